From an optimization exercise on the open Yosys and OpenROAD flow, aimed at small area; shortcuts taken in it are not production practice.
In this exercise RTL edits were held to simulation tests only and were not proved equivalent to the original.
The runs stand in the order in which they began. Some may have run side by side, so a run need not build on the results above it, and the first need not be the original design.
The series may have gaps, and a smaller design here may also do less where the tests do not look.
No activity file was given, so power comes from the tool's default toggle rates.

--- run.sh ---
#!/bin/bash
# synth_recipe.tcl (not shown) runs the flow's synth.tcl, then flattens the netlist and writes it again
# the make line also repeats each setting of config.mk as NAME=value (left out here)
make -C /OpenROAD-flow-scripts/flow DESIGN_CONFIG=/design/flow/config.mk WORK_HOME=/design/flow/orfs CLKGATE_MAP_FILE= SYNTH_SCRIPT=/design/flow/synth_recipe.tcl finish
--- config.mk ---
export PLATFORM = sky130hd
export DESIGN_NAME = motor_subsystem
export DESIGN_NICKNAME = motor_subsystem
export VERILOG_FILES = /design/flow/design.v
export SDC_FILE = /design/flow/constraint.sdc
export NUM_CORES = 4
export LEC_CHECK = 0
export CAP_MARGIN = 20
export CORE_MARGIN = 2
export CORE_UTILIZATION = 40
export SLEW_MARGIN = 20
--- constraint.sdc ---
create_clock -name core_clock -period 10.0 [get_ports {clock}]
set_input_delay 2.0000 -clock core_clock [delete_from_list [all_inputs] [get_ports {clock}]]
set_output_delay 2.0000 -clock core_clock [all_outputs]
set_load 0.01 [all_outputs]
--- design.v ---
module spark_pwm 
(
    input       reset_n,     
    input       clock,       
    input       clk_en,      
    input       pwm_enable,  
    input [7:0] pwm_ratio,   
    input       pwm_direction,  
    input       pwm_update,  
    output reg  pwm_done,    
    output reg  pwm_signal   
);
wire [11:0]  high_time;
reg  [11:0]  pwm_counter;
reg  [11:0]  pwm_target;
reg          pwm_en_sync;
assign high_time = pwm_direction ?  12'd635 + {4'b0, pwm_ratio[7:0]}:
                                    12'd635 - {4'b0, pwm_ratio[7:0]};
always @( posedge clock or negedge reset_n ) begin
    if( ~reset_n ) begin
        pwm_counter <= 12'h0;
        pwm_target  <= 12'h0;
        pwm_done    <= 1'b0;
        pwm_signal  <= 1'b0;
        pwm_en_sync <= 1'b0;
    end
    else if(clk_en) begin
        if(pwm_en_sync) begin
            pwm_counter <= pwm_counter + 12'h1;
            if(pwm_counter[11:0] == 12'h0) begin
                if(!pwm_enable)
                    pwm_en_sync <= 1'b0;
                if(pwm_update) begin
                    pwm_target <= high_time;
                    pwm_done   <= 1'b1;
                end                
            end
            else if(pwm_counter[11:0] < pwm_target[11:0]) begin
                pwm_signal <= 1'b1;
                pwm_done   <= 1'b0;
            end
            else begin
                pwm_signal <= 1'b0;
                pwm_done   <= 1'b0;
            end
        end
        else 
            pwm_en_sync <= pwm_enable;
    end
end
endmodule
module pwm 
(
    input       reset_n,     
    input       clock,       
    input       clk_en,      
    input       pwm_enable,  
    input [7:0] pwm_ratio,   
    input       pwm_update,  
    output reg  pwm_done,    
    output reg  pwm_signal   
);
reg [7:0]   pwm_counter;
reg [7:0]   pwm_target;
reg         pwm_en_sync;
always @( posedge clock or negedge reset_n ) begin
    if( ~reset_n ) begin
        pwm_counter <= 8'h0;
        pwm_target  <= 8'h0;
        pwm_done    <= 1'b0;
        pwm_signal  <= 1'b0;
        pwm_en_sync <= 1'b0;
    end
    else if(clk_en) begin
        if(pwm_en_sync) begin
            pwm_counter <= pwm_counter + 8'h1;
            if(pwm_counter[7:0] == 8'h0) begin
                if(!pwm_enable)
                    pwm_en_sync <= 1'b0;
                if(pwm_update) begin
                    pwm_target <= pwm_ratio;
                    pwm_done   <= 1'b1;
                end                
            end
            else if(pwm_counter[7:0] < pwm_target[7:0]) begin
                pwm_signal <= 1'b1;
                pwm_done   <= 1'b0;
            end
            else begin
                pwm_signal <= 1'b0;
                pwm_done   <= 1'b0;
            end
        end
        else 
            pwm_en_sync <= pwm_enable;
    end
end
endmodule
module servo_ctrl 
(
    input       reset_n,             
    input       clock,               
    input       clk_en,              
    input       pwm_enable,          
    input [7:0] start_pwm_ratio,     
    input [7:0] target_pwm_ratio,    
    output      pwm_signal           
);
localparam IDLE             = 3'd0;
localparam GO_TO_START      = 3'd1;
localparam CALCULATE_DELTA  = 3'd2;
localparam ACCELERATE       = 3'd3;
localparam CRUISE           = 3'd4;
localparam DECELERATE       = 3'd5;
localparam HOLD             = 3'd6;
wire    [7:0]   pwm_ratio;            
wire    [7:0]   linear_profile       [7:0];
reg     [7:0]   adjusted_pwm_ratio;
wire            pwm_done;
reg     [2:0]   curr_step;
reg     [7:0]   curr_pwm_ratio;
reg     [7:0]   profile_delay;
reg     [2:0]   state;
reg             accel_flag;
reg             direction;
reg             pwm_done_ff, pwm_done_went_high;
assign linear_profile[0][7:0]  = 8'd65;
assign linear_profile[1][7:0]  = 8'd48;
assign linear_profile[2][7:0]  = 8'd33;
assign linear_profile[3][7:0]  = 8'd21;
assign linear_profile[4][7:0]  = 8'd12;
assign linear_profile[5][7:0]  = 8'd6;
assign linear_profile[6][7:0]  = 8'd3;
assign linear_profile[7][7:0]  = 8'd2;
always @( posedge clock or negedge reset_n ) begin
    if( ~reset_n ) begin
        curr_step           <= 3'h0;
        curr_pwm_ratio      <= 8'h0;
        profile_delay       <= 8'h0;
        accel_flag          <= 1'b0;
        direction           <= 1'b0;
        state               <= IDLE;
        pwm_done_ff         <= 1'b0;
        pwm_done_went_high  <= 1'b0;        
        adjusted_pwm_ratio  <= 8'h0;
    end
    else if(clk_en) begin
        pwm_done_ff         <= pwm_done;
        pwm_done_went_high  <= ~pwm_done_ff & pwm_done;
        case(state)
            IDLE: begin
                if(pwm_enable) begin
                    curr_pwm_ratio      <= start_pwm_ratio;
                    state               <= GO_TO_START;
                    if(target_pwm_ratio == 8'h0)
                        adjusted_pwm_ratio  <= start_pwm_ratio;
                    else
                        adjusted_pwm_ratio  <= target_pwm_ratio;
                end
            end
            GO_TO_START: begin
                if(profile_delay[7:0] == 8'h20) begin
                    state           <= CALCULATE_DELTA;
                    profile_delay   <= 8'h0;
                end
                else begin
                    if( pwm_done_went_high == 1'b1 ) 
                        profile_delay   <= profile_delay + 8'h1;
                end
            end
            CALCULATE_DELTA: begin
                if(adjusted_pwm_ratio > curr_pwm_ratio) begin
                    direction       <= 1'b1;
                    if(adjusted_pwm_ratio - curr_pwm_ratio > 8'd16) begin
                        state       <= ACCELERATE;
                        accel_flag  <= 1'b1;
                    end
                    else begin
                        state       <= CRUISE;
                        accel_flag  <= 1'b0;
                    end
                end
                else if(adjusted_pwm_ratio <= curr_pwm_ratio) begin
                    direction       <= 1'b0;
                    if(curr_pwm_ratio - adjusted_pwm_ratio > 8'd16) begin
                        state       <= ACCELERATE;
                        accel_flag  <= 1'b1;
                    end
                    else begin
                        state       <= CRUISE;
                        accel_flag  <= 1'b0;
                    end
                end
            end
            ACCELERATE: begin
                if(curr_step < 3'h7) begin
                    if( pwm_done_went_high == 1'b1 ) begin
                        if(profile_delay[7:0] == linear_profile[curr_step]) begin
                            curr_step       <= curr_step + 3'h1;
                            profile_delay   <= 8'h0;
                            if(direction) begin
                                curr_pwm_ratio <= curr_pwm_ratio + 8'h1;
                            end
                            else begin
                                curr_pwm_ratio <= curr_pwm_ratio - 8'h1;
                            end
                        end
                        else begin
                            profile_delay   <= profile_delay + 8'h1;
                        end
                    end
                end
                else begin
                    state           <= CRUISE;
                    profile_delay   <= 8'h0;
                end
            end
            CRUISE: begin
                if(accel_flag) begin
                    if( pwm_done_went_high == 1'b1 ) begin
                        if(profile_delay[7:0] == linear_profile[7]) begin
                            if(direction == 1'b0) begin
                                if(curr_pwm_ratio - adjusted_pwm_ratio < 8) begin
                                    state           <= DECELERATE;
                                    profile_delay   <= 8'h0;
                                    curr_step       <= 3'h6;
                                end 
                                else begin
                                    curr_pwm_ratio  <= curr_pwm_ratio - 8'h1;
                                    profile_delay   <= 8'h0;
                                end
                            end
                            else begin
                                if(adjusted_pwm_ratio - curr_pwm_ratio < 8) begin
                                    state           <= DECELERATE;
                                    profile_delay   <= 8'h0;
                                    curr_step       <= 3'h6;
                                end 
                                else begin
                                    curr_pwm_ratio  <= curr_pwm_ratio + 8'h1;
                                    profile_delay   <= 8'h0;
                                end
                            end
                        end
                        else begin
                            profile_delay   <= profile_delay + 8'h1;
                        end
                    end
                end
                else begin
                    if(curr_pwm_ratio == adjusted_pwm_ratio) begin
                        state           <= HOLD;
                    end
                    else begin
                        if( pwm_done_went_high == 1'b1 ) begin
                            if(profile_delay[7:0] == linear_profile[7]) begin
                                if(direction == 1'b0)
                                    curr_pwm_ratio  <= curr_pwm_ratio - 8'h1;
                                else 
                                    curr_pwm_ratio  <= curr_pwm_ratio + 8'h1;
                                profile_delay   <= 8'h0;
                            end
                            else begin
                                profile_delay       <= profile_delay + 8'h1;
                            end
                        end
                    end
                end
            end
            DECELERATE: begin
                if(curr_step > 3'h0) begin
                    if( pwm_done_went_high == 1'b1 ) begin
                        if(profile_delay[7:0] == linear_profile[curr_step]) begin
                            curr_step       <= curr_step - 3'h1;
                            profile_delay   <= 8'h0;
                            if(direction) begin
                                curr_pwm_ratio <= curr_pwm_ratio + 8'h1;
                            end
                            else begin
                                curr_pwm_ratio <= curr_pwm_ratio - 8'h1;
                            end
                        end
                        else begin
                            profile_delay   <= profile_delay + 8'h1;
                        end
                    end
                end
                else begin
                    state           <= HOLD;
                    profile_delay   <= 8'h0;
                end
            end
            HOLD: begin
                profile_delay   <= 8'h0;
                if(pwm_enable == 1'b0) begin
                    state <= IDLE;
                end
                else begin
                    if(target_pwm_ratio == 8'h0)
                        adjusted_pwm_ratio  <= start_pwm_ratio;
                    else
                        adjusted_pwm_ratio  <= target_pwm_ratio;  
                    if(curr_pwm_ratio != adjusted_pwm_ratio) begin
                        state <= CALCULATE_DELTA;
                    end
                end
            end
            default: begin
                state <= IDLE;
            end
        endcase
    end
end
pwm servo_pwm(
    .reset_n                (reset_n),
    .clock                  (clock),
    .clk_en                 (clk_en),
    .pwm_enable             (pwm_enable),
    .pwm_ratio              (curr_pwm_ratio[7:0]),
    .pwm_update             (1'b1),
    .pwm_done               (pwm_done),
    .pwm_signal             (pwm_signal)
);
endmodule
module spi ( 
    input                   reset_n,     
    input                   clock,       
    input                   spi_clk,     
    input                   cs_n,        
    input                   mosi,        
    input           [7:0]   rd_data,
    output                  miso,        
    output reg      [5:0]   address,
    output reg              write_en,
    output reg      [7:0]   wr_data,
    output reg              read_en
);
wire                rx_parity, tx_parity, data_valid;
wire                shift_en;
reg                 shift_en_ff, shift_en_ff2;
reg                 shift_en_wentlow;
reg                 read, write;
reg                 parity;
reg                 cs_n_ff, cs_n_ff2;
reg                 mosi_ff;
reg                 csn_wenthigh, csn_wenthigh_ff, csn_wentlow;
reg     [15:0]      shift_in_reg, shift_out_reg, mosi_reg;
assign shift_en = spi_clk & (~cs_n);
assign rx_parity = ^({mosi_reg[15], mosi_reg[13:0]});
always @(posedge clock or negedge reset_n) begin
    if(~reset_n) begin
        wr_data[7:0]    <= 8'b0;
        address[5:0]    <= 6'b0;
        parity          <= 1'b0;
        read            <= 1'b0;
        write           <= 1'b0;
    end
    else begin
        if(csn_wenthigh) begin
            wr_data[7:0]    <= mosi_reg[7:0];
            address[5:0]    <= mosi_reg[13:8];
            parity          <= mosi_reg[14];
            read            <= mosi_reg[15];
            write           <= ~mosi_reg[15];
        end
    end   
end
assign data_valid = (mosi_reg[15:0] != 16'hFF) & ~(parity ^ rx_parity);
always @(posedge clock or negedge reset_n) begin
    if(~reset_n) begin
        cs_n_ff             <= 1'b0;
        cs_n_ff2            <= 1'b0;
        shift_en_ff         <= 1'b0;
        shift_en_ff2        <= 1'b0;
        mosi_ff             <= 1'b0;
        shift_en_wentlow    <= 1'b0;
        csn_wenthigh        <= 1'b0;
        csn_wenthigh_ff     <= 1'b0;
        csn_wentlow         <= 1'b0;
    end
    else begin
        cs_n_ff             <= cs_n;
        cs_n_ff2            <= cs_n_ff;
        shift_en_ff         <= shift_en;
        mosi_ff             <= mosi;
        shift_en_ff2        <= shift_en_ff;
        shift_en_wentlow    <= (~shift_en_ff) & shift_en_ff2;
        csn_wenthigh        <= cs_n_ff & (~cs_n_ff2);
        csn_wenthigh_ff     <= csn_wenthigh;
        csn_wentlow         <= (~cs_n_ff) & cs_n_ff2; 
    end
end
assign tx_parity    =   ^({1'b1, address[5:0], rd_data[7:0]});
always @(posedge clock or negedge reset_n) begin
    if(~reset_n) begin
        write_en    <= 1'b0;
        read_en     <= 1'b0;
    end    
    else begin
        write_en    <= csn_wenthigh_ff & write & data_valid;
        read_en     <= csn_wenthigh_ff & read & data_valid; 
    end
end
always @(posedge clock or negedge reset_n) begin
    if(~reset_n)
        shift_in_reg[15:0] <= 16'h0;
    else if(shift_en_ff & ~shift_en_ff2) begin
        shift_in_reg [15:1] <= shift_in_reg[14:0];
        shift_in_reg[0] <= mosi_ff;
    end
end
always @(posedge clock or negedge reset_n) begin
    if(~reset_n)
        mosi_reg[15:0]  <= 16'h0;
    else if(cs_n_ff & (~cs_n_ff2))
        mosi_reg [15:0] <= shift_in_reg[15:0];
end
always @(posedge clock or negedge reset_n) begin
    if(~reset_n)
        shift_out_reg[15:0]     <= 16'b0;
    else begin
        if(csn_wentlow)
            shift_out_reg[15:0]     <= {7'b0, tx_parity, rd_data[7:0]};
        else if(shift_en_wentlow)
            shift_out_reg[15:0]     <= (shift_out_reg[15:0] << 1);   
    end
end
assign miso     = shift_out_reg[15] | cs_n;
endmodule
module reg_file ( 
    input           reset_n,   	      
    input           clock,     	      
    input   [5:0]   address,   	      
    input           write_en,  	      
    input   [7:0]   wr_data,   	      
    input           read_en,  	      
    output reg [7:0]   rd_data,   	  
    output              drv_pwm_enable0,     
    output              drv_pwm_dir0,        
    output      [5:0]   drv_pwm_ratio0,      
    output              drv_pwm_enable1,     
    output              drv_pwm_dir1,        
    output      [5:0]   drv_pwm_ratio1,      
    output              drv_pwm_enable2,     
    output              drv_pwm_dir2,        
    output      [5:0]   drv_pwm_ratio2,      
    output              drv_pwm_enable3,     
    output              drv_pwm_dir3,        
    output      [5:0]   drv_pwm_ratio3,      
    output              rot_pwm_enable0,     
    output              rot_pwm_dir0,        
    output      [5:0]   rot_pwm_ratio0,      
    output              rot_pwm_enable1,     
    output              rot_pwm_dir1,        
    output      [5:0]   rot_pwm_ratio1,      
    output              rot_pwm_enable2,     
    output              rot_pwm_dir2,        
    output      [5:0]   rot_pwm_ratio2,      
    output              rot_pwm_enable3,     
    output              rot_pwm_dir3,        
    output      [5:0]   rot_pwm_ratio3,      
    input       [11:0]  current_angle0,      
    input       [11:0]  current_angle1,      
    input       [11:0]  current_angle2,      
    input       [11:0]  current_angle3,      
    output      [7:0]   servo_position0,     
    output      [7:0]   servo_position1,     
    output      [7:0]   servo_position2,     
    output      [7:0]   servo_position3,     
    input       [31:0]  debug_signals,       
    output      [3:0]   led_pwm,             
    output              led_test_enable,     
    output              motor_hot_led,       
    output              pi_connected_led,    
    output              ps4_connected_led,   
    output              fault_led            
);
reg     [7:0]   reg_file    [27:4];
reg     [11:0]  angle_snap0, angle_snap1, angle_snap2, angle_snap3;
wire drv_bcast = (address == 6'h3) | (address == 6'h1);
always @(posedge clock or negedge reset_n) begin
    if(~reset_n) begin
        rd_data[7:0]        <= 8'b0;
        angle_snap0[11:0]   <= 12'b0;
        angle_snap1[11:0]   <= 12'b0;
        angle_snap2[11:0]   <= 12'b0;
        angle_snap3[11:0]   <= 12'b0;
        reg_file[4] <= 8'b0;
        reg_file[5] <= 8'b0;
        reg_file[6] <= 8'b0;
        reg_file[7] <= 8'b0;
        reg_file[8] <= 8'b0;
        reg_file[9] <= 8'b0;
        reg_file[10] <= 8'b0;
        reg_file[11] <= 8'b0;
        reg_file[12] <= 8'b0;
        reg_file[13] <= 8'b0;
        reg_file[14] <= 8'b0;
        reg_file[15] <= 8'b0;
        reg_file[16] <= 8'b0;
        reg_file[17] <= 8'b0;
        reg_file[18] <= 8'b0;
        reg_file[19] <= 8'b0;
        reg_file[20] <= 8'b0;
        reg_file[21] <= 8'b0;
        reg_file[22] <= 8'b0;
        reg_file[23] <= 8'b0;
        reg_file[24] <= 8'b0;
        reg_file[25] <= 8'b0;
        reg_file[26] <= 8'b0;
        reg_file[27] <= 8'b0;
    end
    else begin
        if(read_en)
            rd_data[7:0]    <= ((address >= 6'h4) & (address <= 6'h1B)) ? reg_file[address[4:0]] : 8'b0;
        if(write_en & ((address == 6'h4) | drv_bcast)) reg_file[6'h4] <= wr_data[7:0];
        if(write_en & ((address == 6'h5) | drv_bcast)) reg_file[6'h5] <= wr_data[7:0];
        if(write_en & ((address == 6'h6) | drv_bcast)) reg_file[6'h6] <= wr_data[7:0];
        if(write_en & ((address == 6'h7) | drv_bcast)) reg_file[6'h7] <= wr_data[7:0];
        if(write_en & (address == 6'h8)) reg_file[6'h8] <= wr_data[7:0];
        if(write_en & (address == 6'hB)) reg_file[6'hB] <= wr_data[7:0];
        if(write_en & (address == 6'hE)) reg_file[6'hE] <= wr_data[7:0];
        if(write_en & (address == 6'h11)) reg_file[6'h11] <= wr_data[7:0];
        reg_file[6'h9]  <= angle_snap0[7:0];
        reg_file[6'hA] <= {4'h0, angle_snap0[11:8]};
        reg_file[6'hC]  <= angle_snap1[7:0];
        reg_file[6'hD] <= {4'h0, angle_snap1[11:8]};
        reg_file[6'hF]  <= angle_snap2[7:0];
        reg_file[6'h10] <= {4'h0, angle_snap2[11:8]};
        reg_file[6'h12]  <= angle_snap3[7:0];
        reg_file[6'h13] <= {4'h0, angle_snap3[11:8]};
        if(write_en & (address == 6'hA) & wr_data[6]) angle_snap0[11:0] <= current_angle0[11:0];
        if(write_en & (address == 6'hD) & wr_data[6]) angle_snap1[11:0] <= current_angle1[11:0];
        if(write_en & (address == 6'h10) & wr_data[6]) angle_snap2[11:0] <= current_angle2[11:0];
        if(write_en & (address == 6'h13) & wr_data[6]) angle_snap3[11:0] <= current_angle3[11:0];
        if(write_en & (address == 6'h14)) reg_file[6'h14] <= wr_data[7:0];
        if(write_en & (address == 6'h15)) reg_file[6'h15] <= wr_data[7:0];
        if(write_en & (address == 6'h16)) reg_file[6'h16] <= wr_data[7:0];
        if(write_en & (address == 6'h17)) reg_file[6'h17] <= wr_data[7:0];
        reg_file[6'h18] <= debug_signals[7:0];
        reg_file[6'h19] <= debug_signals[15:8];
        reg_file[6'h1A] <= debug_signals[23:16];
        if(write_en & (address == 6'h1B)) reg_file[6'h1B] <= wr_data[7:0];
    end
end
assign drv_pwm_enable0      = reg_file[6'h4][7];
assign drv_pwm_dir0         = reg_file[6'h4][6];
assign drv_pwm_ratio0       = reg_file[6'h4][5:0];
assign drv_pwm_enable1      = reg_file[6'h5][7];
assign drv_pwm_dir1         = reg_file[6'h5][6];
assign drv_pwm_ratio1       = reg_file[6'h5][5:0];
assign drv_pwm_enable2      = reg_file[6'h6][7];
assign drv_pwm_dir2         = reg_file[6'h6][6];
assign drv_pwm_ratio2       = reg_file[6'h6][5:0];
assign drv_pwm_enable3      = reg_file[6'h7][7];
assign drv_pwm_dir3         = reg_file[6'h7][6];
assign drv_pwm_ratio3       = reg_file[6'h7][5:0];
assign rot_pwm_enable0      = reg_file[6'h8][7];
assign rot_pwm_dir0         = reg_file[6'h8][6];
assign rot_pwm_ratio0       = reg_file[6'h8][5:0];
assign rot_pwm_enable1      = reg_file[6'hB][7];
assign rot_pwm_dir1         = reg_file[6'hB][6];
assign rot_pwm_ratio1       = reg_file[6'hB][5:0];
assign rot_pwm_enable2      = reg_file[6'hE][7];
assign rot_pwm_dir2         = reg_file[6'hE][6];
assign rot_pwm_ratio2       = reg_file[6'hE][5:0];
assign rot_pwm_enable3      = reg_file[6'h11][7];
assign rot_pwm_dir3         = reg_file[6'h11][6];
assign rot_pwm_ratio3       = reg_file[6'h11][5:0];
assign servo_position0[7:0] = reg_file[6'h14][7:0];
assign servo_position1[7:0] = reg_file[6'h15][7:0];
assign servo_position2[7:0] = reg_file[6'h16][7:0];
assign servo_position3[7:0] = reg_file[6'h17][7:0];
assign led_pwm              = reg_file[6'h1B][7:4];
assign led_test_enable      = reg_file[6'h1B][3];
assign ps4_connected_led    = reg_file[6'h1B][2];
assign pi_connected_led     = reg_file[6'h1B][1];
assign fault_led            = reg_file[6'h1B][0];
assign motor_hot_led        = 1'b0;     
endmodule
module i2c(
    input               reset_n,         
    input               clock,           
    input               clk_en,          
    input               enable,          
    output      [11:0]  raw_angle,       
    output  reg         rd_done,         
    output              scl,             
    input               sda_in,          
    output              sda_out,         
    output              sda_oe           
);
localparam      IDLE        = 4'h0;
localparam      START       = 4'h1;
localparam      DEV_WR      = 4'h2;
localparam      ACK0        = 4'h3;
localparam      READ_ADDR   = 4'h4;
localparam      ACK1        = 4'h5;
localparam      REP_START   = 4'h6;
localparam      DEV_RD      = 4'h7;
localparam      ACK2        = 4'h8;
localparam      DATA0       = 4'h9;
localparam      ACK3        = 4'hA;
localparam      DATA1       = 4'hB;
localparam      NACK        = 4'hC;
localparam      STOP        = 4'hD;
localparam      PAUSE       = 4'hE;
localparam      WRITE_DEVICE    = 8'h6C;
localparam      READ_DEVICE     = 8'h6D;
localparam      READ_RAW_ANGLE  = 8'h0C;
reg     [2:0]   bit_counter;
reg     [3:0]   ns, ps;
reg     [1:0]   substate;
wire            PHASE1, PHASE2, PHASE3, PHASE4;
reg             scl_int, sda_int, tri_mode;
reg             wr_bit;
reg     [7:0]   read_data0, read_data1;
always @(posedge clock or negedge reset_n) begin
    if(~reset_n) begin
        substate[1:0]   <= 2'h0;
        wr_bit          <= 1'h0;
        read_data0[7:0] <= 8'b0;
        read_data1[7:0] <= 8'b0;
        rd_done         <= 1'b0;
    end
    else if(clk_en) begin
        substate[1:0]   <= substate[1:0] + 2'h1;
        if(ps == DEV_WR)
            wr_bit        <= WRITE_DEVICE[3'd7 - bit_counter];
        else if(ps == READ_ADDR)
            wr_bit        <= READ_RAW_ANGLE[3'd7 - bit_counter];
        else if(ps == DEV_RD)
            wr_bit        <= READ_DEVICE[3'd7 - bit_counter];
        else
            wr_bit    <= 1'b0;
        if((ps == DATA0) & PHASE3)
            read_data1[3'd7 - bit_counter] <= sda_in;
        else if((ps == DATA1) & PHASE3)
            read_data0[3'd7 - bit_counter] <= sda_in;
        rd_done <= (ps == STOP);
    end
end
assign PHASE1 = (substate[1:0] == 2'b00);
assign PHASE2 = (substate[1:0] == 2'b01);
assign PHASE3 = (substate[1:0] == 2'b10);
assign PHASE4 = (substate[1:0] == 2'b11);
always @(posedge clock or negedge reset_n) begin
    if(~reset_n) begin
        ps              <= IDLE;
        bit_counter     <= 3'b0;        
    end
    else if(clk_en & (substate[1:0] == 2'b11)) begin
        ps <= ns;        
        if((ps == DEV_WR) | (ps == READ_ADDR) | (ps == DEV_RD) | (ps == DATA0) | (ps == DATA1))
            bit_counter <= bit_counter + 3'h1;
        else
            bit_counter <= 3'h0;        
    end
end
always @(*) begin
    case(ps)
        IDLE: begin
            if(enable)
                ns = START;
            else
                ns = IDLE;
        end
        START: begin
            ns = DEV_WR;
        end
        DEV_WR: begin
            if(bit_counter == 3'h7)
                ns = ACK0;
            else
                ns = DEV_WR;
        end
        ACK0: begin
            ns = READ_ADDR;
        end
        READ_ADDR: begin
            if(bit_counter == 3'h7)
                ns = ACK1;
            else
                ns = READ_ADDR;
        end
        ACK1: begin
            ns = REP_START;
        end
        REP_START: begin
            ns = DEV_RD;
        end
        DEV_RD: begin
            if(bit_counter == 3'h7)
                ns = ACK2;
            else
                ns = DEV_RD; 
        end
        ACK2: begin
            ns = DATA0;
        end
        DATA0: begin
            if(bit_counter == 3'h7)
                ns = ACK3;
            else
                ns = DATA0;
        end
        ACK3: begin
            ns = DATA1;
        end
        DATA1: begin
            if(bit_counter == 3'h7)
                ns = NACK;
            else 
                ns = DATA1;
        end
        NACK: begin
            ns = STOP;
        end
        STOP: begin
            ns = PAUSE;
        end
        PAUSE: begin
            if(enable)
                ns = IDLE;
            else
                ns = START;
        end
        default: begin
            ns = IDLE;
        end
    endcase
end
always @(*) begin
    scl_int     = 1'b1;
    sda_int     = 1'b1;
    tri_mode    = 1'b0;
    case(ps)
        IDLE: begin
            scl_int = 1'b1;
            sda_int = 1'b1;
        end
        START: begin
            tri_mode    = 1'b0;
            if(PHASE1) begin
                scl_int = 1'b1;
                sda_int = 1'b1;
            end 
            else if(PHASE2) begin
                scl_int = 1'b1;
                sda_int = 1'b0;
            end
             else if(PHASE3) begin
                scl_int = 1'b1;
                sda_int = 1'b0;
            end
             else if(PHASE4) begin
                scl_int = 1'b0;
                sda_int = 1'b0;
            end
        end
        DEV_WR: begin
            tri_mode    = 1'b0;
            if(PHASE1) begin
                scl_int = 1'b0;
                sda_int = wr_bit;
            end 
            else if(PHASE2) begin
                scl_int = 1'b0;
                sda_int = wr_bit;
            end
             else if(PHASE3) begin
                scl_int = 1'b1;
                sda_int = wr_bit;
            end
             else if(PHASE4) begin
                scl_int = 1'b1;
                sda_int = wr_bit;
            end
        end
        ACK0: begin
            tri_mode = 1'b1;
            if(PHASE1) begin
                scl_int = 1'b0;
                sda_int = 1'b1;
            end 
            else if(PHASE2) begin
                scl_int = 1'b0;
                sda_int = 1'b1;
            end
             else if(PHASE3) begin
                scl_int = 1'b1;
                sda_int = 1'b1;
            end
             else if(PHASE4) begin
                scl_int = 1'b1;
                sda_int = 1'b1;
            end
        end
        READ_ADDR: begin
            tri_mode    = 1'b0;
            if(PHASE1) begin
                scl_int = 1'b0;
                sda_int = wr_bit;
            end 
            else if(PHASE2) begin
                scl_int = 1'b0;
                sda_int = wr_bit;
            end
             else if(PHASE3) begin
                scl_int = 1'b1;
                sda_int = wr_bit;
            end
             else if(PHASE4) begin
                scl_int = 1'b1;
                sda_int = wr_bit;
            end
        end
        ACK1: begin
            tri_mode = 1'b1;
            if(PHASE1) begin
                scl_int = 1'b0;
                sda_int = 1'b1;
            end 
            else if(PHASE2) begin
                scl_int = 1'b0;
                sda_int = 1'b1;
            end
             else if(PHASE3) begin
                scl_int = 1'b1;
                sda_int = 1'b1;
            end
             else if(PHASE4) begin
                scl_int = 1'b1;
                sda_int = 1'b1;
            end
        end
        REP_START: begin
            tri_mode    = 1'b0;
            if(PHASE1) begin
                scl_int = 1'b0;
                sda_int = 1'b0;
            end 
            else if(PHASE2) begin
                scl_int = 1'b0;
                sda_int = 1'b1;
            end
             else if(PHASE3) begin
                scl_int = 1'b1;
                sda_int = 1'b1;
            end
             else if(PHASE4) begin
                scl_int = 1'b1;
                sda_int = 1'b0;
            end
        end
        DEV_RD: begin
            tri_mode    = 1'b0;
            if(PHASE1) begin
                scl_int = 1'b0;
                sda_int = wr_bit;
            end 
            else if(PHASE2) begin
                scl_int = 1'b0;
                sda_int = wr_bit;
            end
             else if(PHASE3) begin
                scl_int = 1'b1;
                sda_int = wr_bit;
            end
             else if(PHASE4) begin
                scl_int = 1'b1;
                sda_int = wr_bit;
            end
        end
        ACK2: begin
            tri_mode = 1'b1;
            if(PHASE1) begin
                scl_int = 1'b0;
                sda_int = 1'b1;
            end 
            else if(PHASE2) begin
                scl_int = 1'b0;
                sda_int = 1'b1;
            end
             else if(PHASE3) begin
                scl_int = 1'b1;
                sda_int = 1'b1;
            end
             else if(PHASE4) begin
                scl_int = 1'b1;
                sda_int = 1'b1;
            end
        end
        DATA0: begin
            tri_mode = 1'b1;
            if(PHASE1) begin
                scl_int = 1'b0;
                sda_int = 1'b1;
            end 
            else if(PHASE2) begin
                scl_int = 1'b0;
                sda_int = 1'b1;
            end
             else if(PHASE3) begin
                scl_int = 1'b1;
                sda_int = 1'b1;
            end
             else if(PHASE4) begin
                scl_int = 1'b1;
                sda_int = 1'b1;
            end
        end
        ACK3: begin
            tri_mode    = 1'b0;
            if(PHASE1) begin
                scl_int = 1'b0;
                sda_int = 1'b0;
            end 
            else if(PHASE2) begin
                scl_int = 1'b0;
                sda_int = 1'b0;
            end
             else if(PHASE3) begin
                scl_int = 1'b1;
                sda_int = 1'b0;
            end
             else if(PHASE4) begin
                scl_int = 1'b1;
                sda_int = 1'b0;
            end
        end
        DATA1: begin
            tri_mode = 1'b1;
            if(PHASE1) begin
                scl_int = 1'b0;
                sda_int = 1'b1;
            end 
            else if(PHASE2) begin
                scl_int = 1'b0;
                sda_int = 1'b1;
            end
             else if(PHASE3) begin
                scl_int = 1'b1;
                sda_int = 1'b1;
            end
             else if(PHASE4) begin
                scl_int = 1'b1;
                sda_int = 1'b1;
            end
        end
        NACK: begin
            tri_mode    = 1'b0;
            if(PHASE1) begin
                scl_int = 1'b0;
                sda_int = 1'b1;
            end 
            else if(PHASE2) begin
                scl_int = 1'b0;
                sda_int = 1'b1;
            end
             else if(PHASE3) begin
                scl_int = 1'b1;
                sda_int = 1'b1;
            end
             else if(PHASE4) begin
                scl_int = 1'b1;
                sda_int = 1'b1;
            end   
        end
        STOP: begin
            tri_mode    = 1'b0;
            if(PHASE1) begin
                scl_int = 1'b0;
                sda_int = 1'b1;
            end 
            else if(PHASE2) begin
                scl_int = 1'b0;
                sda_int = 1'b0;
            end
             else if(PHASE3) begin
                scl_int = 1'b1;
                sda_int = 1'b0;
            end
             else if(PHASE4) begin
                scl_int = 1'b1;
                sda_int = 1'b1;
            end 
        end
        PAUSE: begin
            tri_mode= 1'b0;
            scl_int = 1'b1;
            sda_int = 1'b1;
        end
        default: begin
            tri_mode= 1'b0;
            scl_int = 1'b1;
            sda_int = 1'b1;
        end
    endcase    
end
assign scl = scl_int;
assign sda_out = sda_int;
assign sda_oe  = ~tri_mode;
assign raw_angle = {read_data1[3:0], read_data0[7:0]};
endmodule
module motor_subsystem(
    input           reset_n,         
    input           clock,           
    input           spi_clock,       
    input           cs_n,            
    input           mosi,            
    output          miso,            
    output  [3:0]   sr_pwm,          
    output  [3:0]   scl,             
    input   [3:0]   sda_in,          
    output  [3:0]   sda_out,         
    output  [3:0]   sda_oe,          
    output  [3:0]   sd_pwm,          
    output  [3:0]   servo_pwm,       
    output          status_fault,    
    output          status_pi,       
    output          status_ps4,      
    output          status_debug     
);
    reg   [19:0]    clock_div_cntr;          
    wire  [5:0]     address;   	             
    wire            write_en;  	             
    wire  [7:0]     wr_data;   	             
    wire            read_en;  	             
    wire  [7:0]     rd_data;   	             
    wire            drv_pwm_enable0, drv_pwm_enable1, drv_pwm_enable2, drv_pwm_enable3;
    wire            drv_pwm_dir0, drv_pwm_dir1, drv_pwm_dir2, drv_pwm_dir3;
    wire  [5:0]     drv_pwm_ratio0, drv_pwm_ratio1, drv_pwm_ratio2, drv_pwm_ratio3;
    wire            rot_pwm_enable0, rot_pwm_enable1, rot_pwm_enable2, rot_pwm_enable3;
    wire            rot_pwm_dir0, rot_pwm_dir1, rot_pwm_dir2, rot_pwm_dir3;
    wire  [5:0]     rot_pwm_ratio0, rot_pwm_ratio1, rot_pwm_ratio2, rot_pwm_ratio3;
    wire  [11:0]    current_angle0, current_angle1, current_angle2, current_angle3;
    wire  [7:0]     servo_control;           
assign servo_control[7:0] = 8'h00;
    wire  [7:0]     servo_position0;         
    wire  [7:0]     servo_position1;         
    wire  [7:0]     servo_position2;         
    wire  [7:0]     servo_position3;         
    wire  [15:0]    pwm_ctrl0_debug;        
    wire            led_test_enable;         
    wire            pi_connected_led, ps4_connected_led, motor_hot_led, fault_led;
    wire  [3:0]     led_pwm;
wire            en5, en6, en10;              
always @(posedge clock or negedge reset_n) begin
    if(~reset_n)
        clock_div_cntr[19:0]     <= 20'b0;
    else
        clock_div_cntr[19:0]     <= clock_div_cntr[19:0] + 20'b1;
end
assign en5  = (clock_div_cntr[5:0]  == 6'h1F);
assign en6  = (clock_div_cntr[6:0]  == 7'h3F);
assign en10 = (clock_div_cntr[10:0] == 11'h3FF);
spi spi(
	.reset_n            (reset_n),           
	.clock              (clock),             
	.spi_clk            (spi_clock),         
	.cs_n               (cs_n),              
	.mosi               (mosi),              
	.miso               (miso),              
    .address            (address[5:0]),	     
    .write_en           (write_en),  	     
    .wr_data            (wr_data[7:0]),	     
    .read_en            (read_en),   	     
    .rd_data            (rd_data[7:0]) 	     
);
reg_file rf(
    .reset_n            (reset_n),   	             
    .clock              (clock),     	             
    .address            (address[5:0]),	             
    .write_en           (write_en),  	             
    .wr_data            (wr_data[7:0]),	             
    .read_en            (read_en),   	             
    .rd_data            (rd_data[7:0]),	             
    .drv_pwm_enable0    (drv_pwm_enable0),           
    .drv_pwm_dir0       (drv_pwm_dir0),              
    .drv_pwm_ratio0     (drv_pwm_ratio0),            
    .drv_pwm_enable1    (drv_pwm_enable1),           
    .drv_pwm_dir1       (drv_pwm_dir1),              
    .drv_pwm_ratio1     (drv_pwm_ratio1),            
    .drv_pwm_enable2    (drv_pwm_enable2),           
    .drv_pwm_dir2       (drv_pwm_dir2),              
    .drv_pwm_ratio2     (drv_pwm_ratio2),            
    .drv_pwm_enable3    (drv_pwm_enable3),           
    .drv_pwm_dir3       (drv_pwm_dir3),              
    .drv_pwm_ratio3     (drv_pwm_ratio3),            
    .rot_pwm_enable0    (rot_pwm_enable0),           
    .rot_pwm_dir0       (rot_pwm_dir0),              
    .rot_pwm_ratio0     (rot_pwm_ratio0),            
    .rot_pwm_enable1    (rot_pwm_enable1),           
    .rot_pwm_dir1       (rot_pwm_dir1),              
    .rot_pwm_ratio1     (rot_pwm_ratio1),            
    .rot_pwm_enable2    (rot_pwm_enable2),           
    .rot_pwm_dir2       (rot_pwm_dir2),              
    .rot_pwm_ratio2     (rot_pwm_ratio2),            
    .rot_pwm_enable3    (rot_pwm_enable3),           
    .rot_pwm_dir3       (rot_pwm_dir3),              
    .rot_pwm_ratio3     (rot_pwm_ratio3),            
    .current_angle0     (current_angle0[11:0]),      
    .current_angle1     (current_angle1[11:0]),      
    .current_angle2     (current_angle2[11:0]),      
    .current_angle3     (current_angle3[11:0]),      
    .servo_position0    (servo_position0),           
    .servo_position1    (servo_position1),           
    .servo_position2    (servo_position2),           
    .servo_position3    (servo_position3),           
    .debug_signals      (32'b0),       
    .led_pwm            (led_pwm[3:0]),              
    .led_test_enable    (led_test_enable),           
    .pi_connected_led   (pi_connected_led),          
    .ps4_connected_led  (ps4_connected_led),         
    .fault_led          (fault_led),                 
    .motor_hot_led      (motor_hot_led)              
);  
i2c i2c_swerve0(    
    .reset_n            (reset_n),               
    .clock              (clock),                 
    .clk_en             (en6),                   
    .enable             (rot_pwm_enable0),       
    .raw_angle          (current_angle0[11:0]),  
    .rd_done            (),                      
    .scl                (scl[0]),                
    .sda_in             (sda_in[0]),             
    .sda_out            (sda_out[0]),            
    .sda_oe             (sda_oe[0])              
);
spark_pwm sr_pwm0(
    .reset_n                (reset_n),                           
    .clock                  (clock),                             
    .clk_en                 (en5),                               
    .pwm_enable             (rot_pwm_enable0),                   
    .pwm_ratio              ({rot_pwm_ratio0[5:0], 2'b0}),       
    .pwm_direction          (rot_pwm_dir0),                      
    .pwm_update             (rot_pwm_enable0),                   
    .pwm_done               (),                                  
    .pwm_signal             (sr_pwm[0])                          
);
i2c i2c_swerve1(    
    .reset_n            (reset_n),               
    .clock              (clock),                 
    .clk_en             (en6),                   
    .enable             (rot_pwm_enable1),       
    .raw_angle          (current_angle1[11:0]),  
    .rd_done            (),                      
    .scl                (scl[1]),                
    .sda_in             (sda_in[1]),             
    .sda_out            (sda_out[1]),            
    .sda_oe             (sda_oe[1])              
);
spark_pwm sr_pwm1(
    .reset_n                (reset_n),                           
    .clock                  (clock),                             
    .clk_en                 (en5),                               
    .pwm_enable             (rot_pwm_enable1),                   
    .pwm_ratio              ({rot_pwm_ratio1[5:0], 2'b0}),       
    .pwm_direction          (rot_pwm_dir1),                      
    .pwm_update             (rot_pwm_enable1),                   
    .pwm_done               (),                                  
    .pwm_signal             (sr_pwm[1])                          
);
i2c i2c_swerve2(    
    .reset_n            (reset_n),               
    .clock              (clock),                 
    .clk_en             (en6),                   
    .enable             (rot_pwm_enable2),       
    .raw_angle          (current_angle2[11:0]),  
    .rd_done            (),                      
    .scl                (scl[2]),                
    .sda_in             (sda_in[2]),             
    .sda_out            (sda_out[2]),            
    .sda_oe             (sda_oe[2])              
);
spark_pwm sr_pwm2(
    .reset_n                (reset_n),                           
    .clock                  (clock),                             
    .clk_en                 (en5),                               
    .pwm_enable             (rot_pwm_enable2),                   
    .pwm_ratio              ({rot_pwm_ratio2[5:0], 2'b0}),       
    .pwm_direction          (rot_pwm_dir2),                      
    .pwm_update             (rot_pwm_enable2),                   
    .pwm_done               (),                                  
    .pwm_signal             (sr_pwm[2])                          
);
i2c i2c_swerve3(    
    .reset_n            (reset_n),               
    .clock              (clock),                 
    .clk_en             (en6),                   
    .enable             (rot_pwm_enable3),       
    .raw_angle          (current_angle3[11:0]),  
    .rd_done            (),                      
    .scl                (scl[3]),                
    .sda_in             (sda_in[3]),             
    .sda_out            (sda_out[3]),            
    .sda_oe             (sda_oe[3])              
);
spark_pwm sr_pwm3(
    .reset_n                (reset_n),                           
    .clock                  (clock),                             
    .clk_en                 (en5),                               
    .pwm_enable             (rot_pwm_enable3),                   
    .pwm_ratio              ({rot_pwm_ratio3[5:0], 2'b0}),       
    .pwm_direction          (rot_pwm_dir3),                      
    .pwm_update             (rot_pwm_enable3),                   
    .pwm_done               (),                                  
    .pwm_signal             (sr_pwm[3])                          
);
spark_pwm sd_pwm0(
    .reset_n                (reset_n),                       
    .clock                  (clock),                         
    .clk_en                 (en5),                           
    .pwm_enable             (drv_pwm_enable0),               
    .pwm_ratio              ({2'b0, drv_pwm_ratio0[5:0]}),   
    .pwm_direction          (drv_pwm_dir0),                  
    .pwm_update             (1'b1),                          
    .pwm_done               (),                              
    .pwm_signal             (sd_pwm[0])                      
);
spark_pwm sd_pwm1(
    .reset_n                (reset_n),                       
    .clock                  (clock),                         
    .clk_en                 (en5),                           
    .pwm_enable             (drv_pwm_enable1),               
    .pwm_ratio              ({2'b0, drv_pwm_ratio1[5:0]}),   
    .pwm_direction          (drv_pwm_dir1),                  
    .pwm_update             (1'b1),                          
    .pwm_done               (),                              
    .pwm_signal             (sd_pwm[1])                      
);
spark_pwm sd_pwm2(
    .reset_n                (reset_n),                       
    .clock                  (clock),                         
    .clk_en                 (en5),                           
    .pwm_enable             (drv_pwm_enable2),               
    .pwm_ratio              ({2'b0, drv_pwm_ratio2[5:0]}),   
    .pwm_direction          (drv_pwm_dir2),                  
    .pwm_update             (1'b1),                          
    .pwm_done               (),                              
    .pwm_signal             (sd_pwm[2])                      
);
spark_pwm sd_pwm3(
    .reset_n                (reset_n),                       
    .clock                  (clock),                         
    .clk_en                 (en5),                           
    .pwm_enable             (drv_pwm_enable3),               
    .pwm_ratio              ({2'b0, drv_pwm_ratio3[5:0]}),   
    .pwm_direction          (drv_pwm_dir3),                  
    .pwm_update             (1'b1),                          
    .pwm_done               (),                              
    .pwm_signal             (sd_pwm[3])                      
);
servo_ctrl base_servo(
    .reset_n                (reset_n),
    .clock                  (clock),
    .clk_en                 (en10),
    .pwm_enable             (servo_control[0]),
    .start_pwm_ratio        (8'd5),
    .target_pwm_ratio       (servo_position0[7:0]),
    .pwm_signal             (servo_pwm[0])
);
pwm wrist_servo(
    .reset_n                (reset_n),
    .clock                  (clock),
    .clk_en                 (en10),
    .pwm_enable             (servo_control[1]),
    .pwm_ratio              (servo_position1[7:0]),
    .pwm_update             (1'b1), 
    .pwm_done               (),
    .pwm_signal             (servo_pwm[1])
);
servo_ctrl center_servo(
    .reset_n                (reset_n),
    .clock                  (clock),
    .clk_en                 (en10),
    .pwm_enable             (servo_control[2]),
    .start_pwm_ratio        (8'd5),
    .target_pwm_ratio       (servo_position2[7:0]),
    .pwm_signal             (servo_pwm[2])
);
pwm grabber_servo(
    .reset_n                (reset_n),
    .clock                  (clock),
    .clk_en                 (en10),
    .pwm_enable             (servo_control[3]),
    .pwm_ratio              (servo_position3[7:0]),
    .pwm_update             (1'b1), 
    .pwm_done               (),
    .pwm_signal             (servo_pwm[3])
);
wire pwm_light;
pwm lights(
    .reset_n                (reset_n),               
    .clock                  (clock),                 
    .clk_en                 (en10),                  
    .pwm_enable             (1'b1),                  
    .pwm_ratio              ({led_pwm[3:0], 4'b0}),  
    .pwm_update             (1'b1),                  
    .pwm_done               (),                      
    .pwm_signal             (pwm_light)              
);
assign status_fault = pwm_light & fault_led;
assign status_pi    = pwm_light & pi_connected_led;
assign status_ps4   = pwm_light & ps4_connected_led;
assign status_debug = pwm_light; 
endmodule
==> flow_summary_export.csv, run 1 <==
group,metric,value,unit
synthesis,synth_seq_cells,706,
setup_path,worstPathMaxFanout,3,
setup_path,worstReg2RegEnd,"center_servo.profile_delay[2]",
cts,hold_buffers,0,
setup_path,ff2ff_path_depth,8,
setup_path,critPathCaptureType,"output port",
cells_and_area,final_common_cell,"dfrtp_1",
setup_path,crit_path_start_kind,"primary input",
run_status,status,"timing/DRC/antenna clean",
synthesis,ys_seq_area_share,47.6,%
timing,finalSetupViolCount,0,
cells_and_area,final_cells,4915,
floorplanning,die_w,309,um
floorplanning,initial_core_util,40.5,%
setup_path,critical_path_class,"primary input to output port",
timing,rsz0062_at_grt,"no",
pwr,irDropWorstVdd,0.120,mV
cells_and_area,drive_above_1_share,11.5,%
setup_path,path_cells,"clkdlybuf4s50_1, or2_2, clkdlybuf4s50_1",
placement,place.gp.congestion,0.849,
timing,tns,0,ns
global_route,grt-ovfl-total,0,
synthesis,ys.flop_type,"dfrtp_1",
setup_path,cp-startpoint,"cs_n",
placement,port_buffers,37,
cells_and_area,final_cell_mix,"dfrtp_1, nand2_1, o21ai_0",
global_route,grt_max_degree,136,
cts,postCtsSetupBuffers,0,
floorplanning,dieArea,0.0953,mm2
cts,insertion_delay,0.65,ns
setup_path,crit_path_end,"miso",
timing,maxSlewHeadroom,32.9,%
cts,clock-sinks,706,
drt,via_per_inst,5.31,
cts,cts_buffers,82,
cells_and_area,largest_reg_flops,152,
flow_run,drv_cap,0,
drt,drc_errors,0,
floorplanning,core_area,0.0918,mm2
cts,clock_path_buffers,3,
drt,via_count,26100,
synthesis,syn_area,0.0371,mm2
timing,hold_viol_final,0,
cells_and_area,areaGrowthSynthToFinish,11.0,%
setup_path,slowest_stage,"clkdlybuf4s50_1",
cells_and_area,diodes,0,
synthesis,ys_warn_count,40,
synthesis,syn_area_per_cell,10.2,um2
cts,clk_transition_reported_paths,0.06,ns
setup_path,r2r_start,"clock_div_cntr[0]",
synthesis,async_flop_share,100,%
setup_path,crit_path_frequent_cell,"clkdlybuf4s50_1",
drt,drtIter0Drc,2038,
placement,place_inst,4770,
setup_path,reg2reg_setup_slack,6.55,ns
pwr,power-per-cell-area,168,mW/mm2
floorplanning,die_h,309,um
drt,postRouteAntennaNets,0,
setup_path,cp.required,8.00,ns
timing,max_freq,191,MHz
synthesis,ys_types,90,
global_route,antenna_found_initial,2,
synthesis,synth-edff-count,0,
drt,first_pass_iters,7,
timing,finalClockSkew,0.0290,ns
timing,post-route-period-util,52.3,%
drt,wl_per_cell,16.7,um
cells_and_area,fill_cells,8681,
floorplanning,ioPinCount,38,
cts,tritoncts,"yes",
global_route,grt_pass1_vias,25200,
drt,wl,82000,um
synthesis,netlist_instances,3652,
cts,cts_resized,0,
cells_and_area,finalNetCount,3866,
cts,htree_levels,3,
setup_path,max_stage_delay,0.48,ns
timing,slew_violations,0,
floorplanning,num_rows,111,
min_path,hp-class,"flip-flop to flip-flop",
pwr,p_leak,18.5,nW
global_route,grt_usage,17.5,%
placement,detailed_place_hpwl,56100,um
timing,tightest_slew,1.01,ns
setup_path,cp.arrival,3.23,ns
timing,post-route-min-period,5.23,ns
global_route,grt_pass1_wl,136000,um
cts,clockRootBuffer,"clkbuf_16",
cell usage after synthesis (7+ instances only):
master	count	area share [%]
nand3_1	109	1.5
dfrtp_1	706	48
mux2i_1	31	0.84
ha_1	245	8.3
a21o_1	34	0.69
or3_1	12	0.20
clkbuf_1	132	1.3
and3_1	37	0.62
buf_2	9	0.12
mux2_2	233	7.1
a222oi_1	7	0.19
o2111ai_1	12	0.28
xor2_1	56	1.3
nand4_1	60	1.0
nor4_1	32	0.54
o21a_1	25	0.51
a22o_1	39	0.92
nand2_1	398	4.0
o41ai_1	13	0.31
inv_1	248	2.5
and2_1	24	0.40
o22ai_1	21	0.35
a221oi_1	10	0.24
nor4b_1	15	0.35
a2111o_1	7	0.21
a21oi_1	108	1.5
buf_4	25	0.51
nor2b_1	33	0.56
a32oi_1	9	0.21
nor3_1	67	0.90
o21ai_0	318	4.3
nand2b_1	25	0.42
a21boi_0	13	0.26
xnor2_1	153	3.6
buf_1	20	0.20
a211oi_1	20	0.40
a22oi_1	28	0.57
a31oi_1	19	0.32
nand3b_1	7	0.14
nor2_1	151	1.5
or2_2	9	0.15
o31ai_1	27	0.55
power by group:
group          total, mW  switching, mW  internal (mW)  leakage [nW]
logic              0.659          0.388          0.271          7.55
clock network       3.02           1.22           1.80          1.34
registers           3.24          0.259           2.98          9.64
total               6.92           1.87           5.05          18.5
per-stage QoR:
step | utilization [%] | cell area [um2] | power [mW] | hold slack [ns] | setup WS, ns
final | 44.9 | 41200 | 6.92 | 0.357 | 4.77
after global routing | 44.9 | 41200 | 7.23 | 0.370 | 4.73
after CTS | 44.9 | 41200 | 7.01 | 0.355 | 4.77
after detailed placement | 41.9 | 38500 | 3.95 | 0.359 | 4.77
after global placement | 41.9 | 38500 | 3.94 | 0.354 | 4.77
after floorplan | - | 37100 | 3.64 | 0.349 | 5.69
kinds of logic (layout without fill, tap and decap cells):
group,Yosys count,in the layout,synth area share (%)
AOI/OAI and AO/OA,769,769,13.2
and+or+nand+nor,1020,1020,13.3
xor gates and xnor gates,209,209,4.93
adders and majority gates,247,247,8.33
buffers and inverters,437,457,4.72
muxes,264,264,7.90
DFF,706,706,47.6
worst min path at each step:
stage / startpoint / to / slack, ns / cells after the start
global route: rf.angle_snap3[2] / rf.reg_file[18][2] / 0.37 / 0
floorplan: rf.angle_snap2[0] / rf.reg_file[15][0] / 0.35 / 0
finish: rf.angle_snap1[1] / rf.reg_file[12][1] / 0.36 / 0
CTS: rf.angle_snap3[2] / rf.reg_file[18][2] / 0.36 / 0
global placement: rf.angle_snap2[8] / rf.reg_file[16][0] / 0.35 / 0
detailed placement: rf.angle_snap3[2] / rf.reg_file[18][2] / 0.36 / 0
per-layer routing:
layer	vias to the layer above	routed length, um	share of wire, %	GRT usage (%)
met5	-	0	0	0
met1	12700	40000	49	25.6
li1	12800	-	-	-
met3	133	3740	4.6	2.97
met4	0	2080	2.5	5.48
met2	457	36200	44	26.5
critical path, delay by kind of cell:
| kind | cells | cell delay (ns) |
|---|---|---|
| buffers and inverters | 2 | 0.93 |
| AND/OR/NAND/NOR | 1 | 0.30 |
area by class of cell:
type	instances	area (um2)	share of cell area (%)
clock inverters	32	344	0.835
inverters	249	935	2.27
well taps	1243	1560	3.77
repair buffers	63	596	1.44
multi-input cells	2509	17700	43.0
clock buffers	113	2380	5.78
flip-flops and latches	706	17700	42.9
==> run 2, diff against run 1 <==
==> design.v (replaced) <==
module spark_pwm #(
    parameter STEER = 0                  
)(
    input           reset_n,             
    input           clock,               
    input           clk_en,              
    input           pwm_enable,          
    input           pwm_direction,       
    input   [5:0]   pwm_ratio,           
    output          pwm_signal           
);
localparam [11:0] OFFSET = STEER ? 12'd132 : 12'd4;
reg  [11:0]  phase;
reg          pwm_en_sync;
reg          dir;
reg  [5:0]   ratio;
reg          loaded;
wire at_zero = (phase == OFFSET);
wire load    = clk_en & pwm_en_sync & at_zero & (STEER ? pwm_enable : 1'b1);
always @( posedge clock or negedge reset_n ) begin
    if( ~reset_n ) begin
        phase       <= OFFSET;
        pwm_en_sync <= 1'b0;
        loaded      <= 1'b0;
    end
    else if(clk_en) begin
        if(pwm_en_sync) begin
            phase <= phase + 12'h1;
            if(at_zero) begin
                if(!pwm_enable)
                    pwm_en_sync <= 1'b0;
                if(load)
                    loaded <= 1'b1;
            end
        end
        else
            pwm_en_sync <= pwm_enable;
    end
end
always @( posedge clock ) begin
    if(load) begin
        dir     <= pwm_direction;
        ratio   <= pwm_ratio;
    end
end
generate
if (STEER) begin : g_steer
    wire low_band = (phase >= 12'd134) & (phase <= 12'd511);
    wire band_lo  = (phase[11:8] == 4'd2);
    wire band_hi  = (phase[11:8] == 4'd3);
    wire [5:0] q  = phase[7:2];
    assign pwm_signal = loaded & (low_band |
                                  (band_lo & (dir | (ratio <= ~q))) |
                                  (band_hi & dir & (q < ratio)));
end
else begin : g_drive
    wire low_band = (phase >= 12'd6) & (phase <= 12'd575);
    wire band_lo  = (phase[11:6] == 6'd9);
    wire band_hi  = (phase[11:6] == 6'd10);
    wire [5:0] q  = phase[5:0];
    assign pwm_signal = low_band |
                        (band_lo & (dir | (ratio <= ~q))) |
                        (band_hi & dir & (q < ratio));
end
endgenerate
endmodule
module pwm
(
    input           reset_n,     
    input           clock,       
    input           clk_en,      
    input   [3:0]   duty,        
    output          pwm_signal   
);
reg [7:0]   step_cnt;
reg [3:0]   target;
always @(posedge clock or negedge reset_n) begin
    if(~reset_n)
        step_cnt    <= 8'h0;
    else if(clk_en)
        step_cnt    <= step_cnt + 8'h1;
end
always @(posedge clock) begin
    if(clk_en & (step_cnt == 8'h1))
        target      <= duty;
end
assign pwm_signal = (step_cnt >= 8'd3) & (step_cnt <= {target, 4'h1});
endmodule
module spi (
    input                   reset_n,     
    input                   clock,       
    input                   spi_clk,     
    input                   cs_n,        
    input                   mosi,        
    input           [7:0]   rd_data,
    output                  miso,        
    output reg      [5:0]   address,
    output reg              write_en,
    output reg      [7:0]   wr_data,
    output reg              read_en
);
reg                 cs_n_ff, cs_n_ff2, cs_n_ff3;
reg                 shift_en_ff, shift_en_ff2, shift_en_wentlow;
reg                 mosi_ff;
reg     [15:0]      shift_in_reg;
reg                 rx_par;
reg                 wr_pend, rd_pend;
reg     [8:0]       tx_data;
reg     [2:0]       tx_zeros;
wire csn_wenthigh   = cs_n_ff2 & ~cs_n_ff3;
wire csn_wentlow    = ~cs_n_ff2 & cs_n_ff3;
wire shift_in       = shift_en_ff & ~shift_en_ff2;
wire data_valid     = ~rx_par & (shift_in_reg != 16'h00FF);
always @(posedge clock or negedge reset_n) begin
    if(~reset_n) begin
        cs_n_ff             <= 1'b0;
        cs_n_ff2            <= 1'b0;
        cs_n_ff3            <= 1'b0;
        shift_en_ff         <= 1'b0;
        shift_en_ff2        <= 1'b0;
        shift_en_wentlow    <= 1'b0;
        mosi_ff             <= 1'b0;
        shift_in_reg        <= 16'h0;
        rx_par              <= 1'b0;
        wr_pend             <= 1'b0;
        rd_pend             <= 1'b0;
        write_en            <= 1'b0;
        read_en             <= 1'b0;
        tx_data             <= 9'h0;
        tx_zeros            <= 3'h0;
    end
    else begin
        cs_n_ff             <= cs_n;
        cs_n_ff2            <= cs_n_ff;
        cs_n_ff3            <= cs_n_ff2;
        shift_en_ff         <= spi_clk & (~cs_n);
        shift_en_ff2        <= shift_en_ff;
        shift_en_wentlow    <= (~shift_en_ff) & shift_en_ff2;
        mosi_ff             <= mosi;
        if(shift_in) begin
            shift_in_reg    <= {shift_in_reg[14:0], mosi_ff};
            rx_par          <= rx_par ^ shift_in_reg[15] ^ mosi_ff;
        end
        wr_pend             <= csn_wenthigh & ~shift_in_reg[15] & data_valid;
        rd_pend             <= csn_wenthigh &  shift_in_reg[15] & data_valid;
        write_en            <= wr_pend;
        read_en             <= rd_pend;
        if(csn_wentlow) begin
            tx_data         <= {^{1'b1, address, rd_data}, rd_data};
            tx_zeros        <= 3'h7;
        end
        else if(shift_en_wentlow) begin
            if(tx_zeros != 3'h0)
                tx_zeros    <= tx_zeros - 3'h1;
            else
                tx_data     <= {tx_data[7:0], 1'b0};
        end
    end
end
always @(posedge clock) begin
    if(csn_wenthigh) begin
        wr_data     <= shift_in_reg[7:0];
        address     <= shift_in_reg[13:8];
    end
end
assign miso = ((tx_zeros == 3'h0) & tx_data[8]) | cs_n;
endmodule
module reg_file (
    input               reset_n,     
    input               clock,       
    input       [5:0]   address,     
    input               write_en,    
    input       [7:0]   wr_data,     
    input               read_en,     
    output reg  [7:0]   rd_data,     
    output reg  [7:0]   drv0, drv1, drv2, drv3,      
    output reg  [7:0]   rot0, rot1, rot2, rot3,      
    input       [11:0]  angle0, angle1, angle2, angle3,  
    output reg  [7:0]   led_test                     
);
reg     [7:0]   servo0, servo1, servo2, servo3;
reg     [11:0]  snap0, snap1, snap2, snap3;
wire drv_bcast = (address == 6'h3) | (address == 6'h1);
wire snap_wr   = write_en & wr_data[6];
always @(posedge clock or negedge reset_n) begin
    if(~reset_n) begin
        rd_data     <= 8'h0;
        drv0        <= 8'h0;
        drv1        <= 8'h0;
        drv2        <= 8'h0;
        drv3        <= 8'h0;
        rot0        <= 8'h0;
        rot1        <= 8'h0;
        rot2        <= 8'h0;
        rot3        <= 8'h0;
        servo0      <= 8'h0;
        servo1      <= 8'h0;
        servo2      <= 8'h0;
        servo3      <= 8'h0;
        led_test    <= 8'h0;
        snap0       <= 12'h0;
        snap1       <= 12'h0;
        snap2       <= 12'h0;
        snap3       <= 12'h0;
    end
    else begin
        if(write_en & ((address == 6'h04) | drv_bcast)) drv0 <= wr_data;
        if(write_en & ((address == 6'h05) | drv_bcast)) drv1 <= wr_data;
        if(write_en & ((address == 6'h06) | drv_bcast)) drv2 <= wr_data;
        if(write_en & ((address == 6'h07) | drv_bcast)) drv3 <= wr_data;
        if(write_en & (address == 6'h08)) rot0 <= wr_data;
        if(write_en & (address == 6'h0B)) rot1 <= wr_data;
        if(write_en & (address == 6'h0E)) rot2 <= wr_data;
        if(write_en & (address == 6'h11)) rot3 <= wr_data;
        if(snap_wr & (address == 6'h0A)) snap0 <= angle0;
        if(snap_wr & (address == 6'h0D)) snap1 <= angle1;
        if(snap_wr & (address == 6'h10)) snap2 <= angle2;
        if(snap_wr & (address == 6'h13)) snap3 <= angle3;
        if(write_en & (address == 6'h14)) servo0 <= wr_data;
        if(write_en & (address == 6'h15)) servo1 <= wr_data;
        if(write_en & (address == 6'h16)) servo2 <= wr_data;
        if(write_en & (address == 6'h17)) servo3 <= wr_data;
        if(write_en & (address == 6'h1B)) led_test <= wr_data;
        if(read_en) begin
            case(address)
                6'h04:   rd_data <= drv0;
                6'h05:   rd_data <= drv1;
                6'h06:   rd_data <= drv2;
                6'h07:   rd_data <= drv3;
                6'h08:   rd_data <= rot0;
                6'h09:   rd_data <= snap0[7:0];
                6'h0A:   rd_data <= {4'h0, snap0[11:8]};
                6'h0B:   rd_data <= rot1;
                6'h0C:   rd_data <= snap1[7:0];
                6'h0D:   rd_data <= {4'h0, snap1[11:8]};
                6'h0E:   rd_data <= rot2;
                6'h0F:   rd_data <= snap2[7:0];
                6'h10:   rd_data <= {4'h0, snap2[11:8]};
                6'h11:   rd_data <= rot3;
                6'h12:   rd_data <= snap3[7:0];
                6'h13:   rd_data <= {4'h0, snap3[11:8]};
                6'h14:   rd_data <= servo0;
                6'h15:   rd_data <= servo1;
                6'h16:   rd_data <= servo2;
                6'h17:   rd_data <= servo3;
                6'h1B:   rd_data <= led_test;
                default: rd_data <= 8'h0;
            endcase
        end
    end
end
endmodule
module i2c(
    input               reset_n,         
    input               clock,           
    input               step,            
    input               sample,          
    input       [1:0]   phase,           
    input               enable,          
    output      [11:0]  raw_angle,       
    output reg          scl,             
    input               sda_in,          
    output reg          sda_out,         
    output reg          sda_oe           
);
localparam      IDLE        = 4'h0;
localparam      START       = 4'h1;
localparam      DEV_WR      = 4'h2;
localparam      ACK0        = 4'h3;
localparam      READ_ADDR   = 4'h4;
localparam      ACK1        = 4'h5;
localparam      REP_START   = 4'h6;
localparam      DEV_RD      = 4'h7;
localparam      ACK2        = 4'h8;
localparam      DATA0       = 4'h9;
localparam      ACK3        = 4'hA;
localparam      DATA1       = 4'hB;
localparam      NACK        = 4'hC;
localparam      STOP        = 4'hD;
localparam      PAUSE       = 4'hE;
localparam      WRITE_DEVICE    = 8'h6C;
localparam      READ_DEVICE     = 8'h6D;
localparam      READ_RAW_ANGLE  = 8'h0C;
reg     [3:0]   ps, ns;
reg     [2:0]   bit_counter;
reg     [7:0]   read_data0;
reg     [3:0]   read_data1;
wire            byte_state = (ps == DEV_WR) | (ps == READ_ADDR) | (ps == DEV_RD) | (ps == DATA0) | (ps == DATA1);
always @(posedge clock or negedge reset_n) begin
    if(~reset_n) begin
        ps              <= IDLE;
        bit_counter     <= 3'b0;
        read_data0      <= 8'b0;
        read_data1      <= 4'b0;
    end
    else begin
        if(step) begin
            ps          <= ns;
            bit_counter <= byte_state ? bit_counter + 3'h1 : 3'h0;
        end
        if(sample & (ps == DATA0) & bit_counter[2])
            read_data1[~bit_counter[1:0]]   <= sda_in;
        if(sample & (ps == DATA1))
            read_data0[~bit_counter]        <= sda_in;
    end
end
always @(*) begin
    case(ps)
        IDLE:       ns = enable ? START : IDLE;
        START:      ns = DEV_WR;
        DEV_WR:     ns = (bit_counter == 3'h7) ? ACK0 : DEV_WR;
        ACK0:       ns = READ_ADDR;
        READ_ADDR:  ns = (bit_counter == 3'h7) ? ACK1 : READ_ADDR;
        ACK1:       ns = REP_START;
        REP_START:  ns = DEV_RD;
        DEV_RD:     ns = (bit_counter == 3'h7) ? ACK2 : DEV_RD;
        ACK2:       ns = DATA0;
        DATA0:      ns = (bit_counter == 3'h7) ? ACK3 : DATA0;
        ACK3:       ns = DATA1;
        DATA1:      ns = (bit_counter == 3'h7) ? NACK : DATA1;
        NACK:       ns = STOP;
        STOP:       ns = PAUSE;
        PAUSE:      ns = enable ? IDLE : START;
        default:    ns = IDLE;
    endcase
end
reg     [7:0]   wr_byte;
wire            first_phase = (phase == 2'b00);
wire    [2:0]   wr_index    = first_phase ? bit_counter - 3'h1 : bit_counter;
wire            wr_bit      = ~(first_phase & (bit_counter == 3'h0)) & wr_byte[~wr_index];
always @(*) begin
    case(ps)
        DEV_WR:     wr_byte = WRITE_DEVICE;
        READ_ADDR:  wr_byte = READ_RAW_ANGLE;
        default:    wr_byte = READ_DEVICE;
    endcase
end
always @(*) begin
    case(ps)
        IDLE:       begin scl = 1'b1;              sda_out = 1'b1;                                    sda_oe = 1'b1; end
        START:      begin scl = (phase != 2'b11);  sda_out = first_phase;                             sda_oe = 1'b1; end
        DEV_WR, READ_ADDR, DEV_RD:
                    begin scl = phase[1];          sda_out = wr_bit;                                  sda_oe = 1'b1; end
        ACK0, ACK1, ACK2, DATA0, DATA1:
                    begin scl = phase[1];          sda_out = 1'b1;                                    sda_oe = 1'b0; end
        REP_START:  begin scl = phase[1];          sda_out = (phase == 2'b01) | (phase == 2'b10);     sda_oe = 1'b1; end
        ACK3:       begin scl = phase[1];          sda_out = 1'b0;                                    sda_oe = 1'b1; end
        NACK:       begin scl = phase[1];          sda_out = 1'b1;                                    sda_oe = 1'b1; end
        STOP:       begin scl = phase[1];          sda_out = (phase == 2'b00) | (phase == 2'b11);     sda_oe = 1'b1; end
        default:    begin scl = 1'b1;              sda_out = 1'b1;                                    sda_oe = 1'b1; end
    endcase
end
assign raw_angle = {read_data1[3:0], read_data0[7:0]};
endmodule
module motor_subsystem(
    input           reset_n,         
    input           clock,           
    input           spi_clock,       
    input           cs_n,            
    input           mosi,            
    output          miso,            
    output  [3:0]   sr_pwm,          
    output  [3:0]   scl,             
    input   [3:0]   sda_in,          
    output  [3:0]   sda_out,         
    output  [3:0]   sda_oe,          
    output  [3:0]   sd_pwm,          
    output  [3:0]   servo_pwm,       
    output          status_fault,    
    output          status_pi,       
    output          status_ps4,      
    output          status_debug     
);
reg   [10:0]    div_cntr;
always @(posedge clock or negedge reset_n) begin
    if(~reset_n)
        div_cntr    <= 11'h040;
    else
        div_cntr    <= div_cntr + 11'h1;
end
wire            low5        = &div_cntr[4:0];
wire            en5         = low5 & ~div_cntr[5];                       
wire            en6         = low5 & div_cntr[5] & div_cntr[6];          
wire            en10        = low5 & div_cntr[5] & (div_cntr[10:6] == 5'b10000);    
wire  [1:0]     i2c_phase   = div_cntr[8:7];
wire            i2c_step    = en6 & (div_cntr[8:7] == 2'b11);            
wire            i2c_sample  = en6 & (div_cntr[8:7] == 2'b10);            
wire  [5:0]     address;
wire            write_en, read_en;
wire  [7:0]     wr_data, rd_data;
wire  [7:0]     drv0, drv1, drv2, drv3;
wire  [7:0]     rot0, rot1, rot2, rot3;
wire  [11:0]    angle0, angle1, angle2, angle3;
wire  [7:0]     led_test;
spi spi(
    .reset_n    (reset_n),
    .clock      (clock),
    .spi_clk    (spi_clock),
    .cs_n       (cs_n),
    .mosi       (mosi),
    .miso       (miso),
    .address    (address),
    .write_en   (write_en),
    .wr_data    (wr_data),
    .read_en    (read_en),
    .rd_data    (rd_data)
);
reg_file rf(
    .reset_n    (reset_n),
    .clock      (clock),
    .address    (address),
    .write_en   (write_en),
    .wr_data    (wr_data),
    .read_en    (read_en),
    .rd_data    (rd_data),
    .drv0       (drv0),
    .drv1       (drv1),
    .drv2       (drv2),
    .drv3       (drv3),
    .rot0       (rot0),
    .rot1       (rot1),
    .rot2       (rot2),
    .rot3       (rot3),
    .angle0     (angle0),
    .angle1     (angle1),
    .angle2     (angle2),
    .angle3     (angle3),
    .led_test   (led_test)
);
i2c i2c0(.reset_n(reset_n), .clock(clock), .step(i2c_step), .sample(i2c_sample), .phase(i2c_phase),
         .enable(rot0[7]), .raw_angle(angle0), .scl(scl[0]), .sda_in(sda_in[0]), .sda_out(sda_out[0]), .sda_oe(sda_oe[0]));
i2c i2c1(.reset_n(reset_n), .clock(clock), .step(i2c_step), .sample(i2c_sample), .phase(i2c_phase),
         .enable(rot1[7]), .raw_angle(angle1), .scl(scl[1]), .sda_in(sda_in[1]), .sda_out(sda_out[1]), .sda_oe(sda_oe[1]));
i2c i2c2(.reset_n(reset_n), .clock(clock), .step(i2c_step), .sample(i2c_sample), .phase(i2c_phase),
         .enable(rot2[7]), .raw_angle(angle2), .scl(scl[2]), .sda_in(sda_in[2]), .sda_out(sda_out[2]), .sda_oe(sda_oe[2]));
i2c i2c3(.reset_n(reset_n), .clock(clock), .step(i2c_step), .sample(i2c_sample), .phase(i2c_phase),
         .enable(rot3[7]), .raw_angle(angle3), .scl(scl[3]), .sda_in(sda_in[3]), .sda_out(sda_out[3]), .sda_oe(sda_oe[3]));
spark_pwm #(.STEER(1)) sr_pwm0(.reset_n(reset_n), .clock(clock), .clk_en(en5), .pwm_enable(rot0[7]),
         .pwm_direction(rot0[6]), .pwm_ratio(rot0[5:0]), .pwm_signal(sr_pwm[0]));
spark_pwm #(.STEER(1)) sr_pwm1(.reset_n(reset_n), .clock(clock), .clk_en(en5), .pwm_enable(rot1[7]),
         .pwm_direction(rot1[6]), .pwm_ratio(rot1[5:0]), .pwm_signal(sr_pwm[1]));
spark_pwm #(.STEER(1)) sr_pwm2(.reset_n(reset_n), .clock(clock), .clk_en(en5), .pwm_enable(rot2[7]),
         .pwm_direction(rot2[6]), .pwm_ratio(rot2[5:0]), .pwm_signal(sr_pwm[2]));
spark_pwm #(.STEER(1)) sr_pwm3(.reset_n(reset_n), .clock(clock), .clk_en(en5), .pwm_enable(rot3[7]),
         .pwm_direction(rot3[6]), .pwm_ratio(rot3[5:0]), .pwm_signal(sr_pwm[3]));
spark_pwm #(.STEER(0)) sd_pwm0(.reset_n(reset_n), .clock(clock), .clk_en(en5), .pwm_enable(drv0[7]),
         .pwm_direction(drv0[6]), .pwm_ratio(drv0[5:0]), .pwm_signal(sd_pwm[0]));
spark_pwm #(.STEER(0)) sd_pwm1(.reset_n(reset_n), .clock(clock), .clk_en(en5), .pwm_enable(drv1[7]),
         .pwm_direction(drv1[6]), .pwm_ratio(drv1[5:0]), .pwm_signal(sd_pwm[1]));
spark_pwm #(.STEER(0)) sd_pwm2(.reset_n(reset_n), .clock(clock), .clk_en(en5), .pwm_enable(drv2[7]),
         .pwm_direction(drv2[6]), .pwm_ratio(drv2[5:0]), .pwm_signal(sd_pwm[2]));
spark_pwm #(.STEER(0)) sd_pwm3(.reset_n(reset_n), .clock(clock), .clk_en(en5), .pwm_enable(drv3[7]),
         .pwm_direction(drv3[6]), .pwm_ratio(drv3[5:0]), .pwm_signal(sd_pwm[3]));
assign servo_pwm = 4'b0;
wire pwm_light;
pwm lights(
    .reset_n    (reset_n),
    .clock      (clock),
    .clk_en     (en10),
    .duty       (led_test[7:4]),
    .pwm_signal (pwm_light)
);
assign status_fault = pwm_light & led_test[0];
assign status_pi    = pwm_light & led_test[1];
assign status_ps4   = pwm_light & led_test[2];
assign status_debug = pwm_light;
endmodule
==> flow_summary_export.csv, run 2 <==
group,metric,value,unit
run_status,status,"timing/DRC/antenna clean",
cells_and_area,final_cell_mix,"dfrtp_1, mux2_2, ha_1",
synthesis,ys_warn_count,7,
placement,port_buffers,33,
cells_and_area,areaGrowthSynthToFinish,10.5,%
setup_path,critPathCaptureType,"output port",
synthesis,syn_area_per_cell,11.0,um2
drt,wl_per_cell,18.6,um
pwr,irDropWorstVdd,0.144,mV
global_route,grt_max_degree,150,
synthesis,synth_most_common_cell,"dfrtp_1",
setup_path,ff2ff_path_depth,7,
cts,clk_transition_reported_paths,0.06,ns
floorplanning,die_w,256,um
setup_path,cp.arrival,3.70,ns
synthesis,netlist_instances,2322,
cts,cts_buffers,53,
cts,postCtsSetupBuffers,0,
synthesis,ys.flop_type,"dfrtp_1",
drt,drtIter0Drc,1183,
timing,post-route-period-util,57.0,%
cells_and_area,diodes,0,
global_route,antenna_found_initial,1,
synthesis,ys_seq_area_share,48.4,%
setup_path,worstPathMaxFanout,32,
cts,clock-sinks,477,
cells_and_area,finalNetCount,2483,
flow_run,drv_cap,0,
floorplanning,die_h,256,um
pwr,p_total,4.49,mW
synthesis,ys_top_cells_by_area,"dfrtp_1, edfxtp_1, ha_1",
global_route,grt_usage,18.1,%
drt,first_pass_iters,7,
pwr,power-per-cell-area,160,mW/mm2
synthesis,ys_types,82,
setup_path,reg2reg_setup_slack,6.47,ns
cts,clock_path_buffers,3,
synthesis,async_flop_share,84.5,%
drt,drc_errors,0,
min_path,min_from,"spi.rd_pend",
synthesis,synth_top_area_share,38.4,%
cells_and_area,drive_above_1_share,13.7,%
floorplanning,dieArea,0.0656,mm2
global_route,grt_pass1_vias,17400,
drt,postRouteAntennaNets,0,
pwr,p_leak,12.4,nW
setup_path,crit_path_start_kind,"flip-flop",
timing,hold_viol_final,0,
placement,place_inst,3089,
placement,place.gp.congestion,0.877,
synthesis,synth_seq_cells,477,
setup_path,critical_path_class,"flip-flop to output port",
synthesis,syn_area,0.0254,mm2
timing,finalSetupViolCount,0,
cts,tritoncts,"yes",
timing,finalClockSkew,0.0249,ns
drt,wl,59300,um
setup_path,cp-startpoint,"div_cntr[8]",
floorplanning,num_rows,92,
timing,post-route-min-period,5.70,ns
drt,via_per_inst,5.51,
cts,htree_levels,2,
setup_path,cp.required,8.00,ns
cells_and_area,final_common_cell,"dfrtp_1",
cts,clockRootBuffer,"clkbuf_16",
synthesis,synth-edff-count,74,
floorplanning,core_area,0.0630,mm2
floorplanning,ioPinCount,38,
cells_and_area,final_cells,3188,
timing,max_freq,176,MHz
cts,cts_resized,0,
floorplanning,initial_core_util,40.4,%
timing,tightest_slew,0.937,ns
timing,maxSlewHeadroom,37.4,%
min_path,hp-class,"flip-flop to flip-flop",
synthesis,synthTopCellsByCount,"dfrtp_1, mux2_2, ha_1, nand2_1, inv_1",
setup_path,r2r_start,"div_cntr[0]",
cells_and_area,largest_reg_flops,16,
cts,insertion_delay,0.61,ns
timing,slew_violations,0,
timing,tns,0,ns
drt,via_count,17600,
synthesis,yosys.area.top_type,"dfrtp_1",
global_route,grt-ovfl-total,0,
timing,rsz0062_at_grt,"no",
min_path,whs_path_depth,0,
global_route,grt_pass1_wl,96300,um
cts,hold_buffers,0,
placement,detailed_place_hpwl,41600,um
-- run 2: cell count changes after synthesis, sizes merged, moves of 56 or more --
cell and change:
nor2 -56, ha -69, dfrtp -316, clkbuf -81, xnor2 -58, o21ai -195, edfxtp +74, nand2 -229
inv -107
-- run 2: power by group --
part | internal, mW | switching [mW] | total (mW)
combinational | 0.117 | 0.148 | 0.265
clock | 1.19 | 0.809 | 2.00
sequential | 2.09 | 0.134 | 2.23
total | 3.40 | 1.09 | 4.49
-- run 2: stage by stage --
step	setup slack [ns]	utilization [%]	cell area (um2)	hold slack, ns
after global routing	4.10	44.6	28100	0.357
final	4.30	44.6	28100	0.347
after floorplan	5.73	-	25500	0.331
after global placement	4.67	41.8	26300	0.334
after CTS	3.91	44.6	28100	0.350
after detailed placement	4.60	41.8	26300	0.336
-- run 2: cells by family after synthesis --
group	share of synthesized area (%)
AO/OA/AOI/OAI	11.4
XOR/XNOR	4.41
adder cells (fa/ha/maj)	8.65
buffers and inverters	4.57
flip-flops	48.4
multiplexers	9.10
other	0.0147
AND/OR/NAND/NOR	13.4
-- run 2: area by class of cell --
class,instances,area (um2)
tap,846,1060
clock inverter,31,324
timing repair buffer,43,423
sequential,477,12300
multi-input combinational,1579,12000
clock buffer,68,1470
inverter,144,541
fill,5833,34900
-- run 2: worst paths after layout --
kind / endpoint
min reg2reg: spi.read_en
max: sda_out[1]
max in group asynchronous: lights.step_cnt[0]
min in group asynchronous: sr_pwm1.phase[10]
min: spi.read_en
max reg2reg: sd_pwm3.ratio[3]
-- run 2: worst max-delay path: stages, from the launching register on --
cell	delay, ns
dfrtp_1	0.51
clkinv_1	0.28
ha_2	0.47
nand2b_1	0.26
a31oi_1	0.25
o22ai_1	0.12
or3_1	0.39
o22ai_1	0.21
clkdlybuf4s50_1	0.59
-- run 2: layer usage --
metal / vias to the layer above / GRT usage [%] / wire length (um)
met5: - / 0.146 / 0
met3: 111 / 2.79 / 2600
met1: 8760 / 24.4 / 26800
met2: 381 / 29.0 / 27600
met4: 0 / 7.33 / 2190
li1: 8303 / - / -
==> run 3, diff against run 2 <==
--- a/design.v
+++ b/design.v
@@ -10,6 +10,22 @@
     output          pwm_signal           
 );
 localparam [11:0] OFFSET = STEER ? 12'd132 : 12'd4;
+function automatic ge_k(input [11:0] x, input [11:0] k);
+    integer i;
+    begin
+        ge_k = 1'b1;
+        for (i = 0; i < 12; i = i + 1)
+            ge_k = k[i] ? (x[i] & ge_k) : (x[i] | ge_k);
+    end
+endfunction
+function automatic le_k(input [11:0] x, input [11:0] k);
+    integer i;
+    begin
+        le_k = 1'b1;
+        for (i = 0; i < 12; i = i + 1)
+            le_k = k[i] ? (~x[i] | le_k) : (~x[i] & le_k);
+    end
+endfunction
 reg  [11:0]  phase;
 reg          pwm_en_sync;
 reg          dir;
@@ -49,18 +65,34 @@
     wire band_lo  = (phase[11:8] == 4'd2);
     wire band_hi  = (phase[11:8] == 4'd3);
     wire [5:0] q  = phase[7:2];
+    wire [5:0] b = ratio ^ {6{dir}};
+    wire c0 = (q[0] & b[0]) | (dir & (q[0] | b[0]));
+    wire c1 = (q[1] & b[1]) | (c0 & (q[1] | b[1]));
+    wire c2 = (q[2] & b[2]) | (c1 & (q[2] | b[2]));
+    wire c3 = (q[3] & b[3]) | (c2 & (q[3] | b[3]));
+    wire c4 = (q[4] & b[4]) | (c3 & (q[4] | b[4]));
+    wire c5 = (q[5] & b[5]) | (c4 & (q[5] | b[5]));
+    wire       below = ~c5;
     assign pwm_signal = loaded & (low_band |
-                                  (band_lo & (dir | (ratio <= ~q))) |
-                                  (band_hi & dir & (q < ratio)));
+                                  (band_lo & (dir | below)) |
+                                  (band_hi & dir & below));
 end
 else begin : g_drive
     wire low_band = (phase >= 12'd6) & (phase <= 12'd575);
     wire band_lo  = (phase[11:6] == 6'd9);
     wire band_hi  = (phase[11:6] == 6'd10);
     wire [5:0] q  = phase[5:0];
+    wire [5:0] b = ratio ^ {6{dir}};
+    wire c0 = (q[0] & b[0]) | (dir & (q[0] | b[0]));
+    wire c1 = (q[1] & b[1]) | (c0 & (q[1] | b[1]));
+    wire c2 = (q[2] & b[2]) | (c1 & (q[2] | b[2]));
+    wire c3 = (q[3] & b[3]) | (c2 & (q[3] | b[3]));
+    wire c4 = (q[4] & b[4]) | (c3 & (q[4] | b[4]));
+    wire c5 = (q[5] & b[5]) | (c4 & (q[5] | b[5]));
+    wire       below = ~c5;
     assign pwm_signal = low_band |
-                        (band_lo & (dir | (ratio <= ~q))) |
-                        (band_hi & dir & (q < ratio));
+                        (band_lo & (dir | below)) |
+                        (band_hi & dir & below);
 end
 endgenerate
 endmodule
@@ -84,7 +116,19 @@
     if(clk_en & (step_cnt == 8'h1))
         target      <= duty;
 end
-assign pwm_signal = (step_cnt >= 8'd3) & (step_cnt <= {target, 4'h1});
+wire [3:0] hi = step_cnt[7:4];
+wire       lt3 = ~hi[3] & target[3];
+wire       eq3 = ~(hi[3] ^ target[3]);
+wire       lt2 = ~hi[2] & target[2];
+wire       eq2 = ~(hi[2] ^ target[2]);
+wire       lt1 = ~hi[1] & target[1];
+wire       eq1 = ~(hi[1] ^ target[1]);
+wire       lt0 = ~hi[0] & target[0];
+wire       eq0 = ~(hi[0] ^ target[0]);
+wire       le_lo = ~(|step_cnt[3:1]);
+wire       below = lt3 | eq3 & (lt2 | eq2 & (lt1 | eq1 & (lt0 | eq0 & le_lo)));
+wire       at_least_3 = (|hi) | (&step_cnt[1:0]) | step_cnt[2] | step_cnt[3];
+assign pwm_signal = at_least_3 & below;
 endmodule
 module spi (
     input                   reset_n,     
@@ -263,21 +307,21 @@
     output reg          sda_out,         
     output reg          sda_oe           
 );
-localparam      IDLE        = 4'h0;
-localparam      START       = 4'h1;
-localparam      DEV_WR      = 4'h2;
-localparam      ACK0        = 4'h3;
-localparam      READ_ADDR   = 4'h4;
-localparam      ACK1        = 4'h5;
-localparam      REP_START   = 4'h6;
-localparam      DEV_RD      = 4'h7;
-localparam      ACK2        = 4'h8;
-localparam      DATA0       = 4'h9;
-localparam      ACK3        = 4'hA;
-localparam      DATA1       = 4'hB;
-localparam      NACK        = 4'hC;
-localparam      STOP        = 4'hD;
-localparam      PAUSE       = 4'hE;
+localparam      IDLE = 4'b0000;
+localparam      START = 4'b0001;
+localparam      DEV_WR = 4'b1000;
+localparam      ACK0 = 4'b0100;
+localparam      READ_ADDR = 4'b1001;
+localparam      ACK1 = 4'b0101;
+localparam      REP_START = 4'b0010;
+localparam      DEV_RD = 4'b1010;
+localparam      ACK2 = 4'b0110;
+localparam      DATA0 = 4'b1100;
+localparam      ACK3 = 4'b0011;
+localparam      DATA1 = 4'b1101;
+localparam      NACK = 4'b0111;
+localparam      STOP = 4'b1011;
+localparam      PAUSE = 4'b1111;
 localparam      WRITE_DEVICE    = 8'h6C;
 localparam      READ_DEVICE     = 8'h6D;
 localparam      READ_RAW_ANGLE  = 8'h0C;
@@ -285,7 +329,7 @@
 reg     [2:0]   bit_counter;
 reg     [7:0]   read_data0;
 reg     [3:0]   read_data1;
-wire            byte_state = (ps == DEV_WR) | (ps == READ_ADDR) | (ps == DEV_RD) | (ps == DATA0) | (ps == DATA1);
+wire            byte_state = ps[3] & ~(ps[1] & ps[0]);
 always @(posedge clock or negedge reset_n) begin
     if(~reset_n) begin
         ps              <= IDLE;
@@ -324,15 +368,15 @@
         default:    ns = IDLE;
     endcase
 end
-reg     [7:0]   wr_byte;
+localparam [7:0] CUR_WR = 8'h36, CUR_RA = 8'h30, CUR_RD = 8'hB6;
+localparam [7:0] PRV_WR = 8'h6C, PRV_RA = 8'h60;
 wire            first_phase = (phase == 2'b00);
-wire    [2:0]   wr_index    = first_phase ? bit_counter - 3'h1 : bit_counter;
-wire            wr_bit      = ~(first_phase & (bit_counter == 3'h0)) & wr_byte[~wr_index];
+reg             wr_bit;
 always @(*) begin
     case(ps)
-        DEV_WR:     wr_byte = WRITE_DEVICE;
-        READ_ADDR:  wr_byte = READ_RAW_ANGLE;
-        default:    wr_byte = READ_DEVICE;
+        READ_ADDR:  wr_bit = first_phase ? PRV_RA[bit_counter] : CUR_RA[bit_counter];
+        DEV_RD:     wr_bit = first_phase ? PRV_WR[bit_counter] : CUR_RD[bit_counter];
+        default:    wr_bit = first_phase ? PRV_WR[bit_counter] : CUR_WR[bit_counter];
     endcase
 end
 always @(*) begin
==> flow/run.sh (new file) <==
#!/bin/bash
# The standard layout, with a clock tree of smaller buffers and no dummy loads,
# and buf_1 port buffers. Every tool's output is in orfs/logs/; make's own output in standard.log.
set -uo pipefail
CTS="-sink_clustering_enable -repair_clock_nets -root_buf sky130_fd_sc_hd__clkbuf_16 -buf_list {sky130_fd_sc_hd__clkbuf_8} -sink_clustering_size 16 -sink_clustering_max_diameter 60 -dont_use_dummy_load"
bash standard.sh "CTS_ARGS=$CTS" "BUFFER_PORTS_ARGS=-buffer_cell sky130_fd_sc_hd__buf_1" finish > standard.log 2>&1
==> standard.sh (new file) <==
#!/bin/bash
# synth_recipe.tcl (not shown) runs the flow's synth.tcl, then flattens the netlist and writes it again
# the make line also repeats each setting of config.mk as NAME=value (left out here)
make -C /OpenROAD-flow-scripts/flow DESIGN_CONFIG=/design/flow/config.mk WORK_HOME=/design/flow/orfs CLKGATE_MAP_FILE= SYNTH_SCRIPT=/design/flow/synth_recipe.tcl "${@:-finish}"
--- a/config.mk
+++ b/config.mk
@@ -7,5 +7,5 @@
 export LEC_CHECK = 0
 export CAP_MARGIN = 20
 export CORE_MARGIN = 2
-export CORE_UTILIZATION = 40
+export CORE_UTILIZATION = 55
 export SLEW_MARGIN = 20
removed: run.sh
==> flow_summary_export.csv, run 3 <==
group,metric,value,unit
run_status,status,"timing/DRC/antenna clean",
synthesis,yosys.area.top_type,"dfrtp_1",
pwr,p_leak,10.7,nW
floorplanning,die_w,214,um
synthesis,ys_top_cells_by_area,"dfrtp_1, edfxtp_1, mux2_2",
timing,tns,0,ns
cells_and_area,multiInputGateArea,0.0108,mm2
synthesis,synth_compound_area_share,12.8,%
cts,clock-sinks,477,
timing,finalSetupViolCount,0,
synthesis,synth_most_common_cell,"dfrtp_1",
global_route,grt_pass1_vias,16300,
global_route,grt_usage,25.5,%
setup_path,crit_path_start_kind,"flip-flop",
cells_and_area,diodes,0,
timing,rsz0062_at_grt,"no",
timing,max_freq,190,MHz
global_route,grt_max_degree,169,
min_path,min_to,"spi.cs_n_ff2",
pwr,p_total,3.54,mW
synthesis,ys_seq_area_share,50.9,%
floorplanning,dieArea,0.0457,mm2
drt,first_pass_iters,5,
setup_path,ff2ff_path_depth,8,
timing,maxSlewHeadroom,26.0,%
timing,finalClockSkew,0.0407,ns
floorplanning,num_rows,76,
synthesis,synth_xor_area_share,5.65,%
pwr,irDropWorstVdd,0.116,mV
synthesis,synthSimpleGateAreaFrac,13.2,%
setup_path,r2r_start,"div_cntr[0]",
global_route,grt-ovfl-total,0,
cells_and_area,areaGrowthSynthToFinish,3.99,%
synthesis,netlist_instances,2249,
setup_path,max_stage_delay,0.58,ns
cells_and_area,final_cell_mix,"dfrtp_1, nand2_1, mux2_2",
pwr,internal_power,2.64,mW
cells_and_area,largest_reg_flops,16,
drt,drtIter0Drc,1426,
setup_path,cp.arrival,3.26,ns
setup_path,cp.required,8.00,ns
cells_and_area,regArea,0.0123,mm2
synthesis,synthTopCellsByCount,"dfrtp_1, nand2_1, mux2_2, o21ai_0, inv_1",
min_path,min_from,"spi.cs_n_ff",
cells_and_area,fill_cells,3745,
pwr,seqPwrFrac,62.9,%
floorplanning,initial_core_util,55.9,%
cts,insertion_delay,0.55,ns
setup_path,slowest_stage,"ha_1",
cts,cts_resized,0,
synthesis,ys_warn_count,7,
floorplanning,core_area,0.0433,mm2
setup_path,reg2reg_setup_slack,6.35,ns
drt,drc_errors,0,
synthesis,synth_top_family_by_area,"simple AND/OR/NAND/NOR gates",
timing,post-route-period-util,52.6,%
floorplanning,die_h,214,um
placement,place.gp.congestion,0.921,
min_path,hp-class,"flip-flop to flip-flop",
timing,post-route-min-period,5.26,ns
timing,holdWs,0.375,ns
setup_path,critPathCaptureType,"output port",
cts,hold_buffers,0,
floorplanning,ioPinCount,38,
synthesis,synth_fa_ha_area_share,4.04,%
synthesis,syn_area,0.0242,mm2
cts,htree_levels,2,
setup_path,worstReg2RegEnd,"i2c1.read_data0[0]",
setup_path,worstPathMaxFanout,16,
placement,place_ws,5.27,ns
cts,clock_path_buffers,3,
synthesis,synthMuxAreaShare,8.98,%
cts,clockRootBuffer,"clkbuf_16",
cts,tritoncts,"yes",
placement,detailed_place_hpwl,40000,um
synthesis,ys.flop_type,"dfrtp_1",
synthesis,async_flop_share,84.5,%
cells_and_area,drive_above_1_share,12.5,%
synthesis,synth_top_area_share,40.3,%
cts,cts_buffers,43,
timing,setup_slack,4.74,ns
pwr,p_switching,905,uW
pwr,pwr-share-comb,7.4,%
pwr,power-per-cell-area,141,mW/mm2
pwr,swShare,25.5,%
cells_and_area,finalNetCount,2278,
cts,postCtsSetupBuffers,0,
synthesis,synth_seq_cells,477,
setup_path,crit_path_frequent_cell,"inv_1",
flow_run,drv_cap,0,
drt,wl,56600,um
cells_and_area,final_common_cell,"dfrtp_1",
drt,via_per_inst,6.06,
pwr,power_frac_clock,29.7,%
cts,clk_transition_reported_paths,0.09,ns
setup_path,path_cells,"inv_1, ha_1, inv_1, o21ai_0, or4bb_1, o211ai_1, a21o_1, buf_1",
drt,via_count,16800,
drt,wl_per_cell,20.4,um
min_path,whs_path_depth,0,
setup_path,critical_path_class,"flip-flop to output port",
timing,hold_viol_final,0,
synthesis,ys_types,79,
timing,tightest_slew,1.10,ns
global_route,grt_pass1_wl,90600,um
synthesis,syn_area_per_cell,10.8,um2
placement,port_buffers,33,
synthesis,synth-edff-count,74,
drt,postRouteAntennaNets,0,
timing,slew_violations,0,
cells_and_area,fin_util,58.2,%
global_route,antenna_found_initial,0,
[run 3: changes by cell type after synthesis, sizes merged, moves of 12 or more]
cell,delta
xor2,+27
nand2,+32
nor2,-18
a22o,-22
and3,+12
a22oi,+26
inv,-37
nand3,-17
o21ai,+14
clkbuf,+47
buf,-24
ha,-101
o22ai,+22
[run 3: metal layers]
| layer | GRT usage [%] | share of wire, % | vias up | wire length (um) |
|---|---|---|---|---|
| met4 | 7.71 | 2.6 | 0 | 1460 |
| met1 | 35.6 | 45 | 8409 | 25700 |
| met2 | 40.3 | 46 | 416 | 25900 |
| met5 | 0 | 0 | - | 0 |
| met3 | 5.10 | 6.2 | 90 | 3520 |
| li1 | - | - | 7912 | - |
[run 3: worst max-delay path by stage]
stage | from | end | slack (ns) | depth (start not counted)
floorplan | cs_n | miso | 5.83 | 1
global route | div_cntr[8] | sda_out[3] | 4.44 | 8
finish | div_cntr[8] | sda_out[3] | 4.74 | 8
CTS | div_cntr[8] | sda_out[3] | 4.69 | 8
detailed placement | div_cntr[8] | sda_out[3] | 5.27 | 8
global placement | div_cntr[8] | sda_out[3] | 5.38 | 8
[run 3: cell type report]
type	instances	area share, %
Multi-Input combinational cell	1521	43.0
Tap cell	585	2.91
Inverter	106	1.58
Clock buffer	43	2.58
Sequential cell	477	49.0
Timing Repair Buffer	45	0.945
[run 3: critical path: cells and delay by family (launching register included)]
family / cells / cell delay [ns]
AO/OA/AOI/OAI: 3 / 0.48
adder cells (fa/ha/maj): 1 / 0.58
buffers and inverters: 3 / 0.70
flip-flops: 1 / 0.49
AND/OR/NAND/NOR: 1 / 0.50
[run 3: power by group through the flow]
stage                     registers [mW]  clock network (mW)  logic (mW)
after CTS                           2.23                1.10       0.263
after global placement              2.26                   0       0.256
after floorplan                     2.19                   0       0.189
after detailed placement            2.27                   0       0.262
final                               2.23                1.05       0.262
after global routing                2.24                1.17       0.287
[run 3: cell families (layout without fill, tap and decap cells)]
kind of cell	Yosys count	after routing
XOR/XNOR	156	156
buffers and inverters	254	194
AND/OR/NAND/NOR	627	627
multiplexers	194	194
AO/OA/AOI/OAI	461	461
adder cells (fa/ha/maj)	79	79
other	1	4
flip-flops	477	477
[run 3: through the flow]
stage / cell area [um2] / cells
after floorplan: 24200 / 2252
final: 25200 / 2777
after CTS: 25100 / 2776
after detailed placement: 24500 / 2733
after global routing: 25200 / 2777
after global placement: 24500 / 2733
==> run 4, diff against run 3 <==
==> flow/run.sh (replaced) <==
#!/bin/bash
# The standard layout, with a clock tree of smaller buffers and no dummy loads,
# and buf_1 port buffers. Every tool's output is in orfs/logs/; make's own output in standard.log.
set -uo pipefail
CTS="-sink_clustering_enable -repair_clock_nets -root_buf sky130_fd_sc_hd__clkbuf_8 -buf_list {sky130_fd_sc_hd__clkbuf_4} -sink_clustering_size 9 -sink_clustering_max_diameter 50 -dont_use_dummy_load"
bash standard.sh "CTS_ARGS=$CTS" "BUFFER_PORTS_ARGS=-buffer_cell sky130_fd_sc_hd__buf_1" finish > standard.log 2>&1
==> flow_summary_export.csv, run 4 <==
group,metric,value,unit
run_status,status,"timing/DRC/antenna clean",
floorplanning,initial_core_util,55.9,%
setup_path,worstReg2RegEnd,"i2c1.read_data0[0]",
global_route,grt_pass1_wl,91100,um
floorplanning,dieArea,0.0457,mm2
drt,drc_errors,0,
setup_path,reg2reg_setup_slack,6.23,ns
global_route,grt-ovfl-total,0,
cts,cts_buffers,66,
cts,postCtsSetupBuffers,0,
setup_path,critical_path_class,"flip-flop to output port",
setup_path,crit_path_start_kind,"flip-flop",
synthesis,synth-edff-count,74,
synthesis,ys_types,79,
min_path,min_from,"spi.rd_pend",
cts,hold_buffers,0,
timing,maxSlewHeadroom,24.7,%
pwr,irDropWorstVdd,0.119,mV
drt,via_count,17000,
cts,clock_path_buffers,3,
timing,finalClockSkew,0.0526,ns
setup_path,ff2ff_path_depth,8,
setup_path,cp.arrival,3.43,ns
setup_path,r2r_start,"div_cntr[0]",
cells_and_area,regArea,0.0123,mm2
synthesis,async_flop_share,84.5,%
drt,postRouteAntennaNets,0,
timing,hold_viol_final,0,
setup_path,cp-startpoint,"div_cntr[8]",
cells_and_area,largest_reg_flops,16,
setup_path,path_cells,"inv_1, ha_1, inv_1, o21ai_0, or4bb_1, o211ai_1, a21o_1, buf_1",
cts,htree_levels,3,
cells_and_area,multiInputGateArea,0.0108,mm2
floorplanning,core_area,0.0433,mm2
placement,placed_cell_area,0.0245,mm2
synthesis,ys.flop_type,"dfrtp_1",
setup_path,critPathCaptureType,"output port",
synthesis,netlist_instances,2249,
synthesis,yosys.area.top_type,"dfrtp_1",
pwr,p_leak,10.7,nW
placement,place.gp.congestion,0.921,
drt,via_per_inst,6.06,
global_route,top_usage_layer,"met2",
timing,tightest_slew,1.12,ns
cts,insertion_delay,0.66,ns
cells_and_area,areaGrowthSynthToFinish,3.60,%
min_path,hp-class,"flip-flop to flip-flop",
setup_path,max_stage_delay,0.60,ns
flow_run,drv_cap,0,
timing,post-route-min-period,5.43,ns
synthesis,synth_top_area_share,40.3,%
min_path,min_to,"spi.read_en",
global_route,antenna_found_initial,0,
timing,slew_violations,0,
setup_path,slowest_stage,"ha_1",
setup_path,cp.required,8.00,ns
cts,clk_transition_reported_paths,0.10,ns
setup_path,crit_path_frequent_cell,"inv_1",
cells_and_area,final_cell_mix,"dfrtp_1, nand2_1, mux2_2",
synthesis,ys_seq_area_share,50.9,%
timing,rsz0062_at_grt,"no",
synthesis,synthTopCellsByCount,"dfrtp_1, nand2_1, mux2_2, o21ai_0, inv_1",
cells_and_area,diodes,0,
timing,finalSetupViolCount,0,
floorplanning,die_h,214,um
floorplanning,num_rows,76,
placement,detailed_place_hpwl,40000,um
global_route,met1_usage,35.7,%
synthesis,synth_seq_cells,477,
synthesis,synth_most_common_cell,"dfrtp_1",
global_route,grt_use_met2,40.2,%
timing,tns,0,ns
floorplanning,ioPinCount,38,
synthesis,syn_area,0.0242,mm2
synthesis,syn_area_per_cell,10.8,um2
cells_and_area,final_common_cell,"dfrtp_1",
timing,max_freq,184,MHz
pwr,power-per-cell-area,139,mW/mm2
synthesis,ys_warn_count,7,
cells_and_area,fill_cells,3767,
setup_path,worstPathMaxFanout,16,
placement,port_buffers,33,
cts,clockRootBuffer,"clkbuf_8",
global_route,grt_max_degree,169,
cts,clock-sinks,477,
cells_and_area,finalNetCount,2301,
min_path,whs_path_depth,0,
global_route,grt_pass1_vias,16500,
timing,post-route-period-util,54.3,%
cts,cts_resized,0,
placement,place_ws,5.27,ns
drt,drtIter0Drc,1457,
timing,setup_slack,4.57,ns
cells_and_area,postLayoutCellArea,0.0251,mm2
cts,tritoncts,"yes",
synthesis,ys_top_cells_by_area,"dfrtp_1, edfxtp_1, mux2_2",
floorplanning,die_w,214,um
drt,wl,57100,um
cells_and_area,drive_above_1_share,13.4,%
global_route,grt.met3_usage,6.40,%
drt,wl_per_cell,20.4,um
drt,first_pass_iters,5,
global_route,grt_usage,25.8,%
-- run 4: cell counts after synthesis --
Identical to the previous run, type by type.
-- run 4: routing by layer --
layer / wire length, um / share of wire, %
met5: 0 / 0
met4: 1530 / 2.7
met2: 25900 / 45
met1: 25900 / 45
met3: 3770 / 6.6
-- run 4: cell type report --
cell class	count	share of cell area (%)
Sequential cell	477	49.2
Multi-Input combinational cell	1521	43.2
Tap cell	585	2.92
Clock buffer	66	2.20
Inverter	106	1.59
Timing Repair Buffer	45	0.948
-- run 4: through the flow --
stage	hold WS [ns]	power, mW	utilization [%]	cells
global placement	0.355	2.52	56.6	2733
detailed placement	0.362	2.53	56.6	2733
floorplan	0.331	2.37	-	2252
global route	0.395	3.64	57.9	2800
finish	0.386	3.48	57.9	2800
CTS	0.398	3.52	57.9	2799
-- run 4: kinds of logic after synthesis --
| family | synth area share, % |
|---|---|
| AO/OA/AOI/OAI | 12.8 |
| XOR/XNOR | 5.65 |
| multiplexers | 8.98 |
| AND/OR/NAND/NOR | 13.2 |
| buffers and inverters | 4.41 |
| other | 0.0155 |
| adder cells (fa/ha/maj) | 4.04 |
| flip-flops | 50.9 |
-- run 4: power breakdown --
part	internal, mW	leakage [nW]	total (mW)	switching [mW]
clock	0.347	0.327	0.988	0.641
combinational	0.114	4.33	0.262	0.149
sequential	2.09	6.01	2.23	0.136
-- run 4: how the worst max path moves through the flow --
stage          depth (start not counted)  slack, ns    endpoint
2_1_floorplan                          1       5.83        miso
3_3_place_gp                           8       5.38  sda_out[3]
3_5_place_dp                           8       5.27  sda_out[3]
4_1_cts                                8       4.57  sda_out[3]
5_1_grt                                8       4.31  sda_out[3]
6_report                               8       4.57  sda_out[3]
-- run 4: worst max-delay path, delay by kind of cell (launching register included) --
kind            cells  cell delay (ns)
simple gates        1             0.50
buf+inv             3             0.72
flops               1             0.50
fa+ha+maj           1             0.60
compound gates      3             0.48
==> run 5, diff against run 4 <==
==> flow/run.sh (replaced) <==
#!/bin/bash
# The standard layout (standard.sh) with three changes:
#  - synthesis maps logic with an area-oriented ABC script (flow/synth.tcl, flow/area.abc);
#  - the clock tree uses clkbuf_8 leaf buffers, a clkbuf_16 root and no dummy loads;
#  - port buffers are buf_1.
# Every tool's output is in orfs/logs/; make's own output is in standard.log.
set -uo pipefail
HERE=$(pwd)
CTS="-sink_clustering_enable -repair_clock_nets -root_buf sky130_fd_sc_hd__clkbuf_16 -buf_list {sky130_fd_sc_hd__clkbuf_8} -sink_clustering_size 16 -sink_clustering_max_diameter 60 -dont_use_dummy_load"
bash standard.sh "SYNTH_SCRIPT=$HERE/flow/synth.tcl" "AREA_ABC_SCRIPT=$HERE/flow/area.abc" \
  "CTS_ARGS=$CTS" "BUFFER_PORTS_ARGS=-buffer_cell sky130_fd_sc_hd__buf_1" finish > standard.log 2>&1
==> flow/area.abc (new file) <==
strash
&get -n
&fraig -x
&put
scorr
dc2
dretime
strash
&get -n
&syn2
&dch -f
&nf -R 1000
&put
strash
&get -n
&syn2
&dch -f
&nf -R 1000
&put
==> flow/synth.tcl (new file) <==
# The standard flow's synthesis script (synth_recipe.tcl) with one change: ABC maps the combinational
# logic with an area-oriented script (flow/area.abc) instead of ORFS's speed script.
# Registers are mapped before ABC runs, so they are the standard synthesis's.
proc synth {args} { yosys synth -nofsm -noshare {*}$args }
proc abc {args} {
  set i [lsearch -exact $args -script]
  if {$i >= 0} { lset args [expr {$i+1}] $::env(AREA_ABC_SCRIPT) }
  puts "area abc: $args"
  yosys abc {*}$args
}
source $::env(SCRIPTS_DIR)/synth.tcl
# left out here: clear keep_hierarchy, flatten, clean up, hide names made inside functions, write 1_2_yosys.v
==> flow_summary_export.csv, run 5 <==
group,metric,value,unit
placement,place_ws,5.35,ns
cts,tritoncts,"yes",
floorplanning,die_w,207,um
setup_path,cp.required,8.00,ns
synthesis,syn_area_per_cell,11.5,um2
setup_path,path_cells,"clkinv_1, ha_1, clkinv_1, nor2_1, xnor2_1, a21oi_1, a21oi_1, mux2i_1, a21oi_1, or2_0, buf_1",
cts,htree_levels,2,
timing,rsz0062_at_grt,"no",
setup_path,cp.arrival,3.19,ns
placement,detailed_place_hpwl,37100,um
cells_and_area,final_cells,2569,
drt,wl_per_cell,20.4,um
timing,max_freq,193,MHz
timing,holdWs,0.357,ns
timing,post-route-min-period,5.19,ns
floorplanning,die_h,207,um
drt,via_per_inst,6.00,
synthesis,ys_types,62,
drt,first_pass_iters,5,
setup_path,critical_path_class,"flip-flop to output port",
setup_path,critPathBufInv,3,
timing,finalClockSkew,0.0554,ns
cts,clk_transition_reported_paths,0.08,ns
cells_and_area,areaGrowthSynthToFinish,6.02,%
global_route,grt_max_degree,79,
synthesis,syn_area,0.0227,mm2
timing,maxSlewHeadroom,30.2,%
synthesis,netlist_instances,1972,
drt,wl,52400,um
setup_path,max_stage_delay,0.50,ns
cells_and_area,drive_above_1_share,3.39,%
cts,clock-sinks,477,
synthesis,synth_seq_cells,477,
setup_path,crit_path_frequent_cell,"a21oi_1",
floorplanning,num_rows,74,
synthesis,async_flop_share,84.5,%
pwr,irDropWorstVdd,0.133,mV
cts,postCtsSetupBuffers,0,
cells_and_area,final_common_cell,"dfrtp_1",
synthesis,ys_seq_area_share,54.4,%
timing,tightest_slew,1.04,ns
cts,clockRootBuffer,"clkbuf_16",
synthesis,ys_top_cells_by_area,"dfrtp_1, edfxtp_1, mux2_1",
drt,postRouteAntennaNets,0,
synthesis,yosys.area.top_type,"dfrtp_1",
floorplanning,ioPinCount,38,
min_path,hp-class,"flip-flop to flip-flop",
placement,port_buffers,33,
cells_and_area,diodes,0,
setup_path,critPathCaptureType,"output port",
setup_path,worstPathMaxFanout,13,
synthesis,synth_most_common_cell,"dfrtp_1",
global_route,grt-ovfl-total,0,
drt,via_count,15400,
floorplanning,dieArea,0.0429,mm2
cts,clock_path_buffers,3,
cts,insertion_delay,0.57,ns
cts,cts_resized,0,
floorplanning,initial_core_util,55.6,%
synthesis,ys.flop_type,"dfrtp_1",
timing,setup_slack,4.81,ns
setup_path,crit_path_start_kind,"flip-flop",
cells_and_area,fill_cells,3452,
drt,drtIter0Drc,1266,
floorplanning,core_area,0.0407,mm2
timing,post-route-period-util,51.9,%
synthesis,synth-edff-count,74,
synthesis,ys_warn_count,7,
global_route,antenna_found_initial,0,
global_route,grt_pass1_wl,84600,um
synthesis,synthTopCellsByCount,"dfrtp_1, nand2_1, mux2_1, nor2_1, o21ai_0",
cts,cts_buffers,42,
setup_path,slowest_stage,"dfrtp_1",
cts,hold_buffers,0,
timing,hold_viol_final,0,
placement,place.gp.congestion,0.907,
setup_path,cp_top_family,"buffers and inverters",
cells_and_area,regArea,0.0123,mm2
cells_and_area,final_cell_mix,"dfrtp_1, nand2_1, mux2_1",
timing,slew_violations,0,
placement,place_inst,2525,
pwr,power-per-cell-area,144,mW/mm2
run_status,status,"timing/DRC/antenna clean",
cells_and_area,largest_reg_flops,16,
global_route,grt_usage,24.6,%
timing,finalSetupViolCount,0,
synthesis,synth_top_area_share,43.1,%
drt,drc_errors,0,
pwr,p_total,3.46,mW
cells_and_area,finalNetCount,2123,
cells_and_area,multiInputGateArea,0.00995,mm2
pwr,p_leak,10.7,nW
flow_run,drv_cap,0,
global_route,grt_pass1_vias,15000,
timing,tns,0,ns
-- run 5: cell types whose count changed in the layout (fill, tap and decap cells not counted), moves of 38 or more --
cell and change:
clkinv_1 +60, o21ai_0 -48, clkbuf_4 -57, nor2_1 +41, mux2_1 +179, inv_1 -105
mux2_2 -183, a21oi_1 +38
-- run 5: routing by layer --
metal | track usage [%] | share of wire (%)
met3 | 3.29 | 4.7
met1 | 35.7 | 46
met2 | 38.3 | 46
met4 | 8.62 | 3.3
met5 | 0 | 0
-- run 5: final cells by class --
class                      count  area share, %
sequential                   477           51.3
clock buffer                  42           2.64
inverter                      61          0.953
multi-input combinational   1413           41.4
tap                          532           2.77
timing repair buffer          44          0.948
-- run 5: cells by family (layout without fill, tap and decap cells) --
logic type / after synthesis / count (layout) / synth area share, %
compound gates: 379 / 379 / 11.1
mux: 195 / 195 / 9.60
buf+inv: 85 / 147 / 1.80
simple gates: 609 / 609 / 13.1
other cells: 1 / 4 / 0.0165
flops: 477 / 477 / 54.4
xor+xnor: 147 / 147 / 5.68
fa+ha+maj: 79 / 79 / 4.32
-- run 5: metrics by stage --
step | utilization [%] | cell area, um2
after detailed placement | 57.3 | 23400
after global placement | 57.3 | 23400
after CTS | 58.9 | 24000
after global routing | 59.0 | 24000
after floorplan | - | 22700
final | 59.0 | 24000
-- run 5: worst reg2reg max path: stages (launching register included) --
cell and delay (ns):
dfrtp_1 0.37, ha_1 0.18, and3_1 0.22, ha_1 0.19, and3_1 0.26, nand2_1 0.18, nor2_1 0.18, nor4bb_1 0.87
nand4_1 0.23, mux2_1 0.36
-- run 5: worst paths after layout --
| path | from | to | slack, ns | depth (start not counted) |
|---|---|---|---|---|
| worst max register to register | div_cntr[0] | i2c1.read_data0[6] | 6.85 | 9 |
| min in group asynchronous | reset_n | rf.rot2[6] | 1.60 | 1 |
| worst min register to register | spi.cs_n_ff | spi.cs_n_ff2 | 0.36 | 0 |
| worst max-delay path | div_cntr[8] | sda_out[0] | 4.81 | 11 |
| worst min-delay path | spi.cs_n_ff | spi.cs_n_ff2 | 0.36 | 0 |
| max in group asynchronous | reset_n | spi.cs_n_ff2 | 6.36 | 3 |
-- run 5: power by group --
part	total [mW]	switching [mW]	internal (mW)
combinational	0.180	0.0977	0.0823
sequential	2.24	0.149	2.09
clock	1.04	0.619	0.423
==> run 6, diff against run 5 <==
--- a/design.v
+++ b/design.v
@@ -29,7 +29,7 @@
 reg  [11:0]  phase;
 reg          pwm_en_sync;
 reg          dir;
-reg  [5:0]   ratio;
+reg  [5:0]   ratio;                
 reg          loaded;
 wire at_zero = (phase == OFFSET);
 wire load    = clk_en & pwm_en_sync & at_zero & (STEER ? pwm_enable : 1'b1);
@@ -65,7 +65,7 @@
     wire band_lo  = (phase[11:8] == 4'd2);
     wire band_hi  = (phase[11:8] == 4'd3);
     wire [5:0] q  = phase[7:2];
-    wire [5:0] b = ratio ^ {6{dir}};
+    wire [5:0] b = ratio;
     wire c0 = (q[0] & b[0]) | (dir & (q[0] | b[0]));
     wire c1 = (q[1] & b[1]) | (c0 & (q[1] | b[1]));
     wire c2 = (q[2] & b[2]) | (c1 & (q[2] | b[2]));
@@ -82,7 +82,7 @@
     wire band_lo  = (phase[11:6] == 6'd9);
     wire band_hi  = (phase[11:6] == 6'd10);
     wire [5:0] q  = phase[5:0];
-    wire [5:0] b = ratio ^ {6{dir}};
+    wire [5:0] b = ratio;
     wire c0 = (q[0] & b[0]) | (dir & (q[0] | b[0]));
     wire c1 = (q[1] & b[1]) | (c0 & (q[1] | b[1]));
     wire c2 = (q[2] & b[2]) | (c1 & (q[2] | b[2]));
@@ -226,6 +226,9 @@
 reg     [11:0]  snap0, snap1, snap2, snap3;
 wire drv_bcast = (address == 6'h3) | (address == 6'h1);
 wire snap_wr   = write_en & wr_data[6];
+wire [7:0] ctl_wr = {wr_data[7:6], wr_data[5:0] ^ {6{wr_data[6]}}};
+wire       ctl_addr = (address[5:2] == 4'b0001) | (address == 6'h08) | (address == 6'h0B) |
+                      (address == 6'h0E) | (address == 6'h11);
 always @(posedge clock or negedge reset_n) begin
     if(~reset_n) begin
         rd_data     <= 8'h0;
@@ -248,14 +251,14 @@
         snap3       <= 12'h0;
     end
     else begin
-        if(write_en & ((address == 6'h04) | drv_bcast)) drv0 <= wr_data;
-        if(write_en & ((address == 6'h05) | drv_bcast)) drv1 <= wr_data;
-        if(write_en & ((address == 6'h06) | drv_bcast)) drv2 <= wr_data;
-        if(write_en & ((address == 6'h07) | drv_bcast)) drv3 <= wr_data;
-        if(write_en & (address == 6'h08)) rot0 <= wr_data;
-        if(write_en & (address == 6'h0B)) rot1 <= wr_data;
-        if(write_en & (address == 6'h0E)) rot2 <= wr_data;
-        if(write_en & (address == 6'h11)) rot3 <= wr_data;
+        if(write_en & ((address == 6'h04) | drv_bcast)) drv0 <= ctl_wr;
+        if(write_en & ((address == 6'h05) | drv_bcast)) drv1 <= ctl_wr;
+        if(write_en & ((address == 6'h06) | drv_bcast)) drv2 <= ctl_wr;
+        if(write_en & ((address == 6'h07) | drv_bcast)) drv3 <= ctl_wr;
+        if(write_en & (address == 6'h08)) rot0 <= ctl_wr;
+        if(write_en & (address == 6'h0B)) rot1 <= ctl_wr;
+        if(write_en & (address == 6'h0E)) rot2 <= ctl_wr;
+        if(write_en & (address == 6'h11)) rot3 <= ctl_wr;
         if(snap_wr & (address == 6'h0A)) snap0 <= angle0;
         if(snap_wr & (address == 6'h0D)) snap1 <= angle1;
         if(snap_wr & (address == 6'h10)) snap2 <= angle2;
@@ -265,34 +268,37 @@
         if(write_en & (address == 6'h16)) servo2 <= wr_data;
         if(write_en & (address == 6'h17)) servo3 <= wr_data;
         if(write_en & (address == 6'h1B)) led_test <= wr_data;
-        if(read_en) begin
-            case(address)
-                6'h04:   rd_data <= drv0;
-                6'h05:   rd_data <= drv1;
-                6'h06:   rd_data <= drv2;
-                6'h07:   rd_data <= drv3;
-                6'h08:   rd_data <= rot0;
-                6'h09:   rd_data <= snap0[7:0];
-                6'h0A:   rd_data <= {4'h0, snap0[11:8]};
-                6'h0B:   rd_data <= rot1;
-                6'h0C:   rd_data <= snap1[7:0];
-                6'h0D:   rd_data <= {4'h0, snap1[11:8]};
-                6'h0E:   rd_data <= rot2;
-                6'h0F:   rd_data <= snap2[7:0];
-                6'h10:   rd_data <= {4'h0, snap2[11:8]};
-                6'h11:   rd_data <= rot3;
-                6'h12:   rd_data <= snap3[7:0];
-                6'h13:   rd_data <= {4'h0, snap3[11:8]};
-                6'h14:   rd_data <= servo0;
-                6'h15:   rd_data <= servo1;
-                6'h16:   rd_data <= servo2;
-                6'h17:   rd_data <= servo3;
-                6'h1B:   rd_data <= led_test;
-                default: rd_data <= 8'h0;
-            endcase
-        end
+        if(read_en)
+            rd_data <= {rd_mux[7:6], rd_mux[5:0] ^ {6{rd_mux[6] & ctl_addr}}};
     end
 end
+reg [7:0] rd_mux;
+always @(*) begin
+    case(address)
+        6'h04:   rd_mux = drv0;
+        6'h05:   rd_mux = drv1;
+        6'h06:   rd_mux = drv2;
+        6'h07:   rd_mux = drv3;
+        6'h08:   rd_mux = rot0;
+        6'h09:   rd_mux = snap0[7:0];
+        6'h0A:   rd_mux = {4'h0, snap0[11:8]};
+        6'h0B:   rd_mux = rot1;
+        6'h0C:   rd_mux = snap1[7:0];
+        6'h0D:   rd_mux = {4'h0, snap1[11:8]};
+        6'h0E:   rd_mux = rot2;
+        6'h0F:   rd_mux = snap2[7:0];
+        6'h10:   rd_mux = {4'h0, snap2[11:8]};
+        6'h11:   rd_mux = rot3;
+        6'h12:   rd_mux = snap3[7:0];
+        6'h13:   rd_mux = {4'h0, snap3[11:8]};
+        6'h14:   rd_mux = servo0;
+        6'h15:   rd_mux = servo1;
+        6'h16:   rd_mux = servo2;
+        6'h17:   rd_mux = servo3;
+        6'h1B:   rd_mux = led_test;
+        default: rd_mux = 8'h0;
+    endcase
+end
 endmodule
 module i2c(
     input               reset_n,         
@@ -329,6 +335,7 @@
 reg     [2:0]   bit_counter;
 reg     [7:0]   read_data0;
 reg     [3:0]   read_data1;
+integer         k;
 wire            byte_state = ps[3] & ~(ps[1] & ps[0]);
 always @(posedge clock or negedge reset_n) begin
     if(~reset_n) begin
@@ -340,12 +347,15 @@
     else begin
         if(step) begin
             ps          <= ns;
-            bit_counter <= byte_state ? bit_counter + 3'h1 : 3'h0;
+            bit_counter <= byte_state ? {bit_counter[2] ^ (bit_counter[1] & bit_counter[0]),
+                                         bit_counter[1] ^ bit_counter[0], ~bit_counter[0]} : 3'h0;
         end
-        if(sample & (ps == DATA0) & bit_counter[2])
-            read_data1[~bit_counter[1:0]]   <= sda_in;
-        if(sample & (ps == DATA1))
-            read_data0[~bit_counter]        <= sda_in;
+        for (k = 0; k < 4; k = k + 1)
+            if(sample & (ps == DATA0) & (bit_counter == 3'd7 - k))
+                read_data1[k]   <= sda_in;
+        for (k = 0; k < 8; k = k + 1)
+            if(sample & (ps == DATA1) & (bit_counter == 3'd7 - k))
+                read_data0[k]   <= sda_in;
     end
 end
 always @(*) begin
==> flow_summary_export.csv, run 6 <==
group,metric,value,unit
setup_path,slowest_stage,"ha_1",
setup_path,path_cells,"clkinv_1, ha_1, clkinv_1, a2bb2oi_1, o32ai_1, o21ai_0, nand2_1, nand3_1, nand3_1, buf_1",
synthesis,ys_warn_count,7,
synthesis,netlist_instances,1920,
synthesis,synth_seq_cells,477,
floorplanning,dieArea,0.0418,mm2
setup_path,crit_path_end,"sda_out[2]",
floorplanning,ioPinCount,38,
timing,slew_violations,0,
pwr,irDropWorstVdd,0.0990,mV
setup_path,reg2reg_setup_slack,6.50,ns
timing,maxSlewHeadroom,27.7,%
floorplanning,initial_core_util,55.7,%
setup_path,ff2ff_path_depth,10,
setup_path,critical_path_class,"flip-flop to output port",
cells_and_area,largest_reg_flops,16,
cells_and_area,final_common_cell,"dfrtp_1",
floorplanning,num_rows,73,
cts,insertion_delay,0.56,ns
drt,postRouteAntennaNets,0,
setup_path,cp_top_family,"buffers and inverters",
timing,hold_viol_final,0,
timing,post-route-min-period,5.18,ns
pwr,p_total,3.51,mW
setup_path,max_stage_delay,0.62,ns
cells_and_area,finalNetCount,2070,
synthesis,syn_area_per_cell,11.5,um2
synthesis,synthTopCellsByCount,"dfrtp_1, nand2_1, mux2_1, o21ai_0, nor2_1",
timing,tightest_slew,1.08,ns
global_route,grt_max_degree,158,
drt,drc_errors,0,
cts,hold_buffers,0,
setup_path,r2r_start,"spi.address[4]",
cts,clockRootBuffer,"clkbuf_16",
setup_path,cp.required,8.00,ns
timing,finalSetupViolCount,0,
cells_and_area,final_cell_mix,"dfrtp_1, nand2_1, mux2_1",
synthesis,synth-edff-count,74,
synthesis,synth_top_area_share,44.1,%
cells_and_area,regArea,0.0123,mm2
synthesis,async_flop_share,84.5,%
pwr,p_leak,10.3,nW
setup_path,worstReg2RegEnd,"rf.rd_data[1]",
placement,place.gp.congestion,0.906,
min_path,hp-class,"flip-flop to flip-flop",
setup_path,critPathBufInv,3,
setup_path,worstPathMaxFanout,15,
synthesis,ys.flop_type,"dfrtp_1",
setup_path,critPathCaptureType,"output port",
run_status,status,"timing/DRC/antenna clean",
cells_and_area,multiInputGateArea,0.00933,mm2
global_route,grt-ovfl-total,0,
floorplanning,core_area,0.0397,mm2
cts,clock-sinks,477,
timing,finalClockSkew,0.0599,ns
pwr,power-per-cell-area,150,mW/mm2
timing,max_freq,193,MHz
global_route,grt_usage,25.7,%
synthesis,ys_top_cells_by_area,"dfrtp_1, edfxtp_1, mux2_1",
cells_and_area,diodes,0,
cts,postCtsSetupBuffers,0,
placement,detailed_place_hpwl,37400,um
global_route,grt_pass1_wl,83400,um
cts,cts_resized,0,
drt,via_per_inst,6.01,
setup_path,crit_path_start_kind,"flip-flop",
cells_and_area,fill_cells,3403,
cts,tritoncts,"yes",
drt,first_pass_iters,6,
placement,port_buffers,33,
drt,via_count,15100,
drt,wl_per_cell,20.6,um
timing,tns,0,ns
synthesis,ys_seq_area_share,55.7,%
synthesis,syn_area,0.0221,mm2
floorplanning,die_h,205,um
synthesis,ys_types,62,
setup_path,cp-startpoint,"div_cntr[8]",
setup_path,crit_cells,10,
cells_and_area,drive_above_1_share,3.43,%
cts,clock_path_buffers,3,
cells_and_area,areaGrowthSynthToFinish,6.07,%
synthesis,yosys.area.top_type,"dfrtp_1",
timing,post-route-period-util,51.8,%
cts,clk_transition_reported_paths,0.10,ns
drt,wl,51700,um
cts,cts_buffers,42,
floorplanning,die_w,205,um
cts,htree_levels,2,
setup_path,cp.arrival,3.18,ns
synthesis,synth_most_common_cell,"dfrtp_1",
global_route,antenna_found_initial,0,
cells_and_area,fin_util,59.0,%
drt,drtIter0Drc,1126,
timing,rsz0062_at_grt,"no",
flow_run,drv_cap,0,
global_route,grt_pass1_vias,14800,
==> run 6: changes by cell type after synthesis, sizes merged, moves of 13 or more <==
| cell | previous run | this run |
|---|---|---|
| clkinv | 61 | 79 |
| o21ai | 94 | 117 |
| a22o | 46 | 28 |
| nand4 | 50 | 33 |
| xor2 | 69 | 41 |
| nor2 | 118 | 100 |
| nand3 | 66 | 79 |
==> run 6: layout make-up <==
type / count / share of cell area [%]
clock buffers: 42 / 2.70
inverters: 79 / 1.26
multi-input cells: 1343 / 39.8
flip-flops and latches: 477 / 52.5
well taps: 525 / 2.80
repair buffers: 43 / 0.918
==> run 6: routing by layer <==
metal | GRT usage (%) | up-vias | share of wire (%)
li1 | - | 7132 | -
met2 | 40.3 | 358 | 46
met4 | 10.3 | 0 | 4.0
met5 | 0 | - | 0
met3 | 3.90 | 115 | 4.6
met1 | 36.0 | 7485 | 45
==> run 6: how the worst min path moves through the flow <==
| stage | start | endpoint | slack, ns | depth (start not counted) |
|---|---|---|---|---|
| after global routing | spi.wr_pend | spi.write_en | 0.39 | 0 |
| after global placement | spi.wr_pend | spi.write_en | 0.34 | 0 |
| after floorplan | spi.cs_n_ff | spi.cs_n_ff2 | 0.33 | 0 |
| after CTS | spi.cs_n_ff | spi.cs_n_ff2 | 0.38 | 0 |
| final | spi.cs_n_ff | spi.cs_n_ff2 | 0.37 | 0 |
| after detailed placement | spi.cs_n_ff | spi.cs_n_ff2 | 0.34 | 0 |
==> run 6: where the power goes <==
| part | switching (mW) | internal (mW) | leakage (nW) |
|---|---|---|---|
| combinational | 0.131 | 0.0832 | 3.85 |
| sequential | 0.151 | 2.11 | 6.08 |
| clock | 0.613 | 0.423 | 0.328 |
| total | 0.895 | 2.61 | 10.3 |
==> run 6: cell families (layout without fill, tap and decap cells) <==
logic type               Yosys count  in the layout  share of synthesized area, %
flip-flops                       477            477                          55.7
XOR/XNOR                         125            125                          4.95
buffers and inverters            103            164                          2.16
AO/OA/AOI/OAI                    388            388                          11.4
adder cells (fa/ha/maj)           79             79                          4.43
multiplexers                     178            178                          9.02
AND/OR/NAND/NOR                  569            569                          12.3
other                              1              4                        0.0170
==> run 6: worst register-to-register path, cell delays in order (launching register included) <==
cell      delay, ns
edfxtp_1       0.49
clkinv_1       0.09
ha_1           0.37
and3_1         0.51
a22o_1         0.26
a21oi_1        0.05
and3_1         0.19
nand4_1        0.15
a21boi_0       0.85
xor2_1         0.26
a21oi_1        0.10
==> run 6: per-stage QoR <==
stage          std cells  area [um2]  hold slack [ns]  setup WS [ns]
5_1_grt             2509       23500            0.389           4.63
6_report            2509       23500            0.372           4.82
4_1_cts             2509       23500            0.377           4.79
3_3_place_gp        2467       22800            0.337           5.47
2_1_floorplan       1923       22100            0.331           5.83
3_5_place_dp        2467       22800            0.344           5.38
==> run 7, diff against run 6 <==
--- a/flow/run.sh
+++ b/flow/run.sh
@@ -6,6 +6,6 @@
 # Every tool's output is in orfs/logs/; make's own output is in standard.log.
 set -uo pipefail
 HERE=$(pwd)
-CTS="-sink_clustering_enable -repair_clock_nets -root_buf sky130_fd_sc_hd__clkbuf_16 -buf_list {sky130_fd_sc_hd__clkbuf_8} -sink_clustering_size 16 -sink_clustering_max_diameter 60 -dont_use_dummy_load"
+CTS="-sink_clustering_enable -repair_clock_nets -root_buf sky130_fd_sc_hd__clkbuf_16 -buf_list {sky130_fd_sc_hd__clkbuf_16} -sink_clustering_size 36 -sink_clustering_max_diameter 80 -dont_use_dummy_load"
 bash standard.sh "SYNTH_SCRIPT=$HERE/flow/synth.tcl" "AREA_ABC_SCRIPT=$HERE/flow/area.abc" \
   "CTS_ARGS=$CTS" "BUFFER_PORTS_ARGS=-buffer_cell sky130_fd_sc_hd__buf_1" finish > standard.log 2>&1
==> flow_summary_export.csv, run 7 <==
group,metric,value,unit
run_status,status,"timing/DRC/antenna clean",
global_route,antenna_found_initial,0,
global_route,grt_pass1_vias,14700,
synthesis,netlist_instances,1920,
synthesis,synth_top_area_share,44.1,%
timing,slew_violations,0,
cts,hold_buffers,0,
setup_path,critPathCaptureType,"output port",
cells_and_area,finalNetCount,2055,
floorplanning,die_w,205,um
global_route,grt_max_degree,158,
setup_path,critical_path_class,"flip-flop to output port",
setup_path,ff2ff_path_depth,10,
timing,post-route-period-util,52.0,%
setup_path,crit_path_end,"sda_out[2]",
setup_path,worstPathMaxFanout,15,
timing,max_freq,192,MHz
synthesis,synthTopCellsByCount,"dfrtp_1, nand2_1, mux2_1, o21ai_0, nor2_1",
timing,rsz0062_at_grt,"no",
cts,tritoncts,"yes",
cells_and_area,areaGrowthSynthToFinish,6.26,%
floorplanning,ioPinCount,38,
timing,holdWs,0.329,ns
drt,via_count,15000,
synthesis,ys.flop_type,"dfrtp_1",
synthesis,ys_top_cells_by_area,"dfrtp_1, edfxtp_1, mux2_1",
synthesis,ys_seq_area_share,55.7,%
timing,finalSetupViolCount,0,
floorplanning,num_rows,73,
placement,port_buffers,33,
pwr,irDropWorstVdd,0.126,mV
setup_path,path_cells,"clkinv_1, ha_1, clkinv_1, a2bb2oi_1, o32ai_1, o21ai_0, nand2_1, nand3_1, nand3_1, buf_1",
drt,drc_errors,0,
timing,tns,0,ns
placement,place.gp.congestion,0.906,
synthesis,syn_area_per_cell,11.5,um2
drt,wl_per_cell,20.6,um
cts,cts_resized,0,
drt,drtIter0Drc,1218,
drt,first_pass_iters,5,
synthesis,async_flop_share,84.5,%
placement,placed_cell_area,0.0228,mm2
cts,postCtsSetupBuffers,0,
drt,wl,51300,um
floorplanning,core_area,0.0397,mm2
setup_path,reg2reg_setup_slack,6.57,ns
synthesis,synth_seq_cells,477,
global_route,grt_pass1_wl,83000,um
cells_and_area,final_cell_mix,"dfrtp_1, nand2_1, mux2_1",
cells_and_area,final_common_cell,"dfrtp_1",
setup_path,max_stage_delay,0.61,ns
synthesis,yosys.area.top_type,"dfrtp_1",
timing,maxSlewHeadroom,27.4,%
synthesis,ys_types,62,
cts,cts_buffers,27,
drt,via_per_inst,6.00,
timing,finalClockSkew,0.116,ns
setup_path,worstReg2RegEnd,"rf.rd_data[1]",
setup_path,cp.arrival,3.20,ns
floorplanning,die_h,205,um
global_route,grt_usage,25.3,%
cells_and_area,final_cells,2494,
cts,clock_path_buffers,3,
cells_and_area,largest_reg_flops,16,
floorplanning,dieArea,0.0418,mm2
synthesis,ys_warn_count,7,
cts,clock-sinks,477,
cts,clk_transition_reported_paths,0.12,ns
drt,postRouteAntennaNets,0,
timing,hold_viol_final,0,
setup_path,cp.required,8.00,ns
setup_path,crit_path_start_kind,"flip-flop",
pwr,power-per-cell-area,151,mW/mm2
cts,insertion_delay,0.62,ns
setup_path,slowest_stage,"ha_1",
pwr,p_leak,10.3,nW
synthesis,synth_most_common_cell,"dfrtp_1",
timing,tightest_slew,1.09,ns
placement,place_inst,2467,
cts,clockRootBuffer,"clkbuf_16",
setup_path,cp-startpoint,"div_cntr[8]",
flow_run,drv_cap,0,
cells_and_area,drive_above_1_share,2.69,%
cells_and_area,diodes,0,
synthesis,synth-edff-count,74,
setup_path,r2r_start,"spi.address[4]",
cts,htree_levels,1,
timing,post-route-min-period,5.20,ns
min_path,hp-class,"flip-flop to flip-flop",
cells_and_area,postLayoutCellArea,0.0235,mm2
global_route,grt-ovfl-total,0,
floorplanning,initial_core_util,55.7,%
placement,detailed_place_hpwl,37400,um
synthesis,syn_area,0.0221,mm2
[run 7: cell counts after synthesis]
Identical to the previous run, type by type.
[run 7: logic make-up after synthesis]
kind of cell	count (synthesis)	synth area share, %
flip-flops	477	55.7
adder cells (fa/ha/maj)	79	4.43
buffers and inverters	103	2.16
AO/OA/AOI/OAI	388	11.4
AND/OR/NAND/NOR	569	12.3
XOR/XNOR	125	4.95
other	1	0.0170
multiplexers	178	9.02
[run 7: power by group]
group / internal (mW) / switching [mW]
Combinational: 0.0832 / 0.131
Clock: 0.478 / 0.596
Sequential: 2.11 / 0.151
Total: 2.67 / 0.878
[run 7: worst min-delay path by stage]
stage                 from      endpoint  slack [ns]  depth (start not counted)
2_1_floorplan  spi.cs_n_ff  spi.cs_n_ff2        0.33                          0
5_1_grt        spi.wr_pend  spi.write_en        0.33                          0
3_3_place_gp   spi.wr_pend  spi.write_en        0.34                          0
6_report       spi.wr_pend  spi.write_en        0.33                          0
3_5_place_dp   spi.cs_n_ff  spi.cs_n_ff2        0.34                          0
4_1_cts        spi.wr_pend  spi.write_en        0.33                          0
[run 7: per-stage QoR]
| step | utilization (%) | setup WS (ns) | power [mW] |
|---|---|---|---|
| 5_1_grt | 59.1 | 4.60 | 3.70 |
| 4_1_cts | 59.1 | 4.75 | 3.59 |
| 3_5_place_dp | 57.4 | 5.38 | 2.51 |
| 3_3_place_gp | 57.4 | 5.47 | 2.50 |
| 2_1_floorplan | - | 5.83 | 2.35 |
| 6_report | 59.1 | 4.80 | 3.55 |
[run 7: worst max-delay path, delay by kind of cell (launching register included)]
family / cells / cell delay, ns
buffers and inverters: 3 / 0.71
adder cells (fa/ha/maj): 1 / 0.61
AO/OA/AOI/OAI: 3 / 0.50
flip-flops: 1 / 0.57
AND/OR/NAND/NOR: 3 / 0.24
[run 7: final cells by class]
type                            count  area [um2]
Fill cell                        3363       16200
Sequential cell                   477       12300
Multi-Input combinational cell   1343        9330
Clock buffer                       27         676
Tap cell                          525         657
Inverter                           79         297
Timing Repair Buffer               43         215
[run 7: per-layer routing]
metal / up-vias / share of wire (%) / global-route usage (%) / wire length, um
met5: - / 0 / 0 / 0
met4: 0 / 3.6 / 8.54 / 1870
met3: 105 / 4.0 / 2.91 / 2050
met2: 334 / 47 / 40.7 / 24000
met1: 7434 / 46 / 35.9 / 23400
li1: 7100 / - / - / -
==> run 8, diff against run 7 <==
--- a/flow/run.sh
+++ b/flow/run.sh
@@ -6,6 +6,6 @@
 # Every tool's output is in orfs/logs/; make's own output is in standard.log.
 set -uo pipefail
 HERE=$(pwd)
-CTS="-sink_clustering_enable -repair_clock_nets -root_buf sky130_fd_sc_hd__clkbuf_16 -buf_list {sky130_fd_sc_hd__clkbuf_16} -sink_clustering_size 36 -sink_clustering_max_diameter 80 -dont_use_dummy_load"
+CTS="-sink_clustering_enable -repair_clock_nets -root_buf sky130_fd_sc_hd__clkbuf_8 -buf_list {sky130_fd_sc_hd__clkbuf_8} -sink_clustering_size 16 -sink_clustering_max_diameter 60 -dont_use_dummy_load"
 bash standard.sh "SYNTH_SCRIPT=$HERE/flow/synth.tcl" "AREA_ABC_SCRIPT=$HERE/flow/area.abc" \
   "CTS_ARGS=$CTS" "BUFFER_PORTS_ARGS=-buffer_cell sky130_fd_sc_hd__buf_1" finish > standard.log 2>&1
==> flow_summary_export.csv, run 8 <==
group,metric,value,unit
timing,tns,0,ns
cells_and_area,final_common_cell,"dfrtp_1",
synthesis,yosys.area.top_type,"dfrtp_1",
floorplanning,core_area,0.0397,mm2
cells_and_area,drive_above_1_share,3.43,%
run_status,status,"timing/DRC/antenna clean",
synthesis,ys_top_cells_by_area,"dfrtp_1, edfxtp_1, mux2_1",
global_route,grt-ovfl-total,0,
setup_path,reg2reg_setup_slack,6.48,ns
synthesis,synth_top_area_share,44.1,%
global_route,grt_max_degree,158,
timing,post-route-period-util,52.5,%
timing,finalClockSkew,0.0811,ns
synthesis,synthTopCellsByCount,"dfrtp_1, nand2_1, mux2_1, o21ai_0, nor2_1",
floorplanning,die_h,205,um
cts,tritoncts,"yes",
cells_and_area,areaGrowthSynthToFinish,5.82,%
setup_path,cp.required,8.00,ns
synthesis,synth_most_common_cell,"dfrtp_1",
synthesis,syn_area_per_cell,11.5,um2
min_path,hp-class,"flip-flop to flip-flop",
timing,maxSlewHeadroom,27.1,%
drt,wl_per_cell,20.6,um
cts,cts_resized,0,
drt,drtIter0Drc,1176,
synthesis,synth-edff-count,74,
placement,place.gp.congestion,0.906,
floorplanning,num_rows,73,
placement,port_buffers,33,
cells_and_area,largest_reg_flops,16,
setup_path,critical_path_class,"flip-flop to output port",
cts,htree_levels,2,
timing,rsz0062_at_grt,"no",
floorplanning,die_w,205,um
setup_path,cp.arrival,3.25,ns
floorplanning,initial_core_util,55.7,%
placement,detailed_place_hpwl,37400,um
setup_path,path_cells,"clkinv_1, ha_1, clkinv_1, a2bb2oi_1, o32ai_1, o21ai_0, nand2_1, nand3_1, nand3_1, buf_1",
cts,clock-sinks,477,
floorplanning,dieArea,0.0418,mm2
timing,finalSetupViolCount,0,
synthesis,syn_area,0.0221,mm2
cts,hold_buffers,0,
pwr,power-per-cell-area,148,mW/mm2
setup_path,crit_path_start_kind,"flip-flop",
synthesis,ys_warn_count,7,
global_route,grt_pass1_wl,83300,um
cts,insertion_delay,0.65,ns
synthesis,ys_types,62,
cts,clk_transition_reported_paths,0.10,ns
cells_and_area,finalNetCount,2070,
synthesis,ys_seq_area_share,55.7,%
drt,via_count,15100,
cts,postCtsSetupBuffers,0,
drt,drc_errors,0,
setup_path,critPathCaptureType,"output port",
drt,wl,51700,um
setup_path,max_stage_delay,0.62,ns
synthesis,netlist_instances,1920,
timing,slew_violations,0,
flow_run,drv_cap,0,
global_route,grt_usage,25.6,%
setup_path,worstPathMaxFanout,15,
cells_and_area,final_cell_mix,"dfrtp_1, nand2_1, mux2_1",
global_route,grt_pass1_vias,14800,
pwr,irDropWorstVdd,0.0887,mV
floorplanning,ioPinCount,38,
global_route,antenna_found_initial,0,
cells_and_area,diodes,0,
cts,clockRootBuffer,"clkbuf_8",
drt,via_per_inst,6.01,
drt,first_pass_iters,5,
synthesis,ys.flop_type,"dfrtp_1",
cts,cts_buffers,42,
timing,post-route-min-period,5.25,ns
synthesis,async_flop_share,84.5,%
drt,postRouteAntennaNets,0,
timing,max_freq,191,MHz
setup_path,slowest_stage,"ha_1",
synthesis,synth_seq_cells,477,
cells_and_area,fin_util,58.9,%
pwr,p_leak,10.2,nW
timing,tightest_slew,1.09,ns
timing,hold_viol_final,0,
cts,clock_path_buffers,3,
==> run 8: cell counts after synthesis <==
Identical to the previous run, type by type.
==> run 8: report_power, final <==
group / internal (mW) / switching (mW)
Combinational: 0.0832 / 0.131
Sequential: 2.11 / 0.151
Clock: 0.376 / 0.612
Total: 2.56 / 0.894
==> run 8: kinds of logic (layout without fill, tap and decap cells) <==
family | after synthesis | after routing | synth area share (%)
and+or+nand+nor | 569 | 569 | 12.3
DFF | 477 | 477 | 55.7
AOI/OAI and AO/OA | 388 | 388 | 11.4
muxes | 178 | 178 | 9.02
xor gates and xnor gates | 125 | 125 | 4.95
buffers and inverters | 103 | 164 | 2.16
adders and majority gates | 79 | 79 | 4.43
other | 1 | 4 | 0.0170
==> run 8: final cells by class <==
class	count	area, um2
inverters	79	297
well taps	525	657
flip-flops and latches	477	12300
clock buffers	42	578
repair buffers	43	215
multi-input cells	1343	9330
fillers	3414	16300
==> run 8: routing by layer <==
layer,wire length (um),vias to the layer above,GRT usage [%]
li1,-,7123,-
met4,2200,0,10.2
met2,23800,346,40.3
met5,0,-,0
met3,2170,121,3.72
met1,23500,7480,36.0
==> run 8: worst max-delay path, delay by kind of cell (launching register included) <==
| family | cells | cell delay (ns) |
|---|---|---|
| AND/OR/NAND/NOR | 3 | 0.24 |
| buffers and inverters | 3 | 0.71 |
| adder cells (fa/ha/maj) | 1 | 0.62 |
| flip-flops | 1 | 0.56 |
| AO/OA/AOI/OAI | 3 | 0.51 |
==> run 8: worst paths after layout <==
check                                     end  cells after the start      startpoint
worst max-delay path               sda_out[2]                     10     div_cntr[8]
worst min-delay path             spi.cs_n_ff2                      0     spi.cs_n_ff
worst max register to register  rf.rd_data[1]                     10  spi.address[4]
worst min register to register   spi.cs_n_ff2                      0     spi.cs_n_ff
max in group asynchronous         rf.snap2[3]                      3         reset_n
min in group asynchronous          rf.drv1[3]                      1         reset_n
==> run 8: through the flow <==
stage / power [mW] / cell area [um2] / hold slack [ns] / setup slack, ns / std cells
2_1_floorplan: 2.35 / 22100 / 0.331 / 5.83 / 1923
3_5_place_dp: 2.51 / 22800 / 0.344 / 5.38 / 2467
4_1_cts: 3.50 / 23400 / 0.377 / 4.70 / 2509
3_3_place_gp: 2.50 / 22800 / 0.337 / 5.47 / 2467
6_report: 3.46 / 23400 / 0.372 / 4.75 / 2509
5_1_grt: 3.61 / 23400 / 0.389 / 4.55 / 2509
==> run 9, diff against run 8 <==
--- a/flow/run.sh
+++ b/flow/run.sh
@@ -6,6 +6,6 @@
 # Every tool's output is in orfs/logs/; make's own output is in standard.log.
 set -uo pipefail
 HERE=$(pwd)
-CTS="-sink_clustering_enable -repair_clock_nets -root_buf sky130_fd_sc_hd__clkbuf_8 -buf_list {sky130_fd_sc_hd__clkbuf_8} -sink_clustering_size 16 -sink_clustering_max_diameter 60 -dont_use_dummy_load"
+CTS="-sink_clustering_enable -repair_clock_nets -root_buf sky130_fd_sc_hd__clkbuf_16 -buf_list {sky130_fd_sc_hd__clkbuf_4 sky130_fd_sc_hd__clkbuf_8} -sink_clustering_size 12 -sink_clustering_max_diameter 50 -dont_use_dummy_load"
 bash standard.sh "SYNTH_SCRIPT=$HERE/flow/synth.tcl" "AREA_ABC_SCRIPT=$HERE/flow/area.abc" \
   "CTS_ARGS=$CTS" "BUFFER_PORTS_ARGS=-buffer_cell sky130_fd_sc_hd__buf_1" finish > standard.log 2>&1
==> flow_summary_export.csv, run 9 <==
group,metric,value,unit
run_status,status,"timing/DRC/antenna clean",
floorplanning,core_area,0.0397,mm2
timing,hold_viol_final,0,
setup_path,worstPathMaxFanout,15,
min_path,hp-class,"flip-flop to flip-flop",
synthesis,synth-edff-count,74,
setup_path,crit_path_start_kind,"flip-flop",
placement,port_buffers,33,
timing,finalClockSkew,0.0334,ns
synthesis,ys_warn_count,7,
min_path,min_to,"spi.cs_n_ff2",
placement,place_ws,5.38,ns
synthesis,ys_top_cells_by_area,"dfrtp_1, edfxtp_1, mux2_1",
synthesis,synthTopCellsByCount,"dfrtp_1, nand2_1, mux2_1, o21ai_0, nor2_1",
synthesis,synth_seq_cells,477,
pwr,p_switching,922,uW
cts,tritoncts,"yes",
pwr,pwr-share-comb,5.9,%
timing,maxSlewHeadroom,27.2,%
setup_path,reg2reg_setup_slack,6.56,ns
cts,clockRootBuffer,"clkbuf_16",
synthesis,synth_most_common_cell,"dfrtp_1",
cells_and_area,finalNetCount,2081,
cts,cts_resized,0,
setup_path,worstReg2RegEnd,"rf.rd_data[1]",
setup_path,ff2ff_path_depth,10,
cells_and_area,final_cell_mix,"dfrtp_1, nand2_1, mux2_1",
synthesis,async_flop_share,84.5,%
drt,via_per_inst,6.03,
cts,clock-sinks,477,
cts,htree_levels,2,
timing,setup_slack,4.80,ns
timing,finalSetupViolCount,0,
drt,drtIter0Drc,1170,
synthesis,ys_types,62,
floorplanning,die_h,205,um
floorplanning,initial_core_util,55.7,%
drt,first_pass_iters,7,
setup_path,cp.arrival,3.20,ns
pwr,power_frac_clock,31.9,%
floorplanning,die_w,205,um
min_path,whs_path_depth,0,
timing,tightest_slew,1.09,ns
drt,wl,51900,um
timing,post-route-min-period,5.20,ns
setup_path,cp.required,8.00,ns
synthesis,netlist_instances,1920,
placement,place.gp.congestion,0.906,
drt,wl_per_cell,20.6,um
synthesis,ys.flop_type,"dfrtp_1",
timing,holdWs,0.365,ns
cells_and_area,final_cells,2520,
pwr,p_leak,10.3,nW
drt,via_count,15200,
cells_and_area,diodes,0,
cts,insertion_delay,0.57,ns
cells_and_area,drive_above_1_share,3.96,%
cells_and_area,largest_reg_flops,16,
floorplanning,ioPinCount,38,
synthesis,synth_top_area_share,44.1,%
setup_path,cp-startpoint,"div_cntr[8]",
global_route,grt_max_degree,158,
global_route,grt-ovfl-total,0,
pwr,irDropWorstVdd,0.109,mV
synthesis,ys_seq_area_share,55.7,%
global_route,antenna_found_initial,0,
setup_path,r2r_start,"spi.address[4]",
placement,place_inst,2467,
cells_and_area,areaGrowthSynthToFinish,6.76,%
pwr,swShare,25.4,%
cts,hold_buffers,0,
synthesis,syn_area_per_cell,11.5,um2
pwr,seqPwrFrac,62.2,%
timing,slew_violations,0,
drt,drc_errors,0,
setup_path,critPathCaptureType,"output port",
global_route,grt_pass1_wl,83800,um
placement,detailed_place_hpwl,37400,um
synthesis,yosys.area.top_type,"dfrtp_1",
floorplanning,num_rows,73,
timing,rsz0062_at_grt,"no",
cts,clock_path_buffers,3,
cts,clk_transition_reported_paths,0.07,ns
timing,max_freq,192,MHz
global_route,grt_usage,25.7,%
synthesis,syn_area,0.0221,mm2
floorplanning,dieArea,0.0418,mm2
min_path,min_from,"spi.cs_n_ff",
setup_path,critical_path_class,"flip-flop to output port",
pwr,power-per-cell-area,154,mW/mm2
timing,tns,0,ns
pwr,internal_power,2.71,mW
timing,post-route-period-util,52.0,%
drt,postRouteAntennaNets,0,
cts,cts_buffers,53,
global_route,grt_pass1_vias,14800,
cells_and_area,final_common_cell,"dfrtp_1",
flow_run,drv_cap,0,
cts,postCtsSetupBuffers,0,
## run 9: routing by layer
layer | track usage (%) | routed length [um] | vias to the layer above
met5 | 0 | 0 | -
met4 | 10.4 | 2290 | 0
met3 | 4.17 | 2510 | 130
met2 | 40.4 | 23700 | 377
met1 | 35.9 | 23400 | 7520
li1 | - | - | 7156
## run 9: power by group through the flow
| stage | Sequential, mW | Clock, mW | Combinational, mW |
|---|---|---|---|
| 2_1_floorplan | 2.21 | 0 | 0.136 |
| 3_3_place_gp | 2.29 | 0 | 0.210 |
| 3_5_place_dp | 2.29 | 0 | 0.217 |
| 4_1_cts | 2.26 | 1.20 | 0.218 |
| 5_1_grt | 2.27 | 1.28 | 0.244 |
| 6_report | 2.26 | 1.16 | 0.213 |
## run 9: layout make-up
class / count / area [um2]
clock buffers: 53 / 786
fillers: 3371 / 16100
inverters: 79 / 297
multi-input cells: 1343 / 9330
flip-flops and latches: 477 / 12300
well taps: 525 / 657
repair buffers: 43 / 215
## run 9: kinds of logic after synthesis
logic type | Yosys count | share of synthesized area, %
AND/OR/NAND/NOR | 569 | 12.3
adder cells (fa/ha/maj) | 79 | 4.43
other | 1 | 0.0170
buffers and inverters | 103 | 2.16
AO/OA/AOI/OAI | 388 | 11.4
multiplexers | 178 | 9.02
XOR/XNOR | 125 | 4.95
flip-flops | 477 | 55.7
## run 9: metrics by stage
step           power, mW  util, %  instance area, um2
2_1_floorplan       2.35        -               22100
3_3_place_gp        2.50     57.4               22800
3_5_place_dp        2.51     57.4               22800
6_report            3.63     59.4               23600
5_1_grt             3.79     59.4               23600
4_1_cts             3.68     59.4               23600
## run 9: worst max-delay path: stages (launching register included)
cell       delay [ns]
dfrtp_1          0.56
clkinv_1         0.10
ha_1             0.62
clkinv_1         0.48
a2bb2oi_1        0.23
o32ai_1          0.09
o21ai_0          0.19
nand2_1          0.07
nand3_1          0.08
nand3_1          0.09
buf_1            0.13
## run 9: worst max-delay path by stage
stage	to	cells past startpoint	slack [ns]
6_report	sda_out[2]	10	4.80
5_1_grt	sda_out[2]	10	4.62
4_1_cts	sda_out[2]	10	4.77
3_5_place_dp	sda_out[2]	10	5.38
3_3_place_gp	sda_out[2]	10	5.47
2_1_floorplan	miso	1	5.83
==> run 10, diff against run 9 <==
--- a/design.v
+++ b/design.v
@@ -163,7 +163,6 @@
         shift_en_ff         <= 1'b0;
         shift_en_ff2        <= 1'b0;
         shift_en_wentlow    <= 1'b0;
-        mosi_ff             <= 1'b0;
         shift_in_reg        <= 16'h0;
         rx_par              <= 1'b0;
         wr_pend             <= 1'b0;
@@ -180,7 +179,6 @@
         shift_en_ff         <= spi_clk & (~cs_n);
         shift_en_ff2        <= shift_en_ff;
         shift_en_wentlow    <= (~shift_en_ff) & shift_en_ff2;
-        mosi_ff             <= mosi;
         if(shift_in) begin
             shift_in_reg    <= {shift_in_reg[14:0], mosi_ff};
             rx_par          <= rx_par ^ shift_in_reg[15] ^ mosi_ff;
@@ -202,6 +200,7 @@
     end
 end
 always @(posedge clock) begin
+    mosi_ff         <= mosi;
     if(csn_wenthigh) begin
         wr_data     <= shift_in_reg[7:0];
         address     <= shift_in_reg[13:8];
==> flow/run.sh (replaced) <==
#!/bin/bash
# The standard layout (standard.sh) with three changes:
#  - synthesis maps logic with an area-oriented ABC script (flow/synth.tcl, flow/area.abc),
#    adders included (no separate half/full-adder cell mapping);
#  - the clock tree uses clkbuf_8 buffers and no dummy loads;
#  - port buffers are buf_1.
# Every tool's output is in orfs/logs/; make's own output is in standard.log.
set -uo pipefail
HERE=$(pwd)
CTS="-sink_clustering_enable -repair_clock_nets -root_buf sky130_fd_sc_hd__clkbuf_8 -buf_list {sky130_fd_sc_hd__clkbuf_8} -sink_clustering_size 16 -sink_clustering_max_diameter 60 -dont_use_dummy_load"
bash standard.sh "SYNTH_SCRIPT=$HERE/flow/synth.tcl" "ADDER_MAP_FILE=" "AREA_ABC_SCRIPT=$HERE/flow/area.abc" \
  "CTS_ARGS=$CTS" "BUFFER_PORTS_ARGS=-buffer_cell sky130_fd_sc_hd__buf_1" finish > standard.log 2>&1
==> flow_summary_export.csv, run 10 <==
group,metric,value,unit
run_status,status,"timing/DRC/antenna clean",
cts,clock-sinks,477,
timing,hold_viol_final,0,
global_route,grt_usage,25.8,%
flow_run,drv_cap,0,
setup_path,crit_path_frequent_cell,"maj3_1",
cells_and_area,areaGrowthSynthToFinish,6.46,%
placement,placed_cell_area,0.0218,mm2
cells_and_area,final_common_cell,"dfrtp_1",
cells_and_area,final_cell_mix,"dfrtp_1, nand2_1, nor2_1",
global_route,grt-ovfl-total,0,
drt,first_pass_iters,7,
setup_path,critPathBufInv,1,
min_path,hp-class,"flip-flop to flip-flop",
pwr,irDropWorstVdd,0.176,mV
synthesis,synth_top_area_share,46.4,%
floorplanning,ioPinCount,38,
cts,insertion_delay,0.63,ns
synthesis,ys_types,60,
setup_path,critPathCaptureType,"output port",
setup_path,path_cells,"maj3_1, a21oi_1, o21ai_0, maj3_1, maj3_1, maj3_1, maj3_1, a2111oi_0, buf_1",
drt,postRouteAntennaNets,0,
pwr,internal_power,2.54,mW
cells_and_area,largest_reg_flops,16,
floorplanning,initial_core_util,55.8,%
cts,postCtsSetupBuffers,0,
synthesis,ys.flop_type,"dfrtp_1",
timing,post-route-min-period,5.62,ns
pwr,p_total,3.41,mW
cells_and_area,postLayoutCellArea,0.0224,mm2
global_route,antenna_found_initial,0,
timing,post-route-period-util,56.2,%
cts,hold_buffers,0,
synthesis,syn_area,0.0210,mm2
placement,port_buffers,33,
pwr,seqPwrFrac,65.4,%
cts,tritoncts,"yes",
floorplanning,num_rows,71,
cells_and_area,finalNetCount,1936,
placement,place.gp.congestion,0.919,
timing,maxSlewHeadroom,31.5,%
pwr,p_leak,9.93,nW
synthesis,ys_top_cells_by_area,"dfrtp_1, edfxtp_1, mux2_1",
drt,wl,49300,um
placement,detailed_place_hpwl,34800,um
timing,rsz0062_at_grt,"no",
cts,cts_buffers,41,
setup_path,crit_path_start_kind,"flip-flop",
cts,cts_resized,0,
global_route,grt_pass1_vias,14000,
floorplanning,core_area,0.0377,mm2
setup_path,worstPathMaxFanout,1,
synthesis,synth-edff-count,74,
synthesis,async_flop_share,84.3,%
pwr,swShare,25.7,%
synthesis,netlist_instances,1849,
cts,clockRootBuffer,"clkbuf_8",
timing,finalClockSkew,0.0464,ns
pwr,pwr-share-comb,5.9,%
setup_path,cp.required,8.00,ns
setup_path,critical_path_class,"flip-flop to output port",
setup_path,slowest_stage,"a2111oi_0",
setup_path,cp.arrival,3.62,ns
global_route,grt_pass1_wl,79000,um
cts,clk_transition_reported_paths,0.09,ns
timing,tns,0,ns
timing,finalSetupViolCount,0,
setup_path,max_stage_delay,0.42,ns
cells_and_area,fin_util,59.4,%
drt,via_per_inst,6.01,
drt,drc_errors,0,
cts,clock_path_buffers,3,
timing,tightest_slew,1.02,ns
synthesis,ys_seq_area_share,58.7,%
drt,wl_per_cell,20.2,um
synthesis,ys_warn_count,7,
floorplanning,die_h,199,um
timing,max_freq,178,MHz
global_route,grt_max_degree,150,
cells_and_area,drive_above_1_share,4.10,%
floorplanning,dieArea,0.0398,mm2
setup_path,cp_top_family,"adder cells",
synthesis,synth_seq_cells,477,
floorplanning,die_w,199,um
drt,via_count,14600,
cts,htree_levels,2,
pwr,p_switching,878,uW
pwr,power_frac_clock,28.6,%
synthesis,synthTopCellsByCount,"dfrtp_1, nand2_1, nor2_1, mux2_1, o21ai_0",
pwr,power-per-cell-area,153,mW/mm2
synthesis,synth_most_common_cell,"dfrtp_1",
drt,drtIter0Drc,1147,
timing,slew_violations,0,
synthesis,syn_area_per_cell,11.4,um2
synthesis,yosys.area.top_type,"dfrtp_1",
==> run 10: per-stage QoR <==
stage                     setup slack (ns)  hold slack [ns]  instances
after floorplan                       5.16            0.331       1852
after detailed placement              5.01            0.340       2395
final                                 4.38            0.336       2437
after global placement                5.02            0.339       2395
after CTS                             4.30            0.328       2436
after global routing                  4.17            0.339       2436
==> run 10: worst paths after layout <==
kind	from	end	slack [ns]	cells after the start
max	sr_pwm2.ratio[0]	sr_pwm[2]	4.38	9
min	spi.cs_n_ff	spi.cs_n_ff2	0.34	0
max reg2reg	spi.address[4]	rf.rd_data[1]	6.48	11
min reg2reg	spi.cs_n_ff	spi.cs_n_ff2	0.34	0
max in group asynchronous	reset_n	i2c0.ps[2]	6.56	3
min in group asynchronous	reset_n	sd_pwm2.phase[0]	1.37	1
==> run 10: logic make-up after synthesis <==
family | Yosys count | synth area share [%]
multiplexers | 176 | 9.39
adder cells (fa/ha/maj) | 10 | 0.477
AO/OA/AOI/OAI | 389 | 11.6
flip-flops | 477 | 58.7
AND/OR/NAND/NOR | 636 | 14.2
XOR/XNOR | 100 | 4.17
other | 1 | 0.0179
buffers and inverters | 60 | 1.50
==> run 10: layout make-up <==
| type | instances | area, um2 |
|---|---|---|
| flip-flops and latches | 477 | 12300 |
| diodes | 1 | 2.50 |
| well taps | 511 | 639 |
| multi-input cells | 1315 | 8380 |
| fillers | 3234 | 15300 |
| clock buffers | 41 | 564 |
| inverters | 36 | 135 |
| repair buffers | 56 | 317 |
==> run 10: layer usage <==
metal	routed length, um	global-route usage, %
met1	22500	37.0
met2	22500	40.2
met3	2900	5.03
met4	1440	7.93
met5	0	0
==> run 10: power groups by stage <==
stage	combinational, mW	sequential (mW)	clock (mW)
after floorplan	0.121	2.20	0
after global placement	0.199	2.27	0
after detailed placement	0.204	2.27	0
after CTS	0.205	2.23	1.01
after global routing	0.232	2.25	1.08
final	0.202	2.23	0.978
==> run 11, diff against run 10 <==
--- a/design.v
+++ b/design.v
@@ -100,20 +100,13 @@
 (
     input           reset_n,     
     input           clock,       
-    input           clk_en,      
+    input   [7:0]   step_cnt,    
     input   [3:0]   duty,        
     output          pwm_signal   
 );
-reg [7:0]   step_cnt;
 reg [3:0]   target;
-always @(posedge clock or negedge reset_n) begin
-    if(~reset_n)
-        step_cnt    <= 8'h0;
-    else if(clk_en)
-        step_cnt    <= step_cnt + 8'h1;
-end
 always @(posedge clock) begin
-    if(clk_en & (step_cnt == 8'h1))
+    if(step_cnt == 8'h1)
         target      <= duty;
 end
 wire [3:0] hi = step_cnt[7:4];
@@ -223,8 +216,20 @@
 );
 reg     [7:0]   servo0, servo1, servo2, servo3;
 reg     [11:0]  snap0, snap1, snap2, snap3;
+wire            snap_wr   = write_en & wr_data[6];
+reg             snap0_v, snap1_v, snap2_v, snap3_v;
+reg             servo0_v, servo1_v, servo2_v, servo3_v;
+always @(posedge clock) begin
+    if(snap_wr & (address == 6'h0A)) snap0 <= angle0;
+    if(snap_wr & (address == 6'h0D)) snap1 <= angle1;
+    if(snap_wr & (address == 6'h10)) snap2 <= angle2;
+    if(snap_wr & (address == 6'h13)) snap3 <= angle3;
+    if(write_en & (address == 6'h14)) servo0 <= wr_data;
+    if(write_en & (address == 6'h15)) servo1 <= wr_data;
+    if(write_en & (address == 6'h16)) servo2 <= wr_data;
+    if(write_en & (address == 6'h17)) servo3 <= wr_data;
+end
 wire drv_bcast = (address == 6'h3) | (address == 6'h1);
-wire snap_wr   = write_en & wr_data[6];
 wire [7:0] ctl_wr = {wr_data[7:6], wr_data[5:0] ^ {6{wr_data[6]}}};
 wire       ctl_addr = (address[5:2] == 4'b0001) | (address == 6'h08) | (address == 6'h0B) |
                       (address == 6'h0E) | (address == 6'h11);
@@ -239,15 +244,15 @@
         rot1        <= 8'h0;
         rot2        <= 8'h0;
         rot3        <= 8'h0;
-        servo0      <= 8'h0;
-        servo1      <= 8'h0;
-        servo2      <= 8'h0;
-        servo3      <= 8'h0;
+        servo0_v    <= 1'b0;
+        servo1_v    <= 1'b0;
+        servo2_v    <= 1'b0;
+        servo3_v    <= 1'b0;
         led_test    <= 8'h0;
-        snap0       <= 12'h0;
-        snap1       <= 12'h0;
-        snap2       <= 12'h0;
-        snap3       <= 12'h0;
+        snap0_v     <= 1'b0;
+        snap1_v     <= 1'b0;
+        snap2_v     <= 1'b0;
+        snap3_v     <= 1'b0;
     end
     else begin
         if(write_en & ((address == 6'h04) | drv_bcast)) drv0 <= ctl_wr;
@@ -258,14 +263,14 @@
         if(write_en & (address == 6'h0B)) rot1 <= ctl_wr;
         if(write_en & (address == 6'h0E)) rot2 <= ctl_wr;
         if(write_en & (address == 6'h11)) rot3 <= ctl_wr;
-        if(snap_wr & (address == 6'h0A)) snap0 <= angle0;
-        if(snap_wr & (address == 6'h0D)) snap1 <= angle1;
-        if(snap_wr & (address == 6'h10)) snap2 <= angle2;
-        if(snap_wr & (address == 6'h13)) snap3 <= angle3;
-        if(write_en & (address == 6'h14)) servo0 <= wr_data;
-        if(write_en & (address == 6'h15)) servo1 <= wr_data;
-        if(write_en & (address == 6'h16)) servo2 <= wr_data;
-        if(write_en & (address == 6'h17)) servo3 <= wr_data;
+        if(snap_wr & (address == 6'h0A)) snap0_v <= 1'b1;
+        if(snap_wr & (address == 6'h0D)) snap1_v <= 1'b1;
+        if(snap_wr & (address == 6'h10)) snap2_v <= 1'b1;
+        if(snap_wr & (address == 6'h13)) snap3_v <= 1'b1;
+        if(write_en & (address == 6'h14)) servo0_v <= 1'b1;
+        if(write_en & (address == 6'h15)) servo1_v <= 1'b1;
+        if(write_en & (address == 6'h16)) servo2_v <= 1'b1;
+        if(write_en & (address == 6'h17)) servo3_v <= 1'b1;
         if(write_en & (address == 6'h1B)) led_test <= wr_data;
         if(read_en)
             rd_data <= {rd_mux[7:6], rd_mux[5:0] ^ {6{rd_mux[6] & ctl_addr}}};
@@ -279,21 +284,21 @@
         6'h06:   rd_mux = drv2;
         6'h07:   rd_mux = drv3;
         6'h08:   rd_mux = rot0;
-        6'h09:   rd_mux = snap0[7:0];
-        6'h0A:   rd_mux = {4'h0, snap0[11:8]};
+        6'h09:   rd_mux = snap0[7:0] & {8{snap0_v}};
+        6'h0A:   rd_mux = {4'h0, snap0[11:8] & {4{snap0_v}}};
         6'h0B:   rd_mux = rot1;
-        6'h0C:   rd_mux = snap1[7:0];
-        6'h0D:   rd_mux = {4'h0, snap1[11:8]};
+        6'h0C:   rd_mux = snap1[7:0] & {8{snap1_v}};
+        6'h0D:   rd_mux = {4'h0, snap1[11:8] & {4{snap1_v}}};
         6'h0E:   rd_mux = rot2;
-        6'h0F:   rd_mux = snap2[7:0];
-        6'h10:   rd_mux = {4'h0, snap2[11:8]};
+        6'h0F:   rd_mux = snap2[7:0] & {8{snap2_v}};
+        6'h10:   rd_mux = {4'h0, snap2[11:8] & {4{snap2_v}}};
         6'h11:   rd_mux = rot3;
-        6'h12:   rd_mux = snap3[7:0];
-        6'h13:   rd_mux = {4'h0, snap3[11:8]};
-        6'h14:   rd_mux = servo0;
-        6'h15:   rd_mux = servo1;
-        6'h16:   rd_mux = servo2;
-        6'h17:   rd_mux = servo3;
+        6'h12:   rd_mux = snap3[7:0] & {8{snap3_v}};
+        6'h13:   rd_mux = {4'h0, snap3[11:8] & {4{snap3_v}}};
+        6'h14:   rd_mux = servo0 & {8{servo0_v}};
+        6'h15:   rd_mux = servo1 & {8{servo1_v}};
+        6'h16:   rd_mux = servo2 & {8{servo2_v}};
+        6'h17:   rd_mux = servo3 & {8{servo3_v}};
         6'h1B:   rd_mux = led_test;
         default: rd_mux = 8'h0;
     endcase
@@ -424,18 +429,17 @@
     output          status_ps4,      
     output          status_debug     
 );
-reg   [10:0]    div_cntr;
+reg   [18:0]    div_cntr;
 always @(posedge clock or negedge reset_n) begin
     if(~reset_n)
-        div_cntr    <= 11'h040;
+        div_cntr    <= 19'h00400;
     else
-        div_cntr    <= div_cntr + 11'h1;
+        div_cntr    <= div_cntr + 19'h1;
 end
 wire            low5        = &div_cntr[4:0];
 wire            en5         = low5 & ~div_cntr[5];                       
-wire            en6         = low5 & div_cntr[5] & div_cntr[6];          
-wire            en10        = low5 & div_cntr[5] & (div_cntr[10:6] == 5'b10000);    
-wire  [1:0]     i2c_phase   = div_cntr[8:7];
+wire            en6         = low5 & div_cntr[5] & ~div_cntr[6];         
+wire  [1:0]     i2c_phase   = {div_cntr[8] ^ (div_cntr[7] & div_cntr[6]), div_cntr[7] ^ div_cntr[6]};
 wire            i2c_step    = en6 & (div_cntr[8:7] == 2'b11);            
 wire            i2c_sample  = en6 & (div_cntr[8:7] == 2'b10);            
 wire  [5:0]     address;
@@ -509,7 +513,7 @@
 pwm lights(
     .reset_n    (reset_n),
     .clock      (clock),
-    .clk_en     (en10),
+    .step_cnt   (div_cntr[18:11]),
     .duty       (led_test[7:4]),
     .pwm_signal (pwm_light)
 );
==> flow_summary_export.csv, run 11 <==
group,metric,value,unit
pwr,power-per-cell-area,161,mW/mm2
setup_path,slowest_stage,"or4_1",
cts,cts_buffers,41,
timing,maxSlewHeadroom,26.4,%
floorplanning,die_h,198,um
placement,detailed_place_hpwl,33500,um
cells_and_area,regArea,0.0129,mm2
floorplanning,num_rows,71,
drt,wl,46900,um
pwr,irDropWorstVdd,0.0740,mV
global_route,grt_pass1_wl,75600,um
global_route,grt_max_degree,79,
drt,postRouteAntennaNets,0,
synthesis,netlist_instances,1782,
synthesis,syn_area_per_cell,11.6,um2
placement,placed_cell_area,0.0214,mm2
setup_path,path_cells,"nand2_1, nand2_1, o21ai_1, buf_4, o21ai_0, buf_4, o21ai_0, a21oi_1, or4_1, buf_1",
global_route,antenna_found_initial,0,
setup_path,cp.arrival,2.82,ns
cts,htree_levels,2,
setup_path,max_stage_delay,0.48,ns
pwr,p_total,3.54,mW
global_route,grt_usage,25.1,%
run_status,status,"timing/DRC/antenna clean",
cells_and_area,diodes,0,
global_route,grt-ovfl-total,0,
timing,hold_viol_final,0,
synthesis,synth_seq_cells,485,
timing,tns,0,ns
timing,post-route-period-util,48.2,%
synthesis,synth_top_area_share,38.3,%
drt,wl_per_cell,19.8,um
min_path,whs_path_depth,0,
cts,cts_resized,0,
cells_and_area,fill_cells,3129,
placement,place_inst,2323,
timing,post-route-min-period,4.82,ns
placement,port_buffers,33,
cts,postCtsSetupBuffers,0,
min_path,min_from,"spi.wr_pend",
min_path,hp-class,"flip-flop to flip-flop",
setup_path,worstPathMaxFanout,15,
floorplanning,die_w,198,um
cells_and_area,finalNetCount,1864,
synthesis,yosys.area.top_type,"dfrtp_1",
floorplanning,core_area,0.0374,mm2
timing,tightest_slew,1.10,ns
synthesis,ys.flop_type,"dfrtp_1",
synthesis,async_flop_share,68.0,%
cells_and_area,final_common_cell,"dfrtp_1",
timing,max_freq,208,MHz
cells_and_area,drive_above_1_share,4.05,%
setup_path,reg2reg_setup_slack,6.30,ns
min_path,min_to,"spi.write_en",
cells_and_area,largest_reg_flops,19,
cells_and_area,final_cells,2364,
floorplanning,dieArea,0.0392,mm2
cells_and_area,final_cell_mix,"dfrtp_1, nand2_1, nor2_1",
cts,clockRootBuffer,"clkbuf_8",
synthesis,syn_area,0.0207,mm2
cells_and_area,areaGrowthSynthToFinish,6.30,%
synthesis,synth_most_common_cell,"dfrtp_1",
drt,via_per_inst,5.89,
synthesis,synth-edff-count,154,
cts,clock-sinks,485,
setup_path,crit_path_start_kind,"flip-flop",
placement,place.gp.congestion,0.945,
flow_run,drv_cap,0,
drt,drc_errors,0,
synthesis,ys_seq_area_share,62.4,%
synthesis,ys_top_cells_by_area,"dfrtp_1, edfxtp_1, mux2_1",
timing,finalSetupViolCount,0,
synthesis,synthTopCellsByCount,"dfrtp_1, nand2_1, nor2_1, edfxtp_1, o21ai_0",
cts,clk_transition_reported_paths,0.09,ns
global_route,grt_pass1_vias,13400,
timing,rsz0062_at_grt,"no",
floorplanning,initial_core_util,55.3,%
cts,hold_buffers,0,
setup_path,critical_path_class,"flip-flop to output port",
cells_and_area,postLayoutCellArea,0.0220,mm2
synthesis,ys_types,58,
setup_path,r2r_start,"div_cntr[0]",
cts,tritoncts,"yes",
cells_and_area,multiInputGateArea,0.00752,mm2
cts,clock_path_buffers,3,
synthesis,ys_warn_count,7,
setup_path,worstReg2RegEnd,"i2c0.read_data0[4]",
drt,first_pass_iters,9,
cts,insertion_delay,0.62,ns
floorplanning,ioPinCount,38,
pwr,p_leak,8.93,nW
setup_path,critPathCaptureType,"output port",
setup_path,cp.required,8.00,ns
setup_path,ff2ff_path_depth,11,
timing,finalClockSkew,0.0460,ns
timing,slew_violations,0,
drt,via_count,13900,
drt,drtIter0Drc,1135,
## run 11: worst max-delay path by stage
stage	depth (start not counted)	from	end	slack (ns)
finish	10	div_cntr[6]	sda_out[1]	5.18
global route	10	div_cntr[6]	sda_out[1]	4.96
CTS	10	div_cntr[6]	sda_out[1]	5.14
detailed placement	3	cs_n	miso	5.63
global placement	3	cs_n	miso	5.64
floorplan	7	div_cntr[6]	sda_out[1]	5.28
## run 11: worst max-delay path: cells and delay by family (launching register included)
kind	cells	cell delay, ns
AND/OR/NAND/NOR	3	0.74
buffers and inverters	3	0.58
AO/OA/AOI/OAI	4	0.43
flip-flops	1	0.46
## run 11: power breakdown
part           internal [mW]  switching, mW  total [mW]  leakage (nW)
clock                  0.368          0.600       0.968         0.295
combinational          0.110          0.155       0.265          2.83
sequential              2.17          0.133        2.31          5.81
total                   2.65          0.888        3.54          8.93
## run 11: per-layer routing
metal | GRT usage (%) | vias to the layer above | routed length (um)
met5 | 0 | - | 0
met4 | 8.16 | 0 | 1430
met3 | 5.40 | 97 | 2770
met2 | 40.5 | 328 | 22100
met1 | 34.1 | 6829 | 20600
li1 | - | 6668 | -
## run 11: area by class of cell
cell class              instances  area share, %
clock buffers                  41           2.57
repair buffers                 51           1.19
flip-flops and latches        485           58.7
inverters                      24          0.410
well taps                     511           2.91
multi-input cells            1252           34.2
## run 11: kinds of logic after synthesis
kind of cell    synth area share [%]
compound gates                  11.7
xor+xnor                        4.28
fa+ha+maj                      0.242
buf+inv                         1.31
flops                           62.4
mux                             5.13
other cells                   0.0181
simple gates                    14.9
## run 11: through the flow
stage / utilization, % / hold WS [ns] / setup slack [ns]
3_3_place_gp: 57.3 / 0.334 / 5.64
6_report: 58.8 / 0.351 / 5.18
2_1_floorplan: - / 0.331 / 5.28
5_1_grt: 58.8 / 0.366 / 4.96
3_5_place_dp: 57.3 / 0.337 / 5.63
4_1_cts: 58.8 / 0.356 / 5.14
==> run 12, diff against run 11 <==
--- a/config.mk
+++ b/config.mk
@@ -5,7 +5,7 @@
 export SDC_FILE = /design/flow/constraint.sdc
 export NUM_CORES = 4
 export LEC_CHECK = 0
-export CAP_MARGIN = 20
+export CAP_MARGIN = 5
 export CORE_MARGIN = 2
 export CORE_UTILIZATION = 55
-export SLEW_MARGIN = 20
+export SLEW_MARGIN = 5
==> flow_summary_export.csv, run 12 <==
group,metric,value,unit
pwr,p_total,3.53,mW
min_path,min_to,"spi.cs_n_ff2",
cts,clock-sinks,485,
synthesis,netlist_instances,1782,
placement,port_buffers,33,
synthesis,ys_types,58,
pwr,p_leak,8.92,nW
floorplanning,initial_core_util,55.3,%
timing,finalSetupViolCount,0,
timing,post-route-period-util,48.0,%
cells_and_area,final_common_cell,"dfrtp_1",
setup_path,crit_path_start_kind,"flip-flop",
synthesis,ys_top_cells_by_area,"dfrtp_1, edfxtp_1, mux2_1",
synthesis,syn_area,0.0207,mm2
drt,drc_errors,0,
cells_and_area,final_cell_mix,"dfrtp_1, nand2_1, nor2_1",
placement,placed_cell_area,0.0214,mm2
setup_path,critPathBufInv,3,
synthesis,synthTopCellsByCount,"dfrtp_1, nand2_1, nor2_1, edfxtp_1, o21ai_0",
cells_and_area,fill_cells,3153,
setup_path,cp.required,8.00,ns
min_path,hp-class,"flip-flop to flip-flop",
cts,htree_levels,2,
timing,holdWs,0.353,ns
drt,via_count,13900,
synthesis,synth_top_area_share,38.3,%
timing,post-route-min-period,4.80,ns
drt,first_pass_iters,9,
setup_path,path_cells,"nand2_1, nand2_1, o21ai_1, buf_4, o21ai_0, buf_4, o21ai_0, a21oi_1, or4_1, buf_1",
global_route,grt_usage,24.9,%
synthesis,syn_area_per_cell,11.6,um2
setup_path,max_stage_delay,0.48,ns
cells_and_area,postLayoutCellArea,0.0220,mm2
pwr,power-per-cell-area,161,mW/mm2
floorplanning,die_w,198,um
floorplanning,dieArea,0.0392,mm2
drt,drtIter0Drc,1166,
drt,wl_per_cell,19.8,um
timing,tightest_slew,1.07,ns
setup_path,slowest_stage,"or4_1",
timing,maxSlewHeadroom,28.3,%
global_route,grt_max_degree,79,
global_route,grt-ovfl-total,0,
pwr,internal_power,2.64,mW
cts,hold_buffers,0,
pwr,power_frac_clock,27.2,%
synthesis,synth_seq_cells,485,
setup_path,cp.arrival,2.80,ns
flow_run,drv_cap,0,
cts,cts_buffers,40,
setup_path,cp-startpoint,"div_cntr[6]",
setup_path,reg2reg_setup_slack,6.31,ns
timing,hold_viol_final,0,
floorplanning,ioPinCount,38,
floorplanning,num_rows,71,
timing,setup_slack,5.20,ns
timing,finalClockSkew,0.0577,ns
global_route,grt_pass1_vias,13200,
cells_and_area,diodes,0,
setup_path,worstReg2RegEnd,"i2c0.read_data0[4]",
global_route,grt_pass1_wl,75200,um
timing,max_freq,208,MHz
setup_path,r2r_start,"div_cntr[0]",
synthesis,synth_most_common_cell,"dfrtp_1",
floorplanning,core_area,0.0374,mm2
cts,tritoncts,"yes",
setup_path,worstPathMaxFanout,15,
cts,clk_transition_reported_paths,0.08,ns
placement,detailed_place_hpwl,33400,um
synthesis,yosys.area.top_type,"dfrtp_1",
cells_and_area,fin_util,58.8,%
cells_and_area,largest_reg_flops,19,
run_status,status,"timing/DRC/antenna clean",
timing,rsz0062_at_grt,"no",
pwr,swShare,25.1,%
synthesis,ys_warn_count,7,
cts,cts_resized,0,
cells_and_area,areaGrowthSynthToFinish,6.24,%
synthesis,ys.flop_type,"dfrtp_1",
placement,place_inst,2323,
cells_and_area,drive_above_1_share,3.99,%
global_route,antenna_found_initial,0,
setup_path,critical_path_class,"flip-flop to output port",
synthesis,async_flop_share,68.0,%
placement,place.gp.congestion,0.945,
pwr,pwr-share-comb,7.5,%
setup_path,cp_top_family,"simple AND/OR/NAND/NOR gates",
pwr,seqPwrFrac,65.3,%
timing,tns,0,ns
drt,wl,46900,um
cells_and_area,finalNetCount,1864,
cells_and_area,multiInputGateArea,0.00752,mm2
cells_and_area,final_cells,2364,
pwr,irDropWorstVdd,0.0879,mV
cts,clock_path_buffers,3,
cells_and_area,regArea,0.0129,mm2
cts,postCtsSetupBuffers,0,
setup_path,critPathCaptureType,"output port",
drt,postRouteAntennaNets,0,
cts,insertion_delay,0.61,ns
timing,slew_violations,0,
drt,via_per_inst,5.88,
pwr,p_switching,887,uW
synthesis,synth-edff-count,154,
cts,clockRootBuffer,"clkbuf_8",
min_path,whs_path_depth,0,
min_path,min_from,"spi.cs_n_ff",
setup_path,ff2ff_path_depth,11,
synthesis,ys_seq_area_share,62.4,%
floorplanning,die_h,198,um
placement,place_ws,5.63,ns
## run 12: cell count changes in the layout (fill, tap and decap cells not counted), sizes merged
cell and delta:
buf +1, clkbuf -1
## run 12: worst max path at each step
stage                             to  cells after the start
after CTS                 sda_out[1]                     10
after global routing      sda_out[1]                     10
after floorplan           sda_out[1]                      7
final                     sda_out[1]                     10
after global placement          miso                      3
after detailed placement        miso                      3
## run 12: logic make-up (layout without fill, tap and decap cells)
logic type      after synthesis  in the layout  synth area share (%)
buf+inv                      48            116                  1.31
fa+ha+maj                     5              5                 0.242
compound gates              380            380                  11.7
simple gates                667            667                  14.9
flops                       485            485                  62.4
other cells                   1              4                0.0181
xor+xnor                    101            101                  4.28
mux                          95             95                  5.13
## run 12: cell type report
class | instances | share of cell area [%]
Sequential cell | 485 | 58.8
Multi-Input combinational cell | 1252 | 34.2
Tap cell | 511 | 2.91
Clock buffer | 40 | 2.50
Timing Repair Buffer | 52 | 1.22
Inverter | 24 | 0.410
## run 12: metal layers
metal | share of wire [%] | vias to the layer above | track usage (%)
met5 | 0 | - | 0
met1 | 44 | 6769 | 34.3
met3 | 5.7 | 101 | 4.50
met2 | 47 | 354 | 39.9
met4 | 3.6 | 0 | 8.94
li1 | - | 6665 | -
## run 12: power by group through the flow
stage / registers, mW / clock network (mW) / logic, mW
finish: 2.31 / 0.960 / 0.264
global route: 2.32 / 1.06 / 0.296
CTS: 2.30 / 0.993 / 0.271
detailed placement: 2.35 / 0 / 0.269
global placement: 2.34 / 0 / 0.264
floorplan: 2.28 / 0 / 0.180
## run 12: worst register-to-register path, stage by stage, from the launching register on
cell     delay (ns)
dfrtp_1        0.42
and3_1         0.25
nand3_1        0.24
nor2_1         0.71
nand2_1        0.23
nor3_1         0.55
nand2_1        0.21
nor2_1         0.20
nand2_1        0.09
nor2_1         0.23
nand3_1        0.12
mux2_1         0.32
==> run 13, diff against run 12 <==
--- a/flow/run.sh
+++ b/flow/run.sh
@@ -7,6 +7,6 @@
 # Every tool's output is in orfs/logs/; make's own output is in standard.log.
 set -uo pipefail
 HERE=$(pwd)
-CTS="-sink_clustering_enable -repair_clock_nets -root_buf sky130_fd_sc_hd__clkbuf_8 -buf_list {sky130_fd_sc_hd__clkbuf_8} -sink_clustering_size 16 -sink_clustering_max_diameter 60 -dont_use_dummy_load"
+CTS="-sink_clustering_enable -repair_clock_nets -root_buf sky130_fd_sc_hd__clkbuf_8 -buf_list {sky130_fd_sc_hd__clkbuf_8} -sink_clustering_size 20 -sink_clustering_max_diameter 60 -dont_use_dummy_load"
 bash standard.sh "SYNTH_SCRIPT=$HERE/flow/synth.tcl" "ADDER_MAP_FILE=" "AREA_ABC_SCRIPT=$HERE/flow/area.abc" \
   "CTS_ARGS=$CTS" "BUFFER_PORTS_ARGS=-buffer_cell sky130_fd_sc_hd__buf_1" finish > standard.log 2>&1
--- a/config.mk
+++ b/config.mk
@@ -5,7 +5,7 @@
 export SDC_FILE = /design/flow/constraint.sdc
 export NUM_CORES = 4
 export LEC_CHECK = 0
-export CAP_MARGIN = 5
+export CAP_MARGIN = 20
 export CORE_MARGIN = 2
 export CORE_UTILIZATION = 55
-export SLEW_MARGIN = 5
+export SLEW_MARGIN = 20
==> flow_summary_export.csv, run 13 <==
group,metric,value,unit
run_status,status,"timing/DRC/antenna clean",
cts,tritoncts,"yes",
cts,cts_buffers,37,
timing,tns,0,ns
timing,tightest_slew,1.09,ns
placement,port_buffers,33,
cts,postCtsSetupBuffers,0,
pwr,seqPwrFrac,65.9,%
pwr,swShare,25.1,%
floorplanning,core_area,0.0374,mm2
drt,wl_per_cell,19.8,um
setup_path,r2r_start,"div_cntr[0]",
timing,rsz0062_at_grt,"no",
pwr,internal_power,2.62,mW
cells_and_area,multiInputGateArea,0.00752,mm2
pwr,p_switching,880,uW
setup_path,critPathCaptureType,"output port",
synthesis,yosys.area.top_type,"dfrtp_1",
synthesis,syn_area_per_cell,11.6,um2
pwr,irDropWorstVdd,0.0662,mV
global_route,grt_max_degree,79,
drt,drc_errors,0,
global_route,grt_usage,25.1,%
drt,via_per_inst,5.87,
timing,post-route-period-util,47.8,%
floorplanning,dieArea,0.0392,mm2
floorplanning,ioPinCount,38,
floorplanning,num_rows,71,
synthesis,ys_types,58,
timing,max_freq,209,MHz
setup_path,worstPathMaxFanout,15,
cts,clockRootBuffer,"clkbuf_8",
timing,maxSlewHeadroom,26.5,%
placement,place_inst,2323,
cts,cts_resized,0,
setup_path,cp.required,8.00,ns
pwr,p_total,3.50,mW
cells_and_area,final_cells,2361,
min_path,min_from,"spi.wr_pend",
synthesis,synthTopCellsByCount,"dfrtp_1, nand2_1, nor2_1, edfxtp_1, o21ai_0",
drt,via_count,13900,
timing,finalClockSkew,0.0408,ns
cts,clock_path_buffers,3,
cts,clk_transition_reported_paths,0.10,ns
setup_path,crit_path_start_kind,"flip-flop",
cells_and_area,diodes,0,
placement,place.gp.congestion,0.945,
cells_and_area,areaGrowthSynthToFinish,6.17,%
drt,postRouteAntennaNets,0,
synthesis,syn_area,0.0207,mm2
cts,hold_buffers,0,
setup_path,worstReg2RegEnd,"i2c0.read_data0[4]",
global_route,grt_pass1_vias,13300,
cts,htree_levels,2,
synthesis,ys_top_cells_by_area,"dfrtp_1, edfxtp_1, mux2_1",
synthesis,ys_warn_count,7,
global_route,grt-ovfl-total,0,
timing,finalSetupViolCount,0,
setup_path,critical_path_class,"flip-flop to output port",
synthesis,synth-edff-count,154,
synthesis,async_flop_share,68.0,%
flow_run,drv_cap,0,
cells_and_area,final_cell_mix,"dfrtp_1, nand2_1, nor2_1",
setup_path,cp.arrival,2.78,ns
min_path,min_to,"spi.write_en",
setup_path,reg2reg_setup_slack,6.31,ns
setup_path,ff2ff_path_depth,11,
synthesis,netlist_instances,1782,
min_path,hp-class,"flip-flop to flip-flop",
drt,wl,46900,um
synthesis,synth_seq_cells,485,
cts,clock-sinks,485,
drt,drtIter0Drc,1105,
cells_and_area,finalNetCount,1861,
cells_and_area,final_common_cell,"dfrtp_1",
timing,hold_viol_final,0,
pwr,power_frac_clock,26.5,%
floorplanning,die_h,198,um
synthesis,ys.flop_type,"dfrtp_1",
synthesis,synth_top_area_share,38.3,%
cts,insertion_delay,0.62,ns
floorplanning,die_w,198,um
floorplanning,initial_core_util,55.3,%
cells_and_area,regArea,0.0129,mm2
timing,slew_violations,0,
pwr,p_leak,8.91,nW
pwr,pwr-share-comb,7.6,%
drt,first_pass_iters,6,
synthesis,ys_seq_area_share,62.4,%
cells_and_area,drive_above_1_share,3.89,%
timing,post-route-min-period,4.78,ns
cells_and_area,largest_reg_flops,19,
cells_and_area,fill_cells,3124,
min_path,whs_path_depth,0,
pwr,power-per-cell-area,159,mW/mm2
synthesis,synth_most_common_cell,"dfrtp_1",
placement,detailed_place_hpwl,33500,um
global_route,antenna_found_initial,0,
global_route,grt_pass1_wl,75500,um
## run 13: metal layers
metal  wire (um)  GRT usage, %  part of all wire [%]
met5           0             0                     0
met4        1330          7.94                   2.8
met3        2760          5.20                   5.9
met2       22200          40.5                    47
met1       20600          34.3                    44
## run 13: worst max-delay path, cell delays in order, from the launching register on
cell and delay [ns]:
dfrtp_1 0.45, nand2_1 0.16, nand2_1 0.10, o21ai_1 0.11
buf_4 0.23, o21ai_0 0.11, buf_4 0.19, o21ai_0 0.16
a21oi_1 0.05, or4_1 0.48, buf_1 0.15
## run 13: logic make-up after synthesis
group | after synthesis | share of synthesized area (%)
and+or+nand+nor | 667 | 14.9
muxes | 95 | 5.13
AOI/OAI and AO/OA | 380 | 11.7
buffers and inverters | 48 | 1.31
xor gates and xnor gates | 101 | 4.28
other | 1 | 0.0181
DFF | 485 | 62.4
adders and majority gates | 5 | 0.242
## run 13: layout make-up
type                       count  area share [%]
sequential                   485            58.8
multi-input combinational   1252            34.2
tap                          511            2.91
clock buffer                  37            2.32
timing repair buffer          52            1.32
inverter                      24           0.410
## run 13: worst max path at each step
stage	startpoint	end	cells after the start
final	div_cntr[6]	sda_out[1]	10
after global routing	div_cntr[6]	sda_out[1]	10
after CTS	div_cntr[6]	sda_out[1]	10
after detailed placement	cs_n	miso	3
after global placement	cs_n	miso	3
after floorplan	div_cntr[6]	sda_out[1]	7
## run 13: power by group through the flow
stage	Combinational, mW	Clock, mW	Sequential [mW]
floorplan	0.180	0	2.28
global placement	0.264	0	2.34
detailed placement	0.269	0	2.35
CTS	0.270	0.965	2.30
global route	0.296	1.04	2.32
finish	0.266	0.926	2.31
## run 13: metrics by stage
step | instance area (um2) | worst slack [ns] | hold WS, ns | util (%)
3_3_place_gp | 21400 | 5.64 | 0.334 | 57.3
4_1_cts | 21900 | 5.18 | 0.363 | 58.7
6_report | 22000 | 5.22 | 0.361 | 58.7
2_1_floorplan | 20700 | 5.28 | 0.331 | -
5_1_grt | 22000 | 5.01 | 0.369 | 58.7
3_5_place_dp | 21400 | 5.63 | 0.337 | 57.3
==> run 14, diff against run 13 <==
==> flow/run.sh (replaced) <==
#!/bin/bash
# The standard layout (standard.sh) with three changes:
#  - synthesis maps logic with an area-oriented ABC script (flow/synth.tcl, flow/area.abc),
#    adders included (no separate half/full-adder cell mapping);
#  - the clock tree uses clkbuf_8 buffers and no dummy loads;
#  - port buffers are buf_1.
# Every tool's output is in orfs/logs/; make's own output is in standard.log.
set -uo pipefail
HERE=$(pwd)
CTS="-sink_clustering_enable -repair_clock_nets -root_buf sky130_fd_sc_hd__clkbuf_8 -buf_list {sky130_fd_sc_hd__clkbuf_8} -sink_clustering_size 16 -sink_clustering_max_diameter 60 -dont_use_dummy_load"
bash standard.sh "SYNTH_SCRIPT=$HERE/flow/synth.tcl" "ADDER_MAP_FILE=" "REMOVE_ABC_BUFFERS=1" "AREA_ABC_SCRIPT=$HERE/flow/area.abc" \
  "CTS_ARGS=$CTS" "BUFFER_PORTS_ARGS=-buffer_cell sky130_fd_sc_hd__buf_1" finish > standard.log 2>&1
--- a/config.mk
+++ b/config.mk
@@ -8,4 +8,5 @@
 export CAP_MARGIN = 20
 export CORE_MARGIN = 2
 export CORE_UTILIZATION = 55
+export GPL_TIMING_DRIVEN = 0
 export SLEW_MARGIN = 20
==> flow_summary_export.csv, run 14 <==
group,metric,value,unit
run_status,status,"timing/DRC/antenna clean",
floorplanning,die_w,198,um
synthesis,ys_top_cells_by_area,"dfrtp_1, edfxtp_1, mux2_1",
cells_and_area,largest_reg_flops,19,
cells_and_area,final_common_cell,"dfrtp_1",
synthesis,async_flop_share,68.0,%
drt,drtIter0Drc,1040,
drt,via_per_inst,5.87,
min_path,hp-class,"flip-flop to flip-flop",
cells_and_area,drive_above_1_share,4.32,%
global_route,grt-ovfl-total,0,
cts,postCtsSetupBuffers,0,
synthesis,netlist_instances,1782,
placement,placed_cell_area,0.0216,mm2
timing,max_freq,189,MHz
synthesis,ys_types,58,
synthesis,synth_top_family_by_area,"simple AND/OR/NAND/NOR gates",
cells_and_area,diodes,0,
cts,cts_buffers,41,
timing,post-route-min-period,5.30,ns
floorplanning,die_h,198,um
timing,tns,0,ns
setup_path,cp_top_family,"compound AO/OA/AOI/OAI gates",
floorplanning,core_area,0.0374,mm2
global_route,grt_max_degree,33,
cts,clock_path_buffers,3,
synthesis,synth_compound_area_share,11.7,%
setup_path,slowest_stage,"o21ai_2",
min_path,min_to,"spi.cs_n_ff2",
synthesis,synthMuxAreaShare,5.13,%
global_route,antenna_found_initial,0,
drt,via_count,13900,
setup_path,critPathBufInv,1,
timing,finalSetupViolCount,0,
setup_path,critical_path_class,"flip-flop to output port",
timing,slew_violations,0,
drt,wl_per_cell,19.8,um
synthesis,ys.flop_type,"dfrtp_1",
min_path,min_from,"spi.cs_n_ff",
synthesis,syn_area_per_cell,11.6,um2
cells_and_area,fill_cells,3141,
placement,port_buffers,33,
setup_path,max_stage_delay,0.60,ns
flow_run,drv_cap,0,
cts,clk_transition_reported_paths,0.10,ns
pwr,irDropWorstVdd,0.0791,mV
synthesis,synth_fa_ha_area_share,0.242,%
global_route,grt_pass1_vias,13300,
floorplanning,num_rows,71,
drt,drc_errors,0,
cells_and_area,areaGrowthSynthToFinish,7.18,%
timing,finalClockSkew,0.0762,ns
cells_and_area,finalNetCount,1863,
cts,clock-sinks,485,
drt,postRouteAntennaNets,0,
synthesis,synth_most_common_cell,"dfrtp_1",
cts,htree_levels,2,
setup_path,cp.required,8.00,ns
synthesis,yosys.area.top_type,"dfrtp_1",
synthesis,synth_top_area_share,38.3,%
cts,tritoncts,"yes",
timing,post-route-period-util,53.0,%
synthesis,ys_warn_count,7,
setup_path,ff2ff_path_depth,11,
synthesis,synthSimpleGateAreaFrac,14.9,%
setup_path,worstPathMaxFanout,15,
cts,cts_resized,0,
global_route,grt_pass1_wl,75300,um
timing,tightest_slew,1.13,ns
global_route,grt_usage,24.9,%
setup_path,r2r_start,"div_cntr[0]",
placement,place.gp.congestion,0.929,
drt,wl,46700,um
setup_path,crit_path_start_kind,"flip-flop",
cts,clockRootBuffer,"clkbuf_8",
placement,detailed_place_hpwl,33600,um
setup_path,critPathCaptureType,"output port",
synthesis,ys_seq_area_share,62.4,%
timing,rsz0062_at_grt,"no",
synthesis,synth-edff-count,154,
timing,hold_viol_final,0,
setup_path,reg2reg_setup_slack,6.25,ns
cells_and_area,postLayoutCellArea,0.0222,mm2
pwr,power-per-cell-area,160,mW/mm2
setup_path,worstReg2RegEnd,"i2c0.read_data0[4]",
cts,insertion_delay,0.64,ns
floorplanning,dieArea,0.0392,mm2
cts,hold_buffers,0,
floorplanning,initial_core_util,55.3,%
floorplanning,ioPinCount,38,
synthesis,syn_area,0.0207,mm2
timing,maxSlewHeadroom,24.1,%
synthesis,synth_seq_cells,485,
synthesis,synth_xor_area_share,4.28,%
min_path,whs_path_depth,0,
setup_path,path_cells,"nor2_1, o21ai_2, o21ai_1, o21ai_0, a21oi_1, or4_1, buf_1",
setup_path,cp.arrival,3.30,ns
cells_and_area,final_cell_mix,"dfrtp_1, nand2_1, nor2_1",
pwr,p_total,3.55,mW
pwr,p_leak,8.99,nW
synthesis,synthTopCellsByCount,"dfrtp_1, nand2_1, nor2_1, edfxtp_1, o21ai_0",
drt,first_pass_iters,6,
-- run 14: cell counts after synthesis --
No cell type changed its count.
-- run 14: where the power goes --
part | internal, mW | switching [mW]
logic | 0.117 | 0.152
clock network | 0.368 | 0.608
registers | 2.17 | 0.136
-- run 14: cell type report --
cell class                      instances  area [um2]  share of cell area [%]
Timing Repair Buffer                   50         413                    1.86
Multi-Input combinational cell       1252        7550                    34.1
Sequential cell                       485       12900                    58.3
Tap cell                              511         639                    2.88
Inverter                               24        90.1                   0.406
Clock buffer                           41         564                    2.54
-- run 14: worst max path at each step --
stage / startpoint / to / slack [ns] / depth (start not counted)
2_1_floorplan: div_cntr[6] / sda_out[1] / 5.36 / 6
3_3_place_gp: reset_n / i2c1.ps[1] / -10.18 / 1
3_5_place_dp: div_cntr[7] / sda_out[1] / 5.38 / 7
4_1_cts: div_cntr[6] / sda_out[1] / 4.66 / 7
5_1_grt: div_cntr[7] / sda_out[1] / 4.52 / 7
6_report: div_cntr[7] / sda_out[1] / 4.70 / 7
-- run 14: per-layer routing --
metal	vias up	part of all wire [%]	global-route usage [%]
met5	-	0	0
met4	0	3.3	9.44
met3	80	5.4	3.95
met2	328	47	39.9
met1	6800	44	34.5
li1	6671	-	-
-- run 14: metrics by stage --
| step | hold slack (ns) | instances | util [%] | worst slack [ns] |
|---|---|---|---|---|
| floorplan | 0.331 | 1761 | - | 5.36 |
| global placement | 0.341 | 2305 | 56.9 | -10.18 |
| detailed placement | 0.341 | 2322 | 57.8 | 5.38 |
| CTS | 0.361 | 2363 | 59.3 | 4.66 |
| global route | 0.365 | 2363 | 59.3 | 4.52 |
| finish | 0.349 | 2363 | 59.3 | 4.70 |
-- run 14: logic make-up after synthesis --
kind of cell | Yosys count
mux | 95
flops | 485
compound gates | 380
fa+ha+maj | 5
xor+xnor | 101
buf+inv | 48
other cells | 1
simple gates | 667
-- run 14: worst reg2reg max path: stages (launching register included) --
cell,delay (ns)
dfrtp_1,0.42
and3_1,0.24
nand3_1,0.26
nor2_1,0.75
nand2_1,0.24
nor3_1,0.54
nand2_1,0.19
nor2_1,0.19
nand2_1,0.09
nor2_1,0.25
nand3_1,0.13
mux2_1,0.32

[re-timing with driven ports]
Ports are ideal in the flow. The routed layouts listed here were re-timed in OpenROAD.
Step 1 (the two cells are an assumption about what drives the block):
set clk [get_ports {clock}]
set_driving_cell -lib_cell sky130_fd_sc_hd__clkbuf_16 $clk
set_driving_cell -lib_cell sky130_fd_sc_hd__buf_2 [delete_from_list [all_inputs] $clk]
Step 2 also shifts input and output timing later by t, the mid clock arrival at the registers, as if the neighbouring blocks saw the same clock.
Slacks: no drivers / after step 1 / after step 2; pairs: no drivers / after step 1.
run | t, ns | setup slack, ns | slew at the worst register clock pin (ns) | worst slew at a driven data input, ns | cell pins on the clock port's net
run 1 | 0.695 | 4.773 / 4.753 / 4.753 | 0.06 / 0.06 | 0.06 | 1
run 2 | 0.663 | 4.303 / 4.242 / 4.841 | 0.06 / 0.06 | 0.05 | 1
run 3 | 0.587 | 4.743 / 4.686 / 5.273 | 0.10 / 0.10 | 0.06 | 1
run 4 | 0.675 | 4.568 / 4.513 / 5.189 | 0.12 / 0.12 | 0.06 | 1
run 5 | 0.599 | 4.806 / 4.746 / 5.345 | 0.11 / 0.11 | 0.05 | 1
run 6 | 0.591 | 4.819 / 4.761 / 5.352 | 0.10 / 0.10 | 0.06 | 1
run 7 | 0.625 | 4.800 / 4.741 / 5.366 | 0.12 / 0.12 | 0.06 | 1
run 8 | 0.661 | 4.753 / 4.696 / 5.357 | 0.10 / 0.10 | 0.06 | 1
run 9 | 0.593 | 4.797 / 4.742 / 5.335 | 0.08 / 0.08 | 0.06 | 1
run 10 | 0.659 | 4.379 / 4.326 / 4.986 | 0.10 / 0.10 | 0.05 | 1
run 11 | 0.651 | 5.181 / 5.128 / 5.615 | 0.10 / 0.10 | 0.05 | 1
run 12 | 0.640 | 5.202 / 5.148 / 5.614 | 0.11 / 0.11 | 0.06 | 1
run 13 | 0.651 | 5.221 / 5.169 / 5.615 | 0.12 / 0.12 | 0.05 | 1
run 14 | 0.652 | 4.705 / 4.651 / 5.303 | 0.11 / 0.11 | 0.05 | 1
After both steps every run listed still meets setup and hold. For run 1, which loses most, drivers alone change the setup slack by -0.020 ns; drivers and shift together by -0.020 ns.
